This design comes from an exercise in tuning for small area and a short achievable clock period on the open sky130 flow, not from production work. Where RTL was checked, it was by simulation tests only, not by an equivalence proof against the original. Runs are listed by start time; runs that overlapped did not see each other's results, and the first one shown may already differ from the original design. Some runs may be left out. An edit can pass the tests and still lose a function that they never use. The RTL of runs 5, 6, 23 and 28 was laid out without a check of its function. Power figures rest on the tool's default switching activity, not on a simulated workload.

**flow/run.sh**
```bash
#!/bin/bash
# synth_recipe.tcl (not shown) runs the flow's synth.tcl, then flattens the netlist and writes it again
# the make line also repeats each setting of config.mk as NAME=value (left out here)
make -C /OpenROAD-flow-scripts/flow DESIGN_CONFIG=/design/flow/config.mk WORK_HOME=/design/flow/orfs CLKGATE_MAP_FILE= SYNTH_SCRIPT=/design/flow/synth_recipe.tcl finish
```
**flow/config.mk**
```make
export PLATFORM = sky130hd
export DESIGN_NAME = MicroUAZ8Bits2020V02
export DESIGN_NICKNAME = MicroUAZ8Bits2020V02
export VERILOG_FILES = /design/flow/design.v
export SDC_FILE = /design/flow/constraint.sdc
export NUM_CORES = 4
export LEC_CHECK = 0
export CAP_MARGIN = 20
export CORE_MARGIN = 2
export CORE_UTILIZATION = 40
export SLEW_MARGIN = 20
```
**flow/constraint.sdc**
```tcl
create_clock -name core_clock -period 6.0 [get_ports {Clk}]
set_input_delay 1.2000 -clock core_clock [delete_from_list [all_inputs] [get_ports {Clk}]]
set_output_delay 1.2000 -clock core_clock [all_outputs]
set_load 0.01 [all_outputs]
```
**flow/design.v**
```verilog
`timescale 1ns / 1ps
module ALU(
    input [7:0] Rx,
    input [7:0] Ry,
    input [2:0] Sel_OP,
    output [7:0] R0,
    output [2:0] Flags
    );
reg [8:0] R;
    always@(*)
    begin
        case(Sel_OP)
            0: R <= Rx+Ry;
            1: R <= Rx-Ry;
            2: R <= Rx<<Ry;
            3: R <= Rx>>Ry;
            4: R <= ~Rx;
            5: R <= Rx&Ry;
            6: R <= Rx|Ry;
            7: R <= Rx^Ry;
        endcase
    end
    assign R0 = R[7:0];
    assign Flags[0] = &(~R);
    assign Flags[1] = R[8];
    assign Flags[2] = R[7];
endmodule
`timescale 1ns / 1ps
module Banco_Registros(
    input Rst,
    input Clk,
    input [5:0] SelR,  
    input  RW,  
    input [7:0] DW,
    output [7:0] Rx,
    output [7:0] Ry
    );
    reg [7:0] Rgs [0:7];
    always @(posedge Clk, posedge Rst) begin
        if(Rst) 
            begin
                Rgs[0]<=0;
                Rgs[1]<=0;
                Rgs[2]<=0;
                Rgs[3]<=0;
                Rgs[4]<=0;
                Rgs[5]<=0;
                Rgs[6]<=0;
                Rgs[7]<=0; 
            end
        else
            if (RW)
                    Rgs[SelR[2:0]]<=DW;
    end
    assign Rx=Rgs[SelR[2:0]];
    assign Ry=Rgs[SelR[5:3]];
endmodule
`timescale 1ns / 1ps
module Control_b_o(
    input Rst,
    input Clk,
    input [7:0] Rx,
    input [7:0] Ry,
    input [7:0] NUM,
    input [1:0] Sel_Op_OutBus,
    output reg [7:0] o_DataOut_Bus,
    output reg [7:0] o_Addres_Data_Bus,
    output reg RW
    );
    always @* begin
        case (Sel_Op_OutBus)
            2'b01:
                begin
                    o_DataOut_Bus = 0;
                    o_Addres_Data_Bus = Ry;
                    RW = 0;
                end
            2'b10:
                begin
                    o_DataOut_Bus = NUM;
                    o_Addres_Data_Bus = Rx;
                    RW = 1;
                end
            2'b11:
                begin
                    o_DataOut_Bus = Ry;
                    o_Addres_Data_Bus = Rx;
                    RW = 1;
                end
            default:
                begin
                    o_DataOut_Bus = 0;
                    o_Addres_Data_Bus = 0;
                    RW = 0;
                end
        endcase
    end
endmodule
`timescale 1ns / 1ps
module Num_Inm
#(parameter n = 8 )
(
    input [n:0] i_Instruction,
    output reg [n-1:0] NUM
    ); 
    reg [n-1:0]NC; 
 always@* 
        begin  
        NC = 8'b0;
        NUM <= {NC[7:3],i_Instruction[2:0]};  
        end  
endmodule
`timescale 1ns / 1ps
module Sel(
    input [2:0] Sel_DW,
    input [7:0] i_R0,
     input [7:0] i_Num,
     input [7:0] i_Dato_Bus,
     input [7:0] i_Ry,
      input [7:0] i_Addres_Instr_Bus,
    output reg [7:0] o_DW
    );
    always@*
       begin
       case (Sel_DW)
       3'b000 :begin o_DW<=i_R0;end
       3'b001 :begin  o_DW<=i_Dato_Bus;end
       3'b010 :begin  o_DW<=i_Num;end
       3'b011 :begin  o_DW<=i_Addres_Instr_Bus;end
       3'b100 :begin  o_DW<=i_Ry;end
       default: begin  o_DW<=0;end       
       endcase
    end   
endmodule
`timescale 1ns / 1ps
module deco(
    input Rst,
    input Clk,
    input [8:0] i_Instruction,
    output reg [3:0] CJ,
    output reg [2:0] Sel_OP,
    output reg [5:0] SelR,
    output reg RW,
    output reg [1:0] Sel_Op_OutBus,
    output reg [2:0] Sel_DW
    );
    parameter  
    LoadRxNum =3'b000,
    LoadRxARy =3'b001,
    StoreARxNum =3'b010,
    StoreARxRy =3'b011,
    MoveRxRy =3'b100,
    MathRxOp =3'b101,
    JumpRxCond =3'b110,
    NOP =3'b111;
    always @(i_Instruction) begin
        case (i_Instruction[8:6])
        LoadRxNum:begin   CJ<=4'b0001; Sel_OP<=0; SelR<={3'b000,i_Instruction[5:3]}; RW<=1; Sel_Op_OutBus<=0; Sel_DW<=3'b010; end
        LoadRxARy:begin   CJ<=4'b0001; Sel_OP<=0; SelR<={i_Instruction[2:0],i_Instruction[5:3]}; RW<=1; Sel_Op_OutBus<=2'b01; Sel_DW<=3'b001; end
        StoreARxNum:begin CJ<=4'b0001; Sel_OP<=0; SelR<={3'b000,i_Instruction[5:3]}; RW<=0; Sel_Op_OutBus<=2'b10; Sel_DW<=3'b111; end
        StoreARxRy:begin  CJ<=4'b0001; Sel_OP<=0; SelR<={i_Instruction[2:0],i_Instruction[5:3]}; RW<=0; Sel_Op_OutBus<=2'b11; Sel_DW<=3'b111; end
        MoveRxRy:begin    CJ<=4'b0001; Sel_OP<=0; SelR<={i_Instruction[2:0],i_Instruction[5:3]}; RW<=1; Sel_Op_OutBus<=0; Sel_DW<=3'b100; end
        MathRxOp:begin    CJ<=4'b0001; Sel_OP<=i_Instruction[2:0]; SelR<={i_Instruction[5:3],3'b000}; RW<=1; Sel_Op_OutBus<=0; Sel_DW<=3'b000; end
        JumpRxCond:begin 
            if(i_Instruction[2:0]==3'b001)  
                begin  CJ<={1'b1,i_Instruction[2:0]}; Sel_OP<=0; SelR<={i_Instruction[5:3],3'b111}; RW<=1; Sel_Op_OutBus<=0; Sel_DW<=3'b011;  end
            else  
                begin  CJ<={1'b1,i_Instruction[2:0]}; Sel_OP<=0; SelR<={i_Instruction[5:3],3'b000}; RW<=0; Sel_Op_OutBus<=0; Sel_DW<=3'b111;  end
            end                                   
        NOP:begin      CJ<=4'b0001; Sel_OP<=0; SelR<=0; RW<=0; Sel_Op_OutBus<=0; Sel_DW<=3'b111; end
        default:begin  CJ<=4'b0001; Sel_OP<=0; SelR<=0; RW<=0; Sel_Op_OutBus<=0; Sel_DW<=3'b111; end
        endcase
    end
endmodule
`timescale 1ns / 1ps
module jump(
    input Rst,
    input Clk,
    input [3:0] CJ,
    input [7:0] i_Rx,
    input [2:0] Flags,
    output [7:0] o_Addres_Instr_Bus
    );
    reg [7:0] PC;
    always @(posedge Clk, posedge Rst) begin
        if(Rst)
            PC<=0;
        else
            case (CJ)
                4'b0000:
                    PC<=PC;
                4'b0001:  
                    PC<=PC+1'b1;
                4'b1000:
                    PC<=i_Rx;
                4'b1001:
                    PC<=i_Rx;
                4'b1010:
                    if(Flags[0])
                        PC<=i_Rx;
                    else
                        PC<=PC+1'b1;
                4'b1011:
                    if(~Flags[0])
                        PC<=i_Rx;
                    else
                            PC<=PC+1'b1;                        
                4'b1100:
                    if(Flags[2])
                        PC<=i_Rx;
                    else
                            PC<=PC+1'b1;                        
                4'b1101:
                    if(~Flags[2])
                        PC<=i_Rx;
                    else
                            PC<=PC+1'b1;                        
                4'b1110:
                    if(Flags[1])
                        PC<=i_Rx;
                    else
                            PC<=PC+1'b1;
                4'b1111:
                    if(~Flags[1])
                        PC<=i_Rx;
                    else
                            PC<=PC+1'b1;
                default: PC<=PC+1'b1;
            endcase
    end
    assign o_Addres_Instr_Bus=PC;
endmodule
`timescale 1ns / 1ps
module Control_unit(
    input Rst,
    input Clk,
    input [8:0] i_Instruction,
    input [7:0] i_Rx,
    input [2:0] Flags,
    output [2:0] Sel_OP,
    output [5:0] SelR,
    output RW,
    output [1:0] Sel_Op_OutBus,
    output [2:0] Sel_DW,
    output [7:0] o_Addres_Instr_Bus
    );
    wire [3:0] w_CJ; 
    reg [2:0] RFlags; 
    deco c_deco(
        .Rst(Rst),
        .Clk(Clk),
        .i_Instruction(i_Instruction),
        .CJ(w_CJ),
        .Sel_OP(Sel_OP),
        .SelR(SelR),
        .RW(RW),
        .Sel_Op_OutBus(Sel_Op_OutBus),
        .Sel_DW(Sel_DW)
        );
    jump c_jump(
        .Rst(Rst),
        .Clk(Clk),
        .CJ(w_CJ),
        .i_Rx(i_Rx),
        .Flags(RFlags),
        .o_Addres_Instr_Bus(o_Addres_Instr_Bus)
        );
    always @(posedge Clk, posedge Rst) begin  
        if(Rst) 
            begin
                RFlags<=0;
            end
        else
            if (i_Instruction[8:6]==3'b101)
                RFlags<=Flags;
    end
endmodule
`timescale 1ns / 1ps
module MicroUAZ8Bits2020V02(
    input Clk,
    input Rst,
    input [8:0] i_Instruction,
    input [7:0] i_Dato_Bus,
    output [7:0] o_Addres_Instruction_Bus,
    output [7:0] o_DataOut_Bus,
    output [7:0] o_Addres_Data_Bus,
    output RW
    );
wire [7:0]W_Num;
wire[2:0] W_Sel_DW;
wire [5:0] W_SelR;
wire  W_RW;
wire [7:0] W_o_DW;
wire [7:0] W_RX;   
wire [7:0] W_RY;  
wire [2:0] W_sel_OP;  
wire [7:0] W_R0; 
wire [2:0] W_Flags; 
wire [1:0] W_Sel_Op_OutBus;
Control_unit
controlador(
    .i_Instruction( i_Instruction),
    .i_Rx(W_RY),
    .Flags(W_Flags),
    .o_Addres_Instr_Bus(o_Addres_Instruction_Bus),
    .Sel_OP(W_sel_OP),
    .SelR(W_SelR),
    .RW(W_RW),
    .Sel_Op_OutBus(W_Sel_Op_OutBus),
    .Sel_DW(W_Sel_DW),
    .Clk(Clk),
    .Rst(Rst)
    );
ALU
    operaciones(
    .Rx(W_RX),   
    .Ry (W_RY),  
    .Sel_OP(W_sel_OP),  
    .R0(W_R0), 
    .Flags(W_Flags)    
    );
Num_Inm
numero(
    .i_Instruction(i_Instruction),
    .NUM(W_Num)
);
Banco_Registros
registros(
    .SelR(W_SelR),
    .RW(W_RW),
    .DW(W_o_DW),
    .Rx(W_RX),
    .Ry(W_RY),
    .Clk(Clk),
    .Rst(Rst)
);
Sel
selector(
    .Sel_DW(W_Sel_DW),
    .i_R0(W_R0),
    .i_Num(W_Num),
    .i_Dato_Bus(i_Dato_Bus),
    .i_Ry(W_RY),
    .i_Addres_Instr_Bus(o_Addres_Instruction_Bus),
    .o_DW(W_o_DW)
);
Control_b_o
controlsalida(
    .Clk(Clk),
    .Rst(Rst),
    .Sel_Op_OutBus(W_Sel_Op_OutBus),
    .Rx(W_RX),
    .Ry(W_RY),
    .NUM(W_Num),
    .o_DataOut_Bus(o_DataOut_Bus),
    .o_Addres_Data_Bus(o_Addres_Data_Bus),
    .RW(RW)
);    
endmodule
```
==> results of run 1 <==
-- power groups by stage --
stage                     clock (mW)  sequential, mW  combinational (mW)
after detailed placement           0           0.834                1.39
after CTS                      0.513           0.825                1.39
after global routing           0.531           0.847                1.56
final                          0.507           0.830                1.42
after global placement             0           0.834                1.38
after floorplan                    0           0.775               0.932
-- layout by cell type (no fill, tap or decap), types with 5 or more instances in the layout --
| master | instances |
|---|---|
| clkdlybuf4s50_1 | 43 |
| buf_4 | 72 |
| o22ai_1 | 22 |
| a221oi_1 | 5 |
| o31ai_1 | 7 |
| a31oi_1 | 10 |
| o221ai_1 | 10 |
| inv_1 | 30 |
| nor3_1 | 21 |
| o21a_1 | 8 |
| nand3_1 | 19 |
| and3_1 | 7 |
| o211ai_1 | 8 |
| clkbuf_16 | 9 |
| o21ai_0 | 39 |
| dfrtp_1 | 75 |
| nand3b_1 | 9 |
| a21oi_1 | 117 |
| ha_1 | 27 |
| xor2_1 | 5 |
| nand2b_1 | 7 |
| nand2_1 | 77 |
| xnor2_1 | 15 |
| a22oi_1 | 7 |
| mux2i_1 | 34 |
| a21o_1 | 5 |
| nor2_1 | 126 |
| nand4_1 | 5 |
| o21ai_1 | 7 |
| nor2b_1 | 12 |
-- sequential cells by signal (all words and copies together) (netlist names) --
register,count
controlador.c_jump.PC,8
controlador.RFlags,3
registros.Rgs,64
-- stage by stage --
step                      power (mW)  instances  hold WS [ns]  setup slack, ns  utilization
final                           2.76       1188         0.534            0.250        0.479
after global placement          2.22       1171         0.514            0.127        0.463
after CTS                       2.73       1187         0.533            0.320        0.478
after global routing            2.93       1187         0.554           0.0192        0.479
after detailed placement        2.22       1171         0.520           0.0513        0.463
after floorplan                 1.71        893         0.474            0.517            -
-- per-layer routing --
metal	global-route usage	vias up	wire, um
met2	0.451	314	11900
met4	0.113	0	679
met1	0.413	3524	12000
met5	0	-	0
li1	-	3405	-
met3	0.0380	47	1820
-- layout make-up --
type,count,area [um2],share of cell area
antenna,1,2.50,0.000303
clock buffer,10,229,0.0278
clock inverter,6,41.3,0.00500
inverter,38,149,0.0180
multi-input combinational,715,4640,0.562
sequential,75,1880,0.227
tap,225,282,0.0341
timing repair buffer,118,1030,0.125
-- path summary, 6_finish.rpt --
path / startpoint / to / slack (ns) / cells after the start
worst max-delay path: i_Instruction[2] / o_Addres_Data_Bus[2] / 0.25 / 11
worst min-delay path: registros.Rgs[1][1] / registros.Rgs[1][1] / 0.53 / 2
worst max register to register: registros.Rgs[1][1] / registros.Rgs[2][7] / 1.99 / 23
worst min register to register: registros.Rgs[1][1] / registros.Rgs[1][1] / 0.53 / 2
max in group asynchronous: Rst / registros.Rgs[2][0] / 3.88 / 3
min in group asynchronous: Rst / controlador.c_jump.PC[6] / 1.46 / 3
-- tightest hold or removal path: cells and delay by family, from the launching register on --
family	cells	cell delay, ns
AOI/OAI and AO/OA	1	0.10
DFF	1	0.34
and+or+nand+nor	1	0.05
-- kinds of logic (layout without fill, tap and decap cells) --
kind of cell | after synthesis | after routing | share of synthesized area
buf+inv | 103 | 172 | 0.0737
mux | 38 | 38 | 0.0562
flops | 75 | 75 | 0.268
compound gates | 315 | 315 | 0.314
simple gates | 314 | 314 | 0.212
other cells | 0 | 1 | 0
fa+ha+maj | 28 | 28 | 0.0510
xor+xnor | 20 | 20 | 0.0250
==> results.py, run 1 <==
metrics = {
    "clocking": {
        "path_clk_slew_ns": 0.06,
        "cts_hold_buffers": 0,
        "cts_buffer_depth": 2,
        "cts_root_buf": "clkbuf_16",
        "cts_tree": "yes",
        "cts_made_buffers": 9,
        "cts_setup_buffers": 0,
        "clock_sinks": 75,
        "insertion_delay_ns": 0.35,
        "ctsResizeCount": 0,
        "cts_htree_levels": 3,
    },
    "timing": {
        "drv_slew": 0,
        "fin_worst_skew_ns": 0.0107,
        "rsz0062_at_grt": "no",
        "fin_crit_sh": 0.958,
        "tightest_slew_ns": 1.10,
        "clock.fmax_mhz": 174,
        "finalSetupTns_ns": 0,
        "layout_min_cycle_time_ns": 5.75,
        "finalSetupViolations": 0,
        "relSlewSlack": 0.259,
        "hold_viol_final": 0,
    },
    "synthesis": {
        "synth_nets": 940,
        "yosys_register_bits": 75,
        "ys_seq_area_frac": 0.268,
        "async_flop_share": 1.00,
        "ys_warn_count": 9,
        "synth.avg_cell_area_um2": 7.85,
        "synth.top_cell.area_share": 0.268,
        "synthTopCellsByCount": "nor2_1 (127), a21oi_1 (117), nand2_1 (77), dfrtp_1 (75), o21ai_0 (39)",
        "synth_edf_count": 0,
        "synth_ff_type": "dfrtp_1",
        "synth_top_area_cell": "dfrtp_1",
        "synth.distinct_cells": 97,
        "synth_most_common_cell": "nor2_1",
        "syn-instance-count": 893,
        "syn_area_um2": 7010,
        "ys_top_cells_by_area": "dfrtp_1 (27%), a21oi_1 (8.4%), nor2_1 (6.8%), mux2i_1 (4.9%), ha_1 (4.8%)",
    },
    "worst_setup_path": {
        "critPathBufInv": 6,
        "worstSetupEndpointType": "output pin",
        "critPathMaxFanout": 14,
        "crit_family": "buffers and inverters",
        "crit_type": "primary input to output pin",
        "crit_path_start_kind": "primary input",
        "critical_path_required_ns": 4.80,
        "cp_slowest_cell": "clkdlybuf4s50_1",
        "critPathMaxStageDelay_ns": 0.58,
        "crit_top_cell": "buf_4",
        "worstPathArrival_ns": 4.55,
        "path_cells": "clkdlybuf4s50_1 -> buf_4 -> or3b_1 -> o22ai_1 -> buf_4 -> nor2_1 -> a31oi_1 -> buf_4 -> inv_1 -> o22ai_1 -> clkdlybuf4s50_1",
    },
    "drt": {
        "vias": 7290,
        "vias_per_cell": 6.14,
        "drt_first_pass_iters": 5,
        "drtIter0Drc": 774,
        "drc": 0,
        "routedWlPerCell_um": 22.2,
        "postRouteAntennaNets": 0,
        "drt-total-wl_um": 26300,
    },
    "job": {
        "drv_cap": 0,
    },
    "pwr": {
        "p_seq_frac": 0.301,
        "swShare": 0.448,
        "switchingPower_mw": 1.23,
        "leakagePower_nw": 3.38,
        "power_frac_comb": 0.515,
        "p_int_mw": 1.52,
        "powerDensity_nw_per_um2": 334,
        "clock_power_share": 0.184,
        "irDropWorstVdd_mv": 0.184,
    },
    "floorplan": {
        "die_x_um": 136,
        "dieArea_um2": 18600,
        "start_util": 0.407,
        "io_pins": 44,
        "core_um2": 17200,
        "die_y_um": 136,
        "rows": 48,
    },
    "final_layout": {
        "postLayoutCellArea_um2": 8250,
        "nFillCells": 1718,
        "nets": 1004,
        "areaGrowthSynthToFinish_pct": 17.7,
        "drive_above_1_share": 0.141,
    },
    "global_routing": {
        "grt_usage": 0.291,
        "grt_pass1_vias": 6955,
        "grt_pass1_wl_um": 41000,
        "grt_max_degree": 76,
        "grt-ovfl-total": 0,
        "antenna_found_initial": 1,
    },
    "placed_design": {
        "port_buffers": 43,
        "place_area_um2": 7970,
        "gp_congestion": 0.955,
        "dp_hpwl_um": 19800,
    },
    "status": {
        "status": "no timing/DRC/antenna violations",
    },
    "worst_hold_path": {
        "hold_path_class": "flop to flop",
    },
}
==> inputs of run 2 (changes only) <==
==> flow/design.v (replaced) <==
`timescale 1ns / 1ps
module MicroUAZ8Bits2020V02(
    input Clk,
    input Rst,
    input [8:0] i_Instruction,
    input [7:0] i_Dato_Bus,
    output [7:0] o_Addres_Instruction_Bus,
    output [7:0] o_DataOut_Bus,
    output [7:0] o_Addres_Data_Bus,
    output RW
    );
    wire [2:0] op = i_Instruction[8:6];
    wire [2:0] a  = i_Instruction[5:3];
    wire [2:0] b  = i_Instruction[2:0];
    reg [7:0] R [0:7];
    reg [7:0] PC;
    reg C;
    reg fl, Zs, Ns;
    wire [7:0] Ra = R[a];
    wire [7:0] Rb = R[b];
    wire [7:0] R0 = R[0];
    wire Z = fl ? (R0 == 8'd0) & ~C : Zs;
    wire N = fl ? R0[7] : Ns;
    assign RW = ~op[2] & op[1];
    assign o_Addres_Data_Bus = op[1] ? Ra : Rb;
    assign o_DataOut_Bus = op[0] ? Rb : {5'b0, b};
    assign o_Addres_Instruction_Bus = PC;
    wire sub = b[0];
    wire [8:0] addsub = {1'b0, R0} + ({1'b0, Ra} ^ {9{sub}}) + {8'b0, sub};
    reg [8:0] res;
    always @* begin
        case (b)
            3'd0, 3'd1: res = addsub;
            3'd2: res = {1'b0, R0} << Ra;
            3'd3: res = {1'b0, R0} >> Ra;
            3'd4: res = {1'b1, ~R0};
            3'd5: res = {1'b0, R0 & Ra};
            3'd6: res = {1'b0, R0 | Ra};
            default: res = {1'b0, R0 ^ Ra};
        endcase
    end
    wire is_math = op == 3'b101;
    wire is_jump = op == 3'b110;
    wire link    = is_jump & (b == 3'd1);
    wire wa = (op[2:1] == 2'b00) | (op == 3'b100);
    wire [7:0] wd = op[2] ? Rb : (op[0] ? i_Dato_Bus : {5'b0, b});
    reg taken;
    always @* begin
        case (b)
            3'd0, 3'd1: taken = 1'b1;
            3'd2: taken = Z;
            3'd3: taken = ~Z;
            3'd4: taken = N;
            3'd5: taken = ~N;
            3'd6: taken = C;
            default: taken = ~C;
        endcase
    end
    integer i;
    always @(posedge Clk, posedge Rst) begin
        if (Rst) begin
            for (i = 0; i < 8; i = i + 1) R[i] <= 8'd0;
            PC <= 8'd0;
            C <= 1'b0; fl <= 1'b0; Zs <= 1'b0; Ns <= 1'b0;
        end else begin
            for (i = 1; i < 7; i = i + 1)
                if (wa && a == i) R[i] <= wd;
            if (is_math) R[0] <= res[7:0];
            else if (wa && a == 3'd0) R[0] <= wd;
            if (link) R[7] <= PC;
            else if (wa && a == 3'd7) R[7] <= wd;
            PC <= (is_jump & taken) ? Ra : PC + 8'd1;
            if (is_math) begin
                C <= res[8];
                fl <= 1'b1;
            end else if (wa && a == 3'd0) begin
                fl <= 1'b0;
                Zs <= Z;
                Ns <= N;
            end
        end
    end
endmodule
--- a/flow/config.mk
+++ b/flow/config.mk
@@ -10,2 +10,3 @@
 export CORE_UTILIZATION = 40
+export SETUP_SLACK_MARGIN = 2.5
 export SLEW_MARGIN = 20
==> results.py, run 2 <==
metrics = {
    "worst_setup_path": {
        "worstPathArrival_ns": 2.67,
        "crit_top_cell": "buf_12",
        "crit_path_start_kind": "primary input",
        "crit_type": "primary input to output pin",
        "cp_slowest_cell": "nor2_2",
        "critical_path_required_ns": 4.80,
        "path_cells": "buf_12 -> buf_12 -> nor2_2 -> a221oi_2 -> mux2i_2 -> buf_4 -> nor2_1 -> a21oi_2 -> buf_2",
        "critPathBufInv": 4,
        "worstSetupEndpointType": "output pin",
        "critPathMaxStageDelay_ns": 0.37,
        "crit_family": "buffers and inverters",
        "critPathMaxFanout": 8,
    },
    "synthesis": {
        "synth_ff_type": "dfrtp_1",
        "ys_seq_area_frac": 0.308,
        "ys_top_cells_by_area": "dfrtp_1 (31%), o21ai_0 (7.0%), mux2i_1 (6.8%), nand2_1 (5.3%), ha_1 (5.1%)",
        "synth.top_cell.area_share": 0.308,
        "synth_top_area_cell": "dfrtp_1",
        "synth.avg_cell_area_um2": 8.69,
        "syn_area_um2": 6180,
        "async_flop_share": 1.00,
        "synth_edf_count": 0,
        "synth_nets": 756,
        "syn-instance-count": 711,
        "synth_most_common_cell": "nand2_1",
        "synthTopCellsByCount": "nand2_1 (88), o21ai_0 (86), dfrtp_1 (76), nor2_1 (46), mux2i_1 (42)",
        "yosys_register_bits": 76,
        "ys_warn_count": 2,
        "synth.distinct_cells": 81,
    },
    "timing": {
        "finalSetupViolations": 0,
        "tightest_slew_ns": 0.979,
        "hold_viol_final": 0,
        "finalSetupTns_ns": 0,
        "fin_crit_sh": 0.644,
        "rsz0062_at_grt": "yes",
        "relSlewSlack": 0.347,
        "clock.fmax_mhz": 259,
        "hold_slack_ns": 0.483,
        "fin_worst_skew_ns": 0.00595,
        "layout_min_cycle_time_ns": 3.87,
        "drv_slew": 0,
    },
    "clocking": {
        "cts_tree": "yes",
        "cts_htree_levels": 3,
        "cts_made_buffers": 9,
        "cts_buffer_depth": 2,
        "path_clk_slew_ns": 0.07,
        "insertion_delay_ns": 0.36,
        "cts_root_buf": "clkbuf_16",
        "clock_sinks": 76,
    },
    "global_routing": {
        "grt_pass1_wl_um": 37500,
        "grt_max_degree": 77,
        "grt_pass1_vias": 6235,
        "antenna_found_initial": 0,
        "grt_usage": 0.304,
        "grt-ovfl-total": 0,
    },
    "drt": {
        "drtIter0Drc": 695,
        "drt-total-wl_um": 24700,
        "routedWlPerCell_um": 24.5,
        "drt_first_pass_iters": 5,
        "vias_per_cell": 6.33,
        "drc": 0,
        "vias": 6389,
        "postRouteAntennaNets": 0,
    },
    "final_layout": {
        "areaGrowthSynthToFinish_pct": 39.9,
        "nFillCells": 1316,
        "num_antenna_cells": 0,
        "ff_latch_area_um2": 1900,
        "nets": 862,
        "postLayoutCellArea_um2": 8640,
        "layout_common_cells": "nand2_1 (87), o21ai_0 (77), dfrtp_1 (76), buf_4 (72)",
        "final_common_cell": "nand2_1",
        "top_register": "R",
        "drive_above_1_share": 0.327,
        "largest_reg_flops": 64,
        "reg.largest.list": "R (64), PC (8)",
        "multiInputGateArea_um2": 4520,
    },
    "floorplan": {
        "io_pins": 44,
        "core_um2": 15100,
        "start_util": 0.408,
        "dieArea_um2": 16400,
        "die_y_um": 128,
        "die_x_um": 128,
        "rows": 45,
    },
    "job": {
        "drv_cap": 0,
    },
    "placed_design": {
        "place_area_um2": 6760,
        "gp_congestion": 1.01,
        "port_buffers": 43,
        "dp_hpwl_um": 16600,
    },
    "status": {
        "status": "no timing/DRC/antenna violations",
    },
    "pwr": {
        "powerDensity_nw_per_um2": 318,
        "leakagePower_nw": 3.73,
        "irDropWorstVdd_mv": 0.216,
    },
    "worst_hold_path": {
        "hold_path_class": "flop to flop",
    },
}
==> run 2: cell types whose count changed after synthesis, moves of 11 or more <==
cell	delta
a21oi_1	-82
nor2_1	-81
o21ai_0	+47
nor3_1	-16
o22ai_1	-15
mux2_2	+12
nand2_1	+11
==> run 2: logic make-up after synthesis <==
family	after synthesis	synth area share
fa+ha+maj	26	0.0539
mux	65	0.126
simple gates	222	0.174
xor+xnor	18	0.0255
compound gates	228	0.254
flops	76	0.308
buf+inv	76	0.0585
==> run 2: metal layers <==
metal	GRT usage	part of all wire
met1	0.389	0.41
met2	0.481	0.47
met3	0.0714	0.075
met4	0.151	0.047
met5	0	0
==> run 2: layout make-up <==
cell class / count / share of cell area
sequential: 76 / 0.220
clock inverter: 7 / 0.0122
clock buffer: 9 / 0.0261
inverter: 27 / 0.0148
tap: 188 / 0.0272
multi-input combinational: 559 / 0.523
timing repair buffer: 144 / 0.177
==> run 2: report_power, final <==
part | switching [mW] | internal [mW] | total [mW]
sequential | 0.209 | 0.639 | 0.848
clock | 0.252 | 0.371 | 0.622
combinational | 0.655 | 0.622 | 1.28
total | 1.12 | 1.63 | 2.75
==> run 2: path summary, 6_finish.rpt <==
| check | start | to | slack [ns] | cells past startpoint |
|---|---|---|---|---|
| setup reg to reg | R[0][6] | R[0][6] | 2.74 | 13 |
| hold / removal | Zs | Zs | 0.48 | 2 |
| min in group asynchronous | Rst | R[4][3] | 1.46 | 3 |
| setup / recovery | i_Instruction[2] | o_Addres_Data_Bus[6] | 2.13 | 9 |
| hold reg to reg | Zs | Zs | 0.48 | 2 |
| max in group asynchronous | Rst | R[1][2] | 3.91 | 3 |
==> run 2: worst min-delay path, delay by kind of cell (launching register included) <==
family / cells / cell delay (ns)
AOI/OAI and AO/OA: 1 / 0.06
DFF: 1 / 0.35
and+or+nand+nor: 1 / 0.05
==> run 2: through the flow <==
stage               utilization  worst slack (ns)  power (mW)  instances
global placement          0.446             0.860        1.80        908
detailed placement        0.446             0.839        1.80        908
CTS                       0.544              2.15        2.61        989
global route              0.571              2.11        2.88       1010
floorplan                     -              1.90        1.44        711
finish                    0.571              2.13        2.75       1010
==> run 2: repair_timing <==
action / 4_1_cts / 5_1_grt
hold endpoints to repair: 0 / 0
hold buffers: 0 / 0
pin swaps: 44 / 23
resized for setup: 223 / 51
setup buffers: 60 / 20
cloned: 5 / 1
endpoints found under the setup margin: 54 / 32
==> inputs of run 3 (changes only) <==
--- a/flow/config.mk
+++ b/flow/config.mk
@@ -10,3 +10,2 @@
 export CORE_UTILIZATION = 40
-export SETUP_SLACK_MARGIN = 2.5
 export SLEW_MARGIN = 20
==> results.py, run 3 <==
metrics = {
    "worst_setup_path": {
        "worstPathArrival_ns": 4.19,
        "cp_slowest_cell": "clkdlybuf4s50_1",
        "crit_top_cell": "clkdlybuf4s50_1",
        "critPathBufInv": 2,
        "path_cells": "clkdlybuf4s50_1 -> nor2_2 -> nand2_2 -> o221ai_2 -> a21oi_1 -> clkdlybuf4s50_1",
        "worstSetupEndpointType": "output pin",
        "critical_path_required_ns": 4.80,
        "crit_type": "primary input to output pin",
        "critPathMaxStageDelay_ns": 0.88,
        "crit_family": "buffers and inverters",
        "crit_path_start_kind": "primary input",
        "critPathMaxFanout": 23,
    },
    "final_layout": {
        "top_register": "R",
        "drive_above_1_share": 0.112,
        "num_antenna_cells": 0,
        "layout_common_cells": "nand2_1 (88), o21ai_0 (86), dfrtp_1 (76), nor2_1 (46), mux2i_1 (42)",
        "reg.largest.list": "R (64), PC (8)",
        "areaGrowthSynthToFinish_pct": 13.2,
        "multiInputGateArea_um2": 3910,
        "nets": 778,
        "largest_reg_flops": 64,
        "layout.cells.non_filler": 926,
        "ff_latch_area_um2": 1900,
        "nFillCells": 1461,
        "final_common_cell": "nand2_1",
        "fin_util": 0.462,
    },
    "clocking": {
        "path_clk_slew_ns": 0.06,
        "insertion_delay_ns": 0.35,
        "cts_buffer_depth": 2,
        "cts_root_buf": "clkbuf_16",
        "cts_setup_buffers": 0,
        "cts_tree": "yes",
        "cts_htree_levels": 3,
        "ctsResizeCount": 0,
        "clock_sinks": 76,
        "cts_hold_buffers": 0,
        "cts_made_buffers": 9,
    },
    "synthesis": {
        "synthTopCellsByCount": "nand2_1 (88), o21ai_0 (86), dfrtp_1 (76), nor2_1 (46), mux2i_1 (42)",
        "syn_area_um2": 6180,
        "synth_most_common_cell": "nand2_1",
        "synth_nets": 756,
        "synth_edf_count": 0,
        "yosys_register_bits": 76,
        "synth.avg_cell_area_um2": 8.69,
        "ys_seq_area_frac": 0.308,
        "ys_warn_count": 2,
        "ys_top_cells_by_area": "dfrtp_1 (31%), o21ai_0 (7.0%), mux2i_1 (6.8%), nand2_1 (5.3%), ha_1 (5.1%)",
        "async_flop_share": 1.00,
        "synth_ff_type": "dfrtp_1",
        "synth.distinct_cells": 81,
        "syn-instance-count": 711,
        "synth_top_area_cell": "dfrtp_1",
        "synth.top_cell.area_share": 0.308,
    },
    "pwr": {
        "irDropWorstVdd_mv": 0.230,
        "total_power_mw": 2.34,
        "powerDensity_nw_per_um2": 335,
        "leakagePower_nw": 2.95,
    },
    "global_routing": {
        "grt_usage": 0.282,
        "grt_pass1_wl_um": 35000,
        "grt_pass1_vias": 5810,
        "grt-ovfl-total": 0,
        "antenna_found_initial": 0,
        "grt_max_degree": 77,
    },
    "floorplan": {
        "io_pins": 44,
        "rows": 45,
        "die_x_um": 128,
        "die_y_um": 128,
        "start_util": 0.408,
        "core_um2": 15100,
        "dieArea_um2": 16400,
    },
    "timing": {
        "finalSetupTns_ns": 0,
        "relSlewSlack": 0.333,
        "finalSetupViolations": 0,
        "hold_viol_final": 0,
        "layout_min_cycle_time_ns": 5.39,
        "fin_crit_sh": 0.899,
        "rsz0062_at_grt": "no",
        "clock.fmax_mhz": 185,
        "drv_slew": 0,
        "fin_worst_skew_ns": 0.00815,
        "tightest_slew_ns": 0.997,
        "hold_slack_ns": 0.474,
    },
    "status": {
        "status": "no timing/DRC/antenna violations",
    },
    "job": {
        "drv_cap": 0,
    },
    "placed_design": {
        "dp_cells": 909,
        "port_buffers": 43,
        "gp_congestion": 0.953,
        "dp_hpwl_um": 16200,
    },
    "drt": {
        "routedWlPerCell_um": 24.1,
        "drt-total-wl_um": 22300,
        "postRouteAntennaNets": 0,
        "vias_per_cell": 6.43,
        "drc": 0,
        "vias": 5955,
        "drt_first_pass_iters": 7,
        "drtIter0Drc": 640,
    },
    "worst_hold_path": {
        "hold_path_class": "flop to flop",
    },
}
-- run 3: cells by family (layout without fill, tap and decap cells) --
kind of cell,count (synthesis),in the layout,share of synthesized area
xor gates and xnor gates,18,18,0.0255
buffers and inverters,76,103,0.0585
AOI/OAI and AO/OA,228,228,0.254
and+or+nand+nor,222,222,0.174
muxes,65,65,0.126
DFF,76,76,0.308
adders and majority gates,26,26,0.0539
-- run 3: metal layers --
metal	vias to the layer above	routed length, um	global-route usage
met1	2916	9550	0.382
met4	0	906	0.134
met2	293	10200	0.426
met5	-	0	0
met3	70	1660	0.0618
li1	2676	-	-
-- run 3: worst min-delay path, delay by kind of cell (launching register included) --
family           cells  cell delay (ns)
flip-flops           1             0.34
AO/OA/AOI/OAI        1             0.06
AND/OR/NAND/NOR      1             0.04
-- run 3: final cells by class --
class	instances	share of cell area
Clock buffer	11	0.0347
Clock inverter	5	0.00501
Inverter	27	0.0147
Multi-Input combinational cell	559	0.560
Sequential cell	76	0.272
Tap cell	188	0.0336
Timing Repair Buffer	60	0.0802
-- run 3: report_power, final --
group	leakage, nW	total [mW]	internal [mW]	switching [mW]
sequential	0.978	0.843	0.639	0.203
clock	0.136	0.525	0.292	0.233
combinational	1.84	0.975	0.431	0.543
total	2.95	2.34	1.36	0.980
-- run 3: stage by stage --
stage / setup slack, ns / instance area, um2
global placement: 0.710 / 6690
floorplan: 1.60 / 6180
CTS: 0.646 / 6970
global route: 0.451 / 6990
finish: 0.607 / 6990
detailed placement: 0.634 / 6690
-- run 3: path summary, 6_finish.rpt --
kind | startpoint | endpoint | slack (ns) | cells past startpoint
max in group asynchronous | Rst | R[0][4] | 4.10 | 4
min | Zs | Zs | 0.47 | 2
min in group asynchronous | Rst | R[1][4] | 1.28 | 3
max reg2reg | R[1][2] | C | 2.59 | 16
min reg2reg | Zs | Zs | 0.47 | 2
max | i_Instruction[4] | o_Addres_Data_Bus[3] | 0.61 | 6
==> inputs of run 4 (changes only) <==
==> flow/flow/run.sh (new file) <==
#!/bin/bash
# Own layout flow: the standard ORFS flow (standard.sh) with two changes:
#  - synthesis maps with an area-oriented ABC script (flow/abc.script);
#  - port buffers use sky130_fd_sc_hd__buf_1 instead of the default
#    delay cell; repair_timing resizes them as timing needs.
# Each tool's output stays in orfs/logs/; make's own output in run_make.log.
set -euo pipefail
W=$(pwd)
export FLOW_WORK=$W
export MY_ABC_SCRIPT=$W/flow/abc.script
bash standard.sh SYNTH_SCRIPT=$W/flow/my_synth.tcl \
  "BUFFER_PORTS_ARGS=-buffer_cell sky130_fd_sc_hd__buf_1" finish > $W/run_make.log 2>&1
==> flow/flow/abc.script (new file) <==
strash
dch
map -a
topo
==> flow/flow/my_synth.tcl (new file) <==
# The standard synthesis (synth_recipe.tcl, sourced unchanged) with one
# change: Yosys's abc pass runs the ABC script named by MY_ABC_SCRIPT in
# place of ORFS's abc_speed script.
proc abc {args} {
  set i [lsearch -exact $args -script]
  if { $i >= 0 && [info exists ::env(MY_ABC_SCRIPT)] } {
    lset args [expr { $i + 1 }] $::env(MY_ABC_SCRIPT)
  }
  puts "my_synth: abc $args"
  yosys abc {*}$args
}
source $::env(FLOW_WORK)/synth_recipe.tcl
==> flow/standard.sh (new file) <==
#!/bin/bash
# synth_recipe.tcl (not shown) runs the flow's synth.tcl, then flattens the netlist and writes it again
# the make line also repeats each setting of config.mk as NAME=value (left out here)
make -C /OpenROAD-flow-scripts/flow DESIGN_CONFIG=/design/flow/config.mk WORK_HOME=/design/flow/orfs CLKGATE_MAP_FILE= SYNTH_SCRIPT=/design/flow/synth_recipe.tcl "${@:-finish}"
--- a/flow/config.mk
+++ b/flow/config.mk
@@ -10,2 +10,3 @@
 export CORE_UTILIZATION = 40
+export SETUP_SLACK_MARGIN = 2.5
 export SLEW_MARGIN = 20
removed: flow/run.sh
==> results.py, run 4 <==
metrics = {
    "clocking": {
        "insertion_delay_ns": 0.35,
        "path_clk_slew_ns": 0.06,
        "cts_htree_levels": 3,
        "cts_tree": "yes",
        "clock_sinks": 76,
        "cts_made_buffers": 9,
        "cts_root_buf": "clkbuf_16",
        "cts_buffer_depth": 2,
    },
    "synthesis": {
        "synth.avg_cell_area_um2": 7.45,
        "async_flop_share": 1.00,
        "ys_warn_count": 2,
        "ys_top_cells_by_area": "dfrtp_1 (36%), a21oi_1 (8.6%), nor2_1 (7.9%), a22oi_1 (7.9%), nand2_1 (7.4%)",
        "ys_seq_area_frac": 0.356,
        "synth.top_cell.area_share": 0.356,
        "synth.distinct_cells": 31,
        "syn-instance-count": 718,
        "synth_most_common_cell": "nor2_1",
        "synth_edf_count": 0,
        "synth_top_area_cell": "dfrtp_1",
        "synth_nets": 763,
        "syn_area_um2": 5350,
        "synth_ff_type": "dfrtp_1",
        "yosys_register_bits": 76,
        "synthTopCellsByCount": "nor2_1 (113), nand2_1 (106), a21oi_1 (92), dfrtp_1 (76), clkinv_1 (73)",
    },
    "floorplan": {
        "rows": 42,
        "core_um2": 13100,
        "io_pins": 44,
        "dieArea_um2": 14300,
        "start_util": 0.407,
        "die_y_um": 120,
        "die_x_um": 120,
    },
    "worst_setup_path": {
        "r2r_end": "C",
        "critical_path_required_ns": 6.23,
        "worstPathArrival_ns": 4.27,
        "r2r_start": "R[5][1]",
        "critPathMaxFanout": 8,
        "crit_path_start_kind": "primary input",
        "rr_worst_depth": 18,
        "worstSetupEndpointType": "flop",
        "reg2reg_slack_ns": 2.75,
        "crit_type": "primary input to flop",
    },
    "timing": {
        "finalSetupTns_ns": 0,
        "fin_worst_skew_ns": 0.00604,
        "tightest_slew_ns": 1.10,
        "rsz0062_at_grt": "yes",
        "finalSetupViolations": 0,
        "drv_slew": 0,
        "layout_min_cycle_time_ns": 4.05,
        "clock.fmax_mhz": 247,
        "hold_viol_final": 0,
        "fin_crit_sh": 0.674,
        "relSlewSlack": 0.263,
    },
    "worst_hold_path": {
        "min_path_cells": 2,
        "whs_endpoint": "R[7][0]",
        "hold_path_class": "flop to flop",
        "hp-start": "R[7][0]",
    },
    "final_layout": {
        "final_common_cell": "nor2_1",
        "postLayoutCellArea_um2": 7980,
        "largest_reg_flops": 64,
        "top_register": "R",
        "layout_common_cells": "nor2_1 (95), nand2_1 (88), a21oi_1 (77), dfrtp_1 (76), buf_4 (75)",
        "nets": 920,
        "nFillCells": 1122,
        "reg.largest.list": "R (64), PC (8)",
        "num_antenna_cells": 0,
        "drive_above_1_share": 0.330,
        "areaGrowthSynthToFinish_pct": 49.3,
        "layout.cells.non_filler": 1056,
    },
    "placed_design": {
        "gp_congestion": 0.936,
        "dp_hpwl_um": 15300,
        "dp_cells": 946,
        "place_area_um2": 6120,
        "port_buffers": 43,
    },
    "drt": {
        "drtIter0Drc": 653,
        "drt_first_pass_iters": 6,
        "postRouteAntennaNets": 0,
        "routedWlPerCell_um": 21.4,
        "vias": 6366,
        "drt-total-wl_um": 22600,
        "vias_per_cell": 6.03,
        "drc": 0,
    },
    "global_routing": {
        "antenna_found_initial": 0,
        "grt_pass1_vias": 6111,
        "grt-ovfl-total": 0,
        "grt_pass1_wl_um": 34100,
        "grt_max_degree": 47,
        "grt_usage": 0.310,
    },
    "pwr": {
        "powerDensity_nw_per_um2": 346,
        "leakagePower_nw": 3.26,
        "irDropWorstVdd_mv": 0.201,
    },
    "status": {
        "status": "no timing/DRC/antenna violations",
    },
    "job": {
        "drv_cap": 0,
    },
}
run 4: report_power, final:
group | total (mW) | internal (mW) | leakage (nW) | switching [mW]
clock network | 0.566 | 0.335 | 0.142 | 0.232
logic | 1.30 | 0.539 | 2.22 | 0.766
registers | 0.893 | 0.662 | 0.899 | 0.231
run 4: worst max path at each step:
stage	from	end	slack (ns)
floorplan	i_Instruction[4]	C	1.89
global placement	i_Instruction[5]	C	0.80
detailed placement	i_Instruction[5]	C	0.60
CTS	i_Instruction[3]	C	2.04
global route	i_Instruction[5]	C	1.77
finish	i_Instruction[5]	C	1.95
run 4: timing repair:
| item | 4_1_cts | 5_1_grt |
|---|---|---|
| gates resized for setup | 142 | 81 |
| setup endpoints to repair | 68 | 25 |
| pin swaps | 54 | 54 |
| hold buffers | 0 | 0 |
| setup buffers | 53 | 38 |
| cloned | 1 | 1 |
run 4: cell families (layout without fill, tap and decap cells):
group                      after synthesis  in the layout  synth area share
AOI/OAI and AO/OA                      254            254             0.293
xor gates and xnor gates                16             16            0.0262
adders and majority gates               26             26            0.0622
buffers and inverters                   73            234            0.0512
DFF                                     76             76             0.356
muxes                                    2              2           0.00374
and+or+nand+nor                        271            272             0.208
run 4: per-stage QoR:
step | setup slack (ns) | hold WS (ns) | power [mW] | utilization
2_1_floorplan | 1.89 | 0.482 | 1.44 | -
3_3_place_gp | 0.803 | 0.518 | 1.78 | 0.466
3_5_place_dp | 0.597 | 0.522 | 1.78 | 0.466
4_1_cts | 2.04 | 0.543 | 2.56 | 0.562
5_1_grt | 1.77 | 0.577 | 2.90 | 0.608
6_report | 1.95 | 0.541 | 2.76 | 0.608
run 4: area by class of cell:
cell class / count / area, um2 / share of cell area
Clock buffer: 11 / 243 / 0.0304
Clock inverter: 5 / 58.8 / 0.00737
Inverter: 73 / 434 / 0.0544
Multi-Input combinational cell: 570 / 3910 / 0.489
Sequential cell: 76 / 1900 / 0.238
Tap cell: 176 / 220 / 0.0276
Timing Repair Buffer: 144 / 1210 / 0.152
Timing Repair inverter: 1 / 8.76 / 0.00110
run 4: routing by layer:
metal  routed length [um]  up-vias  part of all wire  global-route usage
met3                 1460       92             0.065              0.0556
met4                 1320        0             0.058               0.182
met2                11000      319              0.49               0.505
met1                 8850     3043              0.39               0.384
met5                    0        -                 0                   0
li1                     -     2912                 -                   -
run 4: critical path, cell delays in order:
cell and delay, ns:
buf_12 0.13, buf_4 0.14, nor3_4 0.24, a22oi_1 0.15, nand2_1 0.13, o22ai_4 0.10, xor2_2 0.23, clkinv_2 0.08
fa_2 0.38, o31ai_4 0.21, clkinv_2 0.10, nor2_4 0.09, a221o_2 0.17, clkinv_2 0.07, nor2_4 0.10, nor2_2 0.04
nor2_1 0.09, nor2_1 0.07, xor2_1 0.17, a221oi_2 0.28, o21ai_1 0.09
==> inputs of run 5 (changes only) <==
--- a/flow/design.v
+++ b/flow/design.v
@@ -28,3 +28,4 @@
     wire sub = b[0];
-    wire [8:0] addsub = {1'b0, R0} + ({1'b0, Ra} ^ {9{sub}}) + {8'b0, sub};
+    wire [8:0] s = {1'b0, R0 ^ {8{sub}}} + {1'b0, Ra};
+    wire [8:0] addsub = {s[8], s[7:0] ^ {8{sub}}};
     reg [8:0] res;
==> flow/flow/run.sh (replaced) <==
#!/bin/bash
# Own layout flow: the standard ORFS flow (standard.sh), with the
# changes set in flow/opts.sh:
#  - MY_ABC_SCRIPT: ABC script for synthesis's mapping (via my_synth.tcl,
#    which sources synth_recipe.tcl unchanged and only swaps abc's script);
#  - EXTRA: further make variables (port buffer cell, adder mapping, ...).
# Each tool's output stays in orfs/logs/; make's own output in run_make.log.
set -euo pipefail
W=$(pwd)
export FLOW_WORK=$W
EXTRA=()
source $W/flow/opts.sh
bash standard.sh SYNTH_SCRIPT=$W/flow/my_synth.tcl "${EXTRA[@]}" finish > $W/run_make.log 2>&1
==> flow/flow/opts.sh (new file) <==
# options for run.sh
export MY_ABC_SCRIPT=$W/flow/abc.script
EXTRA=( "BUFFER_PORTS_ARGS=-buffer_cell sky130_fd_sc_hd__buf_1" "ADDER_MAP_FILE=" )
==> results.py, run 5 <==
metrics = {
    "status": {
        "status": "no timing/DRC/antenna violations",
    },
    "clocking": {
        "path_clk_slew_ns": 0.06,
        "cts_buffer_depth": 2,
        "insertion_delay_ns": 0.35,
        "cts_tree": "yes",
        "cts_root_buf": "clkbuf_16",
        "cts_htree_levels": 3,
        "cts_made_buffers": 9,
        "clock_sinks": 76,
    },
    "floorplan": {
        "start_util": 0.410,
        "rows": 41,
        "core_um2": 12600,
        "io_pins": 44,
        "die_x_um": 118,
        "dieArea_um2": 13800,
        "die_y_um": 118,
    },
    "worst_hold_path": {
        "whs_endpoint": "Zs",
        "hp-start": "Zs",
        "min_path_cells": 2,
        "hold_path_class": "flop to flop",
    },
    "synthesis": {
        "synth_nets": 749,
        "synth.distinct_cells": 32,
        "syn_area_um2": 5170,
        "synth_top_family_by_area": "compound AO/OA/AOI/OAI gates",
        "synth_most_common_cell": "nor2_1",
        "synth_top_area_cell": "dfrtp_1",
        "ys_warn_count": 2,
        "synthSimpleGateAreaFrac": 0.228,
        "yosys_register_bits": 76,
        "synthTopCellsByCount": "nor2_1 (134), a21oi_1 (99), nand2_1 (96), clkinv_1 (80), dfrtp_1 (76)",
        "synth.avg_cell_area_um2": 7.08,
        "synth_ff_type": "dfrtp_1",
        "synth_edf_count": 0,
        "synth.top_cell.area_share": 0.368,
        "ys_top_cells_by_area": "dfrtp_1 (37%), nor2_1 (9.7%), a21oi_1 (9.6%), a22oi_1 (7.7%), nand2_1 (7.0%)",
        "synth_compound_gate_area_share": 0.325,
        "async_flop_share": 1.00,
        "synthXorXnorAreaFrac": 0.0203,
        "synth.area.mux_share": 0,
        "synthAdderAreaFrac": 0,
        "ys_seq_area_frac": 0.368,
        "syn-instance-count": 730,
    },
    "drt": {
        "vias_per_cell": 6.34,
        "drtIter0Drc": 750,
        "postRouteAntennaNets": 0,
        "vias": 7040,
        "routedWlPerCell_um": 23.2,
        "drt_first_pass_iters": 6,
        "drc": 0,
        "drt-total-wl_um": 25800,
    },
    "global_routing": {
        "antenna_found_initial": 0,
        "grt_max_degree": 50,
        "grt_usage": 0.359,
        "grt_pass1_vias": 6663,
        "grt-ovfl-total": 0,
        "grt_pass1_wl_um": 38000,
    },
    "worst_setup_path": {
        "worstSetupEndpointType": "flop",
        "worstPathArrival_ns": 4.08,
        "reg2reg_slack_ns": 2.78,
        "critPathMaxFanout": 5,
        "r2r_start": "R[0][1]",
        "crit_type": "primary input to flop",
        "rr_worst_depth": 18,
        "crit_path_start_kind": "primary input",
        "critical_path_required_ns": 6.26,
        "r2r_end": "R[0][6]",
    },
    "placed_design": {
        "gp_congestion": 1.03,
        "dp_slack_ns": 0.580,
        "port_buffers": 43,
        "dp_hpwl_um": 16600,
    },
    "final_layout": {
        "nets": 952,
        "largest_reg_flops": 64,
        "multiInputGateArea_um2": 3760,
        "areaGrowthSynthToFinish_pct": 60.4,
        "layout_common_cells": "buf_4 (117), nor2_1 (113), a21oi_1 (81), dfrtp_1 (76), nand2_1 (75)",
        "drive_above_1_share": 0.384,
        "num_antenna_cells": 0,
        "final_common_cell": "buf_4",
        "fin_util": 0.657,
        "ff_latch_area_um2": 1900,
        "reg.largest.list": "R (64), PC (8)",
        "nFillCells": 1068,
        "top_register": "R",
    },
    "timing": {
        "finalSetupViolations": 0,
        "clock.fmax_mhz": 261,
        "finalSetupTns_ns": 0,
        "fin_crit_sh": 0.637,
        "hold_viol_final": 0,
        "drv_slew": 0,
        "layout_min_cycle_time_ns": 3.82,
        "rsz0062_at_grt": "yes",
        "timing.final.ws_setup_ns": 2.18,
        "fin_worst_skew_ns": 0.00857,
        "relSlewSlack": 0.420,
        "tightest_slew_ns": 0.867,
    },
    "pwr": {
        "powerDensity_nw_per_um2": 342,
        "irDropWorstVdd_mv": 0.196,
        "leakagePower_nw": 3.38,
    },
    "job": {
        "drv_cap": 0,
    },
}
==> run 5: final cells by class <==
cell class / count / share of cell area
timing repair buffer: 191 / 0.191
clock buffer: 10 / 0.0288
inverter: 80 / 0.0623
clock inverter: 6 / 0.00845
tap: 172 / 0.0260
sequential: 76 / 0.229
multi-input combinational: 575 / 0.454
==> run 5: worst max-delay path by stage <==
stage	from	end	slack, ns	cells after the start
floorplan	i_Instruction[4]	C	2.42	21
global placement	i_Instruction[5]	R[0][7]	0.56	19
detailed placement	i_Instruction[4]	R[0][7]	0.58	19
CTS	i_Instruction[3]	o_Addres_Data_Bus[4]	2.20	11
global route	i_Instruction[3]	R[0][1]	2.09	23
finish	i_Instruction[3]	R[0][1]	2.18	23
==> run 5: metrics by stage <==
stage | instance area (um2) | cells | power [mW] | hold slack (ns)
after global routing | 8290 | 1110 | 2.96 | 0.545
after CTS | 7690 | 1081 | 2.60 | 0.506
after floorplan | 5480 | 730 | 1.43 | 0.454
after global placement | 5980 | 957 | 1.79 | 0.472
after detailed placement | 5980 | 957 | 1.79 | 0.491
final | 8290 | 1110 | 2.83 | 0.511
==> run 5: critical path, stage by stage <==
cell and delay [ns]:
buf_12 0.12, clkinv_8 0.07, nor3_4 0.05, buf_4 0.14
a22oi_2 0.21, nand3_2 0.14, buf_4 0.16, buf_4 0.12
buf_4 0.12, buf_4 0.12, buf_4 0.12, buf_4 0.13
buf_4 0.13, buf_4 0.12, buf_4 0.13, o21ai_4 0.15
nand2_2 0.09, a21oi_1 0.13, o21ai_0 0.11, o2111ai_1 0.08
a21oi_1 0.06, a211o_2 0.28, o221ai_1 0.07
==> run 5: report_power, final <==
part | switching [mW] | total (mW) | leakage, nW | internal (mW)
sequential | 0.235 | 0.897 | 0.904 | 0.662
clock | 0.246 | 0.584 | 0.153 | 0.338
combinational | 0.805 | 1.35 | 2.32 | 0.546
==> run 5: what timing repair did <==
action / in CTS / in global routing
cloned: 1 / 0
setup endpoints to repair: 71 / 25
buffers inserted: 107 / 29
gates resized for setup: 163 / 110
hold buffers: 0 / 0
pin swaps: 50 / 73
==> run 5: metal layers <==
layer	track usage	vias to the layer above	share of wire
met2	0.596	463	0.47
li1	-	3048	-
met4	0.206	0	0.079
met5	0	-	0
met1	0.433	3345	0.36
met3	0.0727	184	0.092
==> run 5: logic make-up after synthesis <==
| family | Yosys count |
|---|---|
| xor+xnor | 12 |
| flops | 76 |
| simple gates | 286 |
| compound gates | 276 |
| buf+inv | 80 |
==> inputs of run 6 (changes only) <==
==> flow/flow/abc.script (replaced) <==
&get -n
&st
&dch
&nf
&put
--- a/flow/config.mk
+++ b/flow/config.mk
@@ -12 +12,2 @@
 export SLEW_MARGIN = 20
+export TNS_END_PERCENT = 0
==> results.py, run 6 <==
metrics = {
    "synthesis": {
        "synth_ff_type": "dfrtp_1",
        "synthAdderAreaFrac": 0.00185,
        "synth.area.mux_share": 0.00763,
        "synth.avg_cell_area_um2": 8.07,
        "ys_seq_area_frac": 0.351,
        "yosys_register_bits": 76,
        "ys_top_cells_by_area": "dfrtp_1 (35%), nand2_1 (8.6%), o21ai_0 (7.7%), a21oi_1 (5.5%), nor2_1 (3.7%)",
        "synth_most_common_cell": "nand2_1",
        "synth_compound_gate_area_share": 0.344,
        "synth.top_cell.area_share": 0.351,
        "synth.distinct_cells": 53,
        "synthSimpleGateAreaFrac": 0.245,
        "synthTopCellsByCount": "nand2_1 (124), o21ai_0 (83), dfrtp_1 (76), a21oi_1 (59), nor2_1 (53)",
        "synth_edf_count": 0,
        "syn_area_um2": 5410,
        "async_flop_share": 1.00,
        "synthXorXnorAreaFrac": 0.0446,
        "synth_nets": 690,
        "synth_top_family_by_area": "compound AO/OA/AOI/OAI gates",
        "ys_warn_count": 2,
        "syn-instance-count": 671,
        "synth_top_area_cell": "dfrtp_1",
    },
    "pwr": {
        "clock_power_share": 0.229,
        "irDropWorstVdd_mv": 0.250,
        "power_frac_comb": 0.431,
        "p_int_mw": 1.46,
        "leakagePower_nw": 3.01,
        "switchingPower_mw": 1.10,
        "swShare": 0.430,
        "p_seq_frac": 0.340,
        "powerDensity_nw_per_um2": 353,
    },
    "drt": {
        "drtIter0Drc": 1087,
        "postRouteAntennaNets": 0,
        "routedWlPerCell_um": 23.6,
        "vias": 6613,
        "vias_per_cell": 6.72,
        "drt-total-wl_um": 23200,
        "drc": 0,
        "drt_first_pass_iters": 9,
    },
    "floorplan": {
        "dieArea_um2": 14500,
        "io_pins": 44,
        "die_y_um": 120,
        "start_util": 0.409,
        "die_x_um": 120,
        "core_um2": 13200,
        "rows": 42,
    },
    "timing": {
        "rsz0062_at_grt": "yes",
        "fin_worst_skew_ns": 0.00588,
        "finalSetupTns_ns": 0,
        "drv_slew": 0,
        "finalSetupViolations": 0,
        "fin_crit_sh": 0.706,
        "clock.fmax_mhz": 236,
        "hold_slack_ns": 0.511,
        "layout_min_cycle_time_ns": 4.24,
        "hold_viol_final": 0,
        "timing.final.ws_setup_ns": 1.76,
        "relSlewSlack": 0.336,
        "tightest_slew_ns": 0.995,
    },
    "worst_setup_path": {
        "worstPathArrival_ns": 3.04,
        "critical_path_required_ns": 4.80,
        "crit_path_start_kind": "primary input",
        "worstSetupEndpointType": "output pin",
        "critPathMaxFanout": 7,
        "crit_type": "primary input to output pin",
    },
    "global_routing": {
        "grt_usage": 0.321,
        "grt_pass1_wl_um": 35400,
        "antenna_found_initial": 0,
        "top_usage_layer": "met2",
        "grt-ovfl-total": 0,
        "grt_pass1_vias": 6095,
        "use_met3": 0.0467,
        "grt_use_met1": 0.432,
        "grt_max_degree": 77,
        "met2_usage": 0.495,
    },
    "placed_design": {
        "dp_hpwl_um": 16100,
        "port_buffers": 43,
        "place_area_um2": 6060,
        "dp_cells": 911,
        "gp_congestion": 0.987,
        "dp_slack_ns": 0.685,
    },
    "clocking": {
        "cts_buffer_depth": 2,
        "cts_root_buf": "clkbuf_16",
        "clock_sinks": 76,
        "cts_htree_levels": 3,
        "cts_made_buffers": 9,
        "path_clk_slew_ns": 0.06,
        "insertion_delay_ns": 0.34,
        "cts_hold_buffers": 0,
        "cts_tree": "yes",
    },
    "status": {
        "status": "no timing/DRC/antenna violations",
    },
    "final_layout": {
        "reg.largest.list": "R (64), PC (8)",
        "areaGrowthSynthToFinish_pct": 34.2,
        "final_common_cell": "nand2_1",
        "nFillCells": 1227,
        "postLayoutCellArea_um2": 7260,
        "layout.cells.non_filler": 984,
        "drive_above_1_share": 0.199,
        "nets": 822,
        "layout_common_cells": "nand2_1 (123), o21ai_0 (81), dfrtp_1 (76), buf_4 (58), a21oi_1 (49)",
        "num_antenna_cells": 0,
        "largest_reg_flops": 64,
        "top_register": "R",
    },
    "job": {
        "drv_cap": 0,
    },
    "worst_hold_path": {
        "hold_path_class": "flop to flop",
    },
}
run 6: changes by cell type in the layout (fill, tap and decap cells not counted), moves of 14 or more:
| cell | change |
|---|---|
| xnor2_1 | +15 |
| o21ai_2 | -15 |
| buf_4 | -59 |
| nand2_1 | +48 |
| a22oi_1 | -21 |
| buf_6 | -14 |
| a22oi_2 | -14 |
| o21ai_1 | -16 |
| a21oi_1 | -32 |
| a222oi_1 | +15 |
| clkinv_1 | -43 |
| o21ai_0 | +48 |
| nor2_1 | -65 |
run 6: path summary, 6_finish.rpt:
| kind | startpoint | end | slack [ns] | depth (start not counted) |
|---|---|---|---|---|
| max reg2reg | R[0][7] | R[0][7] | 2.67 | 13 |
| max | i_Instruction[5] | o_Addres_Data_Bus[6] | 1.76 | 10 |
| min in group asynchronous | Rst | R[3][2] | 1.13 | 3 |
| min reg2reg | Ns | Ns | 0.51 | 2 |
| min | Ns | Ns | 0.51 | 2 |
| max in group asynchronous | Rst | Zs | 4.21 | 3 |
run 6: logic make-up after synthesis:
logic type,count (synthesis)
compound gates,283
xor+xnor,26
fa+ha+maj,1
buf+inv,7
flops,76
mux,4
simple gates,274
run 6: final cells by class:
cell class              count  area, um2  area share
multi-input cells         590       3900       0.537
flip-flops and latches     76       1900       0.262
repair buffers            119        890       0.123
clock buffers              10        229      0.0315
well taps                 176        220      0.0303
clock inverters             6       87.6      0.0121
inverters                   7       32.5     0.00448
run 6: what timing repair did:
action	4_1_cts	5_1_grt
cloned	4	0
setup buffers	44	7
gates resized for setup	107	6
pin swaps	33	10
setup endpoints to repair	89	26
run 6: power groups by stage:
stage	logic [mW]	registers (mW)	clock network, mW
floorplan	0.636	0.785	0
global placement	0.914	0.862	0
detailed placement	0.923	0.860	0
CTS	1.05	0.858	0.596
global route	1.19	0.887	0.618
finish	1.11	0.872	0.588
run 6: through the flow:
step	total power, mW	util
3_3_place_gp	1.78	0.458
4_1_cts	2.50	0.541
6_report	2.57	0.548
5_1_grt	2.69	0.548
3_5_place_dp	1.78	0.458
2_1_floorplan	1.42	-
run 6: per-layer routing:
layer	share of wire	wire length, um
met1	0.41	9440
met2	0.45	10400
met3	0.087	2030
met4	0.060	1390
met5	0	0
run 6: worst max-delay path: stages:
cell,delay (ns)
buf_16,0.12
buf_8,0.13
and3b_2,0.24
a222oi_1,0.42
nand3_1,0.26
buf_6,0.19
a21oi_4,0.12
buf_6,0.13
a21oi_2,0.05
buf_2,0.17
==> inputs of run 7 (changes only) <==
--- a/flow/design.v
+++ b/flow/design.v
@@ -28,4 +28,3 @@
     wire sub = b[0];
-    wire [8:0] s = {1'b0, R0 ^ {8{sub}}} + {1'b0, Ra};
-    wire [8:0] addsub = {s[8], s[7:0] ^ {8{sub}}};
+    wire [8:0] addsub = {1'b0, R0} + ({1'b0, Ra} ^ {9{sub}}) + {8'b0, sub};
     reg [8:0] res;
==> flow/flow/run.sh (replaced) <==
#!/bin/bash
# Own layout flow: the standard ORFS flow (standard.sh) with two changes:
#  - synthesis maps with an area-oriented ABC script (flow/abc.script);
#  - port buffers use sky130_fd_sc_hd__buf_1 instead of the default
#    delay cell; repair_timing resizes them as timing needs.
# Each tool's output stays in orfs/logs/; make's own output in run_make.log.
set -euo pipefail
W=$(pwd)
export FLOW_WORK=$W
unset MY_ABC_SCRIPT || true
bash standard.sh SYNTH_SCRIPT=$W/flow/my_synth.tcl \
  "BUFFER_PORTS_ARGS=-buffer_cell sky130_fd_sc_hd__buf_1" finish > $W/run_make.log 2>&1
--- a/flow/config.mk
+++ b/flow/config.mk
@@ -12,2 +12 @@
 export SLEW_MARGIN = 20
-export TNS_END_PERCENT = 0
removed: flow/flow/abc.script
removed: flow/flow/opts.sh
==> results.py, run 7 <==
metrics = {
    "placed_design": {
        "dp_hpwl_um": 16100,
        "dp_cells": 907,
        "port_buffers": 43,
        "gp_congestion": 0.989,
    },
    "clocking": {
        "cts_made_buffers": 9,
        "clock_sinks": 76,
        "path_clk_slew_ns": 0.06,
        "cts_tree": "yes",
        "cts_buffer_depth": 2,
        "cts_htree_levels": 3,
        "insertion_delay_ns": 0.36,
        "cts_root_buf": "clkbuf_16",
    },
    "worst_setup_path": {
        "cp_slowest_cell": "a32o_2",
        "critPathMaxStageDelay_ns": 0.21,
        "crit_path_start_kind": "primary input",
        "path_cells": "buf_12 -> buf_6 -> buf_12 -> nor2_4 -> a32o_2 -> o32ai_4 -> buf_4 -> buf_12 -> o21ai_4 -> buf_2",
        "critical_path_required_ns": 4.80,
        "critPathMaxFanout": 6,
        "worstSetupStartpoint": "i_Instruction[5]",
        "crit_top_cell": "buf_12",
        "worstPathArrival_ns": 2.65,
        "crit_type": "primary input to output pin",
        "r2r_start": "R[0][6]",
        "crit_family": "buffers and inverters",
        "critPathBufInv": 6,
        "worstSetupEndpointType": "output pin",
    },
    "global_routing": {
        "grt_max_degree": 77,
        "grt_pass1_vias": 6107,
        "grt_usage": 0.298,
        "grt-ovfl-total": 0,
        "grt_pass1_wl_um": 36800,
        "antenna_found_initial": 0,
    },
    "worst_hold_path": {
        "hp-start": "Zs",
        "hold_path_class": "flop to flop",
    },
    "synthesis": {
        "synth_top_area_cell": "dfrtp_1",
        "ys_top_cells_by_area": "dfrtp_1 (31%), o21ai_0 (7.0%), mux2i_1 (6.8%), nand2_1 (5.3%), ha_1 (5.1%)",
        "synth.distinct_cells": 81,
        "synth.avg_cell_area_um2": 8.69,
        "synth_nets": 756,
        "yosys_register_bits": 76,
        "syn_area_um2": 6180,
        "synthTopCellsByCount": "nand2_1 (88), o21ai_0 (86), dfrtp_1 (76), nor2_1 (46), mux2i_1 (42)",
        "synth_most_common_cell": "nand2_1",
        "synth.top_cell.area_share": 0.308,
        "ys_warn_count": 2,
        "synth_ff_type": "dfrtp_1",
        "ys_seq_area_frac": 0.308,
        "syn-instance-count": 711,
        "async_flop_share": 1.00,
        "synth_edf_count": 0,
    },
    "timing": {
        "fin_crit_sh": 0.641,
        "layout_min_cycle_time_ns": 3.85,
        "finalSetupTns_ns": 0,
        "hold_viol_final": 0,
        "hold_slack_ns": 0.479,
        "clock.fmax_mhz": 260,
        "finalSetupViolations": 0,
        "rsz0062_at_grt": "yes",
        "drv_slew": 0,
        "tightest_slew_ns": 1.11,
        "fin_worst_skew_ns": 0.0118,
        "relSlewSlack": 0.259,
    },
    "drt": {
        "postRouteAntennaNets": 0,
        "drt_first_pass_iters": 6,
        "drt-total-wl_um": 24600,
        "vias_per_cell": 6.45,
        "drtIter0Drc": 700,
        "drc": 0,
        "vias": 6427,
        "routedWlPerCell_um": 24.7,
    },
    "final_layout": {
        "top_register": "R",
        "largest_reg_flops": 64,
        "nets": 848,
        "final_common_cell": "nand2_1",
        "layout.cells.non_filler": 996,
        "reg.largest.list": "R (64), PC (8)",
        "num_antenna_cells": 0,
        "drive_above_1_share": 0.297,
        "layout_common_cells": "nand2_1 (87), o21ai_0 (79), dfrtp_1 (76), buf_4 (63), nor2_1 (39)",
        "fin_util": 0.541,
        "areaGrowthSynthToFinish_pct": 32.7,
    },
    "pwr": {
        "powerDensity_nw_per_um2": 316,
        "leakagePower_nw": 3.54,
        "total_power_mw": 2.59,
        "irDropWorstVdd_mv": 0.203,
    },
    "floorplan": {
        "start_util": 0.408,
        "dieArea_um2": 16400,
        "core_um2": 15100,
        "die_y_um": 128,
        "io_pins": 44,
        "rows": 45,
        "die_x_um": 128,
    },
    "job": {
        "drv_cap": 0,
    },
    "status": {
        "status": "no timing/DRC/antenna violations",
    },
}
==> run 7: cell count changes after synthesis, sizes merged, moves of 10 or more <==
cell    previous run  this run
a21oi             59        35
a222oi            15         0
a31oi             16         6
and4b             10         0
buf                0        26
clkbuf             0        23
ha                 0        25
inv                0        26
mux2               1        14
mux2i              3        42
nand2            124        89
==> run 7: worst paths after layout <==
check                                       endpoint  slack (ns)  cells after the start
worst max-delay path            o_Addres_Data_Bus[1]        2.15                     10
worst max register to register               R[0][6]        2.59                     11
max in group asynchronous                      PC[1]        4.23                      3
worst min-delay path                              Zs        0.48                      2
worst min register to register                    Zs        0.48                      2
min in group asynchronous                    R[1][3]        1.14                      3
==> run 7: cell type report <==
class                      instances  area (um2)
fill                            1358        6950
multi-input combinational        559        4430
sequential                        76        1900
timing repair buffer             130        1240
tap                              188         235
clock buffer                      11         233
inverter                          27         118
clock inverter                     5        37.5
==> run 7: what timing repair did <==
item                                    CTS  global route
hold buffers                              0             0
setup buffers                            47            19
gates resized for setup                 121            54
pin swaps                                36            20
endpoints found under the setup margin   39            32
gates cloned                              4             3
==> run 7: per-stage QoR <==
| stage | cell area (um2) | setup WS, ns |
|---|---|---|
| finish | 8190 | 2.15 |
| detailed placement | 6490 | 0.883 |
| global placement | 6490 | 1.01 |
| floorplan | 6330 | 1.90 |
| global route | 8190 | 2.12 |
| CTS | 7790 | 2.16 |
==> run 7: layer usage <==
| layer | up-vias | global-route usage | routed length [um] |
|---|---|---|---|
| met2 | 368 | 0.463 | 11100 |
| met4 | 0 | 0.160 | 1420 |
| met5 | - | 0 | 0 |
| li1 | 2815 | - | - |
| met1 | 3138 | 0.383 | 9860 |
| met3 | 106 | 0.0697 | 2220 |
==> run 7: worst reg2reg max path, delay by kind of cell (launching register included) <==
family | cells | cell delay [ns]
flip-flops | 1 | 0.66
adder cells (fa/ha/maj) | 1 | 0.33
AO/OA/AOI/OAI | 6 | 1.61
XOR/XNOR | 1 | 0.13
buffers and inverters | 3 | 0.61
==> run 7: report_power, final <==
part	leakage [nW]	internal (mW)	total, mW	switching [mW]
clock	0.126	0.282	0.520	0.238
sequential	0.978	0.639	0.841	0.202
combinational	2.43	0.571	1.23	0.655
==> run 7: logic make-up after synthesis <==
logic type | after synthesis | share of synthesized area
xor gates and xnor gates | 18 | 0.0255
muxes | 65 | 0.126
adders and majority gates | 26 | 0.0539
AOI/OAI and AO/OA | 228 | 0.254
buffers and inverters | 76 | 0.0585
DFF | 76 | 0.308
and+or+nand+nor | 222 | 0.174
==> inputs of run 8 (changes only) <==
--- a/flow/design.v
+++ b/flow/design.v
@@ -25,18 +25,30 @@
     assign o_Addres_Data_Bus = op[1] ? Ra : Rb;
-    assign o_DataOut_Bus = op[0] ? Rb : {5'b0, b};
+    wire [7:0] rbi = (op[0] | op[2]) ? Rb : {5'b0, b};
+    assign o_DataOut_Bus = rbi;
     assign o_Addres_Instruction_Bus = PC;
     wire sub = b[0];
-    wire [8:0] addsub = {1'b0, R0} + ({1'b0, Ra} ^ {9{sub}}) + {8'b0, sub};
-    reg [8:0] res;
+    wire [8:0] s = {1'b0, R0 ^ {8{sub}}} + {1'b0, Ra};
+    wire [8:0] addsub = {s[8], s[7:0] ^ {8{sub}}};
+    wire left = ~b[0];
+    wire [8:0] v = left ? {R0[0], R0[1], R0[2], R0[3], R0[4], R0[5], R0[6], R0[7], 1'b0}
+                        : {1'b0, R0};
+    wire [8:0] vs = v >> Ra;
+    wire [8:0] sh = left ? {vs[0], vs[1], vs[2], vs[3], vs[4], vs[5], vs[6], vs[7], vs[8]} : vs;
+    reg [3:0] tt;
     always @* begin
-        case (b)
-            3'd0, 3'd1: res = addsub;
-            3'd2: res = {1'b0, R0} << Ra;
-            3'd3: res = {1'b0, R0} >> Ra;
-            3'd4: res = {1'b1, ~R0};
-            3'd5: res = {1'b0, R0 & Ra};
-            3'd6: res = {1'b0, R0 | Ra};
-            default: res = {1'b0, R0 ^ Ra};
+        case (b[1:0])
+            2'd0: tt = 4'b0011;    
+            2'd1: tt = 4'b1000;    
+            2'd2: tt = 4'b1110;    
+            default: tt = 4'b0110;  
         endcase
     end
+    wire [7:0] lg;
+    genvar k;
+    generate
+        for (k = 0; k < 8; k = k + 1) begin : lgb
+            assign lg[k] = tt[{R0[k], Ra[k]}];
+        end
+    endgenerate
+    wire [8:0] res = b[2] ? {b[1:0] == 2'd0, lg} : (b[1] ? sh : addsub);
     wire is_math = op == 3'b101;
@@ -45,3 +57,3 @@
     wire wa = (op[2:1] == 2'b00) | (op == 3'b100);
-    wire [7:0] wd = op[2] ? Rb : (op[0] ? i_Dato_Bus : {5'b0, b});
+    wire [7:0] wd = (op[0] & ~op[2]) ? i_Dato_Bus : rbi;
     reg taken;
==> flow/flow/run.sh (replaced) <==
#!/bin/bash
# Own layout flow: the standard ORFS flow (standard.sh), with the
# changes set in flow/opts.sh:
#  - MY_ABC_SCRIPT: ABC script for synthesis's mapping (via my_synth.tcl,
#    which sources synth_recipe.tcl unchanged and only swaps abc's script);
#  - EXTRA: further make variables (port buffer cell, adder mapping, ...).
# Each tool's output stays in orfs/logs/; make's own output in run_make.log.
set -euo pipefail
W=$(pwd)
export FLOW_WORK=$W
EXTRA=()
source $W/flow/opts.sh
bash standard.sh SYNTH_SCRIPT=$W/flow/my_synth.tcl "${EXTRA[@]}" finish > $W/run_make.log 2>&1
==> flow/flow/abc.script (new file) <==
&get -n
&st
&dch
&nf
&put
==> flow/flow/opts.sh (new file) <==
# options for run.sh
export MY_ABC_SCRIPT=$W/flow/abc.script
EXTRA=( "BUFFER_PORTS_ARGS=-buffer_cell sky130_fd_sc_hd__buf_1" "ADDER_MAP_FILE=" )
--- a/flow/config.mk
+++ b/flow/config.mk
@@ -12 +12,2 @@
 export SLEW_MARGIN = 20
+export TNS_END_PERCENT = 0
==> results.py, run 8 <==
metrics = {
    "global_routing": {
        "met2_usage": 0.515,
        "use_met3": 0.0499,
        "grt_pass1_vias": 5781,
        "grt_usage": 0.311,
        "grt-ovfl-total": 0,
        "grt_max_degree": 54,
        "grt_use_met1": 0.396,
        "top_usage_layer": "met2",
        "grt_pass1_wl_um": 33500,
        "antenna_found_initial": 0,
    },
    "floorplan": {
        "die_x_um": 118,
        "start_util": 0.410,
        "rows": 41,
        "dieArea_um2": 13800,
        "die_y_um": 118,
        "core_um2": 12600,
        "io_pins": 44,
    },
    "final_layout": {
        "nets": 759,
        "largest_reg_flops": 64,
        "layout.cells.non_filler": 917,
        "top_register": "R",
        "nFillCells": 1182,
        "fin_util": 0.554,
        "final_common_cell": "nand2_1",
        "layout_common_cells": "nand2_1 (89), dfrtp_1 (76), a21oi_1 (53), o21ai_0 (53), buf_4 (49)",
        "drive_above_1_share": 0.213,
        "reg.largest.list": "R (64), PC (8)",
        "areaGrowthSynthToFinish_pct": 35.3,
        "num_antenna_cells": 0,
        "postLayoutCellArea_um2": 7000,
    },
    "clocking": {
        "cts_htree_levels": 3,
        "cts_root_buf": "clkbuf_16",
        "cts_made_buffers": 9,
        "clock_sinks": 76,
        "cts_hold_buffers": 0,
        "cts_buffer_depth": 2,
        "insertion_delay_ns": 0.35,
        "cts_tree": "yes",
        "path_clk_slew_ns": 0.06,
    },
    "synthesis": {
        "ys_seq_area_frac": 0.368,
        "synth_top_area_cell": "dfrtp_1",
        "syn-instance-count": 621,
        "synth.avg_cell_area_um2": 8.32,
        "synth.top_cell.area_share": 0.368,
        "synth_nets": 640,
        "yosys_register_bits": 76,
        "synth.distinct_cells": 58,
        "async_flop_share": 1.00,
        "syn_area_um2": 5170,
        "synthTopCellsByCount": "nand2_1 (93), dfrtp_1 (76), o21ai_0 (63), nor2_1 (58), a21oi_1 (57)",
        "synth_ff_type": "dfrtp_1",
        "synth_edf_count": 0,
        "synth_most_common_cell": "nand2_1",
        "ys_top_cells_by_area": "dfrtp_1 (37%), nand2_1 (6.8%), o21ai_0 (6.1%), a21oi_1 (5.5%), a22oi_1 (5.1%)",
        "ys_warn_count": 2,
    },
    "timing": {
        "drv_slew": 0,
        "relSlewSlack": 0.278,
        "clock.fmax_mhz": 251,
        "fin_crit_sh": 0.664,
        "fin_worst_skew_ns": 0.0110,
        "hold_slack_ns": 0.514,
        "layout_min_cycle_time_ns": 3.98,
        "hold_viol_final": 0,
        "finalSetupViolations": 0,
        "tightest_slew_ns": 1.05,
        "finalSetupTns_ns": 0,
        "timing.final.ws_setup_ns": 2.02,
        "rsz0062_at_grt": "yes",
    },
    "placed_design": {
        "place_area_um2": 5780,
        "dp_cells": 848,
        "dp_slack_ns": 0.745,
        "dp_hpwl_um": 15000,
        "gp_congestion": 0.996,
        "port_buffers": 43,
    },
    "pwr": {
        "switchingPower_mw": 1.00,
        "irDropWorstVdd_mv": 0.209,
        "powerDensity_nw_per_um2": 348,
        "swShare": 0.412,
        "clock_power_share": 0.249,
        "power_frac_comb": 0.402,
        "p_int_mw": 1.43,
        "total_power_mw": 2.43,
        "p_seq_frac": 0.349,
        "leakagePower_nw": 2.91,
    },
    "drt": {
        "drtIter0Drc": 756,
        "routedWlPerCell_um": 23.6,
        "vias": 5965,
        "postRouteAntennaNets": 0,
        "vias_per_cell": 6.50,
        "drt_first_pass_iters": 6,
        "drt-total-wl_um": 21700,
        "drc": 0,
    },
    "status": {
        "status": "no timing/DRC/antenna violations",
    },
    "worst_setup_path": {
        "critPathBufInv": 3,
        "worstSetupEndpointType": "output pin",
        "crit_type": "primary input to output pin",
        "critPathMaxFanout": 11,
        "worstPathArrival_ns": 2.78,
        "cp_slowest_cell": "a222oi_1",
        "critPathMaxStageDelay_ns": 0.40,
        "critical_path_required_ns": 4.80,
        "crit_path_start_kind": "primary input",
        "path_cells": "buf_12 -> buf_8 -> and3b_2 -> a222oi_1 -> nand3_1 -> o21a_4 -> nand2_2 -> o21ai_2 -> buf_2",
        "crit_family": "compound AO/OA/AOI/OAI gates",
    },
    "worst_hold_path": {
        "hold_path_class": "flop to flop",
    },
    "job": {
        "drv_cap": 0,
    },
}
-- run 8: cell count changes in the layout (fill, tap and decap cells not counted), moves of 9 or more --
cell / before / now
a22oi_1: 14 / 35
a21oi_1: 28 / 53
mux2i_1: 36 / 14
inv_1: 18 / 0
mux4_2: 9 / 0
nor2_1: 39 / 48
o21ai_0: 79 / 53
a222oi_1: 0 / 10
o221ai_1: 9 / 0
buf_4: 63 / 49
ha_1: 24 / 0
-- run 8: path summary, 6_finish.rpt --
kind | cells after the start | start | slack (ns) | to
max | 9 | i_Instruction[5] | 2.02 | o_Addres_Data_Bus[2]
max reg2reg | 11 | R[6][0] | 2.82 | R[0][3]
min in group asynchronous | 2 | Rst | 0.86 | PC[1]
min | 2 | R[6][7] | 0.51 | R[6][7]
min reg2reg | 2 | R[6][7] | 0.51 | R[6][7]
max in group asynchronous | 3 | Rst | 4.06 | fl
-- run 8: power groups by stage --
stage | sequential [mW] | clock (mW) | combinational, mW
floorplan | 0.780 | 0 | 0.584
global route | 0.865 | 0.639 | 1.06
finish | 0.850 | 0.606 | 0.978
global placement | 0.846 | 0 | 0.828
detailed placement | 0.847 | 0 | 0.837
CTS | 0.843 | 0.611 | 0.935
-- run 8: area by class of cell --
type / count / area, um2 / area share
Multi-Input combinational cell: 541 / 3640 / 0.520
Inverter: 6 / 56.3 / 0.00805
Clock inverter: 6 / 95.1 / 0.0136
Timing Repair inverter: 1 / 11.3 / 0.00161
Sequential cell: 76 / 1900 / 0.272
Clock buffer: 10 / 239 / 0.0342
Timing Repair Buffer: 105 / 840 / 0.120
Tap cell: 172 / 215 / 0.0308
-- run 8: metal layers --
layer	vias up	wire length (um)
li1	2667	-
met1	2873	8670
met2	323	10300
met3	102	1690
met4	0	1060
met5	-	0
-- run 8: logic make-up after synthesis --
kind of cell,after synthesis,share of synthesized area
muxes,17,0.0336
xor gates and xnor gates,24,0.0460
adders and majority gates,2,0.00387
and+or+nand+nor,251,0.233
AOI/OAI and AO/OA,245,0.311
buffers and inverters,6,0.00436
DFF,76,0.368
-- run 8: what timing repair did --
| item | 4_1_cts | 5_1_grt |
|---|---|---|
| setup endpoints to repair | 81 | 35 |
| cloned | 4 | 1 |
| buffers inserted | 38 | 10 |
| gates resized for setup | 96 | 19 |
| pin swaps | 22 | 15 |
-- run 8: worst min-delay path, delay by kind of cell, from the launching register on --
| family | cells | cell delay (ns) |
|---|---|---|
| AOI/OAI and AO/OA | 1 | 0.06 |
| DFF | 1 | 0.36 |
| and+or+nand+nor | 1 | 0.06 |
==> inputs of run 9 (changes only) <==
--- a/flow/config.mk
+++ b/flow/config.mk
@@ -10,3 +10,3 @@
 export CORE_UTILIZATION = 40
-export SETUP_SLACK_MARGIN = 2.5
+export SETUP_SLACK_MARGIN = 3.0
 export SLEW_MARGIN = 20
==> results.py, run 9 <==
metrics = {
    "global_routing": {
        "grt_pass1_vias": 5781,
        "grt_pass1_wl_um": 33500,
        "antenna_found_initial": 0,
        "grt_usage": 0.311,
        "grt_max_degree": 54,
        "grt-ovfl-total": 0,
    },
    "synthesis": {
        "ys_warn_count": 2,
        "synth_most_common_cell": "nand2_1",
        "synth.avg_cell_area_um2": 8.32,
        "synth.distinct_cells": 58,
        "synth.top_cell.area_share": 0.368,
        "syn-instance-count": 621,
        "yosys_register_bits": 76,
        "synth_nets": 640,
        "syn_area_um2": 5170,
        "synthTopCellsByCount": "nand2_1 (93), dfrtp_1 (76), o21ai_0 (63), nor2_1 (58), a21oi_1 (57)",
        "synth_edf_count": 0,
        "ys_top_cells_by_area": "dfrtp_1 (37%), nand2_1 (6.8%), o21ai_0 (6.1%), a21oi_1 (5.5%), a22oi_1 (5.1%)",
        "ys_seq_area_frac": 0.368,
        "synth_top_area_cell": "dfrtp_1",
        "synth_ff_type": "dfrtp_1",
        "async_flop_share": 1.00,
    },
    "worst_setup_path": {
        "cp_slowest_cell": "a222oi_1",
        "critical_path_required_ns": 4.80,
        "worstPathArrival_ns": 2.78,
        "worstSetupEndpointType": "output pin",
        "critPathMaxStageDelay_ns": 0.40,
        "crit_path_start_kind": "primary input",
        "critPathBufInv": 3,
        "path_cells": "buf_12 -> buf_8 -> and3b_2 -> a222oi_1 -> nand3_1 -> o21a_4 -> nand2_2 -> o21ai_2 -> buf_2",
        "critPathMaxFanout": 11,
        "crit_type": "primary input to output pin",
        "crit_family": "compound AO/OA/AOI/OAI gates",
    },
    "clocking": {
        "insertion_delay_ns": 0.35,
        "cts_tree": "yes",
        "path_clk_slew_ns": 0.06,
        "cts_hold_buffers": 0,
        "cts_htree_levels": 3,
        "cts_buffer_depth": 2,
        "cts_made_buffers": 9,
        "clock_sinks": 76,
        "cts_root_buf": "clkbuf_16",
    },
    "final_layout": {
        "reg.largest.list": "R (64), PC (8)",
        "layout_common_cells": "nand2_1 (89), dfrtp_1 (76), a21oi_1 (53), o21ai_0 (53), buf_4 (49)",
        "nets": 759,
        "num_antenna_cells": 0,
        "largest_reg_flops": 64,
        "areaGrowthSynthToFinish_pct": 35.3,
        "top_register": "R",
        "final_common_cell": "nand2_1",
        "drive_above_1_share": 0.213,
        "fin_util": 0.554,
    },
    "drt": {
        "wl_met1_um": 8670,
        "routedWlPerCell_um": 23.6,
        "drtIter0Drc": 756,
        "postRouteAntennaNets": 0,
        "drt-total-wl_um": 21700,
        "met2_length_um": 10300,
        "met3_wirelength_um": 1690,
        "vias": 5965,
        "highest_layer": "met4",
        "drc": 0,
        "drt_first_pass_iters": 6,
        "vias_per_cell": 6.50,
    },
    "timing": {
        "relSlewSlack": 0.278,
        "hold_viol_final": 0,
        "layout_min_cycle_time_ns": 3.98,
        "drv_slew": 0,
        "tightest_slew_ns": 1.05,
        "rsz0062_at_grt": "yes",
        "finalSetupTns_ns": 0,
        "fin_worst_skew_ns": 0.0110,
        "clock.fmax_mhz": 251,
        "finalSetupViolations": 0,
        "fin_crit_sh": 0.664,
    },
    "floorplan": {
        "io_pins": 44,
        "core_um2": 12600,
        "start_util": 0.410,
        "dieArea_um2": 13800,
        "die_y_um": 118,
        "die_x_um": 118,
        "rows": 41,
    },
    "pwr": {
        "clock_power_share": 0.249,
        "powerDensity_nw_per_um2": 348,
        "leakagePower_nw": 2.91,
        "p_int_mw": 1.43,
        "irDropWorstVdd_mv": 0.209,
        "power_frac_comb": 0.402,
        "switchingPower_mw": 1.00,
        "swShare": 0.412,
        "p_seq_frac": 0.349,
    },
    "job": {
        "drv_cap": 0,
    },
    "worst_hold_path": {
        "hold_path_class": "flop to flop",
    },
    "placed_design": {
        "dp_hpwl_um": 15000,
        "port_buffers": 43,
        "gp_congestion": 0.996,
    },
    "status": {
        "status": "no timing/DRC/antenna violations",
    },
}
[run 9: cell counts in the layout (fill, tap and decap cells not counted)]
No cell type changed its count.
[run 9: final timing paths]
kind                                  start                    to  slack, ns  depth (start not counted)
hold / removal                      R[6][7]               R[6][7]       0.51                          2
setup / recovery           i_Instruction[5]  o_Addres_Data_Bus[2]       2.02                          9
setup reg to reg                    R[6][0]               R[0][3]       2.82                         11
max in group asynchronous               Rst                    fl       4.06                          3
min in group asynchronous               Rst                 PC[1]       0.86                          2
hold reg to reg                     R[6][7]               R[6][7]       0.51                          2
[run 9: cell families after synthesis]
| family | count (synthesis) | share of synthesized area |
|---|---|---|
| flops | 76 | 0.368 |
| fa+ha+maj | 2 | 0.00387 |
| xor+xnor | 24 | 0.0460 |
| buf+inv | 6 | 0.00436 |
| simple gates | 251 | 0.233 |
| mux | 17 | 0.0336 |
| compound gates | 245 | 0.311 |
[run 9: power groups by stage]
stage | combinational, mW | clock (mW) | sequential (mW)
2_1_floorplan | 0.584 | 0 | 0.780
3_3_place_gp | 0.828 | 0 | 0.846
3_5_place_dp | 0.837 | 0 | 0.847
4_1_cts | 0.935 | 0.611 | 0.843
5_1_grt | 1.06 | 0.639 | 0.865
6_report | 0.978 | 0.606 | 0.850
[run 9: through the flow]
stage                     std cells  setup WS [ns]  total power, mW  hold WS, ns  instance area (um2)
final                           917           2.02             2.43        0.514                 7000
after floorplan                 621           2.39             1.36        0.464                 5310
after global placement          848          0.881             1.67        0.486                 5780
after global routing            917           1.98             2.56        0.545                 7000
after CTS                       906           2.09             2.39        0.515                 6840
after detailed placement        848          0.745             1.68        0.503                 5780
[run 9: layout make-up]
class                   count  area (um2)
multi-input cells         541        3640
well taps                 172         215
inverters                   6        56.3
repair buffers            105         840
fillers                  1182        5620
clock inverters             6        95.1
flip-flops and latches     76        1900
repair inverters            1        11.3
clock buffers              10         239
[run 9: repair_timing]
action	in CTS	in global routing
gates resized for setup	96	19
setup endpoints to repair	91	87
pin swaps	22	15
buffers inserted	38	10
gates cloned	4	1
[run 9: per-layer routing]
layer,vias up,global-route usage
met5,-,0
li1,2667,-
met2,323,0.515
met1,2873,0.396
met3,102,0.0499
met4,0,0.152
[run 9: worst reg2reg max path: cells and delay by family (launching register included)]
family / cells / cell delay, ns
compound gates: 4 / 1.12
xor+xnor: 2 / 0.32
fa+ha+maj: 2 / 0.73
simple gates: 3 / 0.52
flops: 1 / 0.42
==> inputs of run 10 (changes only) <==
==> flow/flow/opts.sh (replaced) <==
# options for run.sh
EXTRA=( "BUFFER_PORTS_ARGS=-buffer_cell sky130_fd_sc_hd__buf_1" "ADDER_MAP_FILE=" )
--- a/flow/config.mk
+++ b/flow/config.mk
@@ -9,4 +9,4 @@
 export CORE_MARGIN = 2
-export CORE_UTILIZATION = 40
-export SETUP_SLACK_MARGIN = 3.0
+export CORE_UTILIZATION = 35
+export SETUP_SLACK_MARGIN = 2.5
 export SLEW_MARGIN = 20
removed: flow/flow/abc.script
==> results.py, run 10 <==
metrics = {
    "synthesis": {
        "synth_most_common_cell": "nand2_1",
        "syn_area_um2": 6230,
        "synth_top_area_cell": "dfrtp_1",
        "synth.avg_cell_area_um2": 8.13,
        "synth.top_cell.area_share": 0.305,
        "synth_nets": 785,
        "synth_ff_type": "dfrtp_1",
        "synth.distinct_cells": 74,
        "syn-instance-count": 766,
        "ys_seq_area_frac": 0.305,
        "yosys_register_bits": 76,
        "synth_edf_count": 0,
        "synthTopCellsByCount": "nand2_1 (97), o21ai_0 (84), dfrtp_1 (76), nor2_1 (67), a21oi_1 (51)",
        "ys_warn_count": 2,
        "async_flop_share": 1.00,
        "ys_top_cells_by_area": "dfrtp_1 (31%), o21ai_0 (6.8%), nand2_1 (5.8%), mux4_2 (5.4%), a21oi_1 (4.1%)",
    },
    "final_layout": {
        "num_antenna_cells": 0,
        "top_register": "R",
        "areaGrowthSynthToFinish_pct": 21.7,
        "nets": 827,
        "nFillCells": 1718,
        "ff_latch_area_um2": 1900,
        "fin_util": 0.437,
        "layout.cells.non_filler": 1038,
        "layout_common_cells": "nand2_1 (97), o21ai_0 (83), dfrtp_1 (76), nor2_1 (60), a21oi_1 (48)",
        "final_common_cell": "nand2_1",
        "postLayoutCellArea_um2": 7580,
        "drive_above_1_share": 0.192,
        "multiInputGateArea_um2": 4240,
        "reg.largest.list": "R (64), PC (8)",
        "largest_reg_flops": 64,
    },
    "worst_hold_path": {
        "hold_path_class": "flop to flop",
        "min_path_cells": 2,
    },
    "global_routing": {
        "antenna_found_initial": 0,
        "grt_pass1_wl_um": 33400,
        "grt_usage": 0.235,
        "grt-ovfl-total": 0,
        "grt_pass1_vias": 5753,
        "grt_max_degree": 77,
    },
    "clocking": {
        "cts_hold_buffers": 0,
        "path_clk_slew_ns": 0.06,
        "cts_tree": "yes",
        "cts_htree_levels": 3,
        "clock_sinks": 76,
        "cts_root_buf": "clkbuf_16",
        "insertion_delay_ns": 0.36,
        "cts_made_buffers": 9,
        "cts_buffer_depth": 2,
    },
    "floorplan": {
        "core_um2": 17400,
        "io_pins": 44,
        "dieArea_um2": 18900,
        "die_y_um": 137,
        "die_x_um": 137,
        "rows": 48,
        "start_util": 0.359,
    },
    "worst_setup_path": {
        "path_cells": "clkbuf_16 -> mux2_2 -> a32o_1 -> a2111oi_4 -> a21oi_2 -> mux2_2 -> buf_1",
        "critPathMaxFanout": 11,
        "rr_worst_depth": 10,
        "crit_path_start_kind": "primary input",
        "worstPathArrival_ns": 2.69,
        "crit_top_cell": "mux2_2",
        "critPathMaxStageDelay_ns": 0.34,
        "cp_slowest_cell": "mux2_2",
        "worstSetupEndpointType": "output pin",
        "crit_type": "primary input to output pin",
        "critical_path_required_ns": 4.80,
    },
    "timing": {
        "fin_crit_sh": 0.649,
        "clock.fmax_mhz": 257,
        "layout_min_cycle_time_ns": 3.89,
        "fin_worst_skew_ns": 0.00944,
        "finalSetupViolations": 0,
        "drv_slew": 0,
        "timing.final.ws_setup_ns": 2.11,
        "hold_slack_ns": 0.502,
        "finalSetupTns_ns": 0,
        "rsz0062_at_grt": "yes",
        "hold_viol_final": 0,
        "tightest_slew_ns": 1.14,
        "relSlewSlack": 0.230,
    },
    "placed_design": {
        "dp_slack_ns": 0.796,
        "gp_congestion": 0.897,
        "dp_cells": 982,
        "place_area_um2": 6500,
        "dp_hpwl_um": 15000,
        "port_buffers": 43,
    },
    "drt": {
        "drtIter0Drc": 626,
        "drc": 0,
        "postRouteAntennaNets": 0,
        "drt_first_pass_iters": 5,
        "vias": 6421,
        "drt-total-wl_um": 22600,
        "routedWlPerCell_um": 21.8,
        "vias_per_cell": 6.19,
    },
    "pwr": {
        "total_power_mw": 2.62,
        "leakagePower_nw": 3.00,
        "irDropWorstVdd_mv": 0.159,
        "powerDensity_nw_per_um2": 346,
    },
    "job": {
        "drv_cap": 0,
    },
    "status": {
        "status": "no timing/DRC/antenna violations",
    },
}
## run 10: changes by cell type after synthesis, sizes merged, moves of 10 or more
cell and change:
a211oi +11, a222oi -10, a22oi -20, buf +19, clkbuf +46, inv +17
mux2 +16, mux2i +11, mux4 +15, nand3 -10, nor2 +11, o21ai +26
o22ai +10
## run 10: critical path: cells and delay by family
family          cells  cell delay [ns]
buf+inv             2             0.29
compound gates      3             0.55
mux                 2             0.63
## run 10: area by class of cell
type	count	area share
Tap cell	225	0.0371
Multi-Input combinational cell	608	0.560
Inverter	18	0.0104
Timing Repair Buffer	95	0.104
Clock inverter	4	0.00429
Sequential cell	76	0.251
Clock buffer	12	0.0338
## run 10: timing repair
item,4_1_cts,5_1_grt
pin swaps,3,10
resized for setup,61,41
setup endpoints to repair,41,25
gates cloned,2,3
setup buffers,10,24
endpoints found under the hold margin,0,0
## run 10: power by group
part           total, mW  switching [mW]  internal, mW
combinational       1.18           0.660         0.518
sequential         0.894           0.241         0.653
clock              0.547           0.241         0.305
total               2.62            1.14          1.48
## run 10: path summary, 6_finish.rpt
check | from | end | slack [ns]
max in group asynchronous | Rst | R[3][2] | 4.47
setup reg to reg | R[1][1] | R[0][5] | 2.83
min in group asynchronous | Rst | R[3][7] | 0.99
hold reg to reg | R[4][4] | R[4][4] | 0.50
hold / removal | R[4][4] | R[4][4] | 0.50
setup / recovery | i_Instruction[0] | o_Addres_Data_Bus[1] | 2.11
## run 10: layer usage
layer	wire [um]	vias up	track usage	share of wire
li1	-	2927	-	-
met5	0	-	0	0
met2	10500	320	0.356	0.46
met1	9510	3107	0.321	0.42
met3	1670	67	0.0397	0.074
met4	987	0	0.125	0.044
## run 10: kinds of logic after synthesis
group / count (synthesis) / synth area share
muxes: 59 / 0.129
buffers and inverters: 83 / 0.0575
DFF: 76 / 0.305
and+or+nand+nor: 256 / 0.190
AOI/OAI and AO/OA: 270 / 0.287
xor gates and xnor gates: 22 / 0.0309
==> inputs of run 11 (changes only) <==
==> flow/flow/abc.script (new file) <==
&get -n
&st
&dch
&nf
&put
==> flow/flow/opts.sh (replaced) <==
# options for run.sh
export MY_ABC_SCRIPT=$W/flow/abc.script
EXTRA=( "BUFFER_PORTS_ARGS=-buffer_cell sky130_fd_sc_hd__buf_1" "ADDER_MAP_FILE=" )
--- a/flow/config.mk
+++ b/flow/config.mk
@@ -9,4 +9,4 @@
 export CORE_MARGIN = 2
-export CORE_UTILIZATION = 35
-export SETUP_SLACK_MARGIN = 2.5
+export CORE_UTILIZATION = 40
+export SETUP_SLACK_MARGIN = 2.0
 export SLEW_MARGIN = 20
==> results.py, run 11 <==
metrics = {
    "global_routing": {
        "grt_usage": 0.320,
        "grt_pass1_vias": 5828,
        "met2_usage": 0.519,
        "grt_use_met1": 0.409,
        "grt-ovfl-total": 0,
        "use_met3": 0.0543,
        "antenna_found_initial": 0,
        "grt_pass1_wl_um": 34100,
        "top_usage_layer": "met2",
        "grt_max_degree": 52,
    },
    "timing": {
        "fin_crit_sh": 0.691,
        "drv_slew": 0,
        "clock.fmax_mhz": 241,
        "fin_worst_skew_ns": 0.0130,
        "rsz0062_at_grt": "yes",
        "hold_viol_final": 0,
        "finalSetupTns_ns": 0,
        "finalSetupViolations": 0,
        "relSlewSlack": 0.252,
        "layout_min_cycle_time_ns": 4.14,
        "tightest_slew_ns": 1.09,
    },
    "final_layout": {
        "areaGrowthSynthToFinish_pct": 29.8,
        "ff_latch_area_um2": 1900,
        "multiInputGateArea_um2": 3430,
        "top_register": "R",
        "drive_above_1_share": 0.166,
        "layout_common_cells": "nand2_1 (90), dfrtp_1 (76), o21ai_0 (57), a21oi_1 (54), nor2_1 (51)",
        "nFillCells": 1200,
        "nets": 755,
        "largest_reg_flops": 64,
        "reg.largest.list": "R (64), PC (8)",
        "final_common_cell": "nand2_1",
        "num_antenna_cells": 0,
        "fin_util": 0.532,
    },
    "clocking": {
        "cts_made_buffers": 9,
        "cts_root_buf": "clkbuf_16",
        "cts_tree": "yes",
        "path_clk_slew_ns": 0.06,
        "insertion_delay_ns": 0.36,
        "cts_buffer_depth": 2,
        "clock_sinks": 76,
        "cts_htree_levels": 3,
    },
    "worst_hold_path": {
        "hp-start": "R[3][4]",
        "hold_path_class": "flop to flop",
    },
    "worst_setup_path": {
        "crit_path_start_kind": "primary input",
        "cp_slowest_cell": "clkdlybuf4s15_2",
        "critPathMaxFanout": 5,
        "worstSetupEndpointType": "output pin",
        "r2r_end": "R[0][7]",
        "reg2reg_slack_ns": 2.78,
        "rr_worst_depth": 11,
        "crit_type": "primary input to output pin",
        "cp-endpoint": "o_DataOut_Bus[2]",
        "worstPathArrival_ns": 2.94,
        "r2r_start": "R[7][0]",
        "critical_path_required_ns": 4.80,
        "worstSetupStartpoint": "i_Instruction[1]",
        "path_cells": "buf_8 -> buf_8 -> buf_4 -> nor3_4 -> clkdlybuf4s15_2 -> a22oi_1 -> nand3_1 -> a21oi_1 -> o21ai_1 -> buf_1",
        "critPathMaxStageDelay_ns": 0.34,
        "crit_top_cell": "buf_8",
    },
    "floorplan": {
        "die_y_um": 118,
        "start_util": 0.410,
        "dieArea_um2": 13800,
        "die_x_um": 118,
        "io_pins": 44,
        "rows": 41,
        "core_um2": 12600,
    },
    "synthesis": {
        "syn_area_um2": 5170,
        "synth.avg_cell_area_um2": 8.32,
        "syn-instance-count": 621,
        "synth.top_cell.area_share": 0.368,
        "synth_nets": 640,
        "synth_ff_type": "dfrtp_1",
        "synth_top_area_cell": "dfrtp_1",
        "async_flop_share": 1.00,
        "ys_seq_area_frac": 0.368,
        "ys_warn_count": 2,
        "yosys_register_bits": 76,
        "synth_most_common_cell": "nand2_1",
        "synthTopCellsByCount": "nand2_1 (93), dfrtp_1 (76), o21ai_0 (63), nor2_1 (58), a21oi_1 (57)",
        "ys_top_cells_by_area": "dfrtp_1 (37%), nand2_1 (6.8%), o21ai_0 (6.1%), a21oi_1 (5.5%), a22oi_1 (5.1%)",
        "synth.distinct_cells": 58,
        "synth_edf_count": 0,
    },
    "placed_design": {
        "gp_congestion": 1.02,
        "dp_hpwl_um": 15200,
        "port_buffers": 43,
    },
    "pwr": {
        "irDropWorstVdd_mv": 0.212,
        "powerDensity_nw_per_um2": 357,
        "leakagePower_nw": 2.80,
    },
    "drt": {
        "drc": 0,
        "vias": 6036,
        "vias_per_cell": 6.61,
        "drt-total-wl_um": 21900,
        "drt_first_pass_iters": 7,
        "postRouteAntennaNets": 0,
        "routedWlPerCell_um": 24.0,
        "drtIter0Drc": 720,
    },
    "status": {
        "status": "no timing/DRC/antenna violations",
    },
    "job": {
        "drv_cap": 0,
    },
}
## run 11: cell types whose count changed after synthesis, moves of 10 or more
| cell | change |
|---|---|
| a222oi_1 | +10 |
| a22oi_1 | +20 |
| o22ai_1 | -10 |
| o21ai_0 | -21 |
| clkbuf_1 | -46 |
| mux4_2 | -15 |
| inv_1 | -17 |
| mux2_2 | -13 |
| nand3_1 | +10 |
| mux2i_1 | -11 |
## run 11: stage by stage
step | cell area, um2 | power (mW) | worst slack [ns] | hold slack [ns] | instances
floorplan | 5170 | 1.34 | 2.03 | 0.464 | 621
global placement | 5750 | 1.65 | 0.876 | 0.493 | 862
detailed placement | 5750 | 1.67 | 0.965 | 0.505 | 862
CTS | 6640 | 2.35 | 1.88 | 0.514 | 911
global route | 6710 | 2.52 | 1.79 | 0.539 | 913
finish | 6710 | 2.39 | 1.86 | 0.514 | 913
## run 11: what timing repair did
action	4_1_cts	5_1_grt
setup buffers	29	2
resized for setup	74	19
hold buffers	0	0
gates cloned	4	0
endpoints found under the setup margin	43	24
pin swaps	4	7
endpoints found under the hold margin	0	0
## run 11: cell families (layout without fill, tap and decap cells)
family | Yosys count | after routing | share of synthesized area
muxes | 17 | 17 | 0.0336
and+or+nand+nor | 251 | 251 | 0.233
adders and majority gates | 2 | 2 | 0.00387
xor gates and xnor gates | 24 | 24 | 0.0460
AOI/OAI and AO/OA | 245 | 245 | 0.311
DFF | 76 | 76 | 0.368
buffers and inverters | 6 | 126 | 0.00436
## run 11: how the worst min path moves through the flow
stage	endpoint	cells after the start
floorplan	R[5][0]	2
finish	R[3][4]	2
global route	R[4][4]	2
global placement	R[5][3]	2
detailed placement	R[3][4]	2
CTS	R[3][4]	2
## run 11: cell type report
type                            count  area share
Sequential cell                    76       0.283
Inverter                            6     0.00559
Clock buffer                       10      0.0341
Multi-Input combinational cell    539       0.511
Timing Repair Buffer              104       0.117
Clock inverter                      6      0.0168
Tap cell                          172      0.0321
## run 11: worst max-delay path, delay by kind of cell
kind | cells | cell delay [ns]
AOI/OAI and AO/OA | 3 | 0.43
buffers and inverters | 5 | 0.91
and+or+nand+nor | 2 | 0.39
## run 11: power by group
group	internal (mW)	switching, mW	leakage (nW)
Sequential	0.651	0.193	0.953
Combinational	0.368	0.548	1.68
Clock	0.407	0.227	0.167
## run 11: layer usage
metal,share of wire,up-vias
met5,0,-
met4,0.065,0
met3,0.093,100
met2,0.46,409
met1,0.39,2878
li1,-,2649
==> inputs of run 12 (changes only) <==
--- a/flow/flow/my_synth.tcl
+++ b/flow/flow/my_synth.tcl
@@ -2,3 +2,4 @@
 # change: Yosys's abc pass runs the ABC script named by MY_ABC_SCRIPT in
-# place of ORFS's abc_speed script.
+# place of ORFS's abc_speed script, and keeps abc from the cells named in
+# MY_ABC_DONT_USE, if set.
 proc abc {args} {
@@ -8,2 +9,5 @@
   }
+  if { [info exists ::env(MY_ABC_DONT_USE)] } {
+    foreach c $::env(MY_ABC_DONT_USE) { lappend args -dont_use $c }
+  }
   puts "my_synth: abc $args"
==> flow/flow/opts.sh (replaced) <==
# options for run.sh
export MY_ABC_SCRIPT=$W/flow/abc.script
export MY_ABC_DONT_USE="sky130_fd_sc_hd__a222oi_1 sky130_fd_sc_hd__a2111oi_0 sky130_fd_sc_hd__a2111oi_1 sky130_fd_sc_hd__o2111ai_1 sky130_fd_sc_hd__o2111ai_2 sky130_fd_sc_hd__a2111o_1 sky130_fd_sc_hd__o2111a_1"
EXTRA=( "BUFFER_PORTS_ARGS=-buffer_cell sky130_fd_sc_hd__buf_1" "ADDER_MAP_FILE=" )
--- a/flow/config.mk
+++ b/flow/config.mk
@@ -10,3 +10,5 @@
 export CORE_UTILIZATION = 40
-export SETUP_SLACK_MARGIN = 2.0
+export CTS_BUF_LIST = sky130_fd_sc_hd__clkbuf_8
+export CTS_CLUSTER_SIZE = 25
+export SETUP_SLACK_MARGIN = 2.5
 export SLEW_MARGIN = 20
==> results.py, run 12 <==
metrics = {
    "synthesis": {
        "synth.avg_cell_area_um2": 8.45,
        "synth_top_area_cell": "dfrtp_1",
        "ys_warn_count": 2,
        "ys_top_cells_by_area": "dfrtp_1 (36%), a22oi_1 (6.2%), a21oi_1 (6.1%), o21ai_0 (6.0%), nand2_1 (5.9%)",
        "yosys_register_bits": 76,
        "synth.distinct_cells": 54,
        "synth_compound_gate_area_share": 0.312,
        "syn_area_um2": 5230,
        "synthAdderAreaFrac": 0.00383,
        "synth_edf_count": 0,
        "synth.top_cell.area_share": 0.364,
        "ys_seq_area_frac": 0.364,
        "synth_nets": 638,
        "synthXorXnorAreaFrac": 0.0522,
        "synth_top_family_by_area": "compound AO/OA/AOI/OAI gates",
        "async_flop_share": 1.00,
        "syn-instance-count": 619,
        "synth_most_common_cell": "nand2_1",
        "synthSimpleGateAreaFrac": 0.223,
        "synthTopCellsByCount": "nand2_1 (82), dfrtp_1 (76), a21oi_1 (64), o21ai_0 (63), nor2_1 (48)",
        "synth.area.mux_share": 0.0411,
        "synth_ff_type": "dfrtp_1",
    },
    "clocking": {
        "cts_buffer_depth": 2,
        "path_clk_slew_ns": 0.08,
        "clock_sinks": 76,
        "cts_root_buf": "clkbuf_8",
        "insertion_delay_ns": 0.38,
        "cts_made_buffers": 9,
        "cts_htree_levels": 3,
        "cts_tree": "yes",
    },
    "global_routing": {
        "grt_pass1_vias": 5737,
        "antenna_found_initial": 0,
        "grt-ovfl-total": 0,
        "grt_usage": 0.313,
        "grt_pass1_wl_um": 33600,
        "grt_max_degree": 77,
    },
    "final_layout": {
        "reg.largest.list": "R (64), PC (8)",
        "largest_reg_flops": 64,
        "drive_above_1_share": 0.207,
        "nFillCells": 1210,
        "layout_common_cells": "nand2_1 (80), dfrtp_1 (76), a21oi_1 (60), o21ai_0 (56), buf_4 (53)",
        "num_antenna_cells": 0,
        "layout.cells.non_filler": 919,
        "areaGrowthSynthToFinish_pct": 33.6,
        "nets": 762,
        "fin_util": 0.551,
        "top_register": "R",
        "postLayoutCellArea_um2": 6990,
        "final_common_cell": "nand2_1",
    },
    "timing": {
        "finalSetupViolations": 0,
        "clock.fmax_mhz": 251,
        "timing.final.ws_setup_ns": 2.01,
        "tightest_slew_ns": 1.18,
        "relSlewSlack": 0.215,
        "rsz0062_at_grt": "yes",
        "layout_min_cycle_time_ns": 3.99,
        "hold_slack_ns": 0.511,
        "finalSetupTns_ns": 0,
        "fin_crit_sh": 0.664,
        "drv_slew": 0,
        "hold_viol_final": 0,
        "fin_worst_skew_ns": 0.0162,
    },
    "worst_setup_path": {
        "rr_worst_depth": 12,
        "crit_type": "primary input to output pin",
        "r2r_end": "R[0][6]",
        "r2r_start": "R[5][0]",
        "worstPathArrival_ns": 2.79,
        "reg2reg_slack_ns": 2.51,
        "cp-endpoint": "o_Addres_Data_Bus[7]",
        "crit_path_start_kind": "primary input",
        "critPathMaxFanout": 7,
        "worstSetupStartpoint": "i_Instruction[1]",
        "critical_path_required_ns": 4.80,
        "worstSetupEndpointType": "output pin",
    },
    "job": {
        "drv_cap": 0,
    },
    "floorplan": {
        "core_um2": 12700,
        "dieArea_um2": 14000,
        "io_pins": 44,
        "rows": 41,
        "die_x_um": 118,
        "die_y_um": 118,
        "start_util": 0.413,
    },
    "drt": {
        "vias_per_cell": 6.52,
        "vias": 5995,
        "drtIter0Drc": 796,
        "drc": 0,
        "routedWlPerCell_um": 24.3,
        "drt-total-wl_um": 22400,
        "drt_first_pass_iters": 6,
        "postRouteAntennaNets": 0,
    },
    "placed_design": {
        "dp_hpwl_um": 14600,
        "port_buffers": 43,
        "gp_congestion": 0.923,
        "dp_slack_ns": 0.840,
        "dp_cells": 847,
        "place_area_um2": 5780,
    },
    "pwr": {
        "leakagePower_nw": 2.93,
        "irDropWorstVdd_mv": 0.170,
        "total_power_mw": 2.25,
        "powerDensity_nw_per_um2": 322,
    },
    "status": {
        "status": "no timing/DRC/antenna violations",
    },
    "worst_hold_path": {
        "hold_path_class": "flop to flop",
    },
}
[run 12: cell count changes after synthesis, sizes merged, moves of 6 or more]
cell,before,now
nor2,58,48
xnor2,12,19
a22oi,35,43
nand3,26,20
nand2,93,82
a222oi,10,0
o22ai,0,6
nand2b,3,9
a21oi,57,64
[run 12: cells by family (layout without fill, tap and decap cells)]
group,count (synthesis),count (layout)
multiplexers,21,21
buffers and inverters,5,133
adder cells (fa/ha/maj),2,2
flip-flops,76,76
XOR/XNOR,28,28
AO/OA/AOI/OAI,253,253
AND/OR/NAND/NOR,234,234
[run 12: critical path: stages]
cell and delay [ns]:
buf_8 0.10, buf_12 0.13, nand2b_4 0.17, nor2_4 0.17, buf_6 0.16, buf_4 0.11
a22oi_1 0.10, a21oi_2 0.17, nor2_1 0.06, a21oi_1 0.23, clkbuf_2 0.18
[run 12: cell type report]
| type | instances | area (um2) | share of cell area |
|---|---|---|---|
| clock inverter | 4 | 50.0 | 0.00716 |
| clock buffer | 11 | 151 | 0.0217 |
| tap | 172 | 215 | 0.0308 |
| sequential | 76 | 1900 | 0.272 |
| multi-input combinational | 538 | 3630 | 0.519 |
| inverter | 5 | 26.3 | 0.00376 |
| timing repair buffer | 113 | 1020 | 0.145 |
[run 12: report_power, final]
group / switching, mW / leakage (nW) / internal, mW
logic: 0.544 / 1.88 / 0.420
clock network: 0.210 / 0.103 / 0.212
registers: 0.213 / 0.950 / 0.650
total: 0.967 / 2.93 / 1.28
[run 12: worst min-delay path by stage]
stage	to	from	slack, ns	cells past startpoint
after detailed placement	R[3][3]	R[3][3]	0.49	2
after global placement	R[3][1]	R[3][1]	0.49	2
final	R[3][3]	R[3][3]	0.51	2
after floorplan	R[5][3]	R[5][3]	0.46	2
after global routing	R[3][3]	R[3][3]	0.56	2
after CTS	R[3][3]	R[3][3]	0.51	2
[run 12: repair_timing]
| item | 4_1_cts | 5_1_grt |
|---|---|---|
| hold endpoints to repair | 0 | 0 |
| pin swaps | 16 | 13 |
| endpoints found under the setup margin | 72 | 26 |
| gates resized for setup | 80 | 40 |
| hold buffers | 0 | 0 |
| gates cloned | 7 | 1 |
| buffers inserted | 34 | 13 |
[run 12: metal layers]
layer / vias to the layer above / wire length (um) / global-route usage
met5: - / 0 / 0
met4: 0 / 1170 / 0.156
met3: 96 / 1720 / 0.0502
met2: 357 / 10600 / 0.519
met1: 2881 / 8880 / 0.395
li1: 2661 / - / -
==> inputs of run 13 (changes only) <==
==> flow/flow/my_synth.tcl (replaced) <==
# The standard synthesis (synth_recipe.tcl, sourced unchanged) with one
# change: Yosys's abc pass runs the ABC script named by MY_ABC_SCRIPT in
# place of ORFS's abc_speed script.
proc abc {args} {
  set i [lsearch -exact $args -script]
  if { $i >= 0 && [info exists ::env(MY_ABC_SCRIPT)] } {
    lset args [expr { $i + 1 }] $::env(MY_ABC_SCRIPT)
  }
  puts "my_synth: abc $args"
  yosys abc {*}$args
}
source $::env(FLOW_WORK)/synth_recipe.tcl
==> flow/flow/opts.sh (replaced) <==
# options for run.sh
export MY_ABC_SCRIPT=$W/flow/abc.script
EXTRA=( "BUFFER_PORTS_ARGS=-buffer_cell sky130_fd_sc_hd__buf_1" "ADDER_MAP_FILE=" )
==> results.py, run 13 <==
metrics = {
    "worst_hold_path": {
        "min_path_cells": 2,
        "hp-start": "R[3][4]",
        "whs_endpoint": "R[3][4]",
        "hold_path_class": "flop to flop",
    },
    "status": {
        "status": "no timing/DRC/antenna violations",
    },
    "synthesis": {
        "synth_ff_type": "dfrtp_1",
        "ys_seq_area_frac": 0.368,
        "async_flop_share": 1.00,
        "synth_nets": 640,
        "synth_top_area_cell": "dfrtp_1",
        "synth.top_cell.area_share": 0.368,
        "syn-instance-count": 621,
        "synthAdderAreaFrac": 0.00387,
        "synthXorXnorAreaFrac": 0.0460,
        "synth.area.mux_share": 0.0336,
        "synthSimpleGateAreaFrac": 0.233,
        "synthTopCellsByCount": "nand2_1 (93), dfrtp_1 (76), o21ai_0 (63), nor2_1 (58), a21oi_1 (57)",
        "yosys_register_bits": 76,
        "synth.avg_cell_area_um2": 8.32,
        "synth_top_family_by_area": "compound AO/OA/AOI/OAI gates",
        "ys_top_cells_by_area": "dfrtp_1 (37%), nand2_1 (6.8%), o21ai_0 (6.1%), a21oi_1 (5.5%), a22oi_1 (5.1%)",
        "syn_area_um2": 5170,
        "synth.distinct_cells": 58,
        "synth_most_common_cell": "nand2_1",
        "ys_warn_count": 2,
        "synth_edf_count": 0,
        "synth_compound_gate_area_share": 0.311,
    },
    "final_layout": {
        "fin_util": 0.545,
        "final_common_cell": "nand2_1",
        "num_antenna_cells": 0,
        "areaGrowthSynthToFinish_pct": 33.1,
        "top_register": "R",
        "layout_common_cells": "nand2_1 (90), dfrtp_1 (76), a21oi_1 (53), o21ai_0 (52), buf_4 (49)",
        "reg.largest.list": "R (64), PC (8)",
        "nets": 759,
        "largest_reg_flops": 64,
        "drive_above_1_share": 0.205,
    },
    "placed_design": {
        "gp_congestion": 0.996,
        "port_buffers": 43,
        "dp_hpwl_um": 15000,
    },
    "timing": {
        "relSlewSlack": 0.243,
        "drv_slew": 0,
        "finalSetupTns_ns": 0,
        "fin_crit_sh": 0.661,
        "tightest_slew_ns": 1.10,
        "hold_viol_final": 0,
        "clock.fmax_mhz": 252,
        "finalSetupViolations": 0,
        "layout_min_cycle_time_ns": 3.97,
        "fin_worst_skew_ns": 0.0164,
        "rsz0062_at_grt": "yes",
    },
    "floorplan": {
        "die_y_um": 118,
        "core_um2": 12600,
        "dieArea_um2": 13800,
        "io_pins": 44,
        "rows": 41,
        "start_util": 0.410,
        "die_x_um": 118,
    },
    "global_routing": {
        "grt_pass1_wl_um": 33800,
        "grt_pass1_vias": 5805,
        "antenna_found_initial": 0,
        "grt-ovfl-total": 0,
        "grt_usage": 0.312,
        "grt_max_degree": 54,
    },
    "worst_setup_path": {
        "r2r_end": "R[0][6]",
        "r2r_start": "R[6][0]",
        "reg2reg_slack_ns": 2.71,
        "worstSetupEndpointType": "output pin",
        "critical_path_required_ns": 4.80,
        "critPathMaxFanout": 8,
        "worstPathArrival_ns": 2.77,
        "rr_worst_depth": 13,
        "crit_type": "primary input to output pin",
        "crit_path_start_kind": "primary input",
    },
    "drt": {
        "routedWlPerCell_um": 23.7,
        "drt-total-wl_um": 21700,
        "vias": 5986,
        "drtIter0Drc": 869,
        "vias_per_cell": 6.53,
        "postRouteAntennaNets": 0,
        "drc": 0,
        "drt_first_pass_iters": 9,
    },
    "clocking": {
        "clock_sinks": 76,
        "cts_hold_buffers": 0,
        "path_clk_slew_ns": 0.08,
        "cts_buffer_depth": 2,
        "insertion_delay_ns": 0.37,
        "cts_tree": "yes",
        "cts_htree_levels": 3,
        "cts_made_buffers": 9,
        "cts_root_buf": "clkbuf_8",
    },
    "pwr": {
        "irDropWorstVdd_mv": 0.273,
        "powerDensity_nw_per_um2": 331,
        "leakagePower_nw": 2.85,
    },
    "job": {
        "drv_cap": 0,
    },
}
-- run 13: critical path: stages --
cell      delay, ns
buf_12         0.11
buf_8          0.13
and3b_1        0.26
a222oi_1       0.38
nand3_1        0.22
o21a_4         0.19
nand2_1        0.06
o21ai_1        0.06
buf_2          0.14
-- run 13: layer usage --
metal  part of all wire  wire length [um]  track usage
met1               0.40              8690        0.394
met5                  0                 0            0
met4              0.045               988        0.149
met3              0.078              1690       0.0557
met2               0.48             10400        0.518
-- run 13: power breakdown --
part	internal, mW	switching [mW]	leakage (nW)
Sequential	0.649	0.200	0.953
Combinational	0.394	0.575	1.78
Clock	0.250	0.212	0.117
-- run 13: cells by family after synthesis --
logic type | Yosys count
xor gates and xnor gates | 24
muxes | 17
AOI/OAI and AO/OA | 245
adders and majority gates | 2
buffers and inverters | 6
DFF | 76
and+or+nand+nor | 251
-- run 13: worst max-delay path by stage --
stage | slack [ns] | end | start
2_1_floorplan | 2.39 | R[0][7] | i_Instruction[4]
3_3_place_gp | 0.88 | C | i_Instruction[3]
3_5_place_dp | 0.75 | C | i_Instruction[3]
4_1_cts | 2.09 | o_Addres_Data_Bus[1] | i_Instruction[4]
5_1_grt | 1.98 | o_Addres_Data_Bus[2] | i_Instruction[5]
6_report | 2.03 | o_Addres_Data_Bus[2] | i_Instruction[5]
-- run 13: per-stage QoR --
step / area [um2] / power, mW / std cells / setup WS [ns] / hold slack (ns)
after floorplan: 5310 / 1.36 / 621 / 2.39 / 0.464
after global placement: 5780 / 1.67 / 848 / 0.881 / 0.486
after detailed placement: 5780 / 1.68 / 848 / 0.745 / 0.503
after CTS: 6750 / 2.24 / 908 / 2.09 / 0.521
after global routing: 6880 / 2.40 / 917 / 1.98 / 0.563
final: 6880 / 2.28 / 917 / 2.03 / 0.520
-- run 13: cell type report --
cell class | instances | area [um2]
well taps | 172 | 215
multi-input cells | 541 | 3620
flip-flops and latches | 76 | 1900
fillers | 1206 | 5740
repair inverters | 1 | 11.3
clock buffers | 10 | 138
inverters | 6 | 53.8
clock inverters | 6 | 95.1
repair buffers | 105 | 850
-- run 13: repair_timing --
item,4_1_cts,5_1_grt
setup buffers,40,8
resized for setup,95,14
endpoints found under the setup margin,81,32
cloned,4,1
pin swaps,22,7
==> inputs of run 14 (changes only) <==
==> flow/flow/abc.script (replaced) <==
&get -n
&st
&dch -f
&nf -R 1000
&put
--- a/flow/flow/my_synth.tcl
+++ b/flow/flow/my_synth.tcl
@@ -2,3 +2,4 @@
 # change: Yosys's abc pass runs the ABC script named by MY_ABC_SCRIPT in
-# place of ORFS's abc_speed script.
+# place of ORFS's abc_speed script, and keeps abc from the cells named in
+# MY_ABC_DONT_USE, if set.
 proc abc {args} {
@@ -8,2 +9,5 @@
   }
+  if { [info exists ::env(MY_ABC_DONT_USE)] } {
+    foreach c $::env(MY_ABC_DONT_USE) { lappend args -dont_use $c }
+  }
   puts "my_synth: abc $args"
==> results.py, run 14 <==
metrics = {
    "status": {
        "status": "no timing/DRC/antenna violations",
    },
    "final_layout": {
        "nets": 741,
        "fin_util": 0.529,
        "top_register": "R",
        "final_common_cell": "nand2_1",
        "largest_reg_flops": 64,
        "num_antenna_cells": 0,
        "areaGrowthSynthToFinish_pct": 28.9,
        "reg.largest.list": "R (64), PC (8)",
        "layout_common_cells": "nand2_1 (112), o21ai_0 (86), dfrtp_1 (76), a21oi_1 (51), buf_4 (51)",
        "drive_above_1_share": 0.183,
        "layout.cells.non_filler": 894,
    },
    "pwr": {
        "swShare": 0.428,
        "leakagePower_nw": 2.67,
        "switchingPower_mw": 0.856,
        "irDropWorstVdd_mv": 0.180,
        "p_seq_frac": 0.407,
        "p_int_mw": 1.14,
        "clock_power_share": 0.177,
        "powerDensity_nw_per_um2": 313,
        "power_frac_comb": 0.417,
    },
    "timing": {
        "hold_slack_ns": 0.523,
        "hold_viol_final": 0,
        "fin_worst_skew_ns": 0.0132,
        "tightest_slew_ns": 1.10,
        "timing.final.ws_setup_ns": 2.03,
        "clock.fmax_mhz": 252,
        "relSlewSlack": 0.263,
        "layout_min_cycle_time_ns": 3.97,
        "fin_crit_sh": 0.662,
        "finalSetupViolations": 0,
        "finalSetupTns_ns": 0,
        "rsz0062_at_grt": "yes",
        "drv_slew": 0,
    },
    "placed_design": {
        "dp_cells": 827,
        "dp_slack_ns": 1.14,
        "dp_hpwl_um": 12800,
        "gp_congestion": 0.991,
        "port_buffers": 43,
    },
    "synthesis": {
        "synth.avg_cell_area_um2": 8.21,
        "ys_top_cells_by_area": "dfrtp_1 (38%), o21ai_0 (9.2%), nand2_1 (8.6%), a22oi_1 (6.2%), a21oi_1 (5.7%)",
        "ys_warn_count": 2,
        "async_flop_share": 1.00,
        "synth_top_area_cell": "dfrtp_1",
        "synth_edf_count": 0,
        "synth.distinct_cells": 44,
        "yosys_register_bits": 76,
        "synth.top_cell.area_share": 0.384,
        "synth_nets": 622,
        "ys_seq_area_frac": 0.384,
        "synthTopCellsByCount": "nand2_1 (114), o21ai_0 (91), dfrtp_1 (76), a21oi_1 (56), nor2_1 (43)",
        "syn-instance-count": 603,
        "synth_ff_type": "dfrtp_1",
        "synth_most_common_cell": "nand2_1",
        "syn_area_um2": 4950,
    },
    "global_routing": {
        "grt_pass1_wl_um": 30900,
        "grt_max_degree": 43,
        "antenna_found_initial": 0,
        "grt_usage": 0.306,
        "grt_pass1_vias": 5446,
        "grt-ovfl-total": 0,
    },
    "drt": {
        "drt-total-wl_um": 19700,
        "postRouteAntennaNets": 0,
        "drc": 0,
        "drtIter0Drc": 822,
        "routedWlPerCell_um": 22.0,
        "drt_first_pass_iters": 6,
        "vias": 5807,
        "vias_per_cell": 6.50,
    },
    "clocking": {
        "cts_hold_buffers": 0,
        "clock_sinks": 76,
        "insertion_delay_ns": 0.37,
        "cts_root_buf": "clkbuf_8",
        "path_clk_slew_ns": 0.08,
        "cts_buffer_depth": 2,
        "cts_tree": "yes",
        "cts_htree_levels": 3,
        "cts_made_buffers": 9,
    },
    "worst_setup_path": {
        "critPathMaxFanout": 10,
        "cp_slowest_cell": "maj3_2",
        "critPathMaxStageDelay_ns": 0.38,
        "crit_type": "primary input to flop",
        "path_cells": "buf_4 -> and3b_2 -> a22oi_1 -> nand4_1 -> o21a_4 -> clkinv_4 -> nor2_4 -> maj3_2 -> maj3_2 -> and3_4 -> nand2_1 -> nand4_1 -> nor2_1 -> o21ai_1 -> a31oi_1 -> o211ai_1 -> a22o_1",
        "critical_path_required_ns": 6.25,
        "worstPathArrival_ns": 4.23,
        "critPathBufInv": 2,
        "crit_path_start_kind": "primary input",
        "crit_family": "compound AO/OA/AOI/OAI gates",
        "worstSetupEndpointType": "flop",
    },
    "floorplan": {
        "core_um2": 12100,
        "io_pins": 44,
        "dieArea_um2": 13300,
        "start_util": 0.411,
        "die_x_um": 115,
        "die_y_um": 115,
        "rows": 40,
    },
    "worst_hold_path": {
        "hold_path_class": "flop to flop",
    },
    "job": {
        "drv_cap": 0,
    },
}
-- run 14: cell types whose count changed in the layout (fill, tap and decap cells not counted), sizes merged, moves of 8 or more --
cell	delta
nand2	+21
nand3	-14
nor2	-15
and3	+8
o21ai	+28
-- run 14: path summary, 6_finish.rpt --
| kind | startpoint | end | slack [ns] | depth (start not counted) |
|---|---|---|---|---|
| setup / recovery | i_Instruction[5] | R[0][7] | 2.03 | 17 |
| hold / removal | R[6][1] | R[6][1] | 0.52 | 2 |
| setup reg to reg | R[2][1] | R[0][7] | 2.85 | 13 |
| max in group asynchronous | Rst | R[6][2] | 4.02 | 3 |
| min in group asynchronous | Rst | PC[4] | 0.93 | 2 |
| hold reg to reg | R[6][1] | R[6][1] | 0.52 | 2 |
-- run 14: routing by layer --
metal | track usage | up-vias | part of all wire
met3 | 0.0685 | 67 | 0.12
met5 | 0 | - | 0
met4 | 0.108 | 0 | 0.039
met1 | 0.448 | 2750 | 0.42
li1 | - | 2568 | -
met2 | 0.444 | 422 | 0.43
-- run 14: power groups by stage --
| stage | Clock [mW] | Combinational [mW] | Sequential (mW) |
|---|---|---|---|
| final | 0.353 | 0.832 | 0.813 |
| after CTS | 0.356 | 0.805 | 0.808 |
| after floorplan | 0 | 0.503 | 0.761 |
| after global placement | 0 | 0.701 | 0.810 |
| after global routing | 0.382 | 0.909 | 0.830 |
| after detailed placement | 0 | 0.716 | 0.814 |
-- run 14: worst register-to-register path: cells and delay by family (launching register included) --
family          cells  cell delay (ns)
flops               1             0.42
simple gates        5             0.63
compound gates      6             1.29
fa+ha+maj           2             0.70
-- run 14: cells by family after synthesis --
logic type / count (synthesis) / share of synthesized area
multiplexers: 17 / 0.0346
flip-flops: 76 / 0.384
AO/OA/AOI/OAI: 257 / 0.326
adder cells (fa/ha/maj): 2 / 0.00404
XOR/XNOR: 24 / 0.0480
buffers and inverters: 4 / 0.00303
AND/OR/NAND/NOR: 223 / 0.200
-- run 14: cell type report --
type                            count  area, um2
Clock inverter                      5       30.0
Inverter                            4       32.5
Fill cell                        1124       5680
Timing Repair Buffer              102        758
Sequential cell                    76       1900
Multi-Input combinational cell    529       3310
Clock buffer                       10        138
Tap cell                          168        210
-- run 14: per-stage QoR --
step | instance area [um2] | total power [mW]
after global routing | 6380 | 2.12
after global placement | 5510 | 1.51
after detailed placement | 5510 | 1.53
after floorplan | 5040 | 1.26
after CTS | 6360 | 1.97
final | 6380 | 2.00
-- run 14: timing repair --
item	in CTS	in global routing
endpoints found under the setup margin	74	36
setup buffers	44	0
resized for setup	80	6
cloned	8	0
pin swaps	28	9
==> inputs of run 15 (changes only) <==
==> flow/flow/abc.script (replaced) <==
&get -n
&st
&dch -f
&nf -R 1000
&st
&dch -f
&nf -R 1000
&put
==> results.py, run 15 <==
metrics = {
    "worst_setup_path": {
        "critical_path_required_ns": 4.80,
        "worstSetupEndpointType": "output pin",
        "crit_type": "primary input to output pin",
        "crit_path_start_kind": "primary input",
        "cp_slowest_cell": "nor2_2",
        "r2r_start": "R[6][0]",
        "reg2reg_slack_ns": 2.61,
        "path_cells": "clkbuf_4 -> clkinv_2 -> nand2_4 -> nor2_2 -> a222oi_1 -> a31oi_1 -> a21oi_1 -> o21ai_0 -> buf_1",
        "worstSetupStartpoint": "i_Instruction[1]",
        "worstPathArrival_ns": 3.03,
        "critPathMaxFanout": 9,
        "critPathMaxStageDelay_ns": 0.37,
    },
    "global_routing": {
        "use_met3": 0.0343,
        "top_usage_layer": "met2",
        "grt_pass1_vias": 5222,
        "grt_max_degree": 77,
        "grt-ovfl-total": 0,
        "antenna_found_initial": 0,
        "grt_usage": 0.305,
        "grt_pass1_wl_um": 30300,
        "met2_usage": 0.475,
        "grt_use_met1": 0.417,
    },
    "synthesis": {
        "synth.area.mux_share": 0.0287,
        "synth_compound_gate_area_share": 0.329,
        "synth_ff_type": "dfrtp_1",
        "ys_top_cells_by_area": "dfrtp_1 (39%), o21ai_0 (9.8%), nand2_1 (8.4%), a22oi_1 (6.1%), a21oi_1 (5.4%)",
        "synthAdderAreaFrac": 0.00407,
        "syn_area_um2": 4920,
        "yosys_register_bits": 76,
        "ys_warn_count": 2,
        "async_flop_share": 1.00,
        "synth_edf_count": 0,
        "synth_top_family_by_area": "compound AO/OA/AOI/OAI gates",
        "synthTopCellsByCount": "nand2_1 (110), o21ai_0 (96), dfrtp_1 (76), a21oi_1 (53), nor2_1 (45)",
        "synth_most_common_cell": "nand2_1",
        "synth.distinct_cells": 47,
        "syn-instance-count": 605,
        "synth.avg_cell_area_um2": 8.13,
        "synthSimpleGateAreaFrac": 0.201,
        "synth.top_cell.area_share": 0.386,
        "synth_nets": 624,
        "synth_top_area_cell": "dfrtp_1",
        "synthXorXnorAreaFrac": 0.0412,
        "ys_seq_area_frac": 0.386,
    },
    "final_layout": {
        "largest_reg_flops": 64,
        "drive_above_1_share": 0.128,
        "num_antenna_cells": 0,
        "final_common_cell": "nand2_1",
        "layout_common_cells": "nand2_1 (108), o21ai_0 (89), dfrtp_1 (76), a21oi_1 (53), a22oi_1 (40)",
        "top_register": "R",
        "reg.largest.list": "R (64), PC (8)",
        "nets": 711,
        "areaGrowthSynthToFinish_pct": 22.2,
    },
    "clocking": {
        "cts_hold_buffers": 0,
        "clock_sinks": 76,
        "cts_buffer_depth": 2,
        "cts_made_buffers": 9,
        "path_clk_slew_ns": 0.08,
        "cts_root_buf": "clkbuf_8",
        "insertion_delay_ns": 0.38,
        "cts_tree": "yes",
        "cts_htree_levels": 3,
    },
    "timing": {
        "rsz0062_at_grt": "yes",
        "finalSetupViolations": 0,
        "fin_worst_skew_ns": 0.0120,
        "clock.fmax_mhz": 237,
        "finalSetupTns_ns": 0,
        "hold_viol_final": 0,
        "drv_slew": 0,
        "fin_crit_sh": 0.705,
        "hold_slack_ns": 0.500,
        "relSlewSlack": 0.260,
        "layout_min_cycle_time_ns": 4.23,
        "tightest_slew_ns": 1.10,
    },
    "floorplan": {
        "die_y_um": 115,
        "die_x_um": 115,
        "rows": 40,
        "start_util": 0.410,
        "core_um2": 12000,
        "dieArea_um2": 13200,
        "io_pins": 44,
    },
    "job": {
        "drv_cap": 0,
    },
    "worst_hold_path": {
        "hp-start": "Ns",
        "hold_path_class": "flop to flop",
    },
    "status": {
        "status": "no timing/DRC/antenna violations",
    },
    "placed_design": {
        "port_buffers": 43,
        "dp_hpwl_um": 13800,
        "gp_congestion": 1.02,
    },
    "pwr": {
        "leakagePower_nw": 2.41,
        "powerDensity_nw_per_um2": 344,
        "irDropWorstVdd_mv": 0.151,
    },
    "drt": {
        "vias_per_cell": 6.57,
        "drtIter0Drc": 866,
        "drc": 0,
        "vias": 5543,
        "drt_first_pass_iters": 10,
        "routedWlPerCell_um": 23.4,
        "postRouteAntennaNets": 0,
        "drt-total-wl_um": 19700,
    },
}
## run 15: cell types whose count changed after synthesis, moves of 4 or more
cell	previous run	this run
a221oi_1	4	8
a21o_1	6	1
nand2b_1	1	5
o221ai_1	0	4
xor2_1	11	4
o211ai_1	13	1
o22ai_1	1	8
nand2_1	114	110
a222oi_1	16	12
o21ai_0	91	96
clkinv_1	4	13
## run 15: final cells by class
| class | count | area [um2] |
|---|---|---|
| fill | 1180 | 6000 |
| multi-input combinational | 516 | 3180 |
| sequential | 76 | 1900 |
| timing repair buffer | 76 | 483 |
| tap | 147 | 184 |
| clock buffer | 12 | 165 |
| inverter | 13 | 55.1 |
| clock inverter | 4 | 47.5 |
## run 15: repair_timing
action / 4_1_cts / 5_1_grt
resized for setup: 47 / 11
pin swaps: 6 / 7
setup endpoints to repair: 76 / 45
buffers inserted: 10 / 10
cloned: 0 / 0
## run 15: worst paths after layout
check | to | cells after the start
worst max-delay path | o_DataOut_Bus[1] | 9
worst min-delay path | Ns | 2
worst max register to register | R[0][6] | 16
worst min register to register | Ns | 2
max in group asynchronous | R[4][7] | 3
min in group asynchronous | R[4][4] | 3
## run 15: kinds of logic (layout without fill, tap and decap cells)
| logic type | count (synthesis) | count (layout) |
|---|---|---|
| and+or+nand+nor | 222 | 222 |
| DFF | 76 | 76 |
| adders and majority gates | 2 | 2 |
| buffers and inverters | 13 | 105 |
| xor gates and xnor gates | 20 | 20 |
| muxes | 14 | 14 |
| AOI/OAI and AO/OA | 258 | 258 |
## run 15: per-stage QoR
step	area (um2)	worst slack (ns)	utilization	total power, mW	instances
after floorplan	5000	1.79	-	1.27	605
after global placement	5440	1.03	0.453	1.55	808
after detailed placement	5440	0.850	0.453	1.56	808
after CTS	5890	1.86	0.491	2.02	834
after global routing	6010	1.71	0.501	2.18	844
final	6010	1.77	0.501	2.07	844
## run 15: worst max-delay path, delay by kind of cell
family,cells,cell delay (ns)
AOI/OAI and AO/OA,4,0.82
buffers and inverters,3,0.52
and+or+nand+nor,2,0.48
## run 15: routing by layer
metal	vias to the layer above	wire, um
met2	380	8890
met1	2583	7980
met4	0	1110
met5	-	0
met3	104	1740
li1	2476	-
## run 15: power by group
| group | total [mW] | switching, mW | leakage [nW] | internal [mW] |
|---|---|---|---|---|
| combinational | 0.809 | 0.485 | 1.32 | 0.324 |
| clock | 0.426 | 0.201 | 0.114 | 0.225 |
| sequential | 0.832 | 0.193 | 0.982 | 0.638 |
| total | 2.07 | 0.880 | 2.41 | 1.19 |
==> inputs of run 16 (changes only) <==
==> flow/flow/abc.script (replaced) <==
&get -n
&st
&dch -f
&nf -R 1000
&put
==> flow/flow/opts.sh (replaced) <==
# options for run.sh
export MY_ABC_SCRIPT=$W/flow/abc.script
EXTRA=( "BUFFER_PORTS_ARGS=-buffer_cell sky130_fd_sc_hd__buf_1" "ADDER_MAP_FILE=" "RECOVER_POWER=100" )
==> results.py, run 16 <==
metrics = {
    "timing": {
        "drv_slew": 43,
        "relSlewSlack": -0.577,
        "fin_worst_skew_ns": 0.0151,
        "finalSetupViolations": 0,
        "fin_crit_sh": 0.827,
        "timing.final.ws_setup_ns": 1.04,
        "finalSetupTns_ns": 0,
        "rsz0062_at_grt": "yes",
        "hold_slack_ns": 0.524,
        "hold_viol_final": 0,
        "tightest_slew_ns": 2.36,
        "clock.fmax_mhz": 202,
        "layout_min_cycle_time_ns": 4.96,
    },
    "final_layout": {
        "nFillCells": 1142,
        "final_common_cell": "nand2_1",
        "reg.largest.list": "R (64), PC (8)",
        "layout_common_cells": "nand2_1 (112), o21ai_0 (87), dfrtp_1 (76), a21oi_1 (53), buf_4 (42)",
        "top_register": "R",
        "areaGrowthSynthToFinish_pct": 27.3,
        "nets": 741,
        "drive_above_1_share": 0.160,
        "fin_util": 0.523,
        "num_antenna_cells": 0,
        "largest_reg_flops": 64,
    },
    "synthesis": {
        "synth_most_common_cell": "nand2_1",
        "synth_edf_count": 0,
        "synth.top_cell.area_share": 0.384,
        "synth_ff_type": "dfrtp_1",
        "ys_warn_count": 2,
        "synth.distinct_cells": 44,
        "synth.avg_cell_area_um2": 8.21,
        "synthTopCellsByCount": "nand2_1 (114), o21ai_0 (91), dfrtp_1 (76), a21oi_1 (56), nor2_1 (43)",
        "synth_top_area_cell": "dfrtp_1",
        "synth_nets": 622,
        "syn_area_um2": 4950,
        "yosys_register_bits": 76,
        "ys_seq_area_frac": 0.384,
        "async_flop_share": 1.00,
        "ys_top_cells_by_area": "dfrtp_1 (38%), o21ai_0 (9.2%), nand2_1 (8.6%), a22oi_1 (6.2%), a21oi_1 (5.7%)",
        "syn-instance-count": 603,
    },
    "drt": {
        "drt-total-wl_um": 19700,
        "postRouteAntennaNets": 0,
        "drc": 0,
        "vias": 5796,
        "vias_per_cell": 6.48,
        "routedWlPerCell_um": 22.0,
        "drt_first_pass_iters": 10,
        "drtIter0Drc": 838,
    },
    "floorplan": {
        "rows": 40,
        "io_pins": 44,
        "dieArea_um2": 13300,
        "die_x_um": 115,
        "start_util": 0.411,
        "die_y_um": 115,
        "core_um2": 12100,
    },
    "worst_setup_path": {
        "crit_family": "buffers and inverters",
        "path_cells": "buf_12 -> clkbuf_1 -> clkinvlp_2 -> nand2_8 -> nor2_1 -> a222oi_1 -> and3_1 -> nand2_1 -> nor2_1 -> a21oi_1 -> clkbuf_1",
        "r2r_start": "R[2][1]",
        "reg2reg_slack_ns": 2.85,
        "r2r_end": "R[0][7]",
        "worstPathArrival_ns": 3.76,
        "critPathMaxStageDelay_ns": 0.53,
        "crit_path_start_kind": "primary input",
        "worstSetupEndpointType": "output pin",
        "cp-endpoint": "o_Addres_Data_Bus[4]",
        "path_depth": 11,
        "critPathMaxFanout": 5,
        "critPathBufInv": 4,
        "cp_slowest_cell": "clkinvlp_2",
        "crit_type": "primary input to output pin",
        "worstSetupStartpoint": "i_Instruction[0]",
        "rr_worst_depth": 13,
        "critical_path_required_ns": 4.80,
    },
    "clocking": {
        "cts_root_buf": "clkbuf_8",
        "cts_htree_levels": 3,
        "path_clk_slew_ns": 0.08,
        "cts_buffer_depth": 2,
        "cts_tree": "yes",
        "cts_hold_buffers": 0,
        "insertion_delay_ns": 0.37,
        "clock_sinks": 76,
        "cts_made_buffers": 9,
    },
    "global_routing": {
        "grt_pass1_vias": 5446,
        "grt_usage": 0.306,
        "antenna_found_initial": 0,
        "grt-ovfl-total": 0,
        "grt_max_degree": 43,
        "grt_pass1_wl_um": 30900,
    },
    "status": {
        "status": "failed layout checks",
        "check.faults": "max-capacitance violations, max-slew violations",
    },
    "placed_design": {
        "gp_congestion": 0.991,
        "dp_hpwl_um": 12800,
        "dp_slack_ns": 1.14,
        "port_buffers": 43,
    },
    "pwr": {
        "irDropWorstVdd_mv": 0.181,
        "swShare": 0.430,
        "p_int_mw": 1.13,
        "total_power_mw": 1.99,
        "leakagePower_nw": 2.61,
        "powerDensity_nw_per_um2": 316,
        "switchingPower_mw": 0.855,
        "clock_power_share": 0.179,
        "p_seq_frac": 0.409,
        "power_frac_comb": 0.413,
    },
    "worst_hold_path": {
        "hold_path_class": "flop to flop",
    },
    "job": {
        "drv_cap": 1,
    },
}
## run 16: changes by cell type after synthesis, sizes merged, moves of 4 or more
cell	change
o221ai	-4
o22ai	-7
a222oi	+4
a221oi	-4
clkinv	-9
a21o	+5
nand2	+4
xor2	+7
nand2b	-4
o21ai	-5
o211ai	+12
## run 16: layout make-up
type                       count  area (um2)  share of cell area
inverter                       4        21.3             0.00337
clock inverter                 5        30.0             0.00476
tap                          168         210              0.0333
clock buffer                  10         138              0.0218
multi-input combinational    529        3290               0.521
sequential                    76        1900               0.302
timing repair buffer         102         719               0.114
## run 16: worst reg2reg max path, cell delays in order (launching register included)
cell	delay, ns
dfrtp_1	0.42
a222oi_1	0.36
nand3_1	0.18
a21o_4	0.24
maj3_2	0.32
maj3_2	0.38
and3_4	0.20
nand2_1	0.05
nand4_1	0.10
nor2_1	0.11
o21ai_1	0.07
a31oi_1	0.24
o211ai_1	0.13
a22o_1	0.23
## run 16: cells by family (layout without fill, tap and decap cells)
| kind of cell | Yosys count | after routing | synth area share |
|---|---|---|---|
| AOI/OAI and AO/OA | 257 | 258 | 0.326 |
| adders and majority gates | 2 | 2 | 0.00404 |
| buffers and inverters | 4 | 121 | 0.00303 |
| and+or+nand+nor | 223 | 228 | 0.200 |
| DFF | 76 | 76 | 0.384 |
| xor gates and xnor gates | 24 | 24 | 0.0480 |
| muxes | 17 | 17 | 0.0346 |
## run 16: per-layer routing
layer | GRT usage | vias to the layer above | routed length, um
li1 | - | 2567 | -
met1 | 0.448 | 2727 | 8160
met2 | 0.444 | 428 | 8440
met3 | 0.0685 | 74 | 2330
met4 | 0.108 | 0 | 746
met5 | 0 | - | 0
## run 16: worst min-delay path by stage
| stage | startpoint | end | slack [ns] | cells after the start |
|---|---|---|---|---|
| 2_1_floorplan | R[3][3] | R[3][3] | 0.47 | 2 |
| 3_3_place_gp | R[6][7] | R[6][7] | 0.49 | 2 |
| 3_5_place_dp | R[3][0] | R[3][0] | 0.50 | 2 |
| 4_1_cts | R[6][1] | R[6][1] | 0.52 | 2 |
| 5_1_grt | R[5][3] | R[5][3] | 0.56 | 2 |
| 6_report | R[6][1] | R[6][1] | 0.52 | 2 |
## run 16: power groups by stage
| stage | clock, mW | sequential, mW | combinational (mW) |
|---|---|---|---|
| after floorplan | 0 | 0.761 | 0.503 |
| after global placement | 0 | 0.810 | 0.701 |
| after detailed placement | 0 | 0.814 | 0.716 |
| after CTS | 0.356 | 0.808 | 0.805 |
| after global routing | 0.382 | 0.829 | 0.898 |
| final | 0.356 | 0.813 | 0.821 |
## run 16: timing repair
item | 4_1_cts | 5_1_grt
resized for setup | 80 | 6
endpoints found under the setup margin | 74 | 36
cloned | 8 | 0
pin swaps | 28 | 9
setup buffers | 44 | 0
## run 16: per-stage QoR
step                      cells  area, um2
final                       894       6310
after global placement      827       5510
after floorplan             603       5040
after detailed placement    827       5510
after global routing        894       6310
after CTS                   894       6360
==> inputs of run 17 (changes only) <==
==> flow/flow/opts.sh (replaced) <==
# options for run.sh
export MY_ABC_SCRIPT=$W/flow/abc.script
EXTRA=( "BUFFER_PORTS_ARGS=-buffer_cell sky130_fd_sc_hd__buf_1" "ADDER_MAP_FILE=" )
--- a/flow/config.mk
+++ b/flow/config.mk
@@ -14,2 +14,2 @@
 export SLEW_MARGIN = 20
-export TNS_END_PERCENT = 0
+export TNS_END_PERCENT = 10
==> results.py, run 17 <==
metrics = {
    "worst_setup_path": {
        "critical_path_required_ns": 4.80,
        "rr_worst_depth": 13,
        "crit_path_start_kind": "primary input",
        "reg2reg_slack_ns": 2.84,
        "r2r_start": "R[3][1]",
        "critPathMaxFanout": 12,
        "worstSetupEndpointType": "output pin",
        "r2r_end": "R[0][7]",
        "worstPathArrival_ns": 2.83,
        "crit_type": "primary input to output pin",
    },
    "floorplan": {
        "die_y_um": 115,
        "rows": 40,
        "dieArea_um2": 13300,
        "core_um2": 12100,
        "start_util": 0.411,
        "die_x_um": 115,
        "io_pins": 44,
    },
    "drt": {
        "routedWlPerCell_um": 22.3,
        "drtIter0Drc": 916,
        "drt-total-wl_um": 20200,
        "vias_per_cell": 6.47,
        "vias": 5852,
        "drt_first_pass_iters": 7,
        "postRouteAntennaNets": 0,
        "drc": 0,
    },
    "global_routing": {
        "grt_pass1_vias": 5464,
        "grt_pass1_wl_um": 31000,
        "antenna_found_initial": 0,
        "grt-ovfl-total": 0,
        "grt_usage": 0.308,
        "grt_max_degree": 43,
    },
    "synthesis": {
        "synth_ff_type": "dfrtp_1",
        "syn-instance-count": 603,
        "synth_most_common_cell": "nand2_1",
        "synth.avg_cell_area_um2": 8.21,
        "synth_nets": 622,
        "synthTopCellsByCount": "nand2_1 (114), o21ai_0 (91), dfrtp_1 (76), a21oi_1 (56), nor2_1 (43)",
        "yosys_register_bits": 76,
        "ys_warn_count": 2,
        "synth.distinct_cells": 44,
        "synth.top_cell.area_share": 0.384,
        "ys_top_cells_by_area": "dfrtp_1 (38%), o21ai_0 (9.2%), nand2_1 (8.6%), a22oi_1 (6.2%), a21oi_1 (5.7%)",
        "synth_edf_count": 0,
        "syn_area_um2": 4950,
        "synth_top_area_cell": "dfrtp_1",
        "async_flop_share": 1.00,
        "ys_seq_area_frac": 0.384,
    },
    "timing": {
        "fin_crit_sh": 0.671,
        "fin_worst_skew_ns": 0.0117,
        "timing.final.ws_setup_ns": 1.97,
        "hold_slack_ns": 0.520,
        "drv_slew": 0,
        "layout_min_cycle_time_ns": 4.03,
        "finalSetupViolations": 0,
        "relSlewSlack": 0.278,
        "clock.fmax_mhz": 248,
        "finalSetupTns_ns": 0,
        "tightest_slew_ns": 1.08,
        "rsz0062_at_grt": "yes",
        "hold_viol_final": 0,
    },
    "final_layout": {
        "num_antenna_cells": 0,
        "drive_above_1_share": 0.208,
        "multiInputGateArea_um2": 3360,
        "nFillCells": 1100,
        "reg.largest.list": "R (64), PC (8)",
        "areaGrowthSynthToFinish_pct": 32.9,
        "top_register": "R",
        "layout_common_cells": "nand2_1 (111), o21ai_0 (78), dfrtp_1 (76), buf_4 (57), a21oi_1 (51)",
        "postLayoutCellArea_um2": 6580,
        "fin_util": 0.546,
        "layout.cells.non_filler": 904,
        "largest_reg_flops": 64,
        "ff_latch_area_um2": 1900,
        "final_common_cell": "nand2_1",
        "nets": 751,
    },
    "clocking": {
        "cts_made_buffers": 9,
        "cts_root_buf": "clkbuf_8",
        "cts_buffer_depth": 2,
        "insertion_delay_ns": 0.36,
        "path_clk_slew_ns": 0.08,
        "clock_sinks": 76,
        "cts_htree_levels": 3,
        "cts_tree": "yes",
        "cts_hold_buffers": 0,
    },
    "placed_design": {
        "port_buffers": 43,
        "place_area_um2": 5510,
        "dp_hpwl_um": 12800,
        "dp_slack_ns": 1.14,
        "dp_cells": 827,
        "gp_congestion": 0.991,
    },
    "worst_hold_path": {
        "whs_endpoint": "R[6][1]",
        "hold_path_class": "flop to flop",
        "min_path_cells": 2,
        "hp-start": "R[6][1]",
    },
    "pwr": {
        "irDropWorstVdd_mv": 0.179,
        "leakagePower_nw": 2.76,
        "total_power_mw": 2.04,
        "powerDensity_nw_per_um2": 311,
    },
    "job": {
        "drv_cap": 0,
    },
    "status": {
        "status": "no timing/DRC/antenna violations",
    },
}
run 17: cell count changes in the layout (fill, tap and decap cells not counted), moves of 3 or more:
| cell | previous run | this run |
|---|---|---|
| buf_4 | 42 | 57 |
| clkbuf_1 | 11 | 0 |
| o21ai_0 | 87 | 78 |
| buf_2 | 0 | 8 |
| o21ai_1 | 2 | 10 |
| clkbuf_4 | 7 | 0 |
| buf_12 | 2 | 6 |
| and3_4 | 2 | 5 |
| nor2_1 | 39 | 36 |
run 17: kinds of logic after synthesis:
family,Yosys count,share of synthesized area
DFF,76,0.384
xor gates and xnor gates,24,0.0480
and+or+nand+nor,223,0.200
muxes,17,0.0346
AOI/OAI and AO/OA,257,0.326
adders and majority gates,2,0.00404
buffers and inverters,4,0.00303
run 17: what timing repair did:
item | CTS | global route
pin swaps | 31 | 23
setup buffers | 47 | 5
endpoints found under the setup margin | 74 | 36
resized for setup | 85 | 30
gates cloned | 8 | 2
run 17: power breakdown:
part	leakage [nW]	total [mW]	switching (mW)	internal, mW
logic	1.69	0.878	0.503	0.374
clock network	0.0893	0.353	0.196	0.157
registers	0.987	0.814	0.176	0.638
total	2.76	2.04	0.875	1.17
run 17: cell type report:
type,count,area share
clock buffers,10,0.0209
clock inverters,5,0.00456
inverters,4,0.00494
multi-input cells,529,0.511
flip-flops and latches,76,0.289
well taps,168,0.0319
repair buffers,112,0.138
run 17: worst max path at each step:
stage | startpoint | to | slack, ns
2_1_floorplan | i_Instruction[3] | R[0][7] | 2.30
3_3_place_gp | i_Instruction[1] | o_Addres_Data_Bus[7] | 1.08
5_1_grt | i_Instruction[0] | o_Addres_Data_Bus[4] | 1.97
3_5_place_dp | i_Instruction[1] | o_DataOut_Bus[0] | 1.14
6_report | i_Instruction[8] | o_DataOut_Bus[0] | 1.97
4_1_cts | i_Instruction[0] | o_Addres_Data_Bus[4] | 2.10
run 17: metal layers:
| metal | GRT usage | wire [um] | up-vias |
|---|---|---|---|
| li1 | - | - | 2584 |
| met1 | 0.450 | 8350 | 2748 |
| met2 | 0.440 | 8650 | 441 |
| met3 | 0.0733 | 2370 | 79 |
| met4 | 0.120 | 802 | 0 |
| met5 | 0 | 0 | - |
run 17: critical path: stages:
cell     delay, ns
buf_1         0.24
nor2_1        0.83
o21ai_0       0.33
buf_2         0.22
==> inputs of run 18 (changes only) <==
--- a/flow/config.mk
+++ b/flow/config.mk
@@ -9,3 +9,3 @@
 export CORE_MARGIN = 2
-export CORE_UTILIZATION = 40
+export CORE_UTILIZATION = 70
 export CTS_BUF_LIST = sky130_fd_sc_hd__clkbuf_8
@@ -14,2 +14,2 @@
 export SLEW_MARGIN = 20
-export TNS_END_PERCENT = 10
+export TNS_END_PERCENT = 0
==> results.py, run 18 <==
metrics = {
    "synthesis": {
        "synth_nets": 622,
        "synthTopCellsByCount": "nand2_1 (114), o21ai_0 (91), dfrtp_1 (76), a21oi_1 (56), nor2_1 (43)",
        "yosys_register_bits": 76,
        "syn-instance-count": 603,
        "synth.top_cell.area_share": 0.384,
        "synth.distinct_cells": 44,
        "ys_top_cells_by_area": "dfrtp_1 (38%), o21ai_0 (9.2%), nand2_1 (8.6%), a22oi_1 (6.2%), a21oi_1 (5.7%)",
        "ys_warn_count": 2,
        "synth_ff_type": "dfrtp_1",
        "async_flop_share": 1.00,
        "synth_most_common_cell": "nand2_1",
        "synth.avg_cell_area_um2": 8.21,
        "synth_top_area_cell": "dfrtp_1",
        "ys_seq_area_frac": 0.384,
        "syn_area_um2": 4950,
        "synth_edf_count": 0,
    },
    "floorplan": {
        "io_pins": 44,
        "die_x_um": 88.1,
        "rows": 30,
        "start_util": 0.725,
        "die_y_um": 88.1,
    },
    "placed_design": {
        "dp_slack_ns": 1.19,
        "port_buffers": 43,
        "dp_hpwl_um": 12300,
        "gp_congestion": 1.02,
    },
    "clocking": {
        "cts_root_buf": "clkbuf_8",
        "cts_buffer_depth": 2,
        "cts_htree_levels": 3,
        "cts_made_buffers": 9,
        "clock_sinks": 76,
    },
    "status": {
        "error": "[ERROR GRT-0232] Routing congestion too high. Check the congestion heatmap in the GUI.",
        "status": "stopped before the end",
        "stop_stage": "global routing",
    },
    "global_routing": {
        "grt-ovfl-total": 13,
        "grt_max_degree": 77,
        "grt_usage": 0.830,
    },
}
==> run 18: cell counts after synthesis <==
Identical to the previous run, type by type.
==> run 18: through the flow <==
| step | area [um2] | std cells | utilization |
|---|---|---|---|
| after floorplan | 5040 | 603 | - |
| after global placement | 5410 | 754 | 0.792 |
| after detailed placement | 5410 | 754 | 0.792 |
| after CTS | 6370 | 826 | 0.933 |
==> run 18: logic make-up after synthesis <==
kind of cell / share of synthesized area
multiplexers: 0.0346
buffers and inverters: 0.00303
flip-flops: 0.384
AND/OR/NAND/NOR: 0.200
adder cells (fa/ha/maj): 0.00404
AO/OA/AOI/OAI: 0.326
XOR/XNOR: 0.0480
==> run 18: timing repair <==
action	in CTS
pin swaps	23
hold buffers	0
gates resized for setup	88
setup buffers	49
setup endpoints to repair	82
gates cloned	7
==> run 18: how the worst max path moves through the flow <==
| stage | cells past startpoint | slack (ns) | start | end |
|---|---|---|---|---|
| 3_3_place_gp | 10 | 1.25 | i_Instruction[1] | o_Addres_Data_Bus[4] |
| 3_5_place_dp | 9 | 1.19 | i_Instruction[1] | o_Addres_Data_Bus[5] |
| 4_1_cts | 9 | 2.16 | i_Instruction[1] | o_DataOut_Bus[1] |
| 2_1_floorplan | 16 | 2.30 | i_Instruction[3] | R[0][7] |
==> run 18: metal layers <==
layer,track usage,overflow
met3,0.730,0
met2,0.957,3
met5,0.377,0
met1,0.844,0
met4,0.787,10
==> run 18: power groups by stage <==
stage	clock network (mW)	registers (mW)	logic, mW
3_3_place_gp	0	0.816	0.687
4_1_cts	0.455	0.817	0.817
3_5_place_dp	0	0.825	0.715
2_1_floorplan	0	0.761	0.503
==> inputs of run 19 (changes only) <==
==> flow/flow/abc.script (replaced) <==
&get -n
&st
&dch -f
&nf -R 1000
&st
&dch -f
&nf -R 1000
&put
--- a/flow/config.mk
+++ b/flow/config.mk
@@ -9,3 +9,3 @@
 export CORE_MARGIN = 2
-export CORE_UTILIZATION = 70
+export CORE_UTILIZATION = 55
 export CTS_BUF_LIST = sky130_fd_sc_hd__clkbuf_8
==> results.py, run 19 <==
metrics = {
    "clocking": {
        "clock_sinks": 76,
        "cts_root_buf": "clkbuf_8",
        "insertion_delay_ns": 0.36,
        "cts_hold_buffers": 0,
        "cts_made_buffers": 9,
        "cts_tree": "yes",
        "cts_buffer_depth": 2,
        "cts_htree_levels": 3,
        "path_clk_slew_ns": 0.09,
    },
    "pwr": {
        "clock_power_share": 0.217,
        "power_frac_comb": 0.388,
        "total_power_mw": 2.11,
        "powerDensity_nw_per_um2": 349,
        "p_int_mw": 1.21,
        "swShare": 0.427,
        "leakagePower_nw": 2.46,
        "switchingPower_mw": 0.901,
        "irDropWorstVdd_mv": 0.176,
        "p_seq_frac": 0.395,
    },
    "synthesis": {
        "synth.avg_cell_area_um2": 8.13,
        "synth.top_cell.area_share": 0.386,
        "ys_warn_count": 2,
        "async_flop_share": 1.00,
        "syn-instance-count": 605,
        "synth_edf_count": 0,
        "synth_most_common_cell": "nand2_1",
        "synth_nets": 624,
        "ys_seq_area_frac": 0.386,
        "syn_area_um2": 4920,
        "synth_top_area_cell": "dfrtp_1",
        "synthTopCellsByCount": "nand2_1 (110), o21ai_0 (96), dfrtp_1 (76), a21oi_1 (53), nor2_1 (45)",
        "yosys_register_bits": 76,
        "ys_top_cells_by_area": "dfrtp_1 (39%), o21ai_0 (9.8%), nand2_1 (8.4%), a22oi_1 (6.1%), a21oi_1 (5.4%)",
        "synth_ff_type": "dfrtp_1",
        "synth.distinct_cells": 47,
    },
    "timing": {
        "rsz0062_at_grt": "yes",
        "relSlewSlack": 0.301,
        "hold_viol_final": 0,
        "finalSetupTns_ns": 0,
        "tightest_slew_ns": 1.04,
        "fin_worst_skew_ns": 0.0118,
        "clock.fmax_mhz": 235,
        "hold_slack_ns": 0.504,
        "fin_crit_sh": 0.709,
        "timing.final.ws_setup_ns": 1.75,
        "layout_min_cycle_time_ns": 4.25,
        "drv_slew": 0,
        "finalSetupViolations": 0,
    },
    "global_routing": {
        "grt-ovfl-total": 0,
        "grt_max_degree": 50,
        "grt_pass1_vias": 5503,
        "antenna_found_initial": 0,
        "grt_usage": 0.402,
        "grt_pass1_wl_um": 30300,
    },
    "worst_setup_path": {
        "crit_family": "simple AND/OR/NAND/NOR gates",
        "rr_worst_depth": 17,
        "r2r_end": "R[0][7]",
        "cp_slowest_cell": "or3_4",
        "worstSetupEndpointType": "flop",
        "path_cells": "buf_12 -> nor3b_4 -> a22o_1 -> a221oi_2 -> and3_4 -> nor2b_4 -> nor2_4 -> or3_4 -> maj3_2 -> nor2_2 -> nor2_2 -> maj3_2 -> o21ai_2 -> nand2b_1 -> a31oi_1 -> xnor2_1 -> a21oi_1 -> o221ai_1 -> a22o_1",
        "worstPathArrival_ns": 4.50,
        "reg2reg_slack_ns": 2.57,
        "r2r_start": "R[1][0]",
        "critPathMaxStageDelay_ns": 0.39,
        "critPathMaxFanout": 5,
        "critPathBufInv": 1,
        "crit_type": "primary input to flop",
        "critical_path_required_ns": 6.25,
        "crit_path_start_kind": "primary input",
    },
    "final_layout": {
        "largest_reg_flops": 64,
        "drive_above_1_share": 0.151,
        "nets": 721,
        "nFillCells": 716,
        "final_common_cell": "nand2_1",
        "reg.largest.list": "R (64), PC (8)",
        "num_antenna_cells": 0,
        "layout_common_cells": "nand2_1 (107), o21ai_0 (88), dfrtp_1 (76), a21oi_1 (52), buf_4 (41)",
        "areaGrowthSynthToFinish_pct": 22.8,
        "top_register": "R",
    },
    "floorplan": {
        "dieArea_um2": 9720,
        "die_y_um": 98.6,
        "start_util": 0.567,
        "die_x_um": 98.6,
        "io_pins": 44,
        "core_um2": 8680,
        "rows": 34,
    },
    "placed_design": {
        "gp_congestion": 1.04,
        "port_buffers": 43,
        "dp_slack_ns": 1.00,
        "dp_hpwl_um": 13600,
    },
    "drt": {
        "vias_per_cell": 7.14,
        "drt-total-wl_um": 19300,
        "drtIter0Drc": 638,
        "drc": 0,
        "routedWlPerCell_um": 23.7,
        "postRouteAntennaNets": 0,
        "drt_first_pass_iters": 10,
        "vias": 5818,
    },
    "worst_hold_path": {
        "min_path_cells": 2,
        "hold_path_class": "flop to flop",
        "whs_endpoint": "Ns",
        "hp-start": "Ns",
    },
    "status": {
        "status": "no timing/DRC/antenna violations",
    },
    "job": {
        "drv_cap": 0,
    },
}
[run 19: changes by cell type after synthesis, sizes merged, moves of 4 or more]
| cell | previous run | this run |
|---|---|---|
| o221ai | 0 | 4 |
| a21o | 6 | 1 |
| clkinv | 4 | 13 |
| a222oi | 16 | 12 |
| o211ai | 13 | 1 |
| xor2 | 11 | 4 |
| nand2b | 1 | 5 |
| nand2 | 114 | 110 |
| o21ai | 91 | 96 |
| o22ai | 1 | 8 |
| a221oi | 4 | 8 |
[run 19: routing by layer]
layer  part of all wire  wire length [um]  GRT usage  vias to the layer above
met2               0.46              8850      0.634                      453
met5                  0                 0          0                        -
met4              0.060              1150      0.227                        0
met1               0.37              7220      0.516                     2742
met3               0.11              2120     0.0872                      117
li1                   -                 -          -                     2506
[run 19: timing repair]
| action | CTS | global route |
|---|---|---|
| resized for setup | 47 | 15 |
| pin swaps | 8 | 14 |
| buffers inserted | 21 | 8 |
| setup endpoints to repair | 89 | 36 |
[run 19: logic make-up after synthesis]
kind of cell	after synthesis	synth area share
AO/OA/AOI/OAI	258	0.329
AND/OR/NAND/NOR	222	0.201
flip-flops	76	0.386
XOR/XNOR	20	0.0412
multiplexers	14	0.0287
buffers and inverters	13	0.00992
adder cells (fa/ha/maj)	2	0.00407
[run 19: power by group through the flow]
stage | registers [mW] | logic, mW | clock network (mW)
after floorplan | 0.761 | 0.508 | 0
after global placement | 0.830 | 0.711 | 0
after detailed placement | 0.830 | 0.725 | 0
after CTS | 0.822 | 0.760 | 0.457
after global routing | 0.845 | 0.899 | 0.475
final | 0.833 | 0.819 | 0.458
[run 19: stage by stage]
step / instance area [um2] / util / cells
2_1_floorplan: 5000 / - / 605
3_3_place_gp: 5400 / 0.623 / 770
3_5_place_dp: 5400 / 0.623 / 770
4_1_cts: 5910 / 0.681 / 807
5_1_grt: 6040 / 0.697 / 815
6_report: 6040 / 0.697 / 815
[run 19: worst min-delay path, stage by stage (launching register included)]
cell and delay, ns:
dfrtp_1 0.36, nand2_1 0.05, o21ai_0 0.06
[run 19: area by class of cell]
cell class / count / area, um2 / area share
multi-input combinational: 516 / 3180 / 0.526
tap: 108 / 135 / 0.0224
clock buffer: 9 / 124 / 0.0205
inverter: 13 / 51.3 / 0.00849
clock inverter: 7 / 97.6 / 0.0161
timing repair buffer: 86 / 557 / 0.0921
sequential: 76 / 1900 / 0.315
[run 19: worst max-delay path by stage]
| stage | startpoint | end | slack (ns) | cells after the start |
|---|---|---|---|---|
| 2_1_floorplan | i_Instruction[4] | R[0][7] | 1.79 | 18 |
| 3_3_place_gp | i_Instruction[1] | o_DataOut_Bus[1] | 1.07 | 8 |
| 3_5_place_dp | i_Instruction[3] | R[0][7] | 1.00 | 19 |
| 4_1_cts | i_Instruction[4] | R[0][7] | 1.92 | 19 |
| 5_1_grt | i_Instruction[5] | R[0][7] | 1.60 | 19 |
| 6_report | i_Instruction[5] | R[0][7] | 1.75 | 19 |
==> inputs of run 20 (changes only) <==
==> flow/flow/abc.script (replaced) <==
&get -n
&st
&dch -f
&nf -R 1000
&put
==> results.py, run 20 <==
metrics = {
    "drt": {
        "drc": 0,
        "drt-total-wl_um": 17900,
        "vias_per_cell": 6.95,
        "vias": 5637,
        "routedWlPerCell_um": 22.1,
        "drtIter0Drc": 812,
        "postRouteAntennaNets": 0,
        "drt_first_pass_iters": 7,
    },
    "worst_setup_path": {
        "crit_family": "buffers and inverters",
        "rr_worst_depth": 13,
        "reg2reg_slack_ns": 2.79,
        "r2r_start": "R[3][1]",
        "critPathMaxFanout": 10,
        "crit_path_start_kind": "primary input",
        "critical_path_required_ns": 4.80,
        "worstPathArrival_ns": 2.78,
        "cp_slowest_cell": "a222oi_1",
        "worstSetupEndpointType": "output pin",
        "r2r_end": "R[0][7]",
        "critPathMaxStageDelay_ns": 0.34,
        "path_cells": "buf_8 -> buf_12 -> nor2_2 -> buf_6 -> buf_4 -> a222oi_1 -> and3_1 -> nand2_1 -> nor2_1 -> a21oi_1 -> buf_1",
        "critPathBufInv": 5,
        "crit_type": "primary input to output pin",
    },
    "final_layout": {
        "num_antenna_cells": 0,
        "reg.largest.list": "R (64), PC (8)",
        "top_register": "R",
        "drive_above_1_share": 0.148,
        "nets": 718,
        "largest_reg_flops": 64,
        "final_common_cell": "nand2_1",
        "postLayoutCellArea_um2": 6120,
        "areaGrowthSynthToFinish_pct": 23.5,
        "nFillCells": 719,
        "layout_common_cells": "nand2_1 (112), o21ai_0 (85), dfrtp_1 (76), a21oi_1 (53), a22oi_1 (41)",
    },
    "placed_design": {
        "dp_hpwl_um": 12300,
        "port_buffers": 43,
        "place_area_um2": 5420,
        "gp_congestion": 1.01,
    },
    "synthesis": {
        "synth_ff_type": "dfrtp_1",
        "ys_top_cells_by_area": "dfrtp_1 (38%), o21ai_0 (9.2%), nand2_1 (8.6%), a22oi_1 (6.2%), a21oi_1 (5.7%)",
        "synth.top_cell.area_share": 0.384,
        "syn_area_um2": 4950,
        "async_flop_share": 1.00,
        "yosys_register_bits": 76,
        "synth_most_common_cell": "nand2_1",
        "synth_nets": 622,
        "ys_warn_count": 2,
        "syn-instance-count": 603,
        "synth.avg_cell_area_um2": 8.21,
        "ys_seq_area_frac": 0.384,
        "synthTopCellsByCount": "nand2_1 (114), o21ai_0 (91), dfrtp_1 (76), a21oi_1 (56), nor2_1 (43)",
        "synth_edf_count": 0,
        "synth_top_area_cell": "dfrtp_1",
        "synth.distinct_cells": 44,
    },
    "clocking": {
        "cts_buffer_depth": 2,
        "insertion_delay_ns": 0.36,
        "cts_made_buffers": 9,
        "cts_tree": "yes",
        "path_clk_slew_ns": 0.08,
        "cts_root_buf": "clkbuf_8",
        "cts_hold_buffers": 0,
        "cts_htree_levels": 3,
        "clock_sinks": 76,
    },
    "status": {
        "status": "no timing/DRC/antenna violations",
    },
    "pwr": {
        "clock_power_share": 0.201,
        "p_int_mw": 1.15,
        "switchingPower_mw": 0.841,
        "p_seq_frac": 0.408,
        "irDropWorstVdd_mv": 0.208,
        "power_frac_comb": 0.391,
        "leakagePower_nw": 2.55,
        "swShare": 0.423,
        "powerDensity_nw_per_um2": 325,
    },
    "timing": {
        "tightest_slew_ns": 1.01,
        "layout_min_cycle_time_ns": 3.98,
        "clock.fmax_mhz": 251,
        "relSlewSlack": 0.318,
        "finalSetupViolations": 0,
        "hold_viol_final": 0,
        "fin_crit_sh": 0.663,
        "fin_worst_skew_ns": 0.00965,
        "finalSetupTns_ns": 0,
        "rsz0062_at_grt": "yes",
        "drv_slew": 0,
    },
    "global_routing": {
        "grt-ovfl-total": 0,
        "antenna_found_initial": 0,
        "grt_pass1_wl_um": 28200,
        "grt_pass1_vias": 5204,
        "grt_usage": 0.368,
        "grt_max_degree": 77,
    },
    "floorplan": {
        "rows": 34,
        "start_util": 0.568,
        "io_pins": 44,
        "die_x_um": 98.9,
        "die_y_um": 98.9,
        "core_um2": 8720,
        "dieArea_um2": 9780,
    },
    "worst_hold_path": {
        "whs_endpoint": "R[6][5]",
        "min_path_cells": 2,
        "hold_path_class": "flop to flop",
        "hp-start": "R[6][5]",
    },
    "job": {
        "drv_cap": 0,
    },
}
-- run 20: power by group through the flow --
| stage | logic, mW | clock network (mW) | registers (mW) |
|---|---|---|---|
| after floorplan | 0.503 | 0 | 0.761 |
| after global placement | 0.687 | 0 | 0.815 |
| after detailed placement | 0.703 | 0 | 0.815 |
| after CTS | 0.749 | 0.402 | 0.808 |
| after global routing | 0.855 | 0.424 | 0.826 |
| final | 0.778 | 0.400 | 0.811 |
-- run 20: timing repair --
item	CTS	global route
setup buffers	21	8
pin swaps	9	5
gates resized for setup	69	6
setup endpoints to repair	89	26
cloned	2	0
-- run 20: cells by family after synthesis --
| family | Yosys count | share of synthesized area |
|---|---|---|
| buffers and inverters | 4 | 0.00303 |
| AO/OA/AOI/OAI | 257 | 0.326 |
| AND/OR/NAND/NOR | 223 | 0.200 |
| XOR/XNOR | 24 | 0.0480 |
| multiplexers | 17 | 0.0346 |
| flip-flops | 76 | 0.384 |
| adder cells (fa/ha/maj) | 2 | 0.00404 |
-- run 20: routing by layer --
metal / global-route usage / routed length (um) / part of all wire
met5: 0 / 0 / 0
met4: 0.130 / 537 / 0.030
met1: 0.519 / 7130 / 0.40
met3: 0.0716 / 2110 / 0.12
met2: 0.567 / 8120 / 0.45
-- run 20: how the worst max path moves through the flow --
stage,cells after the start,slack [ns],startpoint,end
final,11,2.02,i_Instruction[2],o_Addres_Data_Bus[4]
after global routing,10,1.94,i_Instruction[2],o_DataOut_Bus[1]
after CTS,11,2.10,i_Instruction[0],o_Addres_Data_Bus[3]
after detailed placement,9,1.06,i_Instruction[1],o_Addres_Data_Bus[7]
after global placement,9,1.01,i_Instruction[1],o_Addres_Data_Bus[7]
after floorplan,16,2.30,i_Instruction[3],R[0][7]
-- run 20: stage by stage --
stage / cells / hold slack [ns] / setup WS (ns) / power (mW) / util
5_1_grt: 811 / 0.551 / 1.94 / 2.10 / 0.701
3_3_place_gp: 765 / 0.492 / 1.01 / 1.50 / 0.622
2_1_floorplan: 603 / 0.470 / 2.30 / 1.26 / -
4_1_cts: 803 / 0.524 / 2.10 / 1.96 / 0.693
6_report: 811 / 0.520 / 2.02 / 1.99 / 0.701
3_5_place_dp: 765 / 0.505 / 1.06 / 1.52 / 0.622
-- run 20: tightest hold or removal path: stages, from the launching register on --
cell and delay [ns]:
dfrtp_1 0.37, nand2_1 0.05, o21ai_0 0.06
-- run 20: final cells by class --
type                            count  area, um2  share of cell area
Clock buffer                        9        124              0.0203
Clock inverter                      6       65.1              0.0106
Inverter                            4       25.0             0.00409
Multi-Input combinational cell    523       3220               0.526
Sequential cell                    76       1900               0.311
Tap cell                          108        135              0.0221
Timing Repair Buffer               85        649               0.106
==> inputs of run 21 (changes only) <==
==> flow/flow/opts.sh (replaced) <==
# options for run.sh
export MY_ABC_SCRIPT=$W/flow/abc.script
export MY_ABC_DONT_USE="sky130_fd_sc_hd__a222oi_1 sky130_fd_sc_hd__a2111oi_0 sky130_fd_sc_hd__a2111oi_1 sky130_fd_sc_hd__o2111ai_1 sky130_fd_sc_hd__o2111ai_2"
EXTRA=( "BUFFER_PORTS_ARGS=-buffer_cell sky130_fd_sc_hd__buf_1" "ADDER_MAP_FILE=" )
==> results.py, run 21 <==
metrics = {
    "placed_design": {
        "gp_congestion": 1.01,
        "port_buffers": 43,
        "dp_hpwl_um": 12800,
        "dp_cells": 782,
    },
    "synthesis": {
        "async_flop_share": 1.00,
        "synth_edf_count": 0,
        "synthTopCellsByCount": "nand2_1 (127), o21ai_0 (91), dfrtp_1 (76), a21oi_1 (55), a22oi_1 (53)",
        "synth.avg_cell_area_um2": 8.10,
        "synth_top_area_cell": "dfrtp_1",
        "syn_area_um2": 5010,
        "synth_ff_type": "dfrtp_1",
        "synth_nets": 637,
        "synth_most_common_cell": "nand2_1",
        "synth.top_cell.area_share": 0.380,
        "yosys_register_bits": 76,
        "ys_warn_count": 2,
        "ys_seq_area_frac": 0.380,
        "synth.distinct_cells": 40,
        "syn-instance-count": 618,
        "ys_top_cells_by_area": "dfrtp_1 (38%), nand2_1 (9.5%), o21ai_0 (9.1%), a22oi_1 (7.9%), a21oi_1 (5.5%)",
    },
    "pwr": {
        "clock_power_share": 0.220,
        "leakagePower_nw": 2.69,
        "switchingPower_mw": 0.914,
        "irDropWorstVdd_mv": 0.206,
        "power_frac_comb": 0.401,
        "swShare": 0.425,
        "total_power_mw": 2.15,
        "p_seq_frac": 0.379,
        "powerDensity_nw_per_um2": 334,
        "p_int_mw": 1.24,
    },
    "clocking": {
        "cts_hold_buffers": 0,
        "cts_root_buf": "clkbuf_8",
        "cts_buffer_depth": 2,
        "cts_made_buffers": 9,
        "path_clk_slew_ns": 0.09,
        "cts_tree": "yes",
        "clock_sinks": 76,
        "insertion_delay_ns": 0.37,
        "cts_htree_levels": 3,
    },
    "timing": {
        "hold_viol_final": 0,
        "relSlewSlack": 0.256,
        "finalSetupViolations": 0,
        "tightest_slew_ns": 1.11,
        "hold_slack_ns": 0.523,
        "fin_crit_sh": 0.659,
        "finalSetupTns_ns": 0,
        "fin_worst_skew_ns": 0.0126,
        "drv_slew": 0,
        "rsz0062_at_grt": "yes",
        "layout_min_cycle_time_ns": 3.95,
        "clock.fmax_mhz": 253,
    },
    "global_routing": {
        "grt_pass1_wl_um": 30500,
        "grt_usage": 0.402,
        "grt-ovfl-total": 0,
        "antenna_found_initial": 0,
        "grt_pass1_vias": 5476,
        "grt_max_degree": 53,
    },
    "drt": {
        "postRouteAntennaNets": 0,
        "vias": 5878,
        "drc": 0,
        "drt_first_pass_iters": 6,
        "drtIter0Drc": 938,
        "vias_per_cell": 6.95,
        "routedWlPerCell_um": 23.3,
        "drt-total-wl_um": 19700,
    },
    "job": {
        "drv_cap": 0,
    },
    "worst_hold_path": {
        "hold_path_class": "flop to flop",
        "hp-start": "R[3][3]",
        "min_path_cells": 2,
        "whs_endpoint": "R[3][3]",
    },
    "final_layout": {
        "ff_latch_area_um2": 1900,
        "num_antenna_cells": 0,
        "final_common_cell": "nand2_1",
        "largest_reg_flops": 64,
        "top_register": "R",
        "layout.cells.non_filler": 846,
        "multiInputGateArea_um2": 3440,
        "drive_above_1_share": 0.201,
        "areaGrowthSynthToFinish_pct": 28.8,
        "nets": 752,
        "layout_common_cells": "nand2_1 (126), o21ai_0 (82), dfrtp_1 (76), a22oi_1 (49)",
        "nFillCells": 691,
        "reg.largest.list": "R (64), PC (8)",
    },
    "worst_setup_path": {
        "critical_path_required_ns": 4.80,
        "crit_path_start_kind": "primary input",
        "cp_slowest_cell": "o21ai_0",
        "r2r_start": "R[5][0]",
        "crit_type": "primary input to output pin",
        "critPathMaxStageDelay_ns": 0.32,
        "critPathMaxFanout": 11,
        "path_cells": "buf_6 -> buf_8 -> nand2b_4 -> nor2_4 -> a22oi_1 -> nand4_1 -> a21oi_1 -> o21ai_0 -> buf_1",
        "reg2reg_slack_ns": 2.88,
        "worstPathArrival_ns": 2.75,
        "worstSetupEndpointType": "output pin",
        "r2r_end": "R[0][7]",
        "rr_worst_depth": 15,
    },
    "floorplan": {
        "dieArea_um2": 9890,
        "die_y_um": 99.4,
        "rows": 34,
        "core_um2": 8760,
        "die_x_um": 99.4,
        "start_util": 0.572,
        "io_pins": 44,
    },
    "status": {
        "status": "no timing/DRC/antenna violations",
    },
}
[run 21: cell count changes in the layout (fill, tap and decap cells not counted), sizes merged, moves of 6 or more]
cell / change
a222oi: -16
a22oi: +12
and3: -6
buf: +18
nand2: +13
nand4: +6
[run 21: kinds of logic (layout without fill, tap and decap cells)]
group | after synthesis | in the layout | share of synthesized area
fa+ha+maj | 2 | 2 | 0.00400
mux | 21 | 21 | 0.0425
xor+xnor | 24 | 24 | 0.0475
simple gates | 237 | 239 | 0.212
buf+inv | 3 | 120 | 0.00225
compound gates | 255 | 256 | 0.312
flops | 76 | 76 | 0.380
[run 21: critical path, delay by kind of cell]
family / cells / cell delay [ns]
AO/OA/AOI/OAI: 3 / 0.55
buffers and inverters: 3 / 0.50
AND/OR/NAND/NOR: 3 / 0.48
[run 21: per-layer routing]
metal,GRT usage,wire length (um),part of all wire,vias up
met3,0.0963,2650,0.13,110
li1,-,-,-,2577
met5,0,0,0,-
met2,0.584,8480,0.43,485
met1,0.571,7620,0.39,2706
met4,0.178,989,0.050,0
[run 21: power groups by stage]
stage	registers, mW	logic [mW]	clock network (mW)
finish	0.817	0.862	0.473
CTS	0.805	0.788	0.473
global placement	0.808	0.697	0
global route	0.830	0.931	0.492
detailed placement	0.811	0.711	0
floorplan	0.760	0.500	0
[run 21: worst max path at each step]
stage | from | endpoint | slack [ns] | depth (start not counted)
2_1_floorplan | i_Instruction[3] | R[0][7] | 2.30 | 16
3_3_place_gp | i_Instruction[1] | o_Addres_Data_Bus[5] | 1.18 | 9
3_5_place_dp | i_Instruction[1] | o_Addres_Data_Bus[5] | 1.10 | 9
4_1_cts | i_Instruction[5] | o_Addres_Data_Bus[6] | 2.14 | 9
5_1_grt | i_Instruction[4] | R[0][7] | 2.00 | 17
6_report | i_Instruction[0] | o_DataOut_Bus[2] | 2.05 | 9
[run 21: per-stage QoR]
stage | utilization | setup WS (ns) | area (um2)
finish | 0.736 | 2.05 | 6450
global route | 0.736 | 2.00 | 6450
CTS | 0.718 | 2.14 | 6290
detailed placement | 0.627 | 1.10 | 5500
global placement | 0.627 | 1.18 | 5500
floorplan | - | 2.30 | 5100
[run 21: layout make-up]
class / instances / area share
inverter: 3 / 0.00272
timing repair buffer: 101 / 0.113
tap: 108 / 0.0210
clock buffer: 9 / 0.0192
clock inverter: 7 / 0.0161
sequential: 76 / 0.295
multi-input combinational: 542 / 0.533
[run 21: what timing repair did]
action | 4_1_cts | 5_1_grt
endpoints found under the setup margin | 81 | 26
cloned | 4 | 0
gates resized for setup | 80 | 27
pin swaps | 23 | 11
buffers inserted | 38 | 6
==> inputs of run 22 (changes only) <==
==> flow/flow/opts.sh (replaced) <==
# options for run.sh
export MY_ABC_SCRIPT=$W/flow/abc.script
EXTRA=( "BUFFER_PORTS_ARGS=-buffer_cell sky130_fd_sc_hd__buf_1" "ADDER_MAP_FILE=" )
--- a/flow/config.mk
+++ b/flow/config.mk
@@ -12,2 +12,3 @@
 export CTS_CLUSTER_SIZE = 25
+export PLACE_DENSITY = 0.75
 export SETUP_SLACK_MARGIN = 2.5
==> results.py, run 22 <==
metrics = {
    "status": {
        "status": "no timing/DRC/antenna violations",
    },
    "worst_setup_path": {
        "r2r_end": "R[0][7]",
        "crit_path_start_kind": "primary input",
        "critPathMaxFanout": 20,
        "critical_path_required_ns": 6.24,
        "worstSetupEndpointType": "flop",
        "rr_worst_depth": 13,
        "r2r_start": "R[3][1]",
        "crit_type": "primary input to flop",
        "reg2reg_slack_ns": 2.69,
        "worstPathArrival_ns": 4.24,
    },
    "synthesis": {
        "synth.top_cell.area_share": 0.384,
        "synth_ff_type": "dfrtp_1",
        "synth_most_common_cell": "nand2_1",
        "yosys_register_bits": 76,
        "ys_warn_count": 2,
        "ys_top_cells_by_area": "dfrtp_1 (38%), o21ai_0 (9.2%), nand2_1 (8.6%), a22oi_1 (6.2%), a21oi_1 (5.7%)",
        "synth_nets": 622,
        "ys_seq_area_frac": 0.384,
        "synth.avg_cell_area_um2": 8.21,
        "synth_edf_count": 0,
        "synth_top_area_cell": "dfrtp_1",
        "syn-instance-count": 603,
        "async_flop_share": 1.00,
        "synth.distinct_cells": 44,
        "synthTopCellsByCount": "nand2_1 (114), o21ai_0 (91), dfrtp_1 (76), a21oi_1 (56), nor2_1 (43)",
        "syn_area_um2": 4950,
    },
    "floorplan": {
        "core_um2": 8720,
        "die_x_um": 98.9,
        "io_pins": 44,
        "die_y_um": 98.9,
        "rows": 34,
        "start_util": 0.568,
        "dieArea_um2": 9780,
    },
    "final_layout": {
        "nets": 729,
        "final_common_cell": "nand2_1",
        "drive_above_1_share": 0.175,
        "areaGrowthSynthToFinish_pct": 25.7,
        "largest_reg_flops": 64,
        "num_antenna_cells": 0,
        "layout.cells.non_filler": 823,
        "reg.largest.list": "R (64), PC (8)",
        "layout_common_cells": "nand2_1 (112), o21ai_0 (85), dfrtp_1 (76), a21oi_1 (48), buf_4 (45)",
        "top_register": "R",
    },
    "clocking": {
        "cts_tree": "yes",
        "cts_made_buffers": 9,
        "cts_buffer_depth": 2,
        "cts_root_buf": "clkbuf_8",
        "clock_sinks": 76,
        "insertion_delay_ns": 0.36,
        "path_clk_slew_ns": 0.09,
        "cts_htree_levels": 3,
    },
    "global_routing": {
        "grt-ovfl-total": 0,
        "grt_max_degree": 77,
        "grt_pass1_vias": 5147,
        "grt_pass1_wl_um": 28500,
        "antenna_found_initial": 0,
        "grt_usage": 0.369,
    },
    "placed_design": {
        "dp_cells": 765,
        "port_buffers": 43,
        "dp_slack_ns": 1.04,
        "dp_hpwl_um": 12000,
        "gp_congestion": 1.02,
    },
    "drt": {
        "drtIter0Drc": 939,
        "drt-total-wl_um": 18300,
        "drc": 0,
        "drt_first_pass_iters": 10,
        "routedWlPerCell_um": 22.2,
        "vias": 5763,
        "postRouteAntennaNets": 0,
        "vias_per_cell": 7.00,
    },
    "worst_hold_path": {
        "whs_endpoint": "R[6][4]",
        "hp-start": "R[6][4]",
        "hold_path_class": "flop to flop",
        "min_path_cells": 2,
    },
    "pwr": {
        "powerDensity_nw_per_um2": 321,
        "leakagePower_nw": 2.60,
        "clock_power_share": 0.186,
        "switchingPower_mw": 0.875,
        "irDropWorstVdd_mv": 0.174,
        "power_frac_comb": 0.406,
        "swShare": 0.437,
        "p_int_mw": 1.13,
        "p_seq_frac": 0.408,
    },
    "timing": {
        "rsz0062_at_grt": "yes",
        "relSlewSlack": 0.309,
        "fin_worst_skew_ns": 0.0175,
        "finalSetupTns_ns": 0,
        "tightest_slew_ns": 1.03,
        "finalSetupViolations": 0,
        "drv_slew": 0,
        "clock.fmax_mhz": 250,
        "hold_viol_final": 0,
        "timing.final.ws_setup_ns": 2.00,
        "fin_crit_sh": 0.666,
        "layout_min_cycle_time_ns": 4.00,
    },
    "job": {
        "drv_cap": 0,
    },
}
## run 22: power groups by stage
stage               combinational, mW  clock [mW]  sequential (mW)
floorplan                       0.503           0            0.761
global placement                0.692           0            0.811
detailed placement              0.705           0            0.815
CTS                             0.761       0.367            0.808
global route                    0.889       0.392            0.830
finish                          0.812       0.373            0.816
## run 22: repair_timing
action                                  4_1_cts  5_1_grt
buffers inserted                             28        9
endpoints found under the setup margin       82       26
hold buffers                                  0        0
endpoints found under the hold margin         0        0
gates resized for setup                      74       15
pin swaps                                    15       11
cloned                                        3        1
## run 22: how the worst max path moves through the flow
stage,start,cells after the start,slack [ns],to
after global placement,i_Instruction[1],9,1.12,o_Addres_Data_Bus[7]
after floorplan,i_Instruction[3],16,2.30,R[0][7]
after CTS,i_Instruction[0],10,2.14,o_Addres_Data_Bus[3]
after detailed placement,i_Instruction[1],9,1.04,o_Addres_Data_Bus[7]
after global routing,i_Instruction[5],15,1.97,R[0][6]
final,i_Instruction[3],16,2.00,R[0][7]
## run 22: per-stage QoR
step                power [mW]   util  area (um2)  hold WS (ns)
floorplan                 1.26      -        5040         0.470
global placement          1.50  0.622        5420         0.486
detailed placement        1.52  0.622        5420         0.501
CTS                       1.94  0.696        6070         0.520
global route              2.11  0.714        6230         0.553
finish                    2.00  0.714        6230         0.522
## run 22: logic make-up after synthesis
| family | share of synthesized area |
|---|---|
| simple gates | 0.200 |
| xor+xnor | 0.0480 |
| buf+inv | 0.00303 |
| flops | 0.384 |
| mux | 0.0346 |
| compound gates | 0.326 |
| fa+ha+maj | 0.00404 |
## run 22: per-layer routing
layer / wire length [um] / global-route usage
met5: 0 / 0
met4: 684 / 0.123
met3: 2180 / 0.0667
met2: 8040 / 0.547
met1: 7350 / 0.546
## run 22: area by class of cell
type | count | area [um2]
Inverter | 4 | 25.0
Clock buffer | 9 | 124
Timing Repair Buffer | 94 | 698
Multi-Input combinational cell | 525 | 3290
Fill cell | 687 | 2490
Tap cell | 108 | 135
Clock inverter | 7 | 53.8
Sequential cell | 76 | 1900
## run 22: critical path: stages
cell,delay [ns]
buf_12,0.12
nand2_1,0.11
nor2_4,0.08
a222oi_1,0.39
nand3_1,0.16
a21o_4,0.30
maj3_2,0.35
maj3_2,0.39
and3_4,0.20
nand2_1,0.05
nand4_1,0.13
nor2_1,0.12
o21ai_1,0.07
a31oi_1,0.16
o211ai_1,0.13
a22o_1,0.25
==> inputs of run 23 (changes only) <==
--- a/flow/design.v
+++ b/flow/design.v
@@ -25,4 +25,3 @@
     assign o_Addres_Data_Bus = op[1] ? Ra : Rb;
-    wire [7:0] rbi = (op[0] | op[2]) ? Rb : {5'b0, b};
-    assign o_DataOut_Bus = rbi;
+    assign o_DataOut_Bus = op[0] ? Rb : {5'b0, b};
     assign o_Addres_Instruction_Bus = PC;
@@ -57,3 +56,3 @@
     wire wa = (op[2:1] == 2'b00) | (op == 3'b100);
-    wire [7:0] wd = (op[0] & ~op[2]) ? i_Dato_Bus : rbi;
+    wire [7:0] wd = op[2] ? Rb : (op[0] ? i_Dato_Bus : {5'b0, b});
     reg taken;
--- a/flow/config.mk
+++ b/flow/config.mk
@@ -12,3 +12,2 @@
 export CTS_CLUSTER_SIZE = 25
-export PLACE_DENSITY = 0.75
 export SETUP_SLACK_MARGIN = 2.5
==> results.py, run 23 <==
metrics = {
    "final_layout": {
        "postLayoutCellArea_um2": 6620,
        "layout.cells.non_filler": 871,
        "fin_util": 0.755,
        "drive_above_1_share": 0.212,
        "ff_latch_area_um2": 1900,
        "num_antenna_cells": 0,
        "top_register": "R",
        "areaGrowthSynthToFinish_pct": 32.8,
        "final_common_cell": "nand2_1",
        "multiInputGateArea_um2": 3400,
        "nFillCells": 648,
        "reg.largest.list": "R (64), PC (8)",
        "largest_reg_flops": 64,
        "nets": 777,
        "layout_common_cells": "nand2_1 (126), o21ai_0 (83), dfrtp_1 (76), buf_4 (65), a21oi_1 (46)",
    },
    "worst_setup_path": {
        "critical_path_required_ns": 6.22,
        "rr_worst_depth": 13,
        "crit_path_start_kind": "primary input",
        "crit_type": "primary input to flop",
        "worstPathArrival_ns": 4.31,
        "critPathMaxFanout": 10,
        "critPathMaxStageDelay_ns": 0.49,
        "path_cells": "buf_12 -> nor3b_4 -> buf_6 -> a222oi_1 -> nand3_2 -> buf_6 -> buf_4 -> buf_4 -> buf_4 -> buf_4 -> buf_4 -> buf_4 -> buf_4 -> buf_4 -> buf_4 -> buf_4 -> nand3_2 -> a21o_1 -> nand3_1 -> a31oi_1 -> o21ai_1",
        "path_depth": 21,
        "crit_top_cell": "buf_4",
        "critPathBufInv": 13,
        "worstSetupEndpointType": "flop",
        "cp_slowest_cell": "a222oi_1",
        "crit_family": "buffers and inverters",
    },
    "timing": {
        "tightest_slew_ns": 0.967,
        "fin_crit_sh": 0.682,
        "hold_viol_final": 0,
        "fin_worst_skew_ns": 0.0118,
        "finalSetupTns_ns": 0,
        "finalSetupViolations": 0,
        "rsz0062_at_grt": "yes",
        "drv_slew": 0,
        "layout_min_cycle_time_ns": 4.09,
        "relSlewSlack": 0.355,
        "clock.fmax_mhz": 244,
    },
    "drt": {
        "drtIter0Drc": 1012,
        "vias_per_cell": 7.22,
        "postRouteAntennaNets": 0,
        "drt-total-wl_um": 20700,
        "drc": 0,
        "vias": 6286,
        "drt_first_pass_iters": 9,
        "routedWlPerCell_um": 23.8,
    },
    "synthesis": {
        "ys_warn_count": 2,
        "async_flop_share": 1.00,
        "synth_ff_type": "dfrtp_1",
        "syn_area_um2": 4980,
        "synth_edf_count": 0,
        "synth.avg_cell_area_um2": 7.99,
        "ys_seq_area_frac": 0.382,
        "synth_most_common_cell": "nand2_1",
        "synth.distinct_cells": 46,
        "synth.top_cell.area_share": 0.382,
        "synth_top_area_cell": "dfrtp_1",
        "synth_nets": 643,
        "ys_top_cells_by_area": "dfrtp_1 (38%), nand2_1 (9.8%), o21ai_0 (9.4%), a21oi_1 (5.5%), a22oi_1 (4.5%)",
        "syn-instance-count": 624,
        "synthTopCellsByCount": "nand2_1 (130), o21ai_0 (94), dfrtp_1 (76), a21oi_1 (55), nor2_1 (42)",
        "yosys_register_bits": 76,
    },
    "clocking": {
        "path_clk_slew_ns": 0.09,
        "cts_buffer_depth": 2,
        "cts_made_buffers": 9,
        "cts_tree": "yes",
        "cts_htree_levels": 3,
        "cts_root_buf": "clkbuf_8",
        "clock_sinks": 76,
        "insertion_delay_ns": 0.37,
    },
    "worst_hold_path": {
        "min_path_cells": 2,
        "hold_path_class": "flop to flop",
    },
    "floorplan": {
        "die_x_um": 99.2,
        "core_um2": 8760,
        "start_util": 0.569,
        "dieArea_um2": 9840,
        "io_pins": 44,
        "rows": 34,
        "die_y_um": 99.2,
    },
    "pwr": {
        "power_frac_comb": 0.412,
        "irDropWorstVdd_mv": 0.205,
        "leakagePower_nw": 2.88,
        "swShare": 0.432,
        "switchingPower_mw": 0.923,
        "clock_power_share": 0.205,
        "p_int_mw": 1.22,
        "powerDensity_nw_per_um2": 323,
        "p_seq_frac": 0.384,
    },
    "placed_design": {
        "place_area_um2": 5420,
        "port_buffers": 43,
        "gp_congestion": 1.00,
        "dp_hpwl_um": 12400,
        "dp_cells": 787,
    },
    "global_routing": {
        "grt-ovfl-total": 0,
        "antenna_found_initial": 1,
        "grt_max_degree": 77,
        "grt_pass1_vias": 5938,
        "grt_usage": 0.428,
        "grt_pass1_wl_um": 32900,
    },
    "status": {
        "status": "no timing/DRC/antenna violations",
    },
    "job": {
        "drv_cap": 0,
    },
}
-- run 23: cell count changes in the layout (fill, tap and decap cells not counted), moves of 4 or more --
cell,change
nor2_2,+4
a221oi_1,+4
nand2b_1,+4
nand3_2,+4
buf_4,+20
o211ai_1,-10
nand4_1,-4
nand3_1,+11
and3_1,-6
nor2b_1,+7
o21ai_1,+5
a22oi_1,-10
mux2i_1,-9
nand2_1,+14
-- run 23: logic make-up (layout without fill, tap and decap cells) --
| kind of cell | count (synthesis) | count (layout) | synth area share |
|---|---|---|---|
| AO/OA/AOI/OAI | 254 | 254 | 0.320 |
| XOR/XNOR | 24 | 24 | 0.0449 |
| adder cells (fa/ha/maj) | 2 | 2 | 0.00402 |
| buffers and inverters | 4 | 138 | 0.00301 |
| flip-flops | 76 | 76 | 0.382 |
| multiplexers | 9 | 9 | 0.0186 |
| AND/OR/NAND/NOR | 255 | 260 | 0.228 |
-- run 23: path summary, 6_finish.rpt --
kind	startpoint	to	slack [ns]
max reg2reg	R[2][1]	R[0][6]	2.70
max in group asynchronous	Rst	R[0][6]	4.29
min	Zs	Zs	0.53
max	i_Instruction[4]	R[0][5]	1.91
min reg2reg	Zs	Zs	0.53
min in group asynchronous	Rst	R[1][6]	1.10
-- run 23: layer usage --
layer,track usage,part of all wire
met3,0.110,0.15
met2,0.625,0.40
met4,0.212,0.073
met1,0.591,0.37
met5,0,0.00053
-- run 23: cell type report --
| class | instances | area share |
|---|---|---|
| Clock buffer | 10 | 0.0208 |
| Clock inverter | 6 | 0.0108 |
| Inverter | 4 | 0.00491 |
| Multi-Input combinational cell | 549 | 0.514 |
| Sequential cell | 76 | 0.287 |
| Tap cell | 108 | 0.0204 |
| Timing Repair Buffer | 118 | 0.142 |
-- run 23: worst min-delay path, cell delays in order, from the launching register on --
cell and delay (ns):
dfrtp_1 0.38, clkinv_1 0.06, a21oi_1 0.06
-- run 23: timing repair --
action | 4_1_cts | 5_1_grt
resized for setup | 103 | 19
setup endpoints to repair | 75 | 26
cloned | 8 | 0
setup buffers | 56 | 4
hold buffers | 0 | 0
pin swaps | 27 | 12
-- run 23: stage by stage --
stage               setup slack [ns]  power [mW]  hold slack, ns
global route                    1.94        2.23           0.559
finish                          1.91        2.14           0.535
global placement                1.31        1.47           0.488
floorplan                       2.10        1.23           0.449
CTS                             2.12        2.04           0.529
detailed placement              1.20        1.49           0.509
-- run 23: power groups by stage --
stage	sequential [mW]	clock (mW)	combinational, mW
2_1_floorplan	0.752	0	0.480
5_1_grt	0.832	0.449	0.950
6_report	0.820	0.437	0.880
3_5_place_dp	0.812	0	0.679
3_3_place_gp	0.807	0	0.665
4_1_cts	0.806	0.429	0.806
==> inputs of run 24 (changes only) <==
--- a/flow/design.v
+++ b/flow/design.v
@@ -25,3 +25,4 @@
     assign o_Addres_Data_Bus = op[1] ? Ra : Rb;
-    assign o_DataOut_Bus = op[0] ? Rb : {5'b0, b};
+    wire [7:0] rbi = (op[0] | op[2]) ? Rb : {5'b0, b};
+    assign o_DataOut_Bus = rbi;
     assign o_Addres_Instruction_Bus = PC;
@@ -56,3 +57,3 @@
     wire wa = (op[2:1] == 2'b00) | (op == 3'b100);
-    wire [7:0] wd = op[2] ? Rb : (op[0] ? i_Dato_Bus : {5'b0, b});
+    wire [7:0] wd = (op[0] & ~op[2]) ? i_Dato_Bus : rbi;
     reg taken;
--- a/flow/config.mk
+++ b/flow/config.mk
@@ -7,3 +7,3 @@
 export LEC_CHECK = 0
-export CAP_MARGIN = 20
+export CAP_MARGIN = 0
 export CORE_MARGIN = 2
@@ -13,3 +13,3 @@
 export SETUP_SLACK_MARGIN = 2.5
-export SLEW_MARGIN = 20
+export SLEW_MARGIN = 0
 export TNS_END_PERCENT = 0
==> results.py, run 24 <==
metrics = {
    "timing": {
        "drv_slew": 0,
        "fin_crit_sh": 0.663,
        "tightest_slew_ns": 1.19,
        "timing.final.ws_setup_ns": 2.02,
        "rsz0062_at_grt": "yes",
        "finalSetupTns_ns": 0,
        "relSlewSlack": 0.201,
        "clock.fmax_mhz": 251,
        "layout_min_cycle_time_ns": 3.98,
        "hold_viol_final": 0,
        "finalSetupViolations": 0,
        "fin_worst_skew_ns": 0.00924,
    },
    "floorplan": {
        "die_x_um": 98.9,
        "io_pins": 44,
        "dieArea_um2": 9780,
        "rows": 34,
        "core_um2": 8720,
        "die_y_um": 98.9,
        "start_util": 0.568,
    },
    "worst_setup_path": {
        "path_depth": 11,
        "crit_path_start_kind": "primary input",
        "worstSetupEndpointType": "output pin",
        "critPathBufInv": 5,
        "path_cells": "buf_8 -> buf_12 -> nor2_2 -> buf_6 -> buf_4 -> a222oi_1 -> and3_1 -> nand2_1 -> nor2_1 -> a21oi_1 -> buf_1",
        "rr_worst_depth": 13,
        "cp_slowest_cell": "a222oi_1",
        "critPathMaxStageDelay_ns": 0.34,
        "critPathMaxFanout": 10,
        "crit_type": "primary input to output pin",
        "critical_path_required_ns": 4.80,
        "r2r_end": "R[0][7]",
        "r2r_start": "R[3][1]",
        "crit_family": "buffers and inverters",
        "reg2reg_slack_ns": 2.82,
        "worstPathArrival_ns": 2.78,
    },
    "placed_design": {
        "dp_cells": 765,
        "dp_hpwl_um": 12300,
        "dp_slack_ns": 1.06,
        "gp_congestion": 1.01,
        "port_buffers": 43,
    },
    "synthesis": {
        "synth.distinct_cells": 44,
        "synth_ff_type": "dfrtp_1",
        "synth.top_cell.area_share": 0.384,
        "syn_area_um2": 4950,
        "ys_warn_count": 2,
        "synthTopCellsByCount": "nand2_1 (114), o21ai_0 (91), dfrtp_1 (76), a21oi_1 (56), nor2_1 (43)",
        "synth.avg_cell_area_um2": 8.21,
        "synth_edf_count": 0,
        "ys_top_cells_by_area": "dfrtp_1 (38%), o21ai_0 (9.2%), nand2_1 (8.6%), a22oi_1 (6.2%), a21oi_1 (5.7%)",
        "synth_nets": 622,
        "async_flop_share": 1.00,
        "yosys_register_bits": 76,
        "synth_most_common_cell": "nand2_1",
        "ys_seq_area_frac": 0.384,
        "synth_top_area_cell": "dfrtp_1",
        "syn-instance-count": 603,
    },
    "final_layout": {
        "num_antenna_cells": 0,
        "areaGrowthSynthToFinish_pct": 23.4,
        "layout_common_cells": "nand2_1 (112), o21ai_0 (85), dfrtp_1 (76), a21oi_1 (53), a22oi_1 (41)",
        "fin_util": 0.701,
        "final_common_cell": "nand2_1",
        "top_register": "R",
        "nFillCells": 720,
        "reg.largest.list": "R (64), PC (8)",
        "multiInputGateArea_um2": 3210,
        "layout.cells.non_filler": 811,
        "ff_latch_area_um2": 1900,
        "nets": 718,
        "drive_above_1_share": 0.147,
        "largest_reg_flops": 64,
    },
    "global_routing": {
        "grt_max_degree": 77,
        "grt_pass1_vias": 5204,
        "grt_pass1_wl_um": 28200,
        "grt_usage": 0.368,
        "grt-ovfl-total": 0,
        "antenna_found_initial": 0,
    },
    "drt": {
        "vias_per_cell": 6.99,
        "routedWlPerCell_um": 22.0,
        "highest_layer": "met4",
        "wl_met1_um": 7020,
        "met2_length_um": 8130,
        "drt_first_pass_iters": 6,
        "vias": 5667,
        "drc": 0,
        "met3_wirelength_um": 2170,
        "drt-total-wl_um": 17800,
        "drtIter0Drc": 799,
        "postRouteAntennaNets": 0,
    },
    "status": {
        "status": "no timing/DRC/antenna violations",
    },
    "worst_hold_path": {
        "min_path_cells": 2,
        "hp-start": "R[6][5]",
        "whs_endpoint": "R[6][5]",
        "hold_path_class": "flop to flop",
    },
    "pwr": {
        "powerDensity_nw_per_um2": 325,
        "leakagePower_nw": 2.55,
        "irDropWorstVdd_mv": 0.208,
    },
    "clocking": {
        "cts_root_buf": "clkbuf_8",
        "clock_sinks": 76,
        "insertion_delay_ns": 0.36,
        "cts_tree": "yes",
        "cts_made_buffers": 9,
        "cts_htree_levels": 3,
        "path_clk_slew_ns": 0.08,
        "cts_buffer_depth": 2,
        "cts_hold_buffers": 0,
    },
    "job": {
        "drv_cap": 0,
    },
}
run 24: report_power, final:
| group | internal, mW | switching, mW | total [mW] |
|---|---|---|---|
| logic | 0.320 | 0.459 | 0.779 |
| clock network | 0.191 | 0.207 | 0.398 |
| registers | 0.638 | 0.173 | 0.811 |
| total | 1.15 | 0.839 | 1.99 |
run 24: kinds of logic (layout without fill, tap and decap cells):
logic type               count (synthesis)  in the layout  share of synthesized area
adder cells (fa/ha/maj)                  2              2                    0.00404
flip-flops                              76             76                      0.384
AO/OA/AOI/OAI                          257            257                      0.326
buffers and inverters                    4            104                    0.00303
XOR/XNOR                                24             24                     0.0480
AND/OR/NAND/NOR                        223            223                      0.200
multiplexers                            17             17                     0.0346
run 24: layout make-up:
| type | count | area share |
|---|---|---|
| flip-flops and latches | 76 | 0.311 |
| repair buffers | 85 | 0.106 |
| inverters | 4 | 0.00409 |
| multi-input cells | 523 | 0.526 |
| clock inverters | 6 | 0.0106 |
| well taps | 108 | 0.0221 |
| clock buffers | 9 | 0.0203 |
run 24: worst min-delay path, stage by stage, from the launching register on:
cell and delay [ns]:
dfrtp_1 0.37, nand2_1 0.05, o21ai_0 0.06
run 24: through the flow:
| step | area [um2] | hold WS (ns) | power (mW) |
|---|---|---|---|
| 2_1_floorplan | 5040 | 0.470 | 1.26 |
| 3_3_place_gp | 5420 | 0.492 | 1.50 |
| 5_1_grt | 6110 | 0.551 | 2.10 |
| 4_1_cts | 6040 | 0.524 | 1.96 |
| 6_report | 6110 | 0.519 | 1.99 |
| 3_5_place_dp | 5420 | 0.505 | 1.52 |
run 24: layer usage:
| layer | vias up | global-route usage |
|---|---|---|
| li1 | 2504 | - |
| met1 | 2676 | 0.519 |
| met2 | 428 | 0.567 |
| met3 | 59 | 0.0716 |
| met4 | 0 | 0.130 |
| met5 | - | 0 |
run 24: repair_timing:
item | 4_1_cts | 5_1_grt
pin swaps | 9 | 5
resized for setup | 69 | 6
setup endpoints to repair | 89 | 27
cloned | 2 | 0
setup buffers | 21 | 8
run 24: how the worst max path moves through the flow:
stage / start / to
after floorplan: i_Instruction[3] / R[0][7]
after CTS: i_Instruction[0] / o_Addres_Data_Bus[3]
final: i_Instruction[2] / o_Addres_Data_Bus[5]
after global routing: i_Instruction[2] / o_DataOut_Bus[1]
after detailed placement: i_Instruction[1] / o_Addres_Data_Bus[7]
after global placement: i_Instruction[1] / o_Addres_Data_Bus[7]
==> inputs of run 25 (changes only) <==
--- a/flow/config.mk
+++ b/flow/config.mk
@@ -7,3 +7,3 @@
 export LEC_CHECK = 0
-export CAP_MARGIN = 0
+export CAP_MARGIN = 20
 export CORE_MARGIN = 2
@@ -12,4 +12,4 @@
 export CTS_CLUSTER_SIZE = 25
-export SETUP_SLACK_MARGIN = 2.5
-export SLEW_MARGIN = 0
+export SETUP_SLACK_MARGIN = 2.2
+export SLEW_MARGIN = 20
 export TNS_END_PERCENT = 0
==> results.py, run 25 <==
metrics = {
    "placed_design": {
        "gp_congestion": 1.00,
        "port_buffers": 43,
        "dp_hpwl_um": 12200,
    },
    "synthesis": {
        "syn_area_um2": 4950,
        "ys_seq_area_frac": 0.384,
        "synthTopCellsByCount": "nand2_1 (114), o21ai_0 (91), dfrtp_1 (76), a21oi_1 (56), nor2_1 (43)",
        "synth.distinct_cells": 44,
        "synth_edf_count": 0,
        "synth_nets": 622,
        "async_flop_share": 1.00,
        "yosys_register_bits": 76,
        "synth.avg_cell_area_um2": 8.21,
        "ys_top_cells_by_area": "dfrtp_1 (38%), o21ai_0 (9.2%), nand2_1 (8.6%), a22oi_1 (6.2%), a21oi_1 (5.7%)",
        "syn-instance-count": 603,
        "ys_warn_count": 2,
        "synth.top_cell.area_share": 0.384,
        "synth_most_common_cell": "nand2_1",
        "synth_top_area_cell": "dfrtp_1",
        "synth_ff_type": "dfrtp_1",
    },
    "drt": {
        "drt_first_pass_iters": 6,
        "postRouteAntennaNets": 0,
        "drtIter0Drc": 863,
        "vias": 5741,
        "vias_per_cell": 6.89,
        "drc": 0,
        "routedWlPerCell_um": 22.2,
        "drt-total-wl_um": 18500,
    },
    "worst_setup_path": {
        "r2r_end": "R[0][7]",
        "r2r_start": "R[3][1]",
        "rr_worst_depth": 13,
        "path_cells": "buf_12 -> buf_12 -> nand2_8 -> nor2_4 -> buf_6 -> a222oi_1 -> and3_1 -> nand2_2 -> nor2_2 -> a21oi_2 -> buf_2",
        "crit_type": "primary input to output pin",
        "crit_family": "simple AND/OR/NAND/NOR gates",
        "cp_slowest_cell": "a222oi_1",
        "critPathMaxFanout": 6,
        "critPathMaxStageDelay_ns": 0.37,
        "critPathBufInv": 4,
        "reg2reg_slack_ns": 2.94,
        "worstSetupEndpointType": "output pin",
        "worstPathArrival_ns": 2.78,
        "critical_path_required_ns": 4.80,
        "crit_path_start_kind": "primary input",
        "crit_top_cell": "buf_12",
    },
    "clocking": {
        "cts_made_buffers": 9,
        "insertion_delay_ns": 0.37,
        "cts_buffer_depth": 2,
        "cts_hold_buffers": 0,
        "clock_sinks": 76,
        "path_clk_slew_ns": 0.08,
        "cts_htree_levels": 3,
        "cts_root_buf": "clkbuf_8",
        "cts_tree": "yes",
    },
    "global_routing": {
        "grt_usage": 0.375,
        "grt-ovfl-total": 0,
        "antenna_found_initial": 0,
        "grt_max_degree": 77,
        "grt_pass1_wl_um": 28500,
        "grt_pass1_vias": 5248,
    },
    "timing": {
        "fin_worst_skew_ns": 0.0112,
        "drv_slew": 0,
        "finalSetupTns_ns": 0,
        "fin_crit_sh": 0.663,
        "rsz0062_at_grt": "yes",
        "relSlewSlack": 0.320,
        "finalSetupViolations": 0,
        "layout_min_cycle_time_ns": 3.98,
        "hold_viol_final": 0,
        "tightest_slew_ns": 1.02,
        "clock.fmax_mhz": 251,
    },
    "final_layout": {
        "multiInputGateArea_um2": 3310,
        "num_antenna_cells": 0,
        "reg.largest.list": "R (64), PC (8)",
        "ff_latch_area_um2": 1900,
        "nFillCells": 647,
        "largest_reg_flops": 64,
        "top_register": "R",
        "nets": 740,
        "areaGrowthSynthToFinish_pct": 29.4,
        "drive_above_1_share": 0.189,
        "fin_util": 0.735,
        "final_common_cell": "nand2_1",
        "layout_common_cells": "nand2_1 (110), o21ai_0 (83), dfrtp_1 (76), a21oi_1 (52), buf_4 (51)",
    },
    "worst_hold_path": {
        "min_path_cells": 2,
        "whs_endpoint": "R[6][3]",
        "hp-start": "R[6][3]",
        "hold_path_class": "flop to flop",
    },
    "floorplan": {
        "die_y_um": 98.9,
        "die_x_um": 98.9,
        "dieArea_um2": 9780,
        "rows": 34,
        "core_um2": 8720,
        "start_util": 0.568,
        "io_pins": 44,
    },
    "pwr": {
        "leakagePower_nw": 2.68,
        "powerDensity_nw_per_um2": 327,
        "irDropWorstVdd_mv": 0.192,
        "total_power_mw": 2.10,
    },
    "job": {
        "drv_cap": 0,
    },
    "status": {
        "status": "no timing/DRC/antenna violations",
    },
}
==> run 25: how the worst max path moves through the flow <==
stage                     startpoint                   end  slack [ns]  cells after the start
floorplan           i_Instruction[5]               R[0][7]        2.13                     16
global placement    i_Instruction[1]  o_Addres_Data_Bus[7]        1.05                      9
detailed placement  i_Instruction[1]  o_Addres_Data_Bus[7]        1.07                      9
CTS                 i_Instruction[1]  o_Addres_Data_Bus[3]        2.09                     11
global route        i_Instruction[3]               R[0][7]        2.00                     16
finish              i_Instruction[1]  o_Addres_Data_Bus[3]        2.02                     11
==> run 25: kinds of logic after synthesis <==
logic type,synth area share
fa+ha+maj,0.00404
xor+xnor,0.0480
mux,0.0346
compound gates,0.326
simple gates,0.200
buf+inv,0.00303
flops,0.384
==> run 25: report_power, final <==
part | switching, mW | total [mW] | internal, mW
clock | 0.206 | 0.439 | 0.233
combinational | 0.480 | 0.839 | 0.360
sequential | 0.183 | 0.820 | 0.638
==> run 25: per-layer routing <==
metal / vias to the layer above / GRT usage / wire [um]
met2: 409 / 0.584 / 8400
met4: 0 / 0.148 / 755
met5: - / 0 / 0
li1: 2552 / - / -
met1: 2702 / 0.507 / 7350
met3: 78 / 0.0879 / 1980
==> run 25: through the flow <==
| stage | hold WS, ns | instances | area [um2] | worst slack [ns] |
|---|---|---|---|---|
| 2_1_floorplan | 0.470 | 603 | 4990 | 2.13 |
| 5_1_grt | 0.565 | 833 | 6410 | 2.00 |
| 4_1_cts | 0.520 | 819 | 6210 | 2.09 |
| 3_3_place_gp | 0.491 | 765 | 5370 | 1.05 |
| 3_5_place_dp | 0.502 | 765 | 5370 | 1.07 |
| 6_report | 0.520 | 833 | 6410 | 2.02 |
==> run 25: final cells by class <==
cell class | instances | area share
repair buffers | 106 | 0.127
inverters | 4 | 0.00508
well taps | 108 | 0.0211
multi-input cells | 524 | 0.516
clock buffers | 9 | 0.0193
flip-flops and latches | 76 | 0.297
clock inverters | 6 | 0.0139
==> run 25: tightest hold or removal path: cells and delay by family (launching register included) <==
family / cells / cell delay, ns
compound gates: 1 / 0.06
flops: 1 / 0.37
simple gates: 1 / 0.05
==> run 25: what timing repair did <==
item,4_1_cts,5_1_grt
setup endpoints to repair,46,32
gates resized for setup,85,34
buffers inserted,37,14
pin swaps,16,23
cloned,2,0
==> inputs of run 26 (changes only) <==
--- a/flow/config.mk
+++ b/flow/config.mk
@@ -9,6 +9,6 @@
 export CORE_MARGIN = 2
-export CORE_UTILIZATION = 55
+export CORE_UTILIZATION = 60
 export CTS_BUF_LIST = sky130_fd_sc_hd__clkbuf_8
 export CTS_CLUSTER_SIZE = 25
-export SETUP_SLACK_MARGIN = 2.2
+export SETUP_SLACK_MARGIN = 2.5
 export SLEW_MARGIN = 20
==> results.py, run 26 <==
metrics = {
    "status": {
        "status": "no timing/DRC/antenna violations",
    },
    "synthesis": {
        "synth_edf_count": 0,
        "synth.top_cell.area_share": 0.384,
        "synth_nets": 622,
        "syn_area_um2": 4950,
        "synth_ff_type": "dfrtp_1",
        "synthSimpleGateAreaFrac": 0.200,
        "synth_compound_gate_area_share": 0.326,
        "synth.avg_cell_area_um2": 8.21,
        "yosys_register_bits": 76,
        "synthXorXnorAreaFrac": 0.0480,
        "synth.area.mux_share": 0.0346,
        "synthAdderAreaFrac": 0.00404,
        "ys_top_cells_by_area": "dfrtp_1 (38%), o21ai_0 (9.2%), nand2_1 (8.6%), a22oi_1 (6.2%), a21oi_1 (5.7%)",
        "ys_seq_area_frac": 0.384,
        "synth_top_area_cell": "dfrtp_1",
        "synth_top_family_by_area": "compound AO/OA/AOI/OAI gates",
        "syn-instance-count": 603,
        "ys_warn_count": 2,
        "synth.distinct_cells": 44,
        "synth_most_common_cell": "nand2_1",
        "async_flop_share": 1.00,
        "synthTopCellsByCount": "nand2_1 (114), o21ai_0 (91), dfrtp_1 (76), a21oi_1 (56), nor2_1 (43)",
    },
    "final_layout": {
        "drive_above_1_share": 0.212,
        "num_antenna_cells": 0,
        "top_register": "R",
        "reg.largest.list": "R (64), PC (8)",
        "nets": 746,
        "areaGrowthSynthToFinish_pct": 30.1,
        "layout_common_cells": "nand2_1 (111), o21ai_0 (81), dfrtp_1 (76), buf_4 (55), a21oi_1 (47)",
        "layout.cells.non_filler": 837,
        "final_common_cell": "nand2_1",
        "largest_reg_flops": 64,
    },
    "timing": {
        "hold_viol_final": 0,
        "finalSetupViolations": 0,
        "drv_slew": 0,
        "hold_slack_ns": 0.525,
        "finalSetupTns_ns": 0,
        "relSlewSlack": 0.223,
        "tightest_slew_ns": 1.15,
        "layout_min_cycle_time_ns": 4.02,
        "fin_crit_sh": 0.670,
        "rsz0062_at_grt": "yes",
        "fin_worst_skew_ns": 0.0127,
        "clock.fmax_mhz": 249,
    },
    "global_routing": {
        "grt_usage": 0.443,
        "antenna_found_initial": 0,
        "grt_max_degree": 47,
        "grt_pass1_vias": 5641,
        "grt_pass1_wl_um": 30000,
        "grt-ovfl-total": 0,
    },
    "floorplan": {
        "rows": 33,
        "dieArea_um2": 9000,
        "core_um2": 8090,
        "die_x_um": 94.9,
        "die_y_um": 94.9,
        "start_util": 0.612,
        "io_pins": 44,
    },
    "placed_design": {
        "port_buffers": 43,
        "dp_hpwl_um": 12200,
        "gp_congestion": 0.955,
        "dp_cells": 763,
    },
    "worst_setup_path": {
        "crit_path_start_kind": "primary input",
        "worstPathArrival_ns": 2.82,
        "worstSetupEndpointType": "output pin",
        "cp_slowest_cell": "a222oi_1",
        "crit_type": "primary input to output pin",
        "path_cells": "buf_6 -> and3b_2 -> a222oi_1 -> nand3_1 -> o21a_4 -> nand2_1 -> o21ai_1 -> buf_2",
        "critical_path_required_ns": 4.80,
        "critPathMaxStageDelay_ns": 0.43,
        "critPathBufInv": 2,
        "critPathMaxFanout": 10,
        "crit_family": "compound AO/OA/AOI/OAI gates",
    },
    "drt": {
        "drt_first_pass_iters": 9,
        "drc": 0,
        "drt-total-wl_um": 20400,
        "routedWlPerCell_um": 24.4,
        "vias_per_cell": 7.36,
        "drtIter0Drc": 950,
        "vias": 6158,
        "postRouteAntennaNets": 0,
    },
    "clocking": {
        "cts_hold_buffers": 0,
        "cts_buffer_depth": 2,
        "insertion_delay_ns": 0.37,
        "cts_made_buffers": 9,
        "cts_tree": "yes",
        "cts_htree_levels": 3,
        "clock_sinks": 76,
        "path_clk_slew_ns": 0.09,
        "cts_root_buf": "clkbuf_8",
    },
    "pwr": {
        "irDropWorstVdd_mv": 0.176,
        "total_power_mw": 2.10,
        "powerDensity_nw_per_um2": 326,
        "leakagePower_nw": 2.72,
    },
    "job": {
        "drv_cap": 0,
    },
    "worst_hold_path": {
        "hold_path_class": "flop to flop",
    },
}
==> run 26: cells by family (layout without fill, tap and decap cells) <==
family                   Yosys count  in the layout
multiplexers                      17             17
buffers and inverters              4            130
AND/OR/NAND/NOR                  223            225
XOR/XNOR                          24             24
flip-flops                        76             76
AO/OA/AOI/OAI                    257            258
adder cells (fa/ha/maj)            2              2
==> run 26: layer usage <==
metal,wire (um),global-route usage
met1,7480,0.605
met2,8820,0.652
met3,3020,0.117
met4,1080,0.219
met5,0,0
==> run 26: worst min-delay path: stages (launching register included) <==
cell     delay [ns]
dfrtp_1        0.38
nand2_1        0.05
o21ai_0        0.06
==> run 26: worst paths after layout <==
kind | endpoint | cells past startpoint | start | slack, ns
setup / recovery | o_Addres_Data_Bus[2] | 8 | i_Instruction[5] | 1.98
hold / removal | R[5][4] | 2 | R[5][4] | 0.52
max in group asynchronous | PC[6] | 3 | Rst | 4.02
hold reg to reg | R[5][4] | 2 | R[5][4] | 0.52
min in group asynchronous | R[3][4] | 2 | Rst | 0.88
setup reg to reg | R[0][7] | 16 | R[3][1] | 2.84
==> run 26: what timing repair did <==
action | CTS | global route
cloned | 3 | 1
endpoints found under the setup margin | 77 | 26
pin swaps | 22 | 26
gates resized for setup | 90 | 25
endpoints found under the hold margin | 0 | 0
buffers inserted | 38 | 16
==> run 26: report_power, final <==
part           switching, mW  internal (mW)  leakage [nW]
Combinational          0.522          0.364          1.65
Clock                  0.236          0.156        0.0870
Sequential             0.188          0.637         0.987
Total                  0.946           1.16          2.72
==> run 26: metrics by stage <==
step / cell area [um2] / util / setup slack, ns
2_1_floorplan: 5040 / - / 2.30
3_3_place_gp: 5420 / 0.670 / 1.33
3_5_place_dp: 5420 / 0.670 / 1.21
4_1_cts: 6240 / 0.771 / 2.14
5_1_grt: 6440 / 0.796 / 1.90
6_report: 6440 / 0.796 / 1.98
==> run 26: final cells by class <==
type | count | area (um2)
multi-input cells | 526 | 3360
flip-flops and latches | 76 | 1900
fillers | 548 | 1650
repair buffers | 110 | 850
well taps | 105 | 131
clock buffers | 9 | 124
clock inverters | 7 | 55.1
inverters | 4 | 25.0
==> inputs of run 27 (changes only) <==
--- a/flow/config.mk
+++ b/flow/config.mk
@@ -9,5 +9,6 @@
 export CORE_MARGIN = 2
-export CORE_UTILIZATION = 60
+export CORE_UTILIZATION = 55
 export CTS_BUF_LIST = sky130_fd_sc_hd__clkbuf_8
 export CTS_CLUSTER_SIZE = 25
+export GPL_TIMING_DRIVEN = 0
 export SETUP_SLACK_MARGIN = 2.5
==> results.py, run 27 <==
metrics = {
    "status": {
        "status": "no timing/DRC/antenna violations",
    },
    "clocking": {
        "cts_made_buffers": 9,
        "clock_sinks": 76,
        "cts_htree_levels": 3,
        "cts_hold_buffers": 0,
        "cts_root_buf": "clkbuf_8",
        "cts_tree": "yes",
        "path_clk_slew_ns": 0.08,
        "insertion_delay_ns": 0.35,
        "cts_buffer_depth": 2,
    },
    "synthesis": {
        "ys_warn_count": 2,
        "syn-instance-count": 603,
        "syn_area_um2": 4950,
        "synthTopCellsByCount": "nand2_1 (114), o21ai_0 (91), dfrtp_1 (76), a21oi_1 (56), nor2_1 (43)",
        "synth.top_cell.area_share": 0.384,
        "ys_seq_area_frac": 0.384,
        "synth_ff_type": "dfrtp_1",
        "async_flop_share": 1.00,
        "synth_top_area_cell": "dfrtp_1",
        "synth_nets": 622,
        "synth.avg_cell_area_um2": 8.21,
        "synth.distinct_cells": 44,
        "ys_top_cells_by_area": "dfrtp_1 (38%), o21ai_0 (9.2%), nand2_1 (8.6%), a22oi_1 (6.2%), a21oi_1 (5.7%)",
        "synth_most_common_cell": "nand2_1",
        "synth_edf_count": 0,
        "yosys_register_bits": 76,
    },
    "timing": {
        "drv_slew": 0,
        "hold_viol_final": 0,
        "finalSetupViolations": 0,
        "fin_crit_sh": 0.669,
        "layout_min_cycle_time_ns": 4.01,
        "rsz0062_at_grt": "yes",
        "tightest_slew_ns": 1.11,
        "hold_slack_ns": 0.517,
        "fin_worst_skew_ns": 0.0136,
        "clock.fmax_mhz": 249,
        "finalSetupTns_ns": 0,
        "relSlewSlack": 0.255,
    },
    "floorplan": {
        "die_y_um": 98.9,
        "io_pins": 44,
        "rows": 34,
        "core_um2": 8720,
        "start_util": 0.568,
        "die_x_um": 98.9,
        "dieArea_um2": 9780,
    },
    "pwr": {
        "powerDensity_nw_per_um2": 323,
        "leakagePower_nw": 2.76,
        "irDropWorstVdd_mv": 0.187,
    },
    "global_routing": {
        "grt_usage": 0.394,
        "antenna_found_initial": 0,
        "grt_pass1_wl_um": 30000,
        "grt-ovfl-total": 0,
        "grt_pass1_vias": 5501,
        "grt_max_degree": 77,
    },
    "drt": {
        "drc": 0,
        "vias_per_cell": 7.14,
        "postRouteAntennaNets": 0,
        "routedWlPerCell_um": 23.5,
        "drt_first_pass_iters": 8,
        "drt-total-wl_um": 19600,
        "drtIter0Drc": 900,
        "vias": 5966,
    },
    "placed_design": {
        "dp_cells": 755,
        "port_buffers": 43,
        "dp_hpwl_um": 11700,
        "gp_congestion": 0.955,
        "place_area_um2": 5370,
    },
    "worst_setup_path": {
        "critical_path_required_ns": 4.80,
        "r2r_end": "R[0][7]",
        "reg2reg_slack_ns": 2.80,
        "path_cells": "buf_1 -> nor2_1 -> o21ai_0 -> buf_2",
        "critPathMaxFanout": 12,
        "crit_type": "primary input to output pin",
        "worstPathArrival_ns": 2.81,
        "cp_slowest_cell": "nor2_1",
        "critPathMaxStageDelay_ns": 0.88,
        "worstSetupEndpointType": "output pin",
        "r2r_start": "R[3][1]",
        "crit_path_start_kind": "primary input",
        "rr_worst_depth": 13,
    },
    "worst_hold_path": {
        "hp-start": "R[1][3]",
        "hold_path_class": "flop to flop",
        "min_path_cells": 2,
        "whs_endpoint": "R[1][3]",
    },
    "job": {
        "drv_cap": 0,
    },
    "final_layout": {
        "nets": 742,
        "largest_reg_flops": 64,
        "areaGrowthSynthToFinish_pct": 32.1,
        "drive_above_1_share": 0.197,
        "layout.cells.non_filler": 835,
        "postLayoutCellArea_um2": 6540,
        "reg.largest.list": "R (64), PC (8)",
        "top_register": "R",
        "final_common_cell": "nand2_1",
        "num_antenna_cells": 0,
        "layout_common_cells": "nand2_1 (111), o21ai_0 (82), dfrtp_1 (76), buf_4 (53), a21oi_1 (50)",
    },
}
[run 27: cell counts after synthesis]
No cell type changed its count.
[run 27: worst max path at each step]
stage,startpoint,endpoint,cells past startpoint
floorplan,i_Instruction[3],R[0][7],16
global placement,i_Instruction[0],PC[6],9
detailed placement,i_Instruction[0],o_Addres_Data_Bus[7],10
CTS,i_Instruction[4],o_Addres_Data_Bus[4],8
global route,i_Instruction[5],o_Addres_Data_Bus[6],9
finish,i_Instruction[8],o_DataOut_Bus[0],4
[run 27: worst max-delay path: cells and delay by family]
family,cells,cell delay (ns)
buffers and inverters,2,0.47
AOI/OAI and AO/OA,1,0.26
and+or+nand+nor,1,0.88
[run 27: power breakdown]
group	leakage, nW	switching [mW]	total, mW	internal [mW]
Combinational	1.67	0.501	0.869	0.368
Clock	0.105	0.199	0.431	0.233
Sequential	0.987	0.177	0.815	0.638
Total	2.76	0.877	2.12	1.24
[run 27: metrics by stage]
step	setup WS, ns	total power [mW]	util
6_report	1.99	2.12	0.750
4_1_cts	2.17	2.04	0.736
2_1_floorplan	2.30	1.26	-
3_5_place_dp	0.945	1.50	0.615
3_3_place_gp	-0.0295	1.48	0.612
5_1_grt	1.95	2.22	0.750
[run 27: layout make-up]
| type | instances | area, um2 |
|---|---|---|
| inverters | 4 | 37.5 |
| fillers | 641 | 2180 |
| flip-flops and latches | 76 | 1900 |
| clock inverters | 6 | 90.1 |
| well taps | 108 | 135 |
| multi-input cells | 528 | 3400 |
| clock buffers | 9 | 124 |
| repair buffers | 104 | 855 |
[run 27: metal layers]
layer,part of all wire,global-route usage,up-vias
met3,0.14,0.105,113
met2,0.43,0.596,522
met5,0,0,-
li1,-,-,2572
met4,0.045,0.141,0
met1,0.38,0.547,2759
[run 27: kinds of logic after synthesis]
group	share of synthesized area
muxes	0.0346
buffers and inverters	0.00303
xor gates and xnor gates	0.0480
AOI/OAI and AO/OA	0.326
DFF	0.384
and+or+nand+nor	0.200
adders and majority gates	0.00404
[run 27: what timing repair did]
action | 4_1_cts | 5_1_grt
pin swaps | 23 | 12
resized for setup | 91 | 16
endpoints found under the setup margin | 89 | 40
buffers inserted | 49 | 6
gates cloned | 9 | 1
==> inputs of run 28 (changes only) <==
--- a/flow/design.v
+++ b/flow/design.v
@@ -29,4 +29,32 @@
     wire sub = b[0];
-    wire [8:0] s = {1'b0, R0 ^ {8{sub}}} + {1'b0, Ra};
-    wire [8:0] addsub = {s[8], s[7:0] ^ {8{sub}}};
+    wire [7:0] xs = R0 ^ {8{sub}};
+    wire [7:0] g0 = xs & Ra;
+    wire [7:0] p0 = xs ^ Ra;
+    wire [7:0] g1, p1, g2, p2, g3;
+    genvar q;
+    generate
+        for (q = 0; q < 8; q = q + 1) begin : pf
+            if (q % 2 == 1) begin : l1a
+                assign g1[q] = g0[q] | (p0[q] & g0[q-1]);
+                assign p1[q] = p0[q] & p0[q-1];
+            end else begin : l1b
+                assign g1[q] = g0[q];
+                assign p1[q] = p0[q];
+            end
+            if (q % 4 >= 2) begin : l2a
+                assign g2[q] = g1[q] | (p1[q] & g1[(q/4)*4+1]);
+                assign p2[q] = p1[q] & p1[(q/4)*4+1];
+            end else begin : l2b
+                assign g2[q] = g1[q];
+                assign p2[q] = p1[q];
+            end
+            if (q >= 4) begin : l3a
+                assign g3[q] = g2[q] | (p2[q] & g2[3]);
+            end else begin : l3b
+                assign g3[q] = g2[q];
+            end
+        end
+    endgenerate
+    wire [7:0] cin = {g3[6:0], 1'b0};
+    wire [8:0] addsub = {g3[7], (R0 ^ Ra) ^ cin};
     wire left = ~b[0];
--- a/flow/config.mk
+++ b/flow/config.mk
@@ -12,3 +12,2 @@
 export CTS_CLUSTER_SIZE = 25
-export GPL_TIMING_DRIVEN = 0
 export SETUP_SLACK_MARGIN = 2.5
==> results.py, run 28 <==
metrics = {
    "placed_design": {
        "gp_congestion": 1.00,
        "dp_cells": 777,
        "port_buffers": 43,
        "dp_hpwl_um": 12700,
        "dp_slack_ns": 1.02,
        "place_area_um2": 5380,
    },
    "synthesis": {
        "synth_top_area_cell": "dfrtp_1",
        "synth.distinct_cells": 41,
        "syn_area_um2": 4910,
        "ys_top_cells_by_area": "dfrtp_1 (39%), a21oi_1 (8.7%), o21ai_0 (8.6%), nand2_1 (7.1%), a22oi_1 (7.0%)",
        "synth_ff_type": "dfrtp_1",
        "synth_nets": 635,
        "ys_warn_count": 2,
        "synth_most_common_cell": "nand2_1",
        "synthTopCellsByCount": "nand2_1 (93), a21oi_1 (85), o21ai_0 (84), dfrtp_1 (76), nor2_1 (70)",
        "yosys_register_bits": 76,
        "async_flop_share": 1.00,
        "synth.avg_cell_area_um2": 7.97,
        "synth_edf_count": 0,
        "synth.top_cell.area_share": 0.387,
        "syn-instance-count": 616,
        "ys_seq_area_frac": 0.387,
    },
    "worst_setup_path": {
        "r2r_start": "R[3][0]",
        "worstSetupEndpointType": "output pin",
        "worstPathArrival_ns": 2.92,
        "path_cells": "buf_12 -> buf_4 -> nor3b_4 -> buf_4 -> a22oi_2 -> nand2_1 -> a2111oi_4 -> nor2_2 -> a21oi_2 -> buf_4 -> a21oi_2 -> buf_2",
        "critical_path_required_ns": 4.80,
        "critPathMaxFanout": 6,
        "crit_top_cell": "buf_4",
        "critPathMaxStageDelay_ns": 0.39,
        "crit_family": "compound AO/OA/AOI/OAI gates",
        "cp_slowest_cell": "a2111oi_4",
        "crit_type": "primary input to output pin",
        "crit_path_start_kind": "primary input",
        "reg2reg_slack_ns": 2.75,
        "r2r_end": "R[0][7]",
        "critPathBufInv": 5,
        "rr_worst_depth": 16,
    },
    "final_layout": {
        "drive_above_1_share": 0.182,
        "layout_common_cells": "nand2_1 (92), a21oi_1 (79), o21ai_0 (78), dfrtp_1 (76), nor2_1 (63)",
        "top_register": "R",
        "final_common_cell": "nand2_1",
        "nets": 752,
        "fin_util": 0.723,
        "nFillCells": 676,
        "multiInputGateArea_um2": 3280,
        "postLayoutCellArea_um2": 6270,
        "ff_latch_area_um2": 1900,
        "areaGrowthSynthToFinish_pct": 27.8,
        "layout.cells.non_filler": 846,
        "reg.largest.list": "R (64), PC (8)",
        "largest_reg_flops": 64,
        "num_antenna_cells": 0,
    },
    "timing": {
        "fin_worst_skew_ns": 0.00965,
        "fin_crit_sh": 0.686,
        "finalSetupTns_ns": 0,
        "tightest_slew_ns": 1.04,
        "rsz0062_at_grt": "yes",
        "finalSetupViolations": 0,
        "hold_slack_ns": 0.511,
        "hold_viol_final": 0,
        "layout_min_cycle_time_ns": 4.12,
        "clock.fmax_mhz": 243,
        "drv_slew": 0,
        "timing.final.ws_setup_ns": 1.88,
        "relSlewSlack": 0.303,
    },
    "pwr": {
        "total_power_mw": 2.21,
        "swShare": 0.439,
        "leakagePower_nw": 2.55,
        "switchingPower_mw": 0.972,
        "clock_power_share": 0.193,
        "p_seq_frac": 0.389,
        "powerDensity_nw_per_um2": 353,
        "irDropWorstVdd_mv": 0.228,
        "power_frac_comb": 0.418,
        "p_int_mw": 1.24,
    },
    "clocking": {
        "cts_root_buf": "clkbuf_8",
        "cts_htree_levels": 3,
        "clock_sinks": 76,
        "path_clk_slew_ns": 0.09,
        "insertion_delay_ns": 0.36,
        "cts_made_buffers": 9,
        "cts_buffer_depth": 2,
        "cts_hold_buffers": 0,
        "cts_tree": "yes",
    },
    "global_routing": {
        "grt_usage": 0.394,
        "grt_pass1_vias": 5431,
        "grt_pass1_wl_um": 29800,
        "antenna_found_initial": 0,
        "grt_max_degree": 77,
        "grt-ovfl-total": 0,
    },
    "status": {
        "status": "no timing/DRC/antenna violations",
    },
    "worst_hold_path": {
        "hold_path_class": "flop to flop",
        "hp-start": "Zs",
        "min_path_cells": 2,
        "whs_endpoint": "Zs",
    },
    "drt": {
        "vias": 5927,
        "drt-total-wl_um": 19400,
        "drc": 0,
        "drt_first_pass_iters": 6,
        "vias_per_cell": 7.01,
        "postRouteAntennaNets": 0,
        "routedWlPerCell_um": 22.9,
        "drtIter0Drc": 638,
    },
    "floorplan": {
        "die_y_um": 98.5,
        "die_x_um": 98.5,
        "core_um2": 8680,
        "rows": 34,
        "dieArea_um2": 9700,
        "io_pins": 44,
        "start_util": 0.566,
    },
    "job": {
        "drv_cap": 0,
    },
}
-- run 28: cell types whose count changed after synthesis, moves of 7 or more --
cell,change
a21oi_1,+29
a222oi_1,-8
nand2_1,-21
nor2_1,+27
o211ai_1,-11
o21ai_0,-7
xor2_1,-7
-- run 28: power by group through the flow --
| stage | clock network (mW) | registers [mW] | logic (mW) |
|---|---|---|---|
| after CTS | 0.421 | 0.850 | 0.840 |
| after floorplan | 0 | 0.796 | 0.545 |
| after global placement | 0 | 0.852 | 0.748 |
| after global routing | 0.449 | 0.879 | 1.00 |
| final | 0.428 | 0.861 | 0.925 |
| after detailed placement | 0 | 0.856 | 0.763 |
-- run 28: worst register-to-register path, stage by stage, from the launching register on --
cell and delay, ns:
dfrtp_1 0.41, a222oi_1 0.37, nand4_1 0.27, o21ai_4 0.15, nor2_2 0.07, maj3_2 0.32
clkinv_1 0.06, maj3_2 0.22, a21oi_4 0.08, a21oi_2 0.18, clkinv_1 0.09, maj3_1 0.37
xnor2_1 0.15, a21oi_1 0.16, a21oi_1 0.06, nor2_1 0.11, a21oi_1 0.05
-- run 28: cell type report --
cell class	instances	share of cell area
Multi-Input combinational cell	535	0.522
Sequential cell	76	0.303
Timing Repair Buffer	103	0.113
Clock buffer	10	0.0219
Tap cell	108	0.0215
Clock inverter	6	0.0112
Inverter	8	0.00718
-- run 28: cells by family (layout without fill, tap and decap cells) --
group | count (synthesis) | after routing | share of synthesized area
buf+inv | 8 | 127 | 0.00612
mux | 17 | 17 | 0.0352
fa+ha+maj | 4 | 4 | 0.00816
compound gates | 264 | 264 | 0.324
xor+xnor | 20 | 20 | 0.0357
simple gates | 227 | 230 | 0.204
flops | 76 | 76 | 0.387
-- run 28: how the worst max path moves through the flow --
stage,depth (start not counted),endpoint,from
after floorplan,18,R[0][7],i_Instruction[3]
after global placement,18,R[0][7],i_Instruction[4]
after detailed placement,18,R[0][5],i_Instruction[4]
after CTS,10,o_Addres_Data_Bus[7],i_Instruction[5]
after global routing,10,o_Addres_Data_Bus[6],i_Instruction[5]
final,12,o_Addres_Data_Bus[7],i_Instruction[5]
-- run 28: metal layers --
metal,global-route usage,vias up,part of all wire
li1,-,2583,-
met5,0,-,0
met2,0.624,463,0.46
met3,0.0887,116,0.11
met4,0.205,0,0.062
met1,0.509,2765,0.37
-- run 28: timing repair --
| action | CTS | global route |
|---|---|---|
| pin swaps | 19 | 12 |
| setup endpoints to repair | 89 | 26 |
| hold endpoints to repair | 0 | 0 |
| gates resized for setup | 64 | 15 |
| buffers inserted | 37 | 13 |
| gates cloned | 2 | 1 |

## static timing again, ports no longer ideal
How much do the figures lean on ideal ports? The routed layouts below were timed once more, with nothing changed but the port constraints. Step 1: set_driving_cell puts a clkbuf_16 on Clk and a buf_2 on each other input, an assumption about the parent block. Step 2 adds t to the input delays and takes it off the output delays; t is the mean of the earliest and latest rising clock arrival at the registers after step 1. Input paths then give back, and output paths get back, about the clock's delay inside the block. a / b / c = no drivers / after step 1 / after step 2; a / b = the first two.
| run | t, ns | slack for setup (ns) | clock arrival spread, ns |
|---|---|---|---|
| run 1 | 0.383 | 0.250 / 0.226 / -0.078 | 0.011 / 0.011 |
| run 2 | 0.401 | 2.133 / 1.953 / 1.816 | 0.006 / 0.006 |
| run 3 | 0.393 | 0.607 / 0.582 / 0.515 | 0.008 / 0.008 |
| run 4 | 0.387 | 1.953 / 1.948 / 1.561 | 0.006 / 0.006 |
| run 5 | 0.390 | 2.175 / 2.094 / 1.780 | 0.008 / 0.009 |
| run 6 | 0.382 | 1.761 / 1.700 / 1.430 | 0.006 / 0.006 |
| run 7 | 0.393 | 2.152 / 2.064 / 1.770 | 0.012 / 0.012 |
| run 8 | 0.380 | 2.015 / 1.968 / 1.727 | 0.011 / 0.011 |
| run 9 | 0.380 | 2.015 / 1.968 / 1.727 | 0.011 / 0.011 |
| run 10 | 0.395 | 2.107 / 2.003 / 1.750 | 0.010 / 0.010 |
| run 11 | 0.388 | 1.856 / 1.814 / 1.550 | 0.013 / 0.013 |
| run 12 | 0.403 | 2.015 / 1.859 / 1.546 | 0.016 / 0.016 |
| run 13 | 0.398 | 2.033 / 1.985 / 1.643 | 0.016 / 0.016 |
| run 14 | 0.393 | 2.026 / 1.989 / 1.641 | 0.013 / 0.013 |
| run 15 | 0.404 | 1.773 / 1.739 / 1.420 | 0.013 / 0.013 |
| run 16 | 0.395 | 1.041 / 0.977 / 0.690 | 0.015 / 0.015 |
| run 17 | 0.392 | 1.972 / 1.952 / 1.644 | 0.012 / 0.012 |
| run 19 | 0.394 | 1.748 / 1.731 / 1.337 | 0.012 / 0.012 |
| run 20 | 0.387 | 2.020 / 1.945 / 1.640 | 0.010 / 0.010 |
| run 21 | 0.399 | 2.047 / 1.931 / 1.610 | 0.013 / 0.013 |
| run 22 | 0.383 | 2.003 / 1.912 / 1.596 | 0.018 / 0.017 |
| run 23 | 0.401 | 1.908 / 1.889 / 1.488 | 0.012 / 0.012 |
| run 24 | 0.383 | 2.023 / 1.947 / 1.668 | 0.009 / 0.010 |
| run 25 | 0.399 | 2.023 / 1.929 / 1.754 | 0.011 / 0.011 |
| run 26 | 0.402 | 1.982 / 1.943 / 1.637 | 0.014 / 0.015 |
| run 27 | 0.377 | 1.987 / 1.952 / 1.617 | 0.014 / 0.014 |
| run 28 | 0.393 | 1.884 / 1.824 / 1.584 | 0.010 / 0.010 |
With both steps, setup timing fails in run 1, where it was met with ideal ports. The setup slack of run 12, which loses most, moves by -0.156 ns with the drivers and by -0.469 ns with both steps.
